Source: an optimization exercise on an open RTL-to-GDS flow (aim: small area, a short achievable clock period and few clock cycles). Production flows keep margins and buffers that such runs may drop.
Where RTL was checked, it was by simulation tests only, not by an equivalence proof against the original.
The runs stand in the order in which they began. Some may have run side by side, so a run need not build on the results above it, and the first need not be the original design.
Not every run is shown, and edits may drop behaviour that the tests do not exercise.
For run 2, only the layout was checked, not whether the RTL still works.
Power is estimated from default activity; no workload was simulated.

**flow/config.mk**
```make
export PLATFORM = sky130hd
export DESIGN_NAME = CHIP
export DESIGN_NICKNAME = CHIP
export VERILOG_FILES = /design/flow/design.v
export SDC_FILE = /design/flow/constraint.sdc
export NUM_CORES = 8
export LEC_CHECK = 0
export CAP_MARGIN = 20
export CORE_MARGIN = 2
export CORE_UTILIZATION = 40
export SETUP_SLACK_MARGIN = 0.5
export SLEW_MARGIN = 20
```
**flow/constraint.sdc**
```tcl
create_clock -name core_clock -period 11.0 [get_ports {i_clk}]
set_input_delay 2.2000 -clock core_clock [delete_from_list [all_inputs] [get_ports {i_clk}]]
set_output_delay 2.2000 -clock core_clock [all_outputs]
set_load 0.01 [all_outputs]
```
**flow/design.v**
```verilog
module CHIP #(                                                                                  
    parameter BIT_W = 32                                                                        
)(                                                                                              
        input               i_clk,                                                              
        input               i_rst_n,                                                            
        input  [BIT_W-1:0]  i_IMEM_data,                                                        
        output [BIT_W-1:0]  o_IMEM_addr,                                                        
        output              o_IMEM_cen,   
        input               i_DMEM_stall,    
        input  [BIT_W-1:0]  i_DMEM_rdata,                                                       
        output              o_DMEM_cen,   
        output              o_DMEM_wen,    
        output [BIT_W-1:0]  o_DMEM_addr,                                                        
        output [BIT_W-1:0]  o_DMEM_wdata                                                        
);                                                                                              
        parameter       OP_AUIPC = 7'b0010111;
        parameter       OP_JAL   = 7'b1101111;
        parameter       OP_JALR  = 7'b1100111;
        parameter       R_type   = 7'b0110011;
        parameter       add      = 5'b00000;
        parameter       sub      = 5'b10000;
        parameter       mul      = 5'b01000;
        parameter       anD      = 5'b00111;
        parameter       xoR      = 5'b00100;
        parameter       I_type   = 7'b0010011;
        parameter       addi     = 3'b000;
        parameter       slli     = 3'b001;
        parameter       slti     = 3'b010;
        parameter       srai     = 3'b101;
        parameter       OP_ECALL = 7'b1110011;
        parameter       OP_LW    = 7'b0000011;  
        parameter       OP_SW    = 7'b0100011;  
        parameter       SB_type  = 7'b1100011;  
        parameter       beq      = 3'b000;
        parameter       bne      = 3'b001;
        parameter       blt      = 3'b100;
        parameter       bge      = 3'b101;
        parameter       Single   = 1'b0;
        parameter       Multi    = 1'b1;
        reg   [  BIT_W-1:0] PC, next_PC;
        wire                mem_cen, mem_wen;   
        wire                reg_wen;
        wire                mem_wait;
        reg                 br_taken;
        wire  [  BIT_W-1:0] Read_data1, Read_data2;  
        reg   [  BIT_W-1:0] Write_data;  
        wire  [        4:0] Read_register1, Read_register2, Write_register;  
        wire  [        6:0] op;
        reg   [  BIT_W-1:0] ALU_result;
        reg   [  BIT_W-1:0] ImmGen;
        wire  [        4:0] ALU_Control;
        reg                 state,state_nxt;
        wire  [        1:0] mode;
        wire  [2*BIT_W-1:0] out;
        wire                ready;
        wire                valid; 
        assign o_IMEM_addr = PC;
        assign Read_register1= i_IMEM_data[19:15];
        assign Read_register2 = i_IMEM_data[24:20];
        assign Write_register  = i_IMEM_data[11:7];
        assign op = i_IMEM_data[6:0];
        assign mem_cen = (op == OP_LW) | (op == OP_SW);
        assign mem_wait = mem_cen & i_DMEM_stall;
        assign reg_wen = !((op == SB_type) | (op == OP_SW) | (op == OP_ECALL)) && (state_nxt != Multi) && !mem_wait;
        assign o_IMEM_cen = 1'b1;
        assign ALU_Control = {i_IMEM_data[30], i_IMEM_data[25], i_IMEM_data[14:12]};
        assign mode = 2'b0;
        assign valid = ((state == Single) && (state_nxt == Multi))? 1'b1 : 1'b0;
        assign mem_wen = (op == OP_SW);
        assign o_DMEM_wen = mem_wen;
        assign o_DMEM_addr = ALU_result;
        assign o_DMEM_wdata = Read_data2;
        assign o_DMEM_cen = mem_cen;
    Reg_file reg0(               
        .i_clk  (i_clk),             
        .i_rst_n(i_rst_n),         
        .wen    (reg_wen),          
        .rs1    (Read_register1),                
        .rs2    (Read_register2),                
        .rd     (Write_register),                 
        .wdata  (Write_data),             
        .rdata1 (Read_data1),           
        .rdata2 (Read_data2)
    );
    MULDIV_unit hw2(
        .i_clk  (i_clk),
        .i_rst_n(i_rst_n),
        .i_valid(valid),
        .o_done (ready),
        .i_inst (mode),
        .i_A    (Read_data1),
        .i_B    (Read_data2),
        .o_data (out)
    );
    always @(*) begin
        if ((state_nxt == Multi) || mem_wait) next_PC = PC;
        else begin
            case (op)
            SB_type: next_PC = br_taken? (PC + (ImmGen << 1)) : (PC + 4);
            OP_ECALL: next_PC = PC;
            OP_JAL : next_PC = ALU_result;
            OP_JALR: next_PC = ALU_result;
            default: next_PC = PC + 4;
            endcase 
        end      
    end
    always @(*) begin
        case (op)
            OP_JAL:     Write_data = PC + 4;
            OP_JALR:    Write_data = PC + 4;
            OP_LW:      Write_data = i_DMEM_rdata;
            default:    Write_data = ALU_result;
        endcase
    end
    always @(*) begin
        case (op)
            SB_type :   ImmGen = {{21{i_IMEM_data[31]}}, i_IMEM_data[7], i_IMEM_data[30:25], i_IMEM_data[11:8]};
            OP_AUIPC:   ImmGen = {i_IMEM_data[31:12], 12'b0};
            OP_JAL:     ImmGen = {{12{i_IMEM_data[31]}}, i_IMEM_data[19:12], i_IMEM_data[20], i_IMEM_data[30:21], 1'b0};
            OP_SW:      ImmGen=  {{21{i_IMEM_data[31]}}, i_IMEM_data[30:25], i_IMEM_data[11:7]};
            R_type:  ImmGen = 32'b0;
            I_type:  begin
                case (ALU_Control[2:0])
                    slli:    ImmGen = {27'b0, i_IMEM_data[24:20]};
                    srai:    ImmGen = {27'b0, i_IMEM_data[24:20]};
                    default: ImmGen = {{21{i_IMEM_data[31]}}, i_IMEM_data[30:20]};
                endcase
            end
            default: ImmGen = {{21{i_IMEM_data[31]}}, i_IMEM_data[30:20]};
        endcase 
    end
    always @(*) begin
        case (op)
            SB_type:    ALU_result = Read_data1 - Read_data2;
            OP_AUIPC:   ALU_result = PC + ImmGen;
            OP_JAL:     ALU_result = PC + ImmGen;
            R_type: begin
                case (ALU_Control)
                    add:     ALU_result = Read_data1 + Read_data2;
                    sub:     ALU_result = Read_data1 - Read_data2;
                    anD:     ALU_result = Read_data1 & Read_data2;
                    xoR:     ALU_result = Read_data1 ^ Read_data2;
                    mul:     ALU_result = out[31:0];
                    default: ALU_result = 32'b0;
                endcase
            end
            I_type:  begin
                case (ALU_Control[2:0])
                    addi:    ALU_result = Read_data1 + ImmGen;
                    slli:    ALU_result = Read_data1 << ImmGen;
                    slti:    ALU_result = {31'b0, ($signed(Read_data1) < $signed(ImmGen))};
                    srai:    ALU_result = $signed(Read_data1) >>> ImmGen[4:0];
                    default: ALU_result = 32'b0;
                endcase
            end
            default: ALU_result = Read_data1 + ImmGen;
        endcase
    end
    always @(*) begin
        case (ALU_Control[2:0])
            beq:     br_taken = (Read_data1 == Read_data2);
            bne:     br_taken = (Read_data1 != Read_data2);
            blt:     br_taken = ($signed(Read_data1) <  $signed(Read_data2));
            bge:     br_taken = ($signed(Read_data1) >= $signed(Read_data2));
            default: br_taken = 1'b0;
        endcase
    end
    always @(*) begin
        case (state)
            Single:  state_nxt = ((op == R_type) && (ALU_Control == mul))? Multi : Single;
            Multi:   state_nxt = ready? Single : Multi;
            default: state_nxt = Single;
        endcase
    end
    always @(posedge i_clk or negedge i_rst_n) begin
        if (!i_rst_n) begin
            PC <= 32'h00010000;  
            state <= Single;
        end
        else begin
            PC <= next_PC;
            state <= state_nxt;
        end
    end
endmodule
module Reg_file(i_clk, i_rst_n, wen, rs1, rs2, rd, wdata, rdata1, rdata2);
    parameter BITS = 32;
    parameter word_depth = 32;
    parameter addr_width = 5;  
    input i_clk, i_rst_n, wen;  
    input [BITS-1:0] wdata;
    input [addr_width-1:0] rs1, rs2, rd;
    output [BITS-1:0] rdata1, rdata2;
    reg [BITS-1:0] mem [0:word_depth-1];
    reg [BITS-1:0] mem_nxt [0:word_depth-1];
    integer i;
    assign rdata1 = mem[rs1];
    assign rdata2 = mem[rs2];
    always @(*) begin
        for (i=0; i<word_depth; i=i+1)
            mem_nxt[i] = (wen && (rd == i)) ? wdata : mem[i];
    end
    always @(posedge i_clk or negedge i_rst_n) begin
        if (!i_rst_n) begin
            mem[0] <= 0;
            for (i=1; i<word_depth; i=i+1) begin
                case(i)
                    32'd2: mem[i] <= 32'hbffffff0;
                    32'd3: mem[i] <= 32'h10008000;
                    default: mem[i] <= 32'h0;
                endcase
            end
        end
        else begin
            mem[0] <= 0;
            for (i=1; i<word_depth; i=i+1)
                mem[i] <= mem_nxt[i];
        end       
    end
endmodule
module MULDIV_unit(i_clk, i_rst_n, i_valid, i_A, i_B, i_inst, o_data, o_done);
    parameter DATA_W = 32;
    input                       i_clk;
    input                       i_rst_n;
    input                       i_valid;
    input [DATA_W - 1 : 0]      i_A;
    input [DATA_W - 1 : 0]      i_B;
    input [         1 : 0]      i_inst;
    output [2*DATA_W - 1 : 0]   o_data;
    output                      o_done;
    parameter S_IDLE = 2'd0;
    parameter S_MUL  = 2'd1;
    parameter S_OUT  = 2'd2;
    reg        [            3 : 0]       state, next_state;
    reg        [            4 : 0]       count, next_count;
    reg        [ 2*DATA_W - 1 : 0]       shift;
    reg        [ 2*DATA_W - 1 : 0]       next_shift;
    reg        [      DATA_W  : 0]       output_data;
    reg        [   DATA_W - 1 : 0]       input_data;
    reg        [   DATA_W - 1 : 0]       next_input_data;
    reg                                  o_valid;
    assign o_data = shift;
    assign o_done = o_valid;
    always @(*) begin
        case(state)
            S_IDLE  : begin
                if (i_valid && i_inst==2'b0) begin
                    next_state <= S_MUL;
                end
                else begin
                    next_state <= S_IDLE;
                end
            end
            S_MUL   : begin
                if (count==31) begin
                    next_state <= S_OUT;
                end
                else begin
                    next_state <= S_MUL;
                end
            end
            S_OUT   : begin
                next_state <= S_IDLE;                  
            end
            default : next_state <= 0;
        endcase
    end
    always @(*) begin
        if(state==S_MUL && count<31) begin
            next_count = count + 1;
        end
        else begin
            next_count = 0;
        end
    end
    always @(*) begin
        case(state)
            S_IDLE   : begin
                output_data = 0;
            end           
            S_MUL   : begin
                if (shift[0] == 1) begin
                    output_data = i_B + shift[63:32];
                end 
                else begin
                    output_data = shift[63:32];
                end
            end
            S_OUT   : begin
                    output_data = 0;                 
            end
            default : output_data = 0;
        endcase
    end
    always @(*) begin
        if(state==S_OUT) o_valid = 1;
        else o_valid = 0;
    end
    always @(*) begin
        if (!i_valid) begin
            next_input_data = 0;
        end
        else begin
            next_input_data = i_B;
        end
    end
    always @(*) begin
        case(state)
            S_IDLE   : begin
                if (!i_valid) begin
                    next_shift[31:0] = 0;
                    next_shift[63:32] = 32'b0;
                end
                else begin
                    next_shift[31:0] = i_A;
                    next_shift[63:32] = 32'b0;
                end
            end
            S_MUL   : begin
                next_shift = {output_data, shift[31:1]};
            end
            S_OUT   : begin
                next_shift = shift;                 
            end
            default : next_shift = shift;
        endcase
    end
    always @(posedge i_clk or negedge i_rst_n) begin
        if (!i_rst_n) begin
            state <= S_IDLE;
            shift <= 0;
            count <= 0;
            input_data <= 0;
        end
        else begin
            state <= next_state;
            count <= next_count;
            shift <= next_shift;
            input_data <= next_input_data;
        end
    end
endmodule
```
**flow/run.sh**
```bash
#!/bin/bash
# synth_recipe.tcl (not shown) runs the flow's synth.tcl, then flattens the netlist and writes it again
# the make line also repeats each setting of config.mk as NAME=value (left out here)
make -C /OpenROAD-flow-scripts/flow DESIGN_CONFIG=/design/flow/config.mk WORK_HOME=/design/flow/orfs CLKGATE_MAP_FILE= SYNTH_SCRIPT=/design/flow/synth_recipe.tcl finish
```
==> impl_metrics.json, run 1 <==
{
  "cpPeakStageDelay_ns": 0.52,
  "cts.sinks": 1096,
  "cp-start-kind": "input port",
  "antenna_found_initial": 52,
  "cp.required_ns": 8.80,
  "dp_hpwl_mm": 380,
  "drive_gt1_share_pct": 23.2,
  "dr.pass1.iters": 12,
  "synth_ff_type": "dfrtp_1",
  "grt_pass1_vias": 81100,
  "hold_buffers": 0,
  "power.switching_w": 0.00887,
  "ys_top_cells_by_count": "dfrtp_1, nand2_1, o21ai_0, clkbuf_1, nor2_1",
  "min_period_ns": 10.70,
  "syn_to_final_growth_pct": 26.5,
  "worstMarginPinSlew_ns": 1.33,
  "post-route-cell-area_sq_mm": 0.0927,
  "cp_slowest_cell": "a2111o_1",
  "wire_per_inst_microns": 43.4,
  "path_delay_family": "buffers and inverters",
  "syn_avg_cell_area_sq_um": 8.56,
  "vias": 86600,
  "drc": 0,
  "use_met3_pct": 22.9,
  "cts-root-buf": "clkbuf_16",
  "initial_core_util_pct": 40.2,
  "whs_path_depth": 1,
  "cp-end-kind": "output pin",
  "place_area_sq_mm": 0.0863,
  "drt-vias-per-instance": 7.23,
  "grt_pass1_wl_mm": 695,
  "hold_violations": 0,
  "totalPowerFinal_w": 0.0196,
  "clk_latency_ns": 0.84,
  "clock.fmax_mhz": 93.4,
  "ir_drop_v": 0.000159,
  "ant_nets": 0,
  "status": "no timing/DRC/antenna violations",
  "overflow": 0,
  "die_x_microns": 432,
  "yosysSeqAreaShare_pct": 37.5,
  "synth_seq_cells": 1096,
  "synth.most_common_cell": "dfrtp_1",
  "clock_skew_ns": 0.0815,
  "fin_nets": 9728,
  "worst-path-buf-inv": 10,
  "post-place-ws_ns": -0.544,
  "die_area_sq_mm": 0.187,
  "cts_buffers": 134,
  "synth_area_leaders": "dfrtp_1, o21ai_0, a22oi_1",
  "met2_usage_pct": 75.5,
  "worst-r2r-cell-count": 22,
  "fin_util_pct": 50.8,
  "synth_edf_count": 0,
  "setup-violations-final": 0,
  "finalMaxSlewViolations": 0,
  "grt_use_met1_pct": 61.7,
  "grt_max_degree": 171,
  "synth_top_area_share_pct": 36.4,
  "critPathKind": "in2out",
  "yosys_warnings": 5,
  "wl_mm": 519,
  "power_frac_comb_pct": 44.2,
  "cp_max_fo": 14,
  "setup-tns-final_ns": 0,
  "grt_use_total_pct": 54.1,
  "leakage_nw": 42.3,
  "fin_crit_sh_pct": 97.3,
  "layout_setup_ws_ns": 0.299,
  "cts_tree": "yes",
  "port_buffers": 164,
  "nFillCells": 17200,
  "rows": 157,
  "core_sq_mm": 0.182,
  "cpMostUsedCell": "buf_4",
  "htree_levels": 4,
  "chipHeight_microns": 432,
  "clock_path_buffers": 3,
  "gp_congestion": 1.15,
  "rsz0062_at_grt": "yes",
  "syn_inst": 8566,
  "pwr-share-seq_pct": 31.7,
  "hold_path.class": "reg2reg",
  "async_reset_ff_share_pct": 100,
  "yosysUniqueCellTypes": 118,
  "grt-busiest-layer": "met2",
  "max_slew_margin_pct": 10.8,
  "p_sw_share_pct": 45.1,
  "p_int_w": 0.0108,
  "synth_area_sq_mm": 0.0733,
  "power_density_mw_per_mm2": 212,
  "ios": 166,
  "syn_nets": 8862,
  "clkTransAtPathRegs_ns": 0.06,
  "maxCapViolCount": 0,
  "path_depth": 25,
  "dr.first_iter.drc_count": 15600,
  "arrival_ns": 8.50,
  "synth_area_leader_cell": "dfrtp_1",
  "clockPowerShare_pct": 24.1
}
final cells by class:
type                            count  area (sq um)  area share [%]
Inverter                          183           687           0.741
Clock buffer                      190          3800            4.09
Tap cell                         2385          2980            3.22
Antenna cell                       43           108           0.116
Timing Repair Buffer             1461         12900            13.9
Sequential cell                  1096         27500            29.6
Multi-Input combinational cell   6556         44000            47.4
Clock inverter                     56           837           0.903
worst reg2reg max path, delay by kind of cell (launching register included):
kind / cells / cell delay, ns
adders and majority gates: 1 / 0.28
AOI/OAI and AO/OA: 5 / 1.15
buffers and inverters: 5 / 1.08
DFF: 1 / 0.52
and+or+nand+nor: 11 / 3.82
stage by stage:
step           cells  hold slack, ns
3_5_place_dp   11600           0.475
3_3_place_gp   11600           0.467
6_report       12000           0.482
4_1_cts        11900           0.483
5_1_grt        11900           0.507
2_1_floorplan   8566           0.447
layer usage:
layer	routed length, microns	part of all wire (%)
met1	178000	34
met2	206000	40
met3	70900	14
met4	63300	12
met5	336	0.065
power by group through the flow:
stage,clock (W),sequential [W],combinational [W]
3_3_place_gp,0,0.00614,0.00792
5_1_grt,0.00491,0.00619,0.00892
4_1_cts,0.00473,0.00607,0.00814
2_1_floorplan,0,0.00550,0.00388
6_report,0.00474,0.00622,0.00868
3_5_place_dp,0,0.00613,0.00801
worst paths after layout:
| kind | start | to | slack [ns] |
|---|---|---|---|
| setup / recovery | i_IMEM_data[18] | o_DMEM_addr[29] | 0.30 |
| hold / removal | hw2.count[0] | hw2.count[0] | 0.48 |
| setup reg to reg | reg0.mem[25][18] | reg0.mem[6][24] | 3.91 |
| hold reg to reg | hw2.count[0] | hw2.count[0] | 0.48 |
| max in group asynchronous | i_rst_n | reg0.mem[20][6] | 7.26 |
| min in group asynchronous | i_rst_n | PC[26] | 1.36 |
placed cells by master (no fill, tap or decap), types with 106 or more instances in the layout:
cell | Yosys | layout
clkdlybuf4s50_1 | 0 | 135
a221oi_1 | 143 | 133
and3_1 | 471 | 470
a21oi_1 | 391 | 376
inv_1 | 180 | 178
buf_4 | 8 | 1159
ha_1 | 223 | 219
a22oi_1 | 500 | 491
xnor2_1 | 111 | 106
mux2_2 | 259 | 259
clkbuf_16 | 0 | 136
nor2_1 | 504 | 435
nand2_1 | 999 | 964
nand3_1 | 252 | 248
o21ai_0 | 796 | 791
dfrtp_1 | 1066 | 1064
buf_12 | 0 | 113
nand4_1 | 120 | 120
nor3_1 | 164 | 156
repair_timing:
item / 4_1_cts / 5_1_grt
resized for setup: 137 / 159
gates cloned: 2 / 0
endpoints found under the setup margin: 30 / 30
pin swaps: 42 / 59
setup buffers: 30 / 32
flip-flops by register name (all words and copies together), names as in the netlist:
register   flops
PC            32
hw2.count      5
hw2.shift     64
hw2.state      2
reg0.mem     992
state          1
cell families after synthesis:
logic type	share of synthesized area, %
compound gates	26.9
mux	5.05
other cells	0.00512
simple gates	19.6
flops	37.5
xor+xnor	1.90
buf+inv	5.04
fa+ha+maj	3.97
Testbench counts, summed over its fixed seeds: cycles 95,004.
==> run 2: changes to the inputs <==
==> flow/design.v (replaced) <==
module CHIP #(
    parameter BIT_W = 32
)(
    input               i_clk,
    input               i_rst_n,
    input  [BIT_W-1:0]  i_IMEM_data,
    output [BIT_W-1:0]  o_IMEM_addr,
    output              o_IMEM_cen,
    input               i_DMEM_stall,
    input  [BIT_W-1:0]  i_DMEM_rdata,
    output              o_DMEM_cen,
    output              o_DMEM_wen,
    output [BIT_W-1:0]  o_DMEM_addr,
    output [BIT_W-1:0]  o_DMEM_wdata
);
    localparam [6:0] OP_R     = 7'b0110011;
    localparam [6:0] OP_I     = 7'b0010011;
    localparam [6:0] OP_AUIPC = 7'b0010111;
    localparam [6:0] OP_JAL   = 7'b1101111;
    localparam [6:0] OP_JALR  = 7'b1100111;
    localparam [6:0] OP_LW    = 7'b0000011;
    localparam [6:0] OP_SW    = 7'b0100011;
    localparam [6:0] OP_BR    = 7'b1100011;
    localparam [6:0] OP_ECALL = 7'b1110011;
    localparam [31:0] PC_RESET = 32'h00010000;
    localparam [31:0] SP_RESET = 32'hbffffff0;
    localparam [31:0] GP_RESET = 32'h10008000;
    reg  [31:0] pc_f;
    reg  [31:0] ir;
    reg  [31:0] pc_d;
    reg         v_d;
    reg         v_e;
    reg  [31:0] x_e, y_e, b_e, t_e;
    reg  [4:0]  rd_e;
    reg         e_wr;        
    reg         e_ld, e_st, e_mul, e_br, e_jalr;
    reg         e_sub;
    reg  [2:0]  e_sel;       
    reg  [2:0]  e_f3;        
    reg         p_cen, p_wen, p_ld;
    reg  [31:0] p_addr, p_wdata;
    reg  [4:0]  p_rd;
    reg         w_v, w_wen, w_ld;
    reg  [31:0] w_addr, w_wdata;
    reg  [4:0]  w_rd;
    reg         r_v;
    reg  [4:0]  r_rd;
    reg  [31:0] r_data;
    reg         m_busy, m_done;
    reg  [4:0]  m_rd;
    reg  [31:0] m_a, m_b, m_acc;
    reg  [31:0] rf [1:31];
    reg  [31:1] rf_v;
    wire [6:0] op_d  = ir[6:0];
    wire [4:0] rd_d  = ir[11:7];
    wire [4:0] rs1_d = ir[19:15];
    wire [4:0] rs2_d = ir[24:20];
    wire [2:0] f3_d  = ir[14:12];
    wire d_r     = (op_d == OP_R);
    wire d_i     = (op_d == OP_I);
    wire d_auipc = (op_d == OP_AUIPC);
    wire d_jal   = (op_d == OP_JAL);
    wire d_jalr  = (op_d == OP_JALR);
    wire d_ld    = (op_d == OP_LW);
    wire d_st    = (op_d == OP_SW);
    wire d_br    = (op_d == OP_BR);
    wire d_ecall = (op_d == OP_ECALL);
    wire d_mul   = d_r & ir[25];
    wire d_use1  = d_r | d_i | d_jalr | d_ld | d_st | d_br;
    wire d_use2  = d_r | d_st | d_br;
    wire d_wrany = (d_r | d_i | d_auipc | d_jal | d_jalr | d_ld) & (rd_d != 5'd0);
    wire [31:0] imm_i = {{20{ir[31]}}, ir[31:20]};
    wire [31:0] imm_s = {{20{ir[31]}}, ir[31:25], ir[11:7]};
    wire [31:0] imm_u = {ir[31:12], 12'b0};
    wire [31:0] imm_b = {{19{ir[31]}}, ir[31], ir[7], ir[30:25], ir[11:8], 1'b0};
    wire [31:0] imm_j = {{11{ir[31]}}, ir[31], ir[19:12], ir[20], ir[30:21], 1'b0};
    function [31:0] rf_init;
        input [4:0] r;
        begin
            case (r)
                5'd2:    rf_init = SP_RESET;
                5'd3:    rf_init = GP_RESET;
                default: rf_init = 32'd0;
            endcase
        end
    endfunction
    wire [31:0] rf_rd1 = (rs1_d == 5'd0) ? 32'd0 : (rf_v[rs1_d] ? rf[rs1_d] : rf_init(rs1_d));
    wire [31:0] rf_rd2 = (rs2_d == 5'd0) ? 32'd0 : (rf_v[rs2_d] ? rf[rs2_d] : rf_init(rs2_d));
    wire [31:0] ex_res;
    wire        ex_wr_now;           
    wire [31:0] rs1_val = (ex_wr_now && rd_e == rs1_d) ? ex_res : rf_rd1;
    wire [31:0] rs2_val = (ex_wr_now && rd_e == rs2_d) ? ex_res : rf_rd2;
    wire pe_e = v_e & (e_ld | e_mul) & (rd_e != 5'd0);
    wire pe_p = p_cen & p_ld;
    wire pe_w = w_v & w_ld;
    wire pe_m = m_busy | m_done;
    function busy_reg;
        input [4:0] r;
        begin
            busy_reg = (r != 5'd0) &&
                       ((pe_e && rd_e == r) || (pe_p && p_rd == r) || (pe_w && w_rd == r) ||
                        (r_v && r_rd == r) || (pe_m && m_rd == r));
        end
    endfunction
    wire hazard_d = v_d & ((d_use1 & busy_reg(rs1_d)) | (d_use2 & busy_reg(rs2_d)) |
                           (d_wrany & busy_reg(rd_d)) | d_ecall);
    wire [31:0] y_in = e_sub ? ~y_e : y_e;
    wire [32:0] sum33 = {1'b0, x_e} + {1'b0, y_in} + {32'd0, e_sub};
    wire [31:0] sum = sum33[31:0];
    wire        lt = (x_e[31] ^ y_e[31]) ? x_e[31] : sum[31];
    wire        eq = (x_e == y_e);
    wire [31:0] shl = x_e << y_e[4:0];
    wire [31:0] sra = $signed(x_e) >>> y_e[4:0];
    reg  [31:0] res;
    always @(*) begin
        case (e_sel)
            3'd0:    res = sum;
            3'd1:    res = x_e & y_e;
            3'd2:    res = x_e ^ y_e;
            3'd3:    res = {31'd0, lt};
            3'd4:    res = shl;
            3'd5:    res = sra;
            default: res = b_e;             
        endcase
    end
    assign ex_res = res;
    reg taken;
    always @(*) begin
        case (e_f3)
            3'b000:  taken = eq;
            3'b001:  taken = ~eq;
            3'b100:  taken = lt;
            3'b101:  taken = ~lt;
            default: taken = 1'b0;
        endcase
    end
    wire wp_r = r_v;
    wire wp_m = m_done & ~r_v;
    wire port_taken = r_v | m_done;
    wire stall_e = v_e & (((e_ld | e_st) & w_v) |
                          (e_mul & (m_busy | m_done)) |
                          (e_wr & port_taken));
    wire go_e = v_e & ~stall_e;
    assign ex_wr_now = go_e & e_wr;
    wire redirect_e = go_e & ((e_br & taken) | e_jalr);
    wire [31:0] target_e = e_jalr ? {sum[31:1], 1'b0} : t_e;
    wire stall_d = stall_e | hazard_d;
    wire go_d = v_d & ~stall_d;
    wire redirect_d = go_d & d_jal;
    wire [31:0] target_d = pc_d + (d_jal ? imm_j : imm_b);
    always @(posedge i_clk or negedge i_rst_n) begin
        if (!i_rst_n) begin
            pc_f <= PC_RESET;
            v_d  <= 1'b0;
        end else begin
            if (redirect_e) begin
                pc_f <= target_e;
                v_d  <= 1'b0;
            end else if (!stall_d) begin
                pc_f <= redirect_d ? target_d : pc_f + 32'd4;
                v_d  <= ~redirect_d;
            end
        end
    end
    always @(posedge i_clk) begin
        if (!redirect_e && !stall_d) begin
            ir   <= i_IMEM_data;
            pc_d <= pc_f;
        end
    end
    assign o_IMEM_addr = pc_f;
    assign o_IMEM_cen  = 1'b1;
    always @(posedge i_clk or negedge i_rst_n) begin
        if (!i_rst_n) begin
            v_e <= 1'b0;
        end else begin
            if (redirect_e) v_e <= 1'b0;
            else if (!stall_e) v_e <= v_d & ~hazard_d;
        end
    end
    always @(posedge i_clk) begin
        if (!stall_e) begin
            x_e    <= d_auipc ? pc_d : rs1_val;
            y_e    <= d_auipc ? imm_u :
                      d_st    ? imm_s :
                      (d_r | d_br) ? rs2_val : imm_i;
            b_e    <= (d_jal | d_jalr) ? pc_f : rs2_val;    
            t_e    <= target_d;
            rd_e   <= rd_d;
            e_wr   <= ((d_r & ~d_mul) | d_i | d_auipc | d_jal | d_jalr) & (rd_d != 5'd0);
            e_ld   <= d_ld;
            e_st   <= d_st;
            e_mul  <= d_mul;
            e_br   <= d_br;
            e_jalr <= d_jalr;
            e_sub  <= (d_r & ir[30]) | d_br | (d_i & f3_d == 3'b010);
            e_f3   <= f3_d;
            if (d_jal | d_jalr)                  e_sel <= 3'd6;
            else if (d_r & f3_d == 3'b111)       e_sel <= 3'd1;
            else if (d_r & f3_d == 3'b100)       e_sel <= 3'd2;
            else if (d_i & f3_d == 3'b010)       e_sel <= 3'd3;
            else if (d_i & f3_d == 3'b001)       e_sel <= 3'd4;
            else if (d_i & f3_d == 3'b101)       e_sel <= 3'd5;
            else                                 e_sel <= 3'd0;
        end
    end
    wire        wb_en   = wp_r | wp_m | ex_wr_now;
    wire [4:0]  wb_rd   = wp_r ? r_rd : wp_m ? m_rd : rd_e;
    wire [31:0] wb_data = wp_r ? r_data : wp_m ? m_acc : ex_res;
    integer k;
    always @(posedge i_clk) begin
        for (k = 1; k < 32; k = k + 1)
            if (wb_en && wb_rd == k) rf[k] <= wb_data;
    end
    always @(posedge i_clk or negedge i_rst_n) begin
        if (!i_rst_n) rf_v <= 31'd0;
        else if (wb_en && wb_rd != 5'd0) rf_v[wb_rd] <= 1'b1;
    end
    wire enq = go_e & (e_ld | e_st);
    wire port_free = ~p_cen | ~i_DMEM_stall;      
    wire q_ld = e_ld & (rd_e != 5'd0);
    always @(posedge i_clk or negedge i_rst_n) begin
        if (!i_rst_n) begin
            p_cen <= 1'b0;
            w_v   <= 1'b0;
            r_v   <= 1'b0;
        end else begin
            r_v <= p_cen & ~i_DMEM_stall & p_ld;
            if (port_free) begin
                p_cen <= w_v | enq;
                w_v   <= 1'b0;
            end else if (enq) begin
                w_v   <= 1'b1;
            end
        end
    end
    always @(posedge i_clk) begin
        if (port_free) begin
            p_wen   <= w_v ? w_wen   : e_st;
            p_ld    <= w_v ? w_ld    : q_ld;
            p_addr  <= w_v ? w_addr  : sum;
            p_wdata <= w_v ? w_wdata : b_e;
            p_rd    <= w_v ? w_rd    : rd_e;
        end
        if (enq) begin
            w_wen   <= e_st;
            w_ld    <= q_ld;
            w_addr  <= sum;
            w_wdata <= b_e;
            w_rd    <= rd_e;
        end
        r_rd   <= p_rd;
        r_data <= i_DMEM_rdata;
    end
    assign o_DMEM_cen   = p_cen;
    assign o_DMEM_wen   = p_wen;
    assign o_DMEM_addr  = p_addr;
    assign o_DMEM_wdata = p_wdata;
    wire        m_start = go_e & e_mul;
    wire [31:0] m_pp0 = m_b[0] ? m_a : 32'd0;
    wire [31:0] m_pp1 = m_b[1] ? {m_a[30:0], 1'b0} : 32'd0;
    wire [31:0] m_nacc = m_acc + m_pp0 + m_pp1;
    wire [31:0] m_nb = {2'b00, m_b[31:2]};
    always @(posedge i_clk or negedge i_rst_n) begin
        if (!i_rst_n) begin
            m_busy <= 1'b0;
            m_done <= 1'b0;
        end else begin
            if (m_start) begin
                m_busy <= 1'b1;
            end else if (m_busy && m_nb == 32'd0) begin
                m_busy <= 1'b0;
                m_done <= 1'b1;
            end else if (wp_m) begin
                m_done <= 1'b0;
            end
        end
    end
    always @(posedge i_clk) begin
        if (m_start) begin
            m_a   <= x_e;
            m_b   <= y_e;
            m_acc <= 32'd0;
            m_rd  <= rd_e;
        end else if (m_busy) begin
            m_a   <= {m_a[29:0], 2'b00};
            m_b   <= m_nb;
            m_acc <= m_nacc;
        end
    end
endmodule
==> run 2 against run 1 <==
Effect of this change: cell count fell by 25%; clock skew up 0.023 ns; wire length down 27%; setup slack improved by 5.0 ns; via count fell by 22%; critical path depth down 12; largest cell class is now sequential cells; sequential cell count up 456; die area increased by 6.3%; first-iteration DRC count fell by 12%; clock-buffer cell count increased by 24; sequential power is 25% higher; highest routed layer unchanged; sequential share of layout area grew 21 points.
==> impl_metrics.json, run 2 <==
{
  "final_common_cell": "edfxtp_1",
  "drc": 0,
  "drive_gt1_share_pct": 13.8,
  "syn_avg_cell_area_sq_um": 12.6,
  "overflow": 0,
  "syn_nets": 6412,
  "cts_setup_buffers": 0,
  "cpMostUsedCell": "buf_4",
  "synth_area_leaders": "edfxtp_1, a221oi_1, a22o_1",
  "hold_violations": 0,
  "fin_util_pct": 46.2,
  "clock.fmax_mhz": 176,
  "hold_path.class": "reg2reg",
  "min_period_ns": 5.67,
  "synth_seq_cells": 1552,
  "cp-end-kind": "flip-flop",
  "top_register": "rf",
  "rsz0062_at_grt": "no",
  "worstMarginPinSlew_ns": 1.30,
  "grt_pass1_wl_mm": 512,
  "setup-violations-final": 0,
  "cp.required_ns": 11.77,
  "clkTransAtPathRegs_ns": 0.06,
  "cp-start-kind": "flip-flop",
  "cpPeakStageDelay_ns": 0.97,
  "die_x_microns": 445,
  "synth_top_area_share_pct": 54.4,
  "maxCapViolCount": 0,
  "grt_use_total_pct": 37.2,
  "most-common-layout-cells": "edfxtp_1, nand2_1, a221oi_1",
  "status": "no timing/DRC/antenna violations",
  "cp_max_fo": 63,
  "grt_max_degree": 82,
  "dr.pass1.iters": 11,
  "htree_levels": 4,
  "dr.first_iter.drc_count": 13800,
  "synth_area_leader_cell": "edfxtp_1",
  "cp_slowest_cell": "nand4b_1",
  "gp_congestion": 1.09,
  "power_density_mw_per_mm2": 190,
  "yosysUniqueCellTypes": 95,
  "ir_drop_v": 0.000196,
  "max_slew_margin_pct": 13.2,
  "leakage_nw": 30.9,
  "yosys_warnings": 34,
  "ios": 166,
  "async_reset_ff_share_pct": 4.51,
  "chipHeight_microns": 445,
  "port_buffers": 164,
  "synth_area_sq_mm": 0.0780,
  "critPathKind": "reg2reg",
  "fin_nets": 6542,
  "syn_inst": 6168,
  "synth_edf_count": 1413,
  "ys_top_cells_by_count": "edfxtp_1, nand2_1, a221oi_1, a22o_1, clkbuf_1",
  "rows": 162,
  "die_area_sq_mm": 0.198,
  "initial_core_util_pct": 40.1,
  "finalMaxSlewViolations": 0,
  "syn_to_final_growth_pct": 15.1,
  "cts-root-buf": "clkbuf_16",
  "yosysSeqAreaShare_pct": 58.4,
  "wl_mm": 381,
  "cts_tree": "yes",
  "crit_chain": "buf_4, xor2_1, ha_1, a21oi_1, o21ai_0, a22oi_1, a211oi_1, or4_4, a31o_1, a211oi_4, buf_4, nand4b_1, nand2_1",
  "hold_buffers": 0,
  "wire_per_inst_microns": 42.3,
  "antenna_found_initial": 36,
  "cts_buffers": 172,
  "drt-vias-per-instance": 7.47,
  "arrival_ns": 6.44,
  "largest_reg_flops": 992,
  "synth.most_common_cell": "edfxtp_1",
  "vias": 67300,
  "clock_skew_ns": 0.105,
  "clk_latency_ns": 0.90,
  "cts.sinks": 1552,
  "fin_crit_sh_pct": 51.6,
  "setup-tns-final_ns": 0,
  "clock_path_buffers": 3,
  "ant_nets": 0,
  "dp_hpwl_mm": 231,
  "grt_pass1_vias": 62400,
  "cts.repair.resized": 0,
  "core_sq_mm": 0.194,
  "synth_ff_type": "edfxtp_1"
}
run 2: changes by cell type in the layout (fill, tap and decap cells not counted), sizes merged, moves of 273 or more:
cell    change
nand2     -512
o21ai     -648
a22oi     -282
edfxtp   +1413
a22o      +273
and3      -435
dfrtp     -997
buf      -1060
run 2: path summary, 6_finish.rpt:
path,slack (ns),start,endpoint,cells past startpoint
setup / recovery,5.33,e_sub,v_e,13
max in group asynchronous,8.47,i_rst_n,w_v,2
hold / removal,0.48,rf_v[14],rf_v[14],1
hold reg to reg,0.48,rf_v[14],rf_v[14],1
setup reg to reg,5.33,e_sub,v_e,13
min in group asynchronous,1.20,i_rst_n,rf_v[3],1
run 2: routing by layer:
metal	track usage [%]	routed length (microns)
met1	43.9	125000
met2	52.5	156000
met3	17.6	62900
met4	27.7	36900
met5	0.659	322
run 2: kinds of logic after synthesis:
logic type,synth area share [%]
multiplexers,4.99
AND/OR/NAND/NOR,9.18
other,0.00481
AO/OA/AOI/OAI,19.5
buffers and inverters,2.63
adder cells (fa/ha/maj),3.16
flip-flops,58.4
XOR/XNOR,2.12
run 2: final cells by class:
type                            instances  area, sq um
Sequential cell                      1552        45600
Timing Repair Buffer                  409         3500
Clock buffer                          214         4630
Tap cell                             2542         3180
Antenna cell                           32         80.1
Clock inverter                        106         1100
Inverter                               77          294
Fill cell                           17200       105000
Multi-Input combinational cell       4086        31400
run 2: worst max-delay path: cells and delay by family (launching register included):
kind	cells	cell delay, ns
compound gates	6	1.74
flops	1	0.34
simple gates	3	1.75
fa+ha+maj	1	0.39
buf+inv	2	1.07
xor+xnor	1	0.14
run 2: power by group:
| group | switching, W | internal [W] |
|---|---|---|
| sequential | 0.000683 | 0.00708 |
| clock | 0.00258 | 0.00335 |
| combinational | 0.00214 | 0.00124 |
| total | 0.00541 | 0.0117 |
run 2: metrics by stage:
step                instances  power [W]  area [sq um]  worst slack [ns]  hold slack (ns)
floorplan                6168    0.00942         78000              4.34            0.424
global placement         8664     0.0110         83800              5.61            0.460
detailed placement       8664     0.0111         83800              5.56            0.470
CTS                      8984     0.0169         89500              5.54            0.483
global route             8988     0.0175         89700              5.17            0.512
finish                   9018     0.0171         89700              5.33            0.485
==> run 3: changes to the inputs <==
--- a/flow/design.v
+++ b/flow/design.v
@@ -31,5 +31,5 @@
     reg         v_d;
     reg         v_e;
-    reg  [31:0] x_e, y_e, b_e, t_e;
+    reg  [31:0] x_e, y_e, b_e;    
     reg  [4:0]  rd_e;
     reg         e_wr;        
@@ -41,10 +41,4 @@
     reg  [31:0] p_addr, p_wdata;
     reg  [4:0]  p_rd;
-    reg         w_v, w_wen, w_ld;
-    reg  [31:0] w_addr, w_wdata;
-    reg  [4:0]  w_rd;
-    reg         r_v;
-    reg  [4:0]  r_rd;
-    reg  [31:0] r_data;
     reg         m_busy, m_done;
     reg  [4:0]  m_rd;
@@ -93,5 +87,4 @@
     wire pe_e = v_e & (e_ld | e_mul) & (rd_e != 5'd0);
     wire pe_p = p_cen & p_ld;
-    wire pe_w = w_v & w_ld;
     wire pe_m = m_busy | m_done;
     function busy_reg;
@@ -99,6 +92,6 @@
         begin
             busy_reg = (r != 5'd0) &&
-                       ((pe_e && rd_e == r) || (pe_p && p_rd == r) || (pe_w && w_rd == r) ||
-                        (r_v && r_rd == r) || (pe_m && m_rd == r));
+                       ((pe_e && rd_e == r) || (pe_p && p_rd == r) ||
+                        (pe_m && m_rd == r));
         end
     endfunction
@@ -135,8 +128,9 @@
         endcase
     end
-    wire wp_r = r_v;
-    wire wp_m = m_done & ~r_v;
-    wire port_taken = r_v | m_done;
-    wire stall_e = v_e & (((e_ld | e_st) & w_v) |
+    wire ld_done = p_cen & p_ld & ~i_DMEM_stall;
+    wire wp_r = ld_done;
+    wire wp_m = m_done & ~ld_done;
+    wire port_taken = ld_done | m_done;
+    wire stall_e = v_e & (((e_ld | e_st) & p_cen & i_DMEM_stall) |
                           (e_mul & (m_busy | m_done)) |
                           (e_wr & port_taken));
@@ -144,9 +138,13 @@
     assign ex_wr_now = go_e & e_wr;
     wire redirect_e = go_e & ((e_br & taken) | e_jalr);
-    wire [31:0] target_e = e_jalr ? {sum[31:1], 1'b0} : t_e;
+    wire [31:0] target_e = e_jalr ? {sum[31:1], 1'b0} : b_e;
     wire stall_d = stall_e | hazard_d;
-    wire go_d = v_d & ~stall_d;
-    wire redirect_d = go_d & d_jal;
-    wire [31:0] target_d = pc_d + (d_jal ? imm_j : imm_b);
+    wire [31:0] link_d   = pc_d + 32'd4;
+    wire [31:0] target_b = pc_d + imm_b;      
+    wire [31:0] f_inst = i_IMEM_data;
+    wire        f_jal  = (f_inst[6:0] == OP_JAL);
+    wire [31:0] f_imm_j = {{11{f_inst[31]}}, f_inst[31], f_inst[19:12], f_inst[20], f_inst[30:21], 1'b0};
+    wire [31:0] target_j = pc_f + f_imm_j;
+    wire [31:0] pc_4 = pc_f + 32'd4;
     always @(posedge i_clk or negedge i_rst_n) begin
         if (!i_rst_n) begin
@@ -158,12 +156,12 @@
                 v_d  <= 1'b0;
             end else if (!stall_d) begin
-                pc_f <= redirect_d ? target_d : pc_f + 32'd4;
-                v_d  <= ~redirect_d;
+                pc_f <= f_jal ? target_j : pc_4;
+                v_d  <= 1'b1;
             end
         end
     end
     always @(posedge i_clk) begin
-        if (!redirect_e && !stall_d) begin
-            ir   <= i_IMEM_data;
+        if (!stall_d) begin
+            ir   <= f_inst;
             pc_d <= pc_f;
         end
@@ -185,6 +183,5 @@
                       d_st    ? imm_s :
                       (d_r | d_br) ? rs2_val : imm_i;
-            b_e    <= (d_jal | d_jalr) ? pc_f : rs2_val;    
-            t_e    <= target_d;
+            b_e    <= (d_jal | d_jalr) ? link_d : d_br ? target_b : rs2_val;
             rd_e   <= rd_d;
             e_wr   <= ((d_r & ~d_mul) | d_i | d_auipc | d_jal | d_jalr) & (rd_d != 5'd0);
@@ -206,6 +203,6 @@
     end
     wire        wb_en   = wp_r | wp_m | ex_wr_now;
-    wire [4:0]  wb_rd   = wp_r ? r_rd : wp_m ? m_rd : rd_e;
-    wire [31:0] wb_data = wp_r ? r_data : wp_m ? m_acc : ex_res;
+    wire [4:0]  wb_rd   = wp_r ? p_rd : wp_m ? m_rd : rd_e;
+    wire [31:0] wb_data = wp_r ? i_DMEM_rdata : wp_m ? m_acc : ex_res;
     integer k;
     always @(posedge i_clk) begin
@@ -223,33 +220,16 @@
         if (!i_rst_n) begin
             p_cen <= 1'b0;
-            w_v   <= 1'b0;
-            r_v   <= 1'b0;
-        end else begin
-            r_v <= p_cen & ~i_DMEM_stall & p_ld;
-            if (port_free) begin
-                p_cen <= w_v | enq;
-                w_v   <= 1'b0;
-            end else if (enq) begin
-                w_v   <= 1'b1;
-            end
+        end else begin
+            if (port_free) p_cen <= enq;
         end
     end
     always @(posedge i_clk) begin
         if (port_free) begin
-            p_wen   <= w_v ? w_wen   : e_st;
-            p_ld    <= w_v ? w_ld    : q_ld;
-            p_addr  <= w_v ? w_addr  : sum;
-            p_wdata <= w_v ? w_wdata : b_e;
-            p_rd    <= w_v ? w_rd    : rd_e;
-        end
-        if (enq) begin
-            w_wen   <= e_st;
-            w_ld    <= q_ld;
-            w_addr  <= sum;
-            w_wdata <= b_e;
-            w_rd    <= rd_e;
-        end
-        r_rd   <= p_rd;
-        r_data <= i_DMEM_rdata;
+            p_wen   <= e_st;
+            p_ld    <= q_ld;
+            p_addr  <= sum;
+            p_wdata <= b_e;
+            p_rd    <= rd_e;
+        end
     end
     assign o_DMEM_cen   = p_cen;
==> flow/flow/run.sh (new file) <==
#!/bin/bash
set -euo pipefail
MARGIN=$(cat "$(dirname "$0")/margin.txt")
bash standard.sh SETUP_SLACK_MARGIN="$MARGIN" finish > flow_make.log 2>&1
==> flow/flow/margin.txt (new file) <==
6.5
==> flow/standard.sh (new file) <==
#!/bin/bash
# synth_recipe.tcl (not shown) runs the flow's synth.tcl, then flattens the netlist and writes it again
# the make line also repeats each setting of config.mk as NAME=value (left out here)
make -C /OpenROAD-flow-scripts/flow DESIGN_CONFIG=/design/flow/config.mk WORK_HOME=/design/flow/orfs CLKGATE_MAP_FILE= SYNTH_SCRIPT=/design/flow/synth_recipe.tcl "${@:-finish}"
--- a/flow/config.mk
+++ b/flow/config.mk
@@ -6,4 +6,5 @@
 export NUM_CORES = 8
 export LEC_CHECK = 0
+export ABC_CLOCK_PERIOD_IN_PS = 3500
 export CAP_MARGIN = 20
 export CORE_MARGIN = 2
removed: flow/run.sh
==> run 3 against run 2 <==
Effect of this change: final area shrank 2.4%; critical endpoint is now x_e[28]; die area shrank 4.6%; wire length grew 0.73%.
==> impl_metrics.json, run 3 <==
{
  "post-route-cell-area_sq_mm": 0.0876,
  "place_area_sq_mm": 0.0804,
  "die_area_sq_mm": 0.189,
  "gp_congestion": 1.02,
  "met2_usage_pct": 54.9,
  "syn_avg_cell_area_sq_um": 12.0,
  "ios": 166,
  "wire_per_inst_microns": 42.4,
  "htree_levels": 4,
  "wl_mm": 384,
  "crit_chain": "buf_4, buf_8, nand2_1, nor2_4, buf_4, a221oi_1, nand4_1, nor3_1, o21bai_1, a21oi_1, nand3_1, o211ai_1",
  "rows": 158,
  "vias": 67100,
  "synth_top_area_share_pct": 52.9,
  "hold_violations": 0,
  "setup-violations-final": 0,
  "synth_area_leaders": "edfxtp_1, a221oi_1, a22o_1",
  "cts-root-buf": "clkbuf_16",
  "syn_inst": 6185,
  "initial_core_util_pct": 40.2,
  "cpMostUsedCell": "buf_4",
  "cp-end-kind": "flip-flop",
  "crit_path_start": "ir[19]",
  "hold_path.class": "reg2reg",
  "syn_nets": 6461,
  "use_met3_pct": 17.4,
  "min_period_ns": 4.64,
  "synth_edf_count": 1310,
  "drive_gt1_share_pct": 15.7,
  "clock_path_buffers": 3,
  "cp-start-kind": "flip-flop",
  "ir_drop_v": 0.000183,
  "dr.first_iter.drc_count": 13900,
  "cts_buffers": 153,
  "fin_nets": 6698,
  "cpPeakStageDelay_ns": 0.74,
  "rrSetupSlack_ns": 6.36,
  "core_sq_mm": 0.185,
  "critPathKind": "reg2reg",
  "fin_cells": 9062,
  "post-place-ws_ns": 4.29,
  "holdCritStartpoint": "rf_v[30]",
  "dp_cells": 8665,
  "cp_max_fo": 36,
  "final_common_cell": "edfxtp_1",
  "clk_latency_ns": 0.87,
  "worstMarginPinSlew_ns": 1.19,
  "hold_buffers": 0,
  "grt_use_total_pct": 38.9,
  "port_buffers": 164,
  "finalMaxSlewViolations": 0,
  "antenna_found_initial": 46,
  "leakage_nw": 30.7,
  "synth_ff_type": "edfxtp_1",
  "grt_max_degree": 78,
  "maxCapViolCount": 0,
  "grt_pass1_vias": 62300,
  "async_reset_ff_share_pct": 4.82,
  "top_register": "rf",
  "rsz0062_at_grt": "yes",
  "setup-tns-final_ns": 0,
  "max_slew_margin_pct": 20.0,
  "cts.sinks": 1410,
  "chipHeight_microns": 435,
  "die_x_microns": 435,
  "syn_to_final_growth_pct": 17.8,
  "drt-vias-per-instance": 7.40,
  "layout_setup_ws_ns": 6.36,
  "yosysUniqueCellTypes": 100,
  "clock.fmax_mhz": 215,
  "ys_top_cells_by_count": "edfxtp_1, nand2_1, nor2_1, a221oi_1, clkbuf_1",
  "arrival_ns": 5.30,
  "clock_skew_ns": 0.117,
  "fin_crit_sh_pct": 42.2,
  "synth_area_sq_mm": 0.0744,
  "grt_pass1_wl_mm": 513,
  "worst-path-buf-inv": 3,
  "path_delay_family": "buffers and inverters",
  "cp_slowest_cell": "buf_4",
  "drc": 0,
  "dr.pass1.iters": 11,
  "yosys_warnings": 34,
  "yosysSeqAreaShare_pct": 56.0,
  "r2r-start": "ir[19]",
  "totalPowerFinal_w": 0.0171,
  "largest_reg_flops": 992,
  "synth_area_leader_cell": "edfxtp_1",
  "status": "no timing/DRC/antenna violations",
  "synth_seq_cells": 1410,
  "most-common-layout-cells": "edfxtp_1, nand2_1, a221oi_1",
  "ant_nets": 0,
  "cp.required_ns": 11.65,
  "cts_tree": "yes",
  "grt-busiest-layer": "met2",
  "overflow": 0,
  "clkTransAtPathRegs_ns": 0.06,
  "power_density_mw_per_mm2": 196,
  "dp_hpwl_mm": 237,
  "grt_use_met1_pct": 45.0,
  "synth.most_common_cell": "edfxtp_1"
}
[run 3: through the flow]
stage                     utilization, %  hold WS (ns)
after floorplan                        -         0.427
after global placement              43.4         0.437
after detailed placement            43.4         0.468
after CTS                           46.8         0.479
after global routing                47.3         0.491
final                               47.3         0.484
[run 3: kinds of logic (layout without fill, tap and decap cells)]
kind of cell               count (synthesis)  after routing  share of synthesized area (%)
AOI/OAI and AO/OA                       2040           2047                           20.4
other                                      1             31                        0.00504
buffers and inverters                    505            864                           2.70
and+or+nand+nor                         1593           1594                           10.3
xor gates and xnor gates                 205            205                           2.42
DFF                                     1410           1410                           56.0
adders and majority gates                209            209                           3.86
muxes                                    222            222                           4.28
[run 3: where the power goes]
group          switching [W]  leakage (nW)  internal [W]
clock network        0.00240          2.51       0.00303
registers           0.000657          13.4       0.00653
logic                0.00285          14.8       0.00168
total                0.00591          30.7        0.0112
[run 3: final cells by class]
cell class / count / area, sq um
clock buffer: 177 / 3950
antenna: 30 / 75.1
clock inverter: 108 / 1270
inverter: 81 / 333
timing repair buffer: 496 / 4400
sequential: 1410 / 41700
multi-input combinational: 4278 / 32700
timing repair inverter: 2 / 10.0
tap: 2480 / 3100
fill: 16600 / 97500
[run 3: worst paths after layout]
check,endpoint,cells past startpoint
max,x_e[28],12
min,rf_v[30],1
max reg2reg,x_e[28],12
min reg2reg,rf_v[30],1
max in group asynchronous,pc_f[5],2
min in group asynchronous,p_cen,1
[run 3: what timing repair did]
item                                    4_1_cts  5_1_grt
endpoints found under the setup margin     2211     1307
pin swaps                                    32       33
cloned                                        6        4
setup buffers                                38       30
gates resized for setup                     132      108
[run 3: per-layer routing]
metal  wire length, microns  share of wire, %
met1                 126000                33
met4                  40400                11
met3                  60700                16
met2                 156000                41
met5                    810              0.21
Testbench counts for the RTL of run 3, summed over its fixed seeds: cycles 76,688.
==> run 4: changes to the inputs <==
--- a/flow/design.v
+++ b/flow/design.v
@@ -83,7 +83,7 @@
     wire [31:0] ex_res;
     wire        ex_wr_now;           
-    wire [31:0] rs1_val = (ex_wr_now && rd_e == rs1_d) ? ex_res : rf_rd1;
-    wire [31:0] rs2_val = (ex_wr_now && rd_e == rs2_d) ? ex_res : rf_rd2;
-    wire pe_e = v_e & (e_ld | e_mul) & (rd_e != 5'd0);
+    wire [31:0] rs1_val = rf_rd1;
+    wire [31:0] rs2_val = rf_rd2;
+    wire pe_e = v_e & (e_ld | e_mul | e_wr) & (rd_e != 5'd0);
     wire pe_p = p_cen & p_ld;
     wire pe_m = m_busy | m_done;
@@ -237,5 +237,5 @@
     assign o_DMEM_addr  = p_addr;
     assign o_DMEM_wdata = p_wdata;
-    wire        m_start = go_e & e_mul;
+    wire        m_start = v_e & e_mul & ~m_busy & ~m_done;    
     wire [31:0] m_pp0 = m_b[0] ? m_a : 32'd0;
     wire [31:0] m_pp1 = m_b[1] ? {m_a[30:0], 1'b0} : 32'd0;
@@ -258,12 +258,10 @@
     end
     always @(posedge i_clk) begin
+        m_a <= m_start ? x_e : {m_a[29:0], 2'b00};
+        m_b <= m_start ? y_e : m_nb;
         if (m_start) begin
-            m_a   <= x_e;
-            m_b   <= y_e;
             m_acc <= 32'd0;
             m_rd  <= rd_e;
         end else if (m_busy) begin
-            m_a   <= {m_a[29:0], 2'b00};
-            m_b   <= m_nb;
             m_acc <= m_nacc;
         end
==> flow/flow/margin.txt (replaced) <==
7.0
==> run 4 against run 3 <==
Effect of this change: the layout now fails its checks (max-capacitance violations, max-slew violations); clock-buffer cell count fell by 2; synthesized cell count decreased by 0.50%; critical path type unchanged; fmax rose by 9.2%; clock power grew 3%.
==> impl_metrics.json, run 4 <==
{
  "power_density_mw_per_mm2": 183,
  "syn_to_final_growth_pct": 24.0,
  "drive_gt1_share_pct": 20.9,
  "hold_path.class": "reg2reg",
  "cp_max_fo": 11,
  "synth_area_leader_cell": "edfxtp_1",
  "synth_edf_count": 1246,
  "synth.most_common_cell": "edfxtp_1",
  "grt_max_degree": 89,
  "synth_top_area_share_pct": 51.3,
  "most-common-layout-cells": "edfxtp_1, a22oi_1, nand2_1",
  "p_int_w": 0.0112,
  "cp-start-kind": "flip-flop",
  "rows": 156,
  "clock.fmax_mhz": 235,
  "ant_nets": 0,
  "dp_hpwl_mm": 221,
  "yosys_warnings": 34,
  "antenna_found_initial": 21,
  "largest_reg_flops": 992,
  "synth_area_leaders": "edfxtp_1, a22oi_1, ha_1",
  "finalMaxSlewViolations": 3,
  "synth_seq_cells": 1410,
  "drc": 0,
  "power.switching_w": 0.00530,
  "setup-tns-final_ns": 0,
  "htree_levels": 4,
  "fin_util_pct": 50.0,
  "clockPowerShare_pct": 33.9,
  "clock_path_buffers": 3,
  "ir_drop_v": 0.000133,
  "worst-r2r-cell-count": 16,
  "dr.first_iter.drc_count": 14400,
  "synth_area_sq_mm": 0.0730,
  "overflow": 0,
  "arrival_ns": 4.85,
  "rsz0062_at_grt": "yes",
  "min_period_ns": 4.25,
  "cts_buffers": 154,
  "grt_use_total_pct": 39.2,
  "dp_cells": 8445,
  "initial_core_util_pct": 40.3,
  "fin_crit_sh_pct": 38.6,
  "syn_avg_cell_area_sq_um": 11.9,
  "fin_cells": 9029,
  "whs_path_depth": 2,
  "fin_nets": 6782,
  "cts_tree": "yes",
  "die_area_sq_mm": 0.186,
  "pwr-share-seq_pct": 40.6,
  "dr.pass1.iters": 14,
  "top_register": "rf",
  "critPathKind": "reg2reg",
  "gp_congestion": 1.03,
  "wire_per_inst_microns": 42.5,
  "vias": 67200,
  "wl_mm": 384,
  "leakage_nw": 32.1,
  "synth_ff_type": "edfxtp_1",
  "syn_inst": 6154,
  "final_common_cell": "edfxtp_1",
  "yosysSeqAreaShare_pct": 56.2,
  "async_reset_ff_share_pct": 4.82,
  "cts.sinks": 1410,
  "grt_pass1_wl_mm": 503,
  "hold_buffers": 0,
  "port_buffers": 164,
  "p_sw_share_pct": 32.1,
  "clkTransAtPathRegs_ns": 0.07,
  "syn_nets": 6430,
  "cp.required_ns": 11.60,
  "grt_pass1_vias": 60800,
  "yosysUniqueCellTypes": 95,
  "chipHeight_microns": 431,
  "setup-violations-final": 0,
  "ys_top_cells_by_count": "edfxtp_1, a22oi_1, nor2_1, nand2_1, clkbuf_1",
  "clock_skew_ns": 0.0888,
  "cp-end-kind": "flip-flop",
  "core_sq_mm": 0.181,
  "hold_violations": 0,
  "clk_latency_ns": 0.87,
  "ios": 166,
  "die_x_microns": 431,
  "power_frac_comb_pct": 25.5,
  "drt-vias-per-instance": 7.45,
  "maxCapViolCount": 1,
  "nFillCells": 15600,
  "status": "failed layout checks",
  "worstMarginPinSlew_ns": 1.89,
  "max_slew_margin_pct": -25.9,
  "violations": "max-capacitance violations, max-slew violations",
  "cts-root-buf": "clkbuf_16"
}
## run 4: worst paths after layout
check                             start   endpoint  slack, ns
max in group asynchronous       i_rst_n    pc_f[4]       8.75
worst max register to register   x_e[2]  rf[7][18]       6.75
worst max-delay path             x_e[2]  rf[7][18]       6.75
worst min register to register  m_b[21]    m_b[19]       0.44
min in group asynchronous       i_rst_n     m_busy       1.24
worst min-delay path            m_b[21]    m_b[19]       0.44
## run 4: worst max-delay path: stages (launching register included)
cell,delay (ns)
edfxtp_1,0.95
ha_2,0.48
a211oi_4,0.29
o211ai_1,0.17
buf_4,0.17
a21o_1,0.19
o21ai_4,0.21
buf_6,0.13
nand2_4,0.05
xor2_4,0.19
a221oi_4,0.32
nor3_4,0.09
a21oi_4,0.18
buf_12,0.13
buf_12,0.14
a21oi_4,0.09
buf_12,0.22
## run 4: cell type report
cell class              instances  area, sq um  area share, %
flip-flops and latches       1410        41100           45.4
multi-input cells            4256        34100           37.6
repair buffers                611         6610           7.30
clock buffers                 175         3980           4.40
well taps                    2370         2970           3.28
clock inverters               111         1430           1.58
inverters                      73          303          0.335
diodes                         23         57.6         0.0636
## run 4: power groups by stage
| stage | registers, W | clock network, W | logic (W) |
|---|---|---|---|
| global placement | 0.00688 | 0 | 0.00287 |
| finish | 0.00670 | 0.00561 | 0.00421 |
| CTS | 0.00669 | 0.00559 | 0.00359 |
| floorplan | 0.00671 | 0 | 0.00164 |
| detailed placement | 0.00688 | 0 | 0.00291 |
| global route | 0.00670 | 0.00579 | 0.00431 |
## run 4: cells by family (layout without fill, tap and decap cells)
family	Yosys count	count (layout)	share of synthesized area, %
fa+ha+maj	209	209	3.93
buf+inv	517	970	2.78
flops	1410	1410	56.2
mux	188	188	4.05
xor+xnor	210	210	2.53
simple gates	1621	1628	10.8
other cells	1	24	0.00514
compound gates	1998	2020	19.7
## run 4: per-stage QoR
stage | hold slack (ns) | power [W] | instance area (sq um) | worst slack [ns]
4_1_cts | 0.445 | 0.0159 | 87800 | 6.73
6_report | 0.443 | 0.0165 | 90500 | 6.75
3_3_place_gp | 0.431 | 0.00976 | 78700 | 4.55
5_1_grt | 0.456 | 0.0168 | 90500 | 6.74
2_1_floorplan | 0.422 | 0.00834 | 73900 | 6.09
3_5_place_dp | 0.436 | 0.00979 | 78700 | 4.73
## run 4: layer usage
layer  up-vias  share of wire [%]  global-route usage, %  wire length [microns]
li1      25400                  -                      -                      -
met1     32500                 33                   46.5                 127000
met2      7174                 40                   54.8                 152000
met3      2116                 17                   19.0                  65600
met4        20                9.8                   28.6                  37800
met5         -               0.18                   1.01                    691
## run 4: timing repair
action | in CTS | in global routing
gates resized for setup | 522 | 281
gates cloned | 22 | 20
pin swaps | 91 | 111
setup buffers | 131 | 97
endpoints found under the setup margin | 2356 | 1964
Testbench counts for the RTL of run 4, summed over its fixed seeds: cycles 79,174.
==> run 5: changes to the inputs <==
--- a/flow/design.v
+++ b/flow/design.v
@@ -83,7 +83,7 @@
     wire [31:0] ex_res;
     wire        ex_wr_now;           
-    wire [31:0] rs1_val = rf_rd1;
-    wire [31:0] rs2_val = rf_rd2;
-    wire pe_e = v_e & (e_ld | e_mul | e_wr) & (rd_e != 5'd0);
+    wire [31:0] rs1_val = (ex_wr_now && rd_e == rs1_d) ? ex_res : rf_rd1;
+    wire [31:0] rs2_val = (ex_wr_now && rd_e == rs2_d) ? ex_res : rf_rd2;
+    wire pe_e = v_e & (e_ld | e_mul) & (rd_e != 5'd0);
     wire pe_p = p_cen & p_ld;
     wire pe_m = m_busy | m_done;
==> run 5 against run 4 <==
Effect of this change: the run now finishes clean; setup slack worse by 0.26 ns; clock skew is 0.0076 ns lower; sequential cell count did not move; critical endpoint is now rf_v[1]; largest cell class unchanged; highest routed layer unchanged.
==> impl_metrics.json, run 5 <==
{
  "ys_top_cells_by_count": "edfxtp_1, nand2_1, nor2_1, a22oi_1, clkbuf_1",
  "die_x_microns": 434,
  "cp.required_ns": 11.72,
  "worst-r2r-cell-count": 12,
  "whs_ns": 0.440,
  "cp-end-kind": "flip-flop",
  "synth_top_area_share_pct": 50.5,
  "gp_congestion": 1.02,
  "ir_drop_v": 0.000149,
  "synth_ff_type": "edfxtp_1",
  "yosysSeqAreaShare_pct": 55.4,
  "maxCapViolCount": 0,
  "hold_violations": 0,
  "syn_inst": 6200,
  "cts_tree": "yes",
  "rrSetupSlack_ns": 6.58,
  "whs_path_depth": 2,
  "drt-vias-per-instance": 7.51,
  "grt_use_total_pct": 40.2,
  "r2r-start": "ir[19]",
  "min_period_ns": 4.51,
  "cp_max_fo": 6,
  "synth_seq_cells": 1410,
  "core_sq_mm": 0.183,
  "grt_pass1_wl_mm": 523,
  "clkTransAtPathRegs_ns": 0.06,
  "fin_nets": 7063,
  "dp_hpwl_mm": 232,
  "cts-root-buf": "clkbuf_16",
  "drive_gt1_share_pct": 24.6,
  "status": "no timing/DRC/antenna violations",
  "hold_path.class": "reg2reg",
  "worst-path-buf-inv": 5,
  "power_density_mw_per_mm2": 177,
  "crit_path_start": "i_DMEM_stall",
  "cts_buffers": 149,
  "yosysUniqueCellTypes": 101,
  "setup-violations-final": 0,
  "fin_util_pct": 51.5,
  "fin_crit_sh_pct": 41.0,
  "arrival_ns": 5.23,
  "ios": 166,
  "wl_mm": 403,
  "cpMostUsedCell": "buf_4",
  "clk_latency_ns": 0.85,
  "cts.sinks": 1410,
  "crit_chain": "buf_8, nand3b_1, buf_12, buf_4, o21ai_4, inv_1, nor2_4, nand2_1, ha_4, or4_4, nor3_4, o21bai_4, buf_4, nor3_2, nand4_1, o21bai_1",
  "port_buffers": 164,
  "worstMarginPinSlew_ns": 1.29,
  "largest_reg_flops": 992,
  "die_area_sq_mm": 0.189,
  "initial_core_util_pct": 40.3,
  "drc": 0,
  "clock.fmax_mhz": 222,
  "cpPeakStageDelay_ns": 0.55,
  "async_reset_ff_share_pct": 4.82,
  "wire_per_inst_microns": 42.8,
  "nFillCells": 15800,
  "cp_slowest_cell": "or4_4",
  "vias": 70700,
  "antenna_found_initial": 25,
  "dr.first_iter.drc_count": 15700,
  "overflow": 0,
  "ant_nets": 0,
  "rr_endpoint": "x_e[17]",
  "synth_area_leader_cell": "edfxtp_1",
  "syn_to_final_growth_pct": 27.6,
  "most-common-layout-cells": "edfxtp_1, nand2_1, buf_4",
  "chipHeight_microns": 434,
  "grt_max_degree": 89,
  "synth.most_common_cell": "edfxtp_1",
  "critPathKind": "in2reg",
  "finalMaxSlewViolations": 0,
  "rows": 157,
  "dr.pass1.iters": 15,
  "yosys_warnings": 34,
  "top_register": "rf",
  "cp-start-kind": "input port",
  "hold_buffers": 0,
  "cp-endpoint": "rf_v[1]",
  "rsz0062_at_grt": "yes",
  "synth_edf_count": 1246,
  "leakage_nw": 33.5,
  "syn_avg_cell_area_sq_um": 11.9,
  "max_slew_margin_pct": 13.6,
  "synth_area_leaders": "edfxtp_1, a22oi_1, a221oi_1",
  "syn_nets": 6476,
  "clock_path_buffers": 3,
  "synth_area_sq_mm": 0.0740,
  "htree_levels": 4,
  "path_depth": 16,
  "clock_skew_ns": 0.0812,
  "grt_pass1_vias": 63000,
  "setup-tns-final_ns": 0,
  "final_common_cell": "edfxtp_1",
  "path_delay_family": "simple AND/OR/NAND/NOR gates"
}
## run 5: kinds of logic (layout without fill, tap and decap cells)
kind of cell | Yosys count | count (layout) | synth area share, %
compound gates | 2001 | 2032 | 20.1
xor+xnor | 215 | 215 | 2.56
fa+ha+maj | 209 | 209 | 3.88
buf+inv | 485 | 1158 | 2.64
flops | 1410 | 1410 | 55.4
mux | 258 | 258 | 4.86
other cells | 1 | 38 | 0.00507
simple gates | 1621 | 1625 | 10.5
## run 5: metrics by stage
step	instances	setup WS (ns)	power [W]	area, sq um
after floorplan	6200	5.80	0.00853	74500
after global placement	8644	4.34	0.0102	79800
after detailed placement	8645	4.14	0.0102	79900
after CTS	9182	6.54	0.0159	90100
after global routing	9386	6.41	0.0170	94400
final	9409	6.49	0.0168	94500
## run 5: power by group
part           leakage, nW  total (W)  switching [W]  internal, W
clock network         2.31    0.00507        0.00235      0.00272
logic                 17.8    0.00486        0.00292      0.00194
registers             13.3    0.00684       0.000425      0.00641
## run 5: repair_timing
item                                     CTS  global route
resized for setup                        662           527
cloned                                    48            37
endpoints found under the setup margin  2375          2121
pin swaps                                135           198
buffers inserted                         217           153
## run 5: how the worst min path moves through the flow
stage / from / end / slack, ns
global placement: m_b[21] / m_b[19] / 0.43
CTS: m_b[20] / m_b[18] / 0.45
finish: m_b[17] / m_b[15] / 0.44
floorplan: m_b[16] / m_b[14] / 0.42
global route: m_b[28] / m_b[26] / 0.46
detailed placement: m_b[18] / m_b[16] / 0.43
## run 5: worst min-delay path, cell delays in order (launching register included)
cell and delay, ns:
dfxtp_1 0.31, nand2_1 0.05, nand2_1 0.04
## run 5: metal layers
layer	up-vias	wire length, microns	global-route usage [%]
met5	-	973	2.99
met4	44	44000	32.2
met3	2514	68700	18.8
met2	7833	159000	56.0
met1	34100	130000	47.1
li1	26200	-	-
## run 5: layout make-up
| type | instances | area [sq um] | area share [%] |
|---|---|---|---|
| clock inverters | 90 | 838 | 0.887 |
| flip-flops and latches | 1410 | 41100 | 43.5 |
| well taps | 2464 | 3080 | 3.26 |
| multi-input cells | 4340 | 36000 | 38.1 |
| repair buffers | 816 | 9200 | 9.74 |
| diodes | 37 | 92.6 | 0.0980 |
| clock buffers | 182 | 3920 | 4.15 |
| repair inverters | 1 | 5.00 | 0.00530 |
| inverters | 69 | 272 | 0.287 |
Testbench counts for the RTL of run 5, summed over its fixed seeds: cycles 76,688.
==> run 6: changes to the inputs <==
--- a/flow/design.v
+++ b/flow/design.v
@@ -30,4 +30,5 @@
     reg  [31:0] pc_d;
     reg         v_d;
+    reg  [31:0] oh1_d, oh2_d;    
     reg         v_e;
     reg  [31:0] x_e, y_e, b_e;    
@@ -79,6 +80,17 @@
         end
     endfunction
-    wire [31:0] rf_rd1 = (rs1_d == 5'd0) ? 32'd0 : (rf_v[rs1_d] ? rf[rs1_d] : rf_init(rs1_d));
-    wire [31:0] rf_rd2 = (rs2_d == 5'd0) ? 32'd0 : (rf_v[rs2_d] ? rf[rs2_d] : rf_init(rs2_d));
+    function [31:0] rf_sel;
+        input [31:0] oh;
+        integer j;
+        begin
+            rf_sel = 32'd0;
+            for (j = 1; j < 32; j = j + 1)
+                rf_sel = rf_sel | ({32{oh[j]}} & rf[j]);
+        end
+    endfunction
+    wire        rf_v1  = |(oh1_d & {rf_v, 1'b1});
+    wire        rf_v2  = |(oh2_d & {rf_v, 1'b1});
+    wire [31:0] rf_rd1 = rf_v1 ? rf_sel(oh1_d) : ({32{oh1_d[2]}} & SP_RESET) | ({32{oh1_d[3]}} & GP_RESET);
+    wire [31:0] rf_rd2 = rf_v2 ? rf_sel(oh2_d) : ({32{oh2_d[2]}} & SP_RESET) | ({32{oh2_d[3]}} & GP_RESET);
     wire [31:0] ex_res;
     wire        ex_wr_now;           
@@ -163,6 +175,8 @@
     always @(posedge i_clk) begin
         if (!stall_d) begin
-            ir   <= f_inst;
-            pc_d <= pc_f;
+            ir    <= f_inst;
+            pc_d  <= pc_f;
+            oh1_d <= 32'd1 << f_inst[19:15];
+            oh2_d <= 32'd1 << f_inst[24:20];
         end
     end
==> flow/flow/run.sh (replaced) <==
#!/bin/bash
set -uo pipefail
HERE=$(dirname "$0")
MARGIN=$(cat "$HERE/margin.txt")
RPT=orfs/reports/sky130hd/CHIP/base/6_finish.rpt

violations() {
  # prints the number of max slew / max cap violations in the finish report
  awk '/report_check_types/ {on=1} on && /VIOLATED/ {n++} /max_slew_check_slack/ {on=0} END {print n+0}' "$RPT"
}

bash standard.sh SETUP_SLACK_MARGIN="$MARGIN" finish > flow_make.log 2>&1
rc=$?
if [[ $rc -ne 0 || ! -f "$RPT" || $(violations) -ne 0 ]]; then
  mv orfs orfs_first
  rm -f out/final.def
  bash standard.sh SETUP_SLACK_MARGIN="$MARGIN" SKIP_GATE_CLONING=1 finish > flow_make_2.log 2>&1
  rc=$?

fi
exit $rc
==> run 6 against run 5 <==
Effect of this change: cell count decreased by 1.5%; register-to-register slack gained 0.08 ns; power fell by 2.8%; wire length shrank 1.7%; critical path type is now reg2reg; fmax up 4.0%; sequential cell count rose by 64; clock-buffer cell count rose by 5; clock skew is 0.013 ns higher; synthesized cell count down 0.15%; sequential power increased by 2%; global-route usage decreased by 0.50 points; critical path depth up 2.
==> impl_metrics.json, run 6 <==
{
  "synth_seq_cells": 1474,
  "largest_reg_flops": 992,
  "drc": 0,
  "power.switching_w": 0.00511,
  "core_sq_mm": 0.186,
  "clockPowerShare_pct": 34.6,
  "clock_skew_ns": 0.0940,
  "gp_congestion": 1.04,
  "die_x_microns": 437,
  "maxCapViolCount": 0,
  "synth_area_leader_cell": "edfxtp_1",
  "top_register": "rf",
  "power_frac_comb_pct": 22.7,
  "totalPowerFinal_w": 0.0163,
  "fin_crit_sh_pct": 39.4,
  "synth_top_area_share_pct": 52.6,
  "final_common_cell": "edfxtp_1",
  "pwr-share-seq_pct": 42.7,
  "dr.first_iter.drc_count": 15400,
  "drt-met1-wl_mm": 129,
  "yosysSeqAreaShare_pct": 57.4,
  "met2WireLength_mm": 159,
  "met3_length_mm": 65.6,
  "rrSetupSlack_ns": 6.66,
  "finalMaxSlewViolations": 0,
  "clk_latency_ns": 0.87,
  "min_period_ns": 4.34,
  "fin_nets": 6893,
  "die_area_sq_mm": 0.191,
  "grt_use_total_pct": 39.7,
  "power_density_mw_per_mm2": 177,
  "cts-root-buf": "clkbuf_16",
  "ir_drop_v": 0.000148,
  "clock_path_buffers": 3,
  "rsz0062_at_grt": "yes",
  "setup-tns-final_ns": 0,
  "worstMarginPinSlew_ns": 1.30,
  "clkTransAtPathRegs_ns": 0.06,
  "antenna_found_initial": 34,
  "drt-vias-per-instance": 7.43,
  "p_sw_share_pct": 31.4,
  "dp_hpwl_mm": 234,
  "htree_levels": 4,
  "ys_top_cells_by_count": "edfxtp_1, nor2_1, nand2_1, a22oi_1, clkbuf_1",
  "cp-end-kind": "flip-flop",
  "synth_area_leaders": "edfxtp_1, a22oi_1, a221oi_1",
  "nFillCells": 16100,
  "dr.pass1.iters": 14,
  "syn_inst": 6191,
  "wl_mm": 396,
  "initial_core_util_pct": 40.3,
  "rows": 158,
  "status": "no timing/DRC/antenna violations",
  "ios": 166,
  "cts_buffers": 158,
  "port_buffers": 164,
  "setup-violations-final": 0,
  "max_slew_margin_pct": 12.9,
  "syn_nets": 6457,
  "cp_max_fo": 15,
  "yosysUniqueCellTypes": 90,
  "yosys_warnings": 2,
  "hold_violations": 0,
  "whs_ns": 0.435,
  "wire_per_inst_microns": 42.7,
  "critPathKind": "reg2reg",
  "arrival_ns": 5.06,
  "leakage_nw": 32.9,
  "chipHeight_microns": 437,
  "syn_to_final_growth_pct": 22.7,
  "cts_tree": "yes",
  "grt_max_degree": 83,
  "dr.max_layer_used": "met5",
  "grt_pass1_wl_mm": 525,
  "cts.sinks": 1474,
  "ant_nets": 0,
  "synth_ff_type": "edfxtp_1",
  "grt_pass1_vias": 63300,
  "overflow": 0,
  "hold_path.class": "reg2reg",
  "vias": 68900,
  "syn_avg_cell_area_sq_um": 12.1,
  "clock.fmax_mhz": 230,
  "cp.required_ns": 11.72,
  "async_reset_ff_share_pct": 4.61,
  "synth_area_sq_mm": 0.0748,
  "most-common-layout-cells": "edfxtp_1, nand2_1, nor2_1",
  "p_int_w": 0.0112,
  "cp-start-kind": "flip-flop",
  "drive_gt1_share_pct": 19.4,
  "synth.most_common_cell": "edfxtp_1",
  "synth_edf_count": 1310
}
-- run 6: cell count changes after synthesis, moves of 30 or more --
cell and delta:
edfxtp_1 +64, nand2_1 -54, buf_2 -36, o211ai_1 -30
a22oi_1 +56, clkbuf_1 +39, mux2i_1 -75, o21a_1 -31
a22o_1 +65, nand3_1 +42
-- run 6: stage by stage --
stage               setup WS, ns  instances  area, sq um  util, %
floorplan                   6.21       6191        75200        -
global placement            3.98       8680        80500     43.4
detailed placement          3.97       8680        80600     43.4
CTS                         6.77       9133        89800     48.4
global route                6.61       9244        91800     49.4
finish                      6.66       9268        91800     49.5
-- run 6: area by class of cell --
class                           instances  area (sq um)  share of cell area (%)
Antenna cell                           32          80.1                  0.0872
Clock inverter                        102          1290                    1.40
Multi-Input combinational cell       4251         32900                    35.8
Clock buffer                          187          4130                    4.49
Tap cell                             2480          3100                    3.38
Inverter                               71           300                   0.327
Timing Repair inverter                  1          16.3                  0.0177
Timing Repair Buffer                  670          7050                    7.68
Sequential cell                      1474         43000                    46.8
-- run 6: kinds of logic (layout without fill, tap and decap cells) --
family | count (synthesis) | count (layout) | share of synthesized area, %
compound gates | 2044 | 2058 | 20.1
xor+xnor | 211 | 211 | 2.47
fa+ha+maj | 199 | 199 | 3.67
buf+inv | 486 | 1031 | 2.48
flops | 1474 | 1474 | 57.4
mux | 172 | 172 | 3.55
other cells | 1 | 33 | 0.00501
simple gates | 1604 | 1610 | 10.3
-- run 6: final timing paths --
| kind | end | start | cells after the start |
|---|---|---|---|
| min | m_b[1] | m_b[3] | 2 |
| min in group asynchronous | pc_f[23] | i_rst_n | 1 |
| min reg2reg | m_b[1] | m_b[3] | 2 |
| max reg2reg | rf[6][23] | e_sub | 18 |
| max in group asynchronous | p_cen | i_rst_n | 2 |
| max | rf[6][23] | e_sub | 18 |
-- run 6: repair_timing --
action,CTS,global route
gates resized for setup,535,220
pin swaps,80,90
endpoints found under the hold margin,0,0
endpoints found under the setup margin,2390,1935
cloned,33,16
setup buffers,131,85
hold buffers,0,0
-- run 6: worst max-delay path: stages, from the launching register on --
cell	delay, ns
edfxtp_1	0.43
buf_12	0.20
buf_4	0.15
xor2_2	0.19
ha_4	0.25
and4_1	0.15
a211o_1	0.34
a211oi_4	0.41
nand4bb_1	0.19
buf_4	0.17
buf_4	0.14
a21oi_4	0.26
xnor2_4	0.21
a21oi_4	0.11
nor3_4	0.32
a21oi_2	0.09
o21ai_4	0.19
buf_12	0.15
bufbuf_16	0.28
-- run 6: layer usage --
metal	global-route usage, %	up-vias
li1	-	25900
met1	47.1	33200
met2	56.2	7326
met3	17.6	2348
met4	30.7	38
met5	0.832	-
-- run 6: power by group through the flow --
| stage | combinational, W | clock, W | sequential, W |
|---|---|---|---|
| floorplan | 0.00158 | 0 | 0.00691 |
| global placement | 0.00281 | 0 | 0.00711 |
| detailed placement | 0.00282 | 0 | 0.00711 |
| CTS | 0.00333 | 0.00561 | 0.00693 |
| global route | 0.00382 | 0.00583 | 0.00694 |
| finish | 0.00370 | 0.00564 | 0.00695 |
Testbench counts for the RTL of run 6, summed over its fixed seeds: cycles 76,688.
==> run 7: changes to the inputs <==
--- a/flow/design.v
+++ b/flow/design.v
@@ -95,7 +95,7 @@
     wire [31:0] ex_res;
     wire        ex_wr_now;           
-    wire [31:0] rs1_val = (ex_wr_now && rd_e == rs1_d) ? ex_res : rf_rd1;
-    wire [31:0] rs2_val = (ex_wr_now && rd_e == rs2_d) ? ex_res : rf_rd2;
-    wire pe_e = v_e & (e_ld | e_mul) & (rd_e != 5'd0);
+    wire [31:0] rs1_val = rf_rd1;
+    wire [31:0] rs2_val = rf_rd2;
+    wire pe_e = v_e & (e_ld | e_mul | e_wr) & (rd_e != 5'd0);
     wire pe_p = p_cen & p_ld;
     wire pe_m = m_busy | m_done;
==> run 7 against run 6 <==
Effect of this change: critical endpoint is now rf[21][28]; critical path type unchanged; die area down 1.1%; wire length is 3.6% lower; register-to-register slack improved by 0.05 ns; clock skew about the same; critical path depth unchanged.
==> impl_metrics.json, run 7 <==
{
  "clkTransAtPathRegs_ns": 0.06,
  "ir_drop_v": 0.000131,
  "syn_nets": 6384,
  "cp_max_fo": 8,
  "maxCapViolCount": 0,
  "setup-tns-final_ns": 0,
  "fin_util_pct": 49.6,
  "fin_nets": 6792,
  "ios": 166,
  "synth.most_common_cell": "edfxtp_1",
  "hold_path.class": "reg2reg",
  "synthSimpleGateAreaFrac_pct": 10.2,
  "drive_gt1_share_pct": 18.2,
  "post-route-cell-area_sq_mm": 0.0910,
  "synth_area_leaders": "edfxtp_1, a22oi_1, a221oi_1",
  "top_register": "rf",
  "synth_xor_area_share_pct": 2.41,
  "yosys_warnings": 2,
  "synth_top_area_share_pct": 53.2,
  "cp.required_ns": 11.66,
  "ant_nets": 0,
  "synth_area_sq_mm": 0.0740,
  "rows": 157,
  "cp-end-kind": "flip-flop",
  "ys_top_cells_by_count": "edfxtp_1, nor2_1, nand2_1, a22oi_1, clkbuf_1",
  "setup-violations-final": 0,
  "wire_per_inst_microns": 41.8,
  "worstMarginPinSlew_ns": 1.42,
  "status": "no timing/DRC/antenna violations",
  "synth_edf_count": 1310,
  "cts.sinks": 1474,
  "synth_fa_ha_area_share_pct": 3.71,
  "cts-root-buf": "clkbuf_16",
  "synth_area_leader_cell": "edfxtp_1",
  "die_x_microns": 434,
  "wl_mm": 382,
  "place_area_sq_mm": 0.0801,
  "synth_compound_area_share_pct": 19.5,
  "syn_avg_cell_area_sq_um": 12.1,
  "grt_pass1_wl_mm": 502,
  "cts_tree": "yes",
  "overflow": 0,
  "async_reset_ff_share_pct": 4.61,
  "gp_congestion": 1.05,
  "yosysUniqueCellTypes": 90,
  "drc": 0,
  "antenna_found_initial": 36,
  "cts_buffers": 154,
  "syn_to_final_growth_pct": 23.0,
  "synth_top_family_by_area": "compound AO/OA/AOI/OAI gates",
  "power_density_mw_per_mm2": 182,
  "clk_latency_ns": 0.86,
  "synth_ff_type": "edfxtp_1",
  "fin_cells": 9146,
  "vias": 67500,
  "grt_use_total_pct": 38.5,
  "initial_core_util_pct": 40.3,
  "port_buffers": 164,
  "dp_hpwl_mm": 226,
  "final_common_cell": "edfxtp_1",
  "critPathKind": "reg2reg",
  "fin_crit_sh_pct": 39.0,
  "chipHeight_microns": 434,
  "finalMaxSlewViolations": 0,
  "clock_skew_ns": 0.0942,
  "rsz0062_at_grt": "yes",
  "dp_cells": 8561,
  "synthMuxAreaShare_pct": 3.64,
  "drt-vias-per-instance": 7.38,
  "dr.first_iter.drc_count": 15000,
  "min_period_ns": 4.29,
  "syn_inst": 6118,
  "largest_reg_flops": 992,
  "yosysSeqAreaShare_pct": 58.1,
  "grt_max_degree": 75,
  "arrival_ns": 4.95,
  "synth_seq_cells": 1474,
  "cp-start-kind": "flip-flop",
  "clock.fmax_mhz": 233,
  "die_area_sq_mm": 0.188,
  "hold_buffers": 0,
  "htree_levels": 4,
  "leakage_nw": 32.3,
  "grt_pass1_vias": 62000,
  "clock_path_buffers": 3,
  "core_sq_mm": 0.183,
  "hold_violations": 0,
  "max_slew_margin_pct": 4.30,
  "most-common-layout-cells": "edfxtp_1, nand2_1, nor2_1",
  "dr.pass1.iters": 12
}
[run 7: kinds of logic after synthesis]
family,count (synthesis)
AO/OA/AOI/OAI,1964
AND/OR/NAND/NOR,1595
flip-flops,1474
buffers and inverters,479
XOR/XNOR,204
multiplexers,202
adder cells (fa/ha/maj),199
other,1
[run 7: metrics by stage]
| step | total power, W | hold slack, ns | setup slack [ns] |
|---|---|---|---|
| after floorplan | 0.00867 | 0.422 | 6.06 |
| after global placement | 0.0101 | 0.429 | 3.91 |
| after detailed placement | 0.0101 | 0.438 | 3.90 |
| after CTS | 0.0160 | 0.420 | 6.85 |
| after global routing | 0.0169 | 0.423 | 6.64 |
| final | 0.0166 | 0.409 | 6.71 |
[run 7: report_power, final]
part           total [W]  switching (W)  leakage (nW)  internal (W)
sequential       0.00701       0.000414          14.1       0.00659
combinational    0.00404        0.00244          15.6       0.00160
clock            0.00557        0.00240          2.57       0.00317
[run 7: worst paths after layout]
kind / from / to / slack [ns] / cells past startpoint
setup / recovery: e_sub / rf[21][28] / 6.71 / 18
hold / removal: m_b[23] / m_b[21] / 0.41 / 2
setup reg to reg: e_sub / rf[21][28] / 6.71 / 18
hold reg to reg: m_b[23] / m_b[21] / 0.41 / 2
max in group asynchronous: i_rst_n / pc_f[5] / 8.53 / 2
min in group asynchronous: i_rst_n / pc_f[21] / 1.19 / 1
[run 7: timing repair]
| action | in CTS | in global routing |
|---|---|---|
| setup buffers | 187 | 86 |
| cloned | 0 | 0 |
| pin swaps | 96 | 79 |
| gates resized for setup | 417 | 183 |
| setup endpoints to repair | 2337 | 1435 |
[run 7: worst max-delay path, stage by stage, from the launching register on]
cell and delay [ns]:
edfxtp_1 0.42, buf_12 0.17, buf_12 0.14, mux2_4 0.29
fa_2 0.41, a211oi_4 0.26, o21ai_2 0.11, and3_4 0.23
a21oi_4 0.24, buf_6 0.14, o21ai_4 0.06, a31o_4 0.24
nor4_4 0.32, a21oi_2 0.09, or3_4 0.42, a31oi_4 0.20
buf_6 0.13, buf_12 0.10, buf_16 0.16
[run 7: layout make-up]
class | count | area [sq um]
Antenna cell | 25 | 62.6
Clock buffer | 187 | 4070
Clock inverter | 100 | 1260
Fill cell | 16000 | 92500
Inverter | 74 | 302
Multi-Input combinational cell | 4165 | 31900
Sequential cell | 1474 | 43000
Tap cell | 2464 | 3080
Timing Repair Buffer | 657 | 7340
[run 7: per-layer routing]
layer	vias up	part of all wire (%)	track usage (%)
met3	2274	18	17.1
met2	7248	40	54.2
met1	32500	33	46.5
li1	25400	-	-
met5	-	0.18	0.859
met4	38	9.7	27.9
Testbench counts for the RTL of run 7, summed over its fixed seeds: cycles 79,174.
==> run 8: changes to the inputs <==
--- a/flow/design.v
+++ b/flow/design.v
@@ -95,7 +95,7 @@
     wire [31:0] ex_res;
     wire        ex_wr_now;           
-    wire [31:0] rs1_val = rf_rd1;
-    wire [31:0] rs2_val = rf_rd2;
-    wire pe_e = v_e & (e_ld | e_mul | e_wr) & (rd_e != 5'd0);
+    wire [31:0] rs1_val = (ex_wr_now && rd_e == rs1_d) ? ex_res : rf_rd1;
+    wire [31:0] rs2_val = (ex_wr_now && rd_e == rs2_d) ? ex_res : rf_rd2;
+    wire pe_e = v_e & (e_ld | e_mul) & (rd_e != 5'd0);
     wire pe_p = p_cen & p_ld;
     wire pe_m = m_busy | m_done;
@@ -152,5 +152,4 @@
     wire [31:0] target_e = e_jalr ? {sum[31:1], 1'b0} : b_e;
     wire stall_d = stall_e | hazard_d;
-    wire [31:0] link_d   = pc_d + 32'd4;
     wire [31:0] target_b = pc_d + imm_b;      
     wire [31:0] f_inst = i_IMEM_data;
@@ -193,9 +192,10 @@
     always @(posedge i_clk) begin
         if (!stall_e) begin
-            x_e    <= d_auipc ? pc_d : rs1_val;
-            y_e    <= d_auipc ? imm_u :
+            x_e    <= (d_auipc | d_jal) ? pc_d : rs1_val;
+            y_e    <= d_jal   ? 32'd4 :
+                      d_auipc ? imm_u :
                       d_st    ? imm_s :
                       (d_r | d_br) ? rs2_val : imm_i;
-            b_e    <= (d_jal | d_jalr) ? link_d : d_br ? target_b : rs2_val;
+            b_e    <= d_jalr ? pc_f : d_br ? target_b : rs2_val;
             rd_e   <= rd_d;
             e_wr   <= ((d_r & ~d_mul) | d_i | d_auipc | d_jal | d_jalr) & (rd_d != 5'd0);
@@ -207,5 +207,5 @@
             e_sub  <= (d_r & ir[30]) | d_br | (d_i & f3_d == 3'b010);
             e_f3   <= f3_d;
-            if (d_jal | d_jalr)                  e_sel <= 3'd6;
+            if (d_jalr)                          e_sel <= 3'd6;
             else if (d_r & f3_d == 3'b111)       e_sel <= 3'd1;
             else if (d_r & f3_d == 3'b100)       e_sel <= 3'd2;
==> flow/flow/margin.txt (replaced) <==
6.75
==> run 8 against run 7 <==
Effect of this change: register-to-register slack worse by 0.15 ns; synthesized cell count increased by 1.3%; critical path depth is 8 lower; cell count shrank 0.31%; core utilization is 1.8 points lower; wire length fell by 0.36%; sequential power barely moved; final area shrank 2.7%; setup slack got worse by 0.15 ns.
==> impl_metrics.json, run 8 <==
{
  "clock_path_buffers": 3,
  "clock.fmax_mhz": 225,
  "grt_use_total_pct": 38.5,
  "drt-vias-per-instance": 7.38,
  "dr.pass1.iters": 11,
  "critPathKind": "reg2reg",
  "layout_setup_ws_ns": 6.56,
  "ios": 166,
  "async_reset_ff_share_pct": 4.61,
  "grt_max_degree": 81,
  "synth_edf_count": 1310,
  "p_sw_share_pct": 30.9,
  "yosysUniqueCellTypes": 95,
  "drive_gt1_share_pct": 15.8,
  "hold_path.class": "reg2reg",
  "die_area_sq_mm": 0.190,
  "cts-root-buf": "clkbuf_16",
  "synth_seq_cells": 1474,
  "max_slew_margin_pct": 4.58,
  "clkTransAtPathRegs_ns": 0.06,
  "maxCapViolCount": 0,
  "synth_area_leader_cell": "edfxtp_1",
  "drc": 0,
  "hold_violations": 0,
  "ys_top_cells_by_count": "edfxtp_1, nor2_1, nand2_1, a22oi_1, clkbuf_1",
  "syn_to_final_growth_pct": 18.7,
  "vias": 67300,
  "worst-r2r-cell-count": 10,
  "totalPowerFinal_w": 0.0157,
  "cts_buffers": 157,
  "antenna_found_initial": 35,
  "fin_crit_sh_pct": 40.4,
  "gp_congestion": 1.04,
  "clock_skew_ns": 0.0659,
  "synth_area_sq_mm": 0.0746,
  "rsz0062_at_grt": "yes",
  "cts.sinks": 1474,
  "power_frac_comb_pct": 20.5,
  "worstHoldEndpoint": "m_a[3]",
  "die_x_microns": 436,
  "clockPowerShare_pct": 34.9,
  "cp-end-kind": "flip-flop",
  "wl_mm": 381,
  "overflow": 0,
  "yosysSeqAreaShare_pct": 57.6,
  "finalMaxSlewViolations": 0,
  "cp-start-kind": "flip-flop",
  "dp_hpwl_mm": 231,
  "r2r-start": "oh2_d[14]",
  "ir_drop_v": 0.000145,
  "post-place-ws_ns": 4.16,
  "setup-violations-final": 0,
  "ant_nets": 0,
  "syn_avg_cell_area_sq_um": 12.0,
  "grt_pass1_vias": 61500,
  "core_sq_mm": 0.185,
  "syn_inst": 6200,
  "chipHeight_microns": 436,
  "synth_area_leaders": "edfxtp_1, a22oi_1, a221oi_1",
  "cts_tree": "yes",
  "synth.most_common_cell": "edfxtp_1",
  "syn_nets": 6465,
  "power_density_mw_per_mm2": 177,
  "yosys_warnings": 2,
  "arrival_ns": 5.00,
  "leakage_nw": 31.3,
  "final_common_cell": "edfxtp_1",
  "rrSetupSlack_ns": 6.56,
  "setup-tns-final_ns": 0,
  "synth_ff_type": "edfxtp_1",
  "pwr-share-seq_pct": 44.6,
  "whs_path_depth": 2,
  "largest_reg_flops": 992,
  "clk_latency_ns": 0.84,
  "min_period_ns": 4.44,
  "rr_endpoint": "y_e[17]",
  "most-common-layout-cells": "edfxtp_1, nand2_1, nor2_1",
  "status": "no timing/DRC/antenna violations",
  "power.switching_w": 0.00484,
  "initial_core_util_pct": 40.3,
  "fin_nets": 6745,
  "dr.first_iter.drc_count": 14900,
  "cp.required_ns": 11.55,
  "rows": 158,
  "wire_per_inst_microns": 41.7,
  "grt_pass1_wl_mm": 509,
  "port_buffers": 164,
  "worstMarginPinSlew_ns": 1.42,
  "top_register": "rf",
  "holdCritStartpoint": "m_a[1]",
  "synth_top_area_share_pct": 52.8,
  "cp_max_fo": 33,
  "htree_levels": 4,
  "p_int_w": 0.0108
}
[run 8: changes by cell type after synthesis, sizes merged, moves of 14 or more]
cell    before  now
a21o        79  103
xor2       108   71
buf         66   84
a21oi      290  262
nor3        90  119
or4          7   24
o22ai       34   62
nand3      202  178
o21a        31   45
a22oi      384  361
a211oi      22   38
[run 8: cell type report]
| type | count | area [sq um] |
|---|---|---|
| well taps | 2480 | 3100 |
| clock buffers | 187 | 4140 |
| fillers | 16400 | 96700 |
| clock inverters | 101 | 1100 |
| diodes | 29 | 72.6 |
| repair inverters | 1 | 5.00 |
| repair buffers | 527 | 4970 |
| inverters | 85 | 343 |
| multi-input cells | 4234 | 31800 |
| flip-flops and latches | 1474 | 43000 |
[run 8: critical path, cell delays in order, from the launching register on]
cell	delay, ns
edfxtp_1	0.32
buf_4	0.50
buf_4	0.53
a22oi_1	0.21
nand4_1	0.14
nor3_2	0.07
buf_8	0.22
o41ai_2	1.22
nor2_1	0.08
a21o_1	0.30
a221o_1	0.37
[run 8: repair_timing]
item / in CTS / in global routing
gates cloned: 12 / 5
gates resized for setup: 230 / 171
endpoints found under the setup margin: 2331 / 1361
pin swaps: 41 / 60
hold buffers: 0 / 0
buffers inserted: 51 / 50
[run 8: metrics by stage]
step	instances	hold slack, ns	util (%)	area (sq um)
after global routing	9092	0.446	47.8	88500
after detailed placement	8680	0.438	43.4	80500
after CTS	9031	0.416	47.1	87200
after global placement	8677	0.432	43.4	80400
after floorplan	6200	0.422	-	75200
final	9118	0.423	47.8	88500
[run 8: how the worst max path moves through the flow]
stage / from / end / slack (ns) / depth (start not counted)
floorplan: i_DMEM_stall / rf_v[28] / 5.93 / 16
global placement: i_DMEM_stall / rf[10][24] / 4.17 / 10
detailed placement: i_DMEM_stall / rf[10][24] / 4.16 / 10
CTS: e_sub / rf[10][25] / 6.55 / 13
global route: e_sub / rf[26][20] / 6.56 / 18
finish: oh2_d[14] / y_e[17] / 6.56 / 10
[run 8: logic make-up after synthesis]
kind of cell	count (synthesis)	share of synthesized area [%]
AO/OA/AOI/OAI	2037	20.3
other	1	0.00503
buffers and inverters	505	2.62
flip-flops	1474	57.6
multiplexers	195	3.59
adder cells (fa/ha/maj)	199	3.68
XOR/XNOR	164	1.93
AND/OR/NAND/NOR	1625	10.3
[run 8: per-layer routing]
layer	track usage (%)	routed length [microns]	part of all wire (%)	vias up
met5	0.378	433	0.11	-
met4	29.0	38000	10	44
met3	17.9	62500	16	2114
met2	54.0	153000	40	6999
met1	45.8	126000	33	32600
li1	-	-	-	25600
[run 8: power groups by stage]
stage | clock network, W | registers (W) | logic [W]
after global routing | 0.00568 | 0.00697 | 0.00334
after detailed placement | 0 | 0.00707 | 0.00275
final | 0.00547 | 0.00698 | 0.00321
after global placement | 0 | 0.00708 | 0.00272
after CTS | 0.00546 | 0.00696 | 0.00292
after floorplan | 0 | 0.00683 | 0.00159
Testbench counts for the RTL of run 8, summed over its fixed seeds: cycles 76,688.
==> run 9: changes to the inputs <==
--- a/flow/design.v
+++ b/flow/design.v
@@ -37,5 +37,6 @@
     reg         e_ld, e_st, e_mul, e_br, e_jalr;
     reg         e_sub;
-    reg  [2:0]  e_sel;       
+    reg  [6:0]  e_sel;       
+    reg  [4:0]  e_sh;        
     reg  [2:0]  e_f3;        
     reg         p_cen, p_wen, p_ld;
@@ -115,18 +116,13 @@
     wire        lt = (x_e[31] ^ y_e[31]) ? x_e[31] : sum[31];
     wire        eq = (x_e == y_e);
-    wire [31:0] shl = x_e << y_e[4:0];
-    wire [31:0] sra = $signed(x_e) >>> y_e[4:0];
-    reg  [31:0] res;
-    always @(*) begin
-        case (e_sel)
-            3'd0:    res = sum;
-            3'd1:    res = x_e & y_e;
-            3'd2:    res = x_e ^ y_e;
-            3'd3:    res = {31'd0, lt};
-            3'd4:    res = shl;
-            3'd5:    res = sra;
-            default: res = b_e;             
-        endcase
-    end
+    wire [31:0] shl = x_e << e_sh;
+    wire [31:0] sra = $signed(x_e) >>> e_sh;
+    wire [31:0] res = ({32{e_sel[0]}} & sum) |
+                      ({32{e_sel[1]}} & (x_e & y_e)) |
+                      ({32{e_sel[2]}} & (x_e ^ y_e)) |
+                      ({32{e_sel[3]}} & {31'd0, lt}) |
+                      ({32{e_sel[4]}} & shl) |
+                      ({32{e_sel[5]}} & sra) |
+                      ({32{e_sel[6]}} & b_e);           
     assign ex_res = res;
     reg taken;
@@ -207,11 +203,12 @@
             e_sub  <= (d_r & ir[30]) | d_br | (d_i & f3_d == 3'b010);
             e_f3   <= f3_d;
-            if (d_jalr)                          e_sel <= 3'd6;
-            else if (d_r & f3_d == 3'b111)       e_sel <= 3'd1;
-            else if (d_r & f3_d == 3'b100)       e_sel <= 3'd2;
-            else if (d_i & f3_d == 3'b010)       e_sel <= 3'd3;
-            else if (d_i & f3_d == 3'b001)       e_sel <= 3'd4;
-            else if (d_i & f3_d == 3'b101)       e_sel <= 3'd5;
-            else                                 e_sel <= 3'd0;
+            e_sh   <= ir[24:20];
+            if (d_jalr)                          e_sel <= 7'b1000000;
+            else if (d_r & f3_d == 3'b111)       e_sel <= 7'b0000010;
+            else if (d_r & f3_d == 3'b100)       e_sel <= 7'b0000100;
+            else if (d_i & f3_d == 3'b010)       e_sel <= 7'b0001000;
+            else if (d_i & f3_d == 3'b001)       e_sel <= 7'b0010000;
+            else if (d_i & f3_d == 3'b101)       e_sel <= 7'b0100000;
+            else                                 e_sel <= 7'b0000001;
         end
     end
==> run 9 against run 8 <==
Effect of this change: still clean on timing, DRC and antenna; fmax increased by 3.8%; final area shrank 0.28%; hold slack better by 0.018 ns; non-clock buffer count shrank 40; clock-buffer cell count rose by 7; die area is 0.45% lower; register-to-register slack better by 0.16 ns; wire length fell by 0.37%; via count decreased by 2.6%; largest cell class unchanged; largest power group unchanged.
==> impl_metrics.json, run 9 <==
{
  "status": "no timing/DRC/antenna violations",
  "drive_gt1_share_pct": 16.0,
  "dr.max_layer_used": "met5",
  "dp_cells": 8498,
  "initial_core_util_pct": 40.2,
  "nFillCells": 16300,
  "fin_cells": 8901,
  "dr.first_iter.drc_count": 14400,
  "finalMaxSlewViolations": 0,
  "largest_reg_flops": 992,
  "rsz0062_at_grt": "yes",
  "most-common-layout-cells": "edfxtp_1, nand2_1, nor2_1",
  "clk_latency_ns": 0.85,
  "vias": 65600,
  "multi_input_area_sq_mm": 0.0312,
  "syn_inst": 6019,
  "power.switching_w": 0.00476,
  "synth_area_leaders": "edfxtp_1, a221oi_1, a22o_1",
  "hold_buffers": 0,
  "cts.sinks": 1483,
  "grt_use_total_pct": 38.5,
  "arrival_ns": 4.85,
  "wire_per_inst_microns": 42.6,
  "pwr-share-seq_pct": 44.6,
  "drc": 0,
  "fin_nets": 6536,
  "syn_nets": 6283,
  "min_period_ns": 4.28,
  "cp.required_ns": 11.57,
  "synth_seq_cells": 1483,
  "met2WireLength_mm": 155,
  "setup-violations-final": 0,
  "synth.most_common_cell": "edfxtp_1",
  "cts_tree": "yes",
  "cp-end-kind": "flip-flop",
  "ys_top_cells_by_count": "edfxtp_1, nand2_1, nor2_1, clkbuf_1, a221oi_1",
  "async_reset_ff_share_pct": 4.59,
  "p_int_w": 0.0109,
  "syn_to_final_growth_pct": 18.9,
  "power_density_mw_per_mm2": 177,
  "max_slew_margin_pct": 12.3,
  "cp-start-kind": "flip-flop",
  "antenna_found_initial": 22,
  "ios": 166,
  "yosys_warnings": 2,
  "overflow": 0,
  "yosysSeqAreaShare_pct": 58.2,
  "ant_nets": 0,
  "ir_drop_v": 0.000139,
  "yosysUniqueCellTypes": 101,
  "hold_violations": 0,
  "grt_pass1_vias": 60700,
  "clock_path_buffers": 3,
  "power_frac_comb_pct": 19.0,
  "worstMarginPinSlew_ns": 1.31,
  "leakage_nw": 30.8,
  "hold_path.class": "reg2reg",
  "dr.pass1.iters": 11,
  "final_common_cell": "edfxtp_1",
  "clock.fmax_mhz": 234,
  "port_buffers": 164,
  "p_sw_share_pct": 30.4,
  "drt-met1-wl_mm": 124,
  "grt_pass1_wl_mm": 506,
  "core_sq_mm": 0.185,
  "whs_ns": 0.441,
  "wl_mm": 379,
  "clkTransAtPathRegs_ns": 0.06,
  "die_x_microns": 435,
  "chipHeight_microns": 435,
  "fin_crit_sh_pct": 38.9,
  "drt-vias-per-instance": 7.37,
  "die_area_sq_mm": 0.189,
  "clockPowerShare_pct": 36.4,
  "synth_ff_type": "edfxtp_1",
  "synth_edf_count": 1319,
  "cts_buffers": 160,
  "gp_congestion": 0.999,
  "layout_setup_ws_ns": 6.72,
  "critPathKind": "reg2reg",
  "cts-root-buf": "clkbuf_16",
  "synth_area_sq_mm": 0.0742,
  "met3_length_mm": 60.3,
  "dp_hpwl_mm": 225,
  "syn_avg_cell_area_sq_um": 12.3,
  "cp_max_fo": 16,
  "regArea_sq_mm": 0.0433,
  "synth_area_leader_cell": "edfxtp_1",
  "clock_skew_ns": 0.0643,
  "htree_levels": 4,
  "grt_max_degree": 133,
  "top_register": "rf",
  "maxCapViolCount": 0,
  "setup-tns-final_ns": 0,
  "rows": 158,
  "synth_top_area_share_pct": 53.4,
  "post-place-ws_ns": 4.44
}
[run 9: cell count changes after synthesis, moves of 18 or more]
cell / before / now
a21o_1: 102 / 50
a221oi_1: 301 / 326
a22o_1: 289 / 310
a22oi_1: 361 / 323
a31oi_1: 38 / 20
buf_1: 62 / 44
mux2i_1: 122 / 102
mux4_2: 56 / 74
nand3_1: 178 / 153
nor2_1: 454 / 388
o21ai_1: 7 / 29
o21bai_1: 22 / 48
o22ai_1: 62 / 27
[run 9: per-stage QoR]
stage               power, W  area (sq um)  utilization [%]
floorplan            0.00827         74900                -
global placement     0.00960         79900             43.2
detailed placement   0.00961         80000             43.3
CTS                   0.0154         87300             47.2
global route          0.0159         88300             47.8
finish                0.0157         88300             47.8
[run 9: cell type report]
cell class / instances / area share, %
Clock inverter: 104 / 1.36
Clock buffer: 194 / 4.86
Timing Repair Buffer: 487 / 5.40
Multi-Input combinational cell: 4050 / 35.4
Inverter: 89 / 0.427
Tap cell: 2480 / 3.51
Sequential cell: 1483 / 49.0
Timing Repair inverter: 1 / 0.0128
Antenna cell: 13 / 0.0368
[run 9: critical path, stage by stage, from the launching register on]
cell,delay (ns)
edfxtp_1,0.83
ha_1,0.43
nor2b_1,0.19
o31ai_2,0.33
a21oi_1,0.15
a21oi_1,0.25
xnor2_2,0.21
a221o_1,0.65
mux2i_4,0.62
a21oi_4,0.12
buf_12,0.22
[run 9: power by group through the flow]
stage | clock network, W | logic [W] | registers, W
after detailed placement | 0 | 0.00256 | 0.00705
after floorplan | 0 | 0.00141 | 0.00686
after CTS | 0.00569 | 0.00271 | 0.00695
after global placement | 0 | 0.00255 | 0.00706
after global routing | 0.00591 | 0.00307 | 0.00696
final | 0.00570 | 0.00298 | 0.00698
[run 9: repair_timing]
action / in CTS / in global routing
endpoints found under the hold margin: 0 / 0
pin swaps: 47 / 58
gates resized for setup: 276 / 129
endpoints found under the setup margin: 2359 / 1641
buffers inserted: 52 / 23
gates cloned: 15 / 2
[run 9: cells by family (layout without fill, tap and decap cells)]
family                   count (synthesis)  in the layout  share of synthesized area (%)
multiplexers                           188            188                           3.81
AO/OA/AOI/OAI                         1960           1971                           19.8
XOR/XNOR                               175            175                           2.06
flip-flops                            1483           1483                           58.2
adder cells (fa/ha/maj)                197            197                           3.66
buffers and inverters                  499            875                           2.66
other                                    1             14                        0.00505
AND/OR/NAND/NOR                       1516           1518                           9.72
[run 9: per-layer routing]
layer | vias to the layer above | track usage, %
li1 | 24900 | -
met1 | 31800 | 44.8
met2 | 6701 | 55.1
met3 | 2146 | 16.9
met4 | 22 | 30.4
met5 | - | 0.252
[run 9: worst paths after layout]
kind	slack [ns]	cells past startpoint	to	start
min in group asynchronous	1.53	1	pc_f[24]	i_rst_n
max in group asynchronous	8.69	1	pc_f[9]	i_rst_n
worst min register to register	0.44	2	m_b[9]	m_b[11]
worst max register to register	6.72	10	rf[21][8]	x_e[2]
worst max-delay path	6.72	10	rf[21][8]	x_e[2]
worst min-delay path	0.44	2	m_b[9]	m_b[11]
Testbench counts for the RTL of run 9, summed over its fixed seeds: cycles 76,688.
==> run 10: changes to the inputs <==
--- a/flow/design.v
+++ b/flow/design.v
@@ -28,5 +28,5 @@
     reg  [31:0] pc_f;
     reg  [31:0] ir;
-    reg  [31:0] pc_d;
+    reg  [31:0] pcx_d;           
     reg         v_d;
     reg  [31:0] oh1_d, oh2_d;    
@@ -69,6 +69,4 @@
     wire [31:0] imm_s = {{20{ir[31]}}, ir[31:25], ir[11:7]};
     wire [31:0] imm_u = {ir[31:12], 12'b0};
-    wire [31:0] imm_b = {{19{ir[31]}}, ir[31], ir[7], ir[30:25], ir[11:8], 1'b0};
-    wire [31:0] imm_j = {{11{ir[31]}}, ir[31], ir[19:12], ir[20], ir[30:21], 1'b0};
     function [31:0] rf_init;
         input [4:0] r;
@@ -148,9 +146,11 @@
     wire [31:0] target_e = e_jalr ? {sum[31:1], 1'b0} : b_e;
     wire stall_d = stall_e | hazard_d;
-    wire [31:0] target_b = pc_d + imm_b;      
     wire [31:0] f_inst = i_IMEM_data;
     wire        f_jal  = (f_inst[6:0] == OP_JAL);
+    wire        f_br   = (f_inst[6:0] == OP_BR);
     wire [31:0] f_imm_j = {{11{f_inst[31]}}, f_inst[31], f_inst[19:12], f_inst[20], f_inst[30:21], 1'b0};
-    wire [31:0] target_j = pc_f + f_imm_j;
+    wire [31:0] f_imm_b = {{19{f_inst[31]}}, f_inst[31], f_inst[7], f_inst[30:25], f_inst[11:8], 1'b0};
+    wire [31:0] target_j = pc_f + f_imm_j;    
+    wire [31:0] target_b = pc_f + f_imm_b;    
     wire [31:0] pc_4 = pc_f + 32'd4;
     always @(posedge i_clk or negedge i_rst_n) begin
@@ -171,5 +171,5 @@
         if (!stall_d) begin
             ir    <= f_inst;
-            pc_d  <= pc_f;
+            pcx_d <= f_br ? target_b : f_jal ? pc_4 : pc_f;
             oh1_d <= 32'd1 << f_inst[19:15];
             oh2_d <= 32'd1 << f_inst[24:20];
@@ -188,10 +188,9 @@
     always @(posedge i_clk) begin
         if (!stall_e) begin
-            x_e    <= (d_auipc | d_jal) ? pc_d : rs1_val;
-            y_e    <= d_jal   ? 32'd4 :
-                      d_auipc ? imm_u :
+            x_e    <= d_auipc ? pcx_d : rs1_val;
+            y_e    <= d_auipc ? imm_u :
                       d_st    ? imm_s :
                       (d_r | d_br) ? rs2_val : imm_i;
-            b_e    <= d_jalr ? pc_f : d_br ? target_b : rs2_val;
+            b_e    <= d_jalr ? pc_f : (d_br | d_jal) ? pcx_d : rs2_val;
             rd_e   <= rd_d;
             e_wr   <= ((d_r & ~d_mul) | d_i | d_auipc | d_jal | d_jalr) & (rd_d != 5'd0);
@@ -204,5 +203,5 @@
             e_f3   <= f3_d;
             e_sh   <= ir[24:20];
-            if (d_jalr)                          e_sel <= 7'b1000000;
+            if (d_jalr | d_jal)                  e_sel <= 7'b1000000;
             else if (d_r & f3_d == 3'b111)       e_sel <= 7'b0000010;
             else if (d_r & f3_d == 3'b100)       e_sel <= 7'b0000100;
@@ -223,5 +222,7 @@
     always @(posedge i_clk or negedge i_rst_n) begin
         if (!i_rst_n) rf_v <= 31'd0;
-        else if (wb_en && wb_rd != 5'd0) rf_v[wb_rd] <= 1'b1;
+        else
+            for (k = 1; k < 32; k = k + 1)
+                if (wb_en && wb_rd == k) rf_v[k] <= 1'b1;
     end
     wire enq = go_e & (e_ld | e_st);
==> flow/flow/margin.txt (replaced) <==
7.0
==> run 10 against run 9 <==
Effect of this change: power rose by 5.5%; hold slack got worse by 0.027 ns; fmax fell by 3.2%; global-route usage rose by 1.1 points; synthesized cell count rose by 2.5%; critical path type unchanged; largest power group unchanged.
==> impl_metrics.json, run 10 <==
{
  "wire_per_inst_microns": 42.7,
  "largest_reg_flops": 992,
  "yosysSeqAreaShare_pct": 58.2,
  "clock_path_buffers": 3,
  "synth_seq_cells": 1483,
  "hold_path.class": "reg2reg",
  "synth_ff_type": "edfxtp_1",
  "chipHeight_microns": 435,
  "totalPowerFinal_w": 0.0165,
  "leakage_nw": 32.7,
  "grt_pass1_vias": 62700,
  "syn_inst": 6167,
  "fin_crit_sh_pct": 40.2,
  "grt_pass1_wl_mm": 521,
  "fin_nets": 6832,
  "synth_area_leaders": "edfxtp_1, a22oi_1, a221oi_1",
  "status": "no timing/DRC/antenna violations",
  "rsz0062_at_grt": "yes",
  "grt_max_degree": 84,
  "syn_to_final_growth_pct": 23.1,
  "power_density_mw_per_mm2": 181,
  "nFillCells": 16000,
  "worstMarginPinSlew_ns": 1.34,
  "gp_congestion": 1.04,
  "synth_area_sq_mm": 0.0743,
  "wl_mm": 394,
  "rows": 158,
  "top_register": "rf",
  "htree_levels": 4,
  "clockPowerShare_pct": 34.0,
  "fin_util_pct": 49.4,
  "drive_gt1_share_pct": 20.6,
  "drt-vias-per-instance": 7.43,
  "cts.sinks": 1483,
  "setup-tns-final_ns": 0,
  "power.switching_w": 0.00523,
  "p_sw_share_pct": 31.7,
  "post-place-ws_ns": 3.86,
  "synth.most_common_cell": "edfxtp_1",
  "finalMaxSlewViolations": 0,
  "final_common_cell": "edfxtp_1",
  "grt_use_total_pct": 39.6,
  "dp_hpwl_mm": 233,
  "holdCritStartpoint": "m_a[5]",
  "clock.fmax_mhz": 226,
  "synth_edf_count": 1319,
  "die_x_microns": 435,
  "synth_top_area_share_pct": 53.3,
  "synth_area_leader_cell": "edfxtp_1",
  "yosys_warnings": 2,
  "cts-root-buf": "clkbuf_16",
  "cts_tree": "yes",
  "crit_path_start": "e_sub",
  "clock_skew_ns": 0.0860,
  "met2_usage_pct": 55.2,
  "p_int_w": 0.0113,
  "clk_latency_ns": 0.85,
  "cp.required_ns": 11.47,
  "core_sq_mm": 0.185,
  "layout_setup_ws_ns": 6.58,
  "vias": 68500,
  "cp_max_fo": 31,
  "grt_use_met1_pct": 46.2,
  "max_slew_margin_pct": 10.6,
  "async_reset_ff_share_pct": 4.59,
  "ys_top_cells_by_count": "edfxtp_1, nand2_1, nor2_1, a22oi_1, clkbuf_1",
  "antenna_found_initial": 20,
  "overflow": 0,
  "die_area_sq_mm": 0.189,
  "ios": 166,
  "hold_violations": 0,
  "syn_nets": 6405,
  "dr.pass1.iters": 13,
  "use_met3_pct": 19.2,
  "whs_ns": 0.414,
  "ant_nets": 0,
  "pwr-share-seq_pct": 42.1,
  "clkTransAtPathRegs_ns": 0.07,
  "port_buffers": 164,
  "arrival_ns": 4.89,
  "cp-end-kind": "flip-flop",
  "ir_drop_v": 0.000177,
  "most-common-layout-cells": "edfxtp_1, nand2_1, nor2_1",
  "initial_core_util_pct": 40.2,
  "r2r-start": "e_sub",
  "drc": 0,
  "setup-violations-final": 0,
  "cp-start-kind": "flip-flop",
  "grt-busiest-layer": "met2",
  "power_frac_comb_pct": 23.9,
  "critPathKind": "reg2reg",
  "cts_buffers": 155,
  "dr.first_iter.drc_count": 15700,
  "min_period_ns": 4.42,
  "yosysUniqueCellTypes": 82,
  "syn_avg_cell_area_sq_um": 12.0,
  "maxCapViolCount": 0
}
## run 10: cell types whose count changed in the layout (fill, tap and decap cells not counted), moves of 31 or more
cell             delta
o21bai_1           -34
or2_2              +31
a221oi_1           -39
buf_12             +32
buf_4             +133
a22oi_1            +58
nor2_1             +45
ha_1               -50
clkdlybuf4s50_1    -59
xor2_1             +48
dlygate4sd2_1      +53
## run 10: power groups by stage
stage               clock network [W]  logic (W)  registers, W
finish                        0.00562    0.00394       0.00695
CTS                           0.00560    0.00342       0.00693
detailed placement                  0    0.00276       0.00715
global placement                    0    0.00274       0.00716
global route                  0.00583    0.00402       0.00693
floorplan                           0    0.00146       0.00691
## run 10: cell families after synthesis
group / count (synthesis) / synth area share [%]
compound gates: 1979 / 19.5
xor+xnor: 208 / 2.45
fa+ha+maj: 171 / 3.23
buf+inv: 502 / 2.57
flops: 1483 / 58.2
mux: 181 / 3.60
other cells: 1 / 0.00505
simple gates: 1642 / 10.4
## run 10: layer usage
layer  part of all wire, %  wire (microns)
met5                  0.12             457
met4                    10           40500
met1                    32          126000
met3                    17           68700
met2                    40          158000
## run 10: timing repair
item	4_1_cts	5_1_grt
gates resized for setup	567	289
setup buffers	153	85
pin swaps	132	127
setup endpoints to repair	2441	2016
gates cloned	31	20
hold buffers	0	0
## run 10: critical path, cell delays in order, from the launching register on
cell and delay (ns):
edfxtp_1 0.38, buf_6 0.16, buf_12 0.15, buf_4 0.14
xor2_2 0.16, inv_1 0.07, fa_2 0.38, xnor2_1 0.73
nand2_1 0.12, nand3_1 0.17, a31oi_1 0.11, inv_1 0.32
mux2i_1 0.22, a21oi_4 0.91
## run 10: area by class of cell
class	instances	area, sq um	share of cell area [%]
repair inverters	3	22.5	0.0246
clock buffers	199	4230	4.63
flip-flops and latches	1483	43300	47.4
inverters	62	236	0.259
well taps	2480	3100	3.39
repair buffers	685	6980	7.64
multi-input cells	4204	32400	35.4
diodes	18	45.0	0.0493
clock inverters	85	1130	1.24
## run 10: final timing paths
path / to / slack (ns) / cells after the start
worst max register to register: rf[12][2] / 6.58 / 13
max in group asynchronous: pc_f[6] / 8.43 / 2
worst min register to register: m_a[7] / 0.41 / 2
min in group asynchronous: pc_f[29] / 1.21 / 1
worst max-delay path: rf[12][2] / 6.58 / 13
worst min-delay path: m_a[7] / 0.41 / 2
## run 10: metrics by stage
step,instance area (sq um),cells
6_report,91400,9219
2_1_floorplan,74300,6167
4_1_cts,88900,9095
3_3_place_gp,79700,8627
3_5_place_dp,79800,8627
5_1_grt,91400,9202
Testbench counts for the RTL of run 10, summed over its fixed seeds: cycles 76,688.
==> run 11: changes to the inputs <==
==> flow/flow/margin.txt (replaced) <==
6.75
==> run 11 against run 10 <==
Effect of this change: critical path depth is 2 lower; clock-buffer cell count down 2; synthesized cell count unchanged; clock skew rose by 0.0019 ns; non-clock buffer count shrank 156; hold slack got worse by 0.0065 ns; fmax rose by 0.42%; highest routed layer unchanged; clock power fell by 2%; cell count down 1.9%; largest cell class unchanged; still clean on timing, DRC and antenna; register-to-register slack gained 0.02 ns; sequential power grew 2%; die area did not move.
==> impl_metrics.json, run 11 <==
{
  "status": "no timing/DRC/antenna violations",
  "crit_chain": "ha_1, and4_1, and3_1, nand2_1, nor2b_2, nor2_1, xnor2_2, a21o_1, mux2i_1, a21oi_2, buf_4",
  "clock_path_buffers": 3,
  "most-common-layout-cells": "edfxtp_1, nand2_1, nor2_1",
  "hold_violations": 0,
  "power_density_mw_per_mm2": 180,
  "antenna_found_initial": 19,
  "syn_nets": 6405,
  "ys_top_cells_by_count": "edfxtp_1, nand2_1, nor2_1, a22oi_1, clkbuf_1",
  "clkTransAtPathRegs_ns": 0.06,
  "vias": 66100,
  "cts.sinks": 1483,
  "dp_hpwl_mm": 233,
  "grt_pass1_wl_mm": 504,
  "clockPowerShare_pct": 34.9,
  "cp.required_ns": 11.63,
  "wire_per_inst_microns": 41.6,
  "cp_slowest_cell": "edfxtp_1",
  "yosys_warnings": 2,
  "leakage_nw": 31.2,
  "cpPeakStageDelay_ns": 0.72,
  "min_period_ns": 4.40,
  "chipHeight_microns": 435,
  "synth_area_sq_mm": 0.0743,
  "dr.first_iter.drc_count": 14500,
  "rows": 158,
  "cts_tree": "yes",
  "cp-start-kind": "flip-flop",
  "post-route-cell-area_sq_mm": 0.0880,
  "syn_avg_cell_area_sq_um": 12.0,
  "fin_crit_sh_pct": 40.0,
  "cp-end-kind": "flip-flop",
  "wl_mm": 376,
  "initial_core_util_pct": 40.2,
  "synth.most_common_cell": "edfxtp_1",
  "synth_ff_type": "edfxtp_1",
  "finalMaxSlewViolations": 0,
  "grt_use_total_pct": 38.1,
  "critPathKind": "reg2reg",
  "htree_levels": 4,
  "grt_max_degree": 78,
  "clk_latency_ns": 0.87,
  "cp_max_fo": 31,
  "final_common_cell": "edfxtp_1",
  "die_x_microns": 435,
  "cts_buffers": 158,
  "largest_reg_flops": 992,
  "syn_to_final_growth_pct": 18.6,
  "max_slew_margin_pct": 11.5,
  "top_register": "rf",
  "synth_edf_count": 1319,
  "setup-tns-final_ns": 0,
  "setup-violations-final": 0,
  "drt-vias-per-instance": 7.31,
  "synth_area_leaders": "edfxtp_1, a22oi_1, a221oi_1",
  "yosysUniqueCellTypes": 82,
  "gp_congestion": 1.01,
  "clock_skew_ns": 0.0879,
  "power.switching_w": 0.00495,
  "syn_inst": 6167,
  "ir_drop_v": 0.000147,
  "synth_seq_cells": 1483,
  "fin_nets": 6654,
  "dr.pass1.iters": 14,
  "arrival_ns": 5.03,
  "overflow": 0,
  "rsz0062_at_grt": "yes",
  "pwr-share-seq_pct": 44.7,
  "drive_gt1_share_pct": 16.0,
  "hold_buffers": 0,
  "async_reset_ff_share_pct": 4.59,
  "core_sq_mm": 0.185,
  "clock.fmax_mhz": 227,
  "synth_top_area_share_pct": 53.3,
  "ios": 166,
  "hold_path.class": "reg2reg",
  "power_frac_comb_pct": 20.4,
  "place_area_sq_mm": 0.0797,
  "maxCapViolCount": 0,
  "p_sw_share_pct": 31.3,
  "worstMarginPinSlew_ns": 1.32,
  "p_int_w": 0.0109,
  "die_area_sq_mm": 0.189,
  "cts-root-buf": "clkbuf_16",
  "drc": 0,
  "synth_area_leader_cell": "edfxtp_1",
  "grt_pass1_vias": 61100,
  "port_buffers": 164,
  "nFillCells": 16300,
  "ant_nets": 0,
  "yosysSeqAreaShare_pct": 58.2
}
[run 11: cell types whose count changed in the layout (fill, tap and decap cells not counted), moves of 15 or more]
cell / before / now
dlygate4sd2_1: 54 / 12
o21ai_1: 35 / 16
a21oi_4: 42 / 19
ha_4: 36 / 17
buf_4: 378 / 275
buf_12: 66 / 48
buf_6: 45 / 18
nand2_1: 445 / 461
ha_1: 86 / 101
o21ai_0: 199 / 234
clkdlybuf4s50_1: 90 / 137
[run 11: routing by layer]
| metal | vias to the layer above | wire [microns] | GRT usage, % |
|---|---|---|---|
| met5 | - | 148 | 0.151 |
| met4 | 22 | 34700 | 26.8 |
| met3 | 2065 | 58800 | 15.2 |
| met2 | 6792 | 156000 | 55.4 |
| met1 | 32000 | 126000 | 46.1 |
| li1 | 25200 | - | - |
[run 11: cell families after synthesis]
| kind of cell | Yosys count | share of synthesized area, % |
|---|---|---|
| compound gates | 1979 | 19.5 |
| xor+xnor | 208 | 2.45 |
| fa+ha+maj | 171 | 3.23 |
| buf+inv | 502 | 2.57 |
| flops | 1483 | 58.2 |
| mux | 181 | 3.60 |
| other cells | 1 | 0.00505 |
| simple gates | 1642 | 10.4 |
[run 11: repair_timing]
item,4_1_cts,5_1_grt
setup endpoints to repair,2448,1632
pin swaps,74,53
gates resized for setup,315,126
buffers inserted,81,43
[run 11: power by group through the flow]
stage | logic (W) | clock network (W) | registers, W
final | 0.00323 | 0.00552 | 0.00707
after global routing | 0.00335 | 0.00573 | 0.00705
after CTS | 0.00296 | 0.00551 | 0.00704
after detailed placement | 0.00269 | 0 | 0.00718
after global placement | 0.00267 | 0 | 0.00718
after floorplan | 0.00146 | 0 | 0.00691
[run 11: worst max-delay path: cells and delay by family (launching register included)]
family | cells | cell delay (ns)
compound gates | 2 | 0.64
xor+xnor | 1 | 0.58
fa+ha+maj | 1 | 0.62
buf+inv | 1 | 0.31
flops | 1 | 0.72
mux | 1 | 0.24
simple gates | 5 | 1.06
[run 11: path summary, 6_finish.rpt]
path                            cells after the start    start        end  slack [ns]
worst max-delay path                               11  x_e[13]  rf[5][19]        6.60
worst min-delay path                                2  m_b[14]    m_b[12]        0.41
worst max register to register                     11  x_e[13]  rf[5][19]        6.60
worst min register to register                      2  m_b[14]    m_b[12]        0.41
max in group asynchronous                           2  i_rst_n     m_busy        8.43
min in group asynchronous                           1  i_rst_n   pc_f[23]        1.21
[run 11: stage by stage]
step	hold WS (ns)	total power (W)	setup WS, ns	utilization, %	instances
floorplan	0.422	0.00836	4.73	-	6167
global placement	0.433	0.00986	3.26	43.1	8609
detailed placement	0.437	0.00986	3.20	43.1	8610
CTS	0.395	0.0155	6.58	47.1	8984
global route	0.424	0.0161	6.61	47.6	9029
finish	0.407	0.0158	6.60	47.6	9041
[run 11: cell type report]
class / count / area, sq um / area share [%]
multi-input cells: 4182 / 30700 / 34.9
well taps: 2480 / 3100 / 3.53
clock buffers: 197 / 4220 / 4.80
repair buffers: 529 / 5360 / 6.09
clock inverters: 96 / 1040 / 1.19
diodes: 12 / 30.0 / 0.0341
flip-flops and latches: 1483 / 43300 / 49.2
inverters: 62 / 236 / 0.269
==> run 12: changes to the inputs <==
--- a/flow/design.v
+++ b/flow/design.v
@@ -29,4 +29,5 @@
     reg  [31:0] ir;
     reg  [31:0] pcx_d;           
+    reg         pred_d;          
     reg         v_d;
     reg  [31:0] oh1_d, oh2_d;    
@@ -37,4 +38,5 @@
     reg         e_ld, e_st, e_mul, e_br, e_jalr;
     reg         e_sub;
+    reg         e_pred;
     reg  [6:0]  e_sel;       
     reg  [4:0]  e_sh;        
@@ -143,5 +145,5 @@
     wire go_e = v_e & ~stall_e;
     assign ex_wr_now = go_e & e_wr;
-    wire redirect_e = go_e & ((e_br & taken) | e_jalr);
+    wire redirect_e = go_e & ((e_br & (taken ^ e_pred)) | e_jalr);
     wire [31:0] target_e = e_jalr ? {sum[31:1], 1'b0} : b_e;
     wire stall_d = stall_e | hazard_d;
@@ -149,4 +151,5 @@
     wire        f_jal  = (f_inst[6:0] == OP_JAL);
     wire        f_br   = (f_inst[6:0] == OP_BR);
+    wire        f_pred = f_br & f_inst[31];             
     wire [31:0] f_imm_j = {{11{f_inst[31]}}, f_inst[31], f_inst[19:12], f_inst[20], f_inst[30:21], 1'b0};
     wire [31:0] f_imm_b = {{19{f_inst[31]}}, f_inst[31], f_inst[7], f_inst[30:25], f_inst[11:8], 1'b0};
@@ -163,5 +166,5 @@
                 v_d  <= 1'b0;
             end else if (!stall_d) begin
-                pc_f <= f_jal ? target_j : pc_4;
+                pc_f <= f_jal ? target_j : f_pred ? target_b : pc_4;
                 v_d  <= 1'b1;
             end
@@ -171,5 +174,6 @@
         if (!stall_d) begin
             ir    <= f_inst;
-            pcx_d <= f_br ? target_b : f_jal ? pc_4 : pc_f;
+            pcx_d <= (f_br & ~f_pred) ? target_b : (f_jal | f_pred) ? pc_4 : pc_f;
+            pred_d <= f_pred;
             oh1_d <= 32'd1 << f_inst[19:15];
             oh2_d <= 32'd1 << f_inst[24:20];
@@ -202,4 +206,5 @@
             e_sub  <= (d_r & ir[30]) | d_br | (d_i & f3_d == 3'b010);
             e_f3   <= f3_d;
+            e_pred <= pred_d;
             e_sh   <= ir[24:20];
             if (d_jalr | d_jal)                  e_sel <= 7'b1000000;
==> flow/flow/run.sh (replaced) <==
#!/bin/bash
set -uo pipefail
HERE=$(dirname "$0")
MARGIN=$(cat "$HERE/margin.txt")
RPT=orfs/reports/sky130hd/CHIP/base/6_finish.rpt

violations() {
  # the number of max slew / max cap violations in the finish report
  awk '/report_check_types/ {on=1} on && /VIOLATED/ {n++} /max_slew_check_slack/ {on=0} END {print n+0}' "$RPT"
}

bash standard.sh SETUP_SLACK_MARGIN="$MARGIN" SKIP_GATE_CLONING=1 finish > flow_make.log 2>&1
rc=$?
if [[ $rc -ne 0 || ! -f "$RPT" || $(violations) -ne 0 ]]; then
  mv orfs orfs_first
  rm -f out/final.def
  MARGIN2=$(awk -v m="$MARGIN" 'BEGIN {print m - 0.25}')
  bash standard.sh SETUP_SLACK_MARGIN="$MARGIN2" SKIP_GATE_CLONING=1 finish > flow_make_2.log 2>&1
  rc=$?
fi
exit $rc
==> run 12 against run 11 <==
Effect of this change: still clean; combinational power is 9.0% higher; core utilization is 0.13 points higher; clock skew is 0.0033 ns lower; clock power hardly changed; synthesized area is 0.62% higher; global-route usage is 0.92 points lower; setup slack better by 0.098 ns; non-clock buffer count is 9 lower; sequential power is 1% higher; register-to-register slack better by 0.098 ns; die area is 0.62% higher; first-iteration DRC count is 4.0% lower; critical path type unchanged; critical endpoint is now rf[2][27]; highest routed layer unchanged.
==> impl_metrics.json, run 12 <==
{
  "clk_latency_ns": 0.85,
  "initial_core_util_pct": 40.3,
  "antenna_found_initial": 15,
  "worstMarginPinSlew_ns": 1.42,
  "wl_mm": 368,
  "fin_cells": 8891,
  "clock_path_buffers": 3,
  "async_reset_ff_share_pct": 4.58,
  "cpMostUsedCell": "buf_4",
  "die_x_microns": 436,
  "most-common-layout-cells": "edfxtp_1, nor2_1, a22oi_1",
  "cp-start-kind": "flip-flop",
  "synth.most_common_cell": "edfxtp_1",
  "drt-vias-per-instance": 7.38,
  "arrival_ns": 4.85,
  "top_register": "rf",
  "fin_crit_sh_pct": 39.1,
  "hold_violations": 0,
  "cts_tree": "yes",
  "worst-r2r-cell-count": 12,
  "synth_seq_cells": 1485,
  "worst-path-buf-inv": 2,
  "overflow": 0,
  "chipHeight_microns": 436,
  "critPathKind": "reg2reg",
  "power_density_mw_per_mm2": 183,
  "maxCapViolCount": 0,
  "synth_area_sq_mm": 0.0747,
  "grt_max_degree": 81,
  "synth_area_leaders": "edfxtp_1, a22oi_1, a221oi_1",
  "yosysUniqueCellTypes": 107,
  "max_slew_margin_pct": 5.66,
  "largest_reg_flops": 992,
  "syn_to_final_growth_pct": 18.5,
  "multi_input_area_sq_mm": 0.0314,
  "yosys_warnings": 2,
  "synth_area_leader_cell": "edfxtp_1",
  "min_period_ns": 4.30,
  "cp_max_fo": 31,
  "gp_congestion": 1.00,
  "cp.required_ns": 11.54,
  "whs_path_depth": 1,
  "cp_slowest_cell": "edfxtp_1",
  "crit_chain": "ha_1, a21oi_1, o31ai_4, nand2b_1, nand3b_2, a31oi_4, buf_4, xor2_4, o2111ai_2, mux2i_2, a21oi_2, buf_4",
  "nFillCells": 16400,
  "fin_nets": 6500,
  "clock.fmax_mhz": 232,
  "clkTransAtPathRegs_ns": 0.07,
  "rows": 158,
  "syn_nets": 6262,
  "synth_top_area_share_pct": 53.1,
  "hold_buffers": 0,
  "htree_levels": 4,
  "rrSetupSlack_ns": 6.70,
  "setup-tns-final_ns": 0,
  "ys_top_cells_by_count": "edfxtp_1, nor2_1, a22oi_1, clkbuf_1, a221oi_1",
  "ios": 166,
  "drive_gt1_share_pct": 17.9,
  "cts_buffers": 158,
  "finalMaxSlewViolations": 0,
  "dr.pass1.iters": 14,
  "final_common_cell": "edfxtp_1",
  "setup-violations-final": 0,
  "dp_hpwl_mm": 220,
  "synth_edf_count": 1321,
  "wire_per_inst_microns": 41.3,
  "path_delay_family": "compound AO/OA/AOI/OAI gates",
  "syn_avg_cell_area_sq_um": 12.4,
  "yosysSeqAreaShare_pct": 57.9,
  "vias": 65600,
  "ant_nets": 0,
  "rsz0062_at_grt": "yes",
  "syn_inst": 6024,
  "holdCritStartpoint": "m_a[11]",
  "hold_path.class": "reg2reg",
  "dr.first_iter.drc_count": 13900,
  "die_area_sq_mm": 0.190,
  "cts-root-buf": "clkbuf_16",
  "leakage_nw": 31.1,
  "cts.sinks": 1485,
  "ir_drop_v": 0.000127,
  "cp-end-kind": "flip-flop",
  "r2r-start": "x_e[18]",
  "status": "no timing/DRC/antenna violations",
  "port_buffers": 164,
  "grt_pass1_wl_mm": 497,
  "grt_pass1_vias": 60800,
  "rr_endpoint": "rf[2][27]",
  "regArea_sq_mm": 0.0433,
  "cpPeakStageDelay_ns": 0.85,
  "drc": 0,
  "grt_use_total_pct": 37.2,
  "worstHoldEndpoint": "m_a[13]",
  "core_sq_mm": 0.185,
  "dp_cells": 8458,
  "clock_skew_ns": 0.0846,
  "synth_ff_type": "edfxtp_1"
}
==> run 12: logic make-up after synthesis <==
logic type | share of synthesized area, %
compound gates | 19.4
xor+xnor | 2.44
fa+ha+maj | 3.21
buf+inv | 2.77
flops | 57.9
mux | 5.11
other cells | 0.00502
simple gates | 9.11
==> run 12: layout make-up <==
cell class	count	share of cell area, %
diodes	17	0.0480
flip-flops and latches	1485	48.9
inverters	74	0.319
clock buffers	190	4.74
multi-input cells	4023	35.5
clock inverters	102	1.27
repair buffers	520	5.73
well taps	2480	3.50
==> run 12: worst max path at each step <==
stage / from / endpoint / cells past startpoint
after floorplan: i_DMEM_stall / rf[10][10] / 6
after global placement: i_DMEM_stall / pc_f[23] / 9
after detailed placement: i_DMEM_stall / pc_f[23] / 9
after CTS: e_sub / rf[26][15] / 12
after global routing: e_sub / rf[29][27] / 15
final: x_e[18] / rf[2][27] / 12
==> run 12: where the power goes <==
part | leakage (nW) | switching [W] | internal [W]
sequential | 14.3 | 0.000522 | 0.00663
clock | 2.59 | 0.00244 | 0.00309
combinational | 14.3 | 0.00218 | 0.00134
==> run 12: layer usage <==
metal	up-vias	GRT usage (%)	share of wire, %
met4	27	26.2	9.4
met2	6748	53.9	41
li1	24800	-	-
met3	2058	15.9	16
met1	32000	44.3	33
met5	-	0.806	0.19
==> run 12: metrics by stage <==
stage          cell area (sq um)  setup slack [ns]  hold slack (ns)  total power [W]  util, %
6_report                   88600              6.70            0.452           0.0162     47.8
5_1_grt                    88500              6.68            0.476           0.0165     47.7
4_1_cts                    87500              6.65            0.459           0.0159     47.2
3_5_place_dp               80300              4.21            0.462           0.0102     43.3
3_3_place_gp               80200              4.22            0.456           0.0102     43.3
2_1_floorplan              75400              6.50            0.400          0.00868        -
==> run 12: what timing repair did <==
item,in CTS,in global routing
setup endpoints to repair,2329,1381
hold endpoints to repair,0,0
buffers inserted,77,47
pin swaps,58,52
gates resized for setup,253,170
Testbench counts for the RTL of run 12, summed over its fixed seeds: cycles 76,381.
==> run 13: changes to the inputs <==
==> flow/flow/margin.txt (replaced) <==
6.5
==> run 13 against run 12 <==
Effect of this change: largest power group unchanged; synthesized cell count stayed put; hold slack better by 0.013 ns; die area stayed put; sequential share of layout area is 0.34 points higher; critical path depth is 1 lower; largest cell class unchanged; still clean.
==> impl_metrics.json, run 13 <==
{
  "worst-r2r-cell-count": 13,
  "gp_congestion": 1.01,
  "overflow": 0,
  "met2WireLength_mm": 152,
  "cp_max_fo": 33,
  "synth_area_leader_cell": "edfxtp_1",
  "synth_area_sq_mm": 0.0747,
  "drc": 0,
  "antenna_found_initial": 18,
  "synthMuxAreaShare_pct": 5.11,
  "ios": 166,
  "clock_path_buffers": 3,
  "dr.pass1.iters": 13,
  "dr.first_iter.drc_count": 13900,
  "most-common-layout-cells": "edfxtp_1, nor2_1, a22oi_1",
  "ant_nets": 0,
  "drt-met1-wl_mm": 121,
  "hold_path.class": "reg2reg",
  "wire_per_inst_microns": 41.4,
  "core_sq_mm": 0.185,
  "clkTransAtPathRegs_ns": 0.06,
  "synth.most_common_cell": "edfxtp_1",
  "rsz0062_at_grt": "yes",
  "holdCritStartpoint": "e_st",
  "min_period_ns": 4.59,
  "chipHeight_microns": 436,
  "worstMarginPinSlew_ns": 1.31,
  "hold_violations": 0,
  "synth_ff_type": "edfxtp_1",
  "cp.required_ns": 11.42,
  "yosysSeqAreaShare_pct": 57.9,
  "drive_gt1_share_pct": 16.0,
  "cpMostUsedCell": "nor2_4",
  "power.switching_w": 0.00506,
  "ir_drop_v": 0.000125,
  "syn_to_final_growth_pct": 17.6,
  "grt_max_degree": 79,
  "synth_top_area_share_pct": 53.1,
  "whs_path_depth": 0,
  "yosysUniqueCellTypes": 107,
  "finalMaxSlewViolations": 0,
  "path_delay_family": "buffers and inverters",
  "arrival_ns": 5.01,
  "grt_use_total_pct": 37.0,
  "clockPowerShare_pct": 35.3,
  "die_area_sq_mm": 0.190,
  "clock.fmax_mhz": 218,
  "wl_mm": 366,
  "rows": 158,
  "synth_xor_area_share_pct": 2.44,
  "cp_slowest_cell": "clkdlybuf4s50_1",
  "final_common_cell": "edfxtp_1",
  "largest_reg_flops": 992,
  "cp-start-kind": "input port",
  "dr.max_layer_used": "met5",
  "synth_compound_area_share_pct": 19.4,
  "p_sw_share_pct": 31.2,
  "p_int_w": 0.0112,
  "maxCapViolCount": 0,
  "setup-tns-final_ns": 0,
  "synthSimpleGateAreaFrac_pct": 9.11,
  "r2r-start": "oh2_d[28]",
  "syn_inst": 6024,
  "rr_endpoint": "b_e[31]",
  "clk_latency_ns": 0.84,
  "pwr-share-seq_pct": 43.9,
  "worstHoldEndpoint": "p_wen",
  "drt-vias-per-instance": 7.34,
  "cpPeakStageDelay_ns": 0.63,
  "setup-violations-final": 0,
  "async_reset_ff_share_pct": 4.58,
  "initial_core_util_pct": 40.3,
  "cts_buffers": 159,
  "cts_tree": "yes",
  "cts-root-buf": "clkbuf_16",
  "rrSetupSlack_ns": 6.46,
  "dp_hpwl_mm": 221,
  "synth_fa_ha_area_share_pct": 3.21,
  "cp-end-kind": "flip-flop",
  "synth_area_leaders": "edfxtp_1, a22oi_1, a221oi_1",
  "top_register": "rf",
  "dp_cells": 8466,
  "yosys_warnings": 2,
  "critPathKind": "in2reg",
  "fin_nets": 6465,
  "ys_top_cells_by_count": "edfxtp_1, nor2_1, a22oi_1, clkbuf_1, a221oi_1",
  "grt_pass1_vias": 60200,
  "synth_seq_cells": 1485,
  "port_buffers": 164,
  "power_density_mw_per_mm2": 185,
  "fin_crit_sh_pct": 41.7,
  "synth_edf_count": 1321,
  "grt_pass1_wl_mm": 493,
  "met3_length_mm": 57.0,
  "die_x_microns": 436,
  "leakage_nw": 31.0,
  "synth_top_family_by_area": "compound AO/OA/AOI/OAI gates",
  "cts.sinks": 1485,
  "htree_levels": 4,
  "power_frac_comb_pct": 20.8,
  "clock_skew_ns": 0.0840,
  "crit_chain": "clkdlybuf4s50_1, nor2_1, buf_4, nand2_1, o221ai_4, nor2_4, a32oi_1, o21ai_2, nand2_2, nor2_4, clkbuf_8",
  "max_slew_margin_pct": 12.2,
  "syn_nets": 6262,
  "vias": 65000,
  "syn_avg_cell_area_sq_um": 12.4,
  "fin_cells": 8850,
  "status": "no timing/DRC/antenna violations",
  "worst-path-buf-inv": 3
}
-- run 13: cell counts after synthesis --
No cell type changed its count.
-- run 13: power by group through the flow --
stage | registers [W] | clock network (W) | logic (W)
2_1_floorplan | 0.00695 | 0 | 0.00171
3_3_place_gp | 0.00723 | 0 | 0.00293
3_5_place_dp | 0.00722 | 0 | 0.00296
4_1_cts | 0.00710 | 0.00570 | 0.00310
5_1_grt | 0.00711 | 0.00595 | 0.00349
6_report | 0.00713 | 0.00573 | 0.00337
-- run 13: kinds of logic (layout without fill, tap and decap cells) --
logic type | count (synthesis) | in the layout
and+or+nand+nor | 1423 | 1423
adders and majority gates | 171 | 171
muxes | 289 | 289
AOI/OAI and AO/OA | 1932 | 1932
other | 1 | 14
DFF | 1485 | 1485
buffers and inverters | 516 | 849
xor gates and xnor gates | 207 | 207
-- run 13: cell type report --
cell class	instances	area (sq um)
Clock buffer	184	4110
Fill cell	16500	97600
Timing Repair Buffer	484	4800
Clock inverter	107	1370
Antenna cell	13	32.5
Tap cell	2480	3100
Inverter	74	282
Multi-Input combinational cell	4023	30900
Sequential cell	1485	43300
-- run 13: layer usage --
layer,vias to the layer above,track usage [%]
li1,24700,-
met1,31500,43.8
met2,6673,53.7
met3,1982,15.5
met4,26,26.9
met5,-,0.378
-- run 13: metrics by stage --
stage / hold WS, ns / setup slack [ns] / power [W] / utilization (%) / cell area, sq um
floorplan: 0.400 / 6.46 / 0.00866 / - / 75300
global placement: 0.443 / 4.45 / 0.0102 / 43.3 / 80200
CTS: 0.460 / 6.18 / 0.0159 / 46.8 / 86900
finish: 0.464 / 6.41 / 0.0162 / 47.4 / 87900
global route: 0.466 / 6.41 / 0.0166 / 47.4 / 87800
detailed placement: 0.454 / 4.39 / 0.0102 / 43.3 / 80200
-- run 13: repair_timing --
action,CTS,global route
pin swaps,36,27
hold buffers,0,0
gates resized for setup,158,126
buffers inserted,44,34
endpoints found under the setup margin,2121,1488
cloned,0,0
-- run 13: worst max-delay path by stage --
stage | from | endpoint | depth (start not counted)
2_1_floorplan | i_DMEM_stall | rf[21][0] | 7
6_report | i_DMEM_stall | rf[18][10] | 11
5_1_grt | i_DMEM_stall | rf[18][10] | 11
3_5_place_dp | i_DMEM_stall | pc_f[23] | 9
4_1_cts | e_sub | rf[30][22] | 15
3_3_place_gp | i_DMEM_stall | pc_f[23] | 9
==> run 14: changes to the inputs <==
==> flow/flow/margin.txt (replaced) <==
6.75
--- a/flow/config.mk
+++ b/flow/config.mk
@@ -10,4 +10,6 @@
 export CORE_MARGIN = 2
 export CORE_UTILIZATION = 40
+export CTS_CLUSTER_DIAMETER = 60
+export CTS_CLUSTER_SIZE = 40
 export SETUP_SLACK_MARGIN = 0.5
 export SLEW_MARGIN = 20
==> run 14 against run 13 <==
Effect of this change: synthesized area is the same; global-route usage shrank 0.15 points; first-iteration DRC count grew 1.3%; synthesized cell count is the same; via count shrank 0.26%; cell count shrank 0.66%; core utilization shrank 0.45 points; clock-buffer cell count shrank 73; die area is the same; largest power group unchanged.
==> impl_metrics.json, run 14 <==
{
  "port_buffers": 164,
  "use_met3_pct": 15.4,
  "maxCapViolCount": 0,
  "drc": 0,
  "wire_per_inst_microns": 41.5,
  "post-route-cell-area_sq_mm": 0.0870,
  "whs_path_depth": 0,
  "final_common_cell": "edfxtp_1",
  "dp_hpwl_mm": 220,
  "worstHoldEndpoint": "p_wen",
  "synth_top_area_share_pct": 53.1,
  "synth_area_leaders": "edfxtp_1, a22oi_1, a221oi_1",
  "setup-violations-final": 0,
  "syn_inst": 6024,
  "met2_usage_pct": 53.7,
  "cts.sinks": 1485,
  "grt_pass1_wl_mm": 491,
  "max_slew_margin_pct": 7.21,
  "clk_latency_ns": 0.84,
  "syn_to_final_growth_pct": 16.5,
  "core_sq_mm": 0.185,
  "leakage_nw": 30.4,
  "grt_pass1_vias": 60000,
  "syn_nets": 6262,
  "r2r-start": "e_sub",
  "ys_top_cells_by_count": "edfxtp_1, nor2_1, a22oi_1, clkbuf_1, a221oi_1",
  "crit_chain": "dlygate4sd2_1, ha_4, and2_4, and3_4, o2111a_1, a211o_1, a21oi_4, o21ai_4, a21oi_2, xor2_1, mux2_2, nand3_1, mux2_2",
  "cp-start-kind": "input port",
  "drt-vias-per-instance": 7.37,
  "grt_use_total_pct": 36.8,
  "synth.most_common_cell": "edfxtp_1",
  "clkTransAtPathRegs_ns": 0.09,
  "rows": 158,
  "hold_violations": 0,
  "whs_ns": 0.489,
  "worstMarginPinSlew_ns": 1.39,
  "rsz0062_at_grt": "yes",
  "dr.first_iter.drc_count": 14100,
  "grt-busiest-layer": "met2",
  "grt_use_met1_pct": 43.8,
  "synth_area_leader_cell": "edfxtp_1",
  "status": "no timing/DRC/antenna violations",
  "clock.fmax_mhz": 233,
  "critPathKind": "in2reg",
  "syn_avg_cell_area_sq_um": 12.4,
  "vias": 64800,
  "power_density_mw_per_mm2": 174,
  "hold_buffers": 0,
  "fin_cells": 8792,
  "fin_nets": 6433,
  "hold_path.class": "reg2reg",
  "clock_skew_ns": 0.105,
  "min_period_ns": 4.30,
  "overflow": 0,
  "drive_gt1_share_pct": 17.0,
  "ir_drop_v": 0.000133,
  "cp_max_fo": 7,
  "ios": 166,
  "grt_max_degree": 81,
  "largest_reg_flops": 992,
  "rr_endpoint": "rf[2][24]",
  "wl_mm": 365,
  "synth_ff_type": "edfxtp_1",
  "regArea_sq_mm": 0.0433,
  "cts_tree": "yes",
  "cp.required_ns": 11.74,
  "multi_input_area_sq_mm": 0.0313,
  "most-common-layout-cells": "edfxtp_1, nor2_1, a22oi_1",
  "ant_nets": 0,
  "antenna_found_initial": 22,
  "die_x_microns": 436,
  "chipHeight_microns": 436,
  "die_area_sq_mm": 0.190,
  "initial_core_util_pct": 40.3,
  "holdCritStartpoint": "e_st",
  "dr.pass1.iters": 12,
  "top_register": "rf",
  "clock_path_buffers": 3,
  "async_reset_ff_share_pct": 4.58,
  "fin_crit_sh_pct": 39.1,
  "dp_cells": 8458,
  "htree_levels": 3,
  "setup-tns-final_ns": 0,
  "finalMaxSlewViolations": 0,
  "yosys_warnings": 2,
  "synth_edf_count": 1321,
  "cpPeakStageDelay_ns": 0.37,
  "cp-end-kind": "flip-flop",
  "cts-root-buf": "clkbuf_16",
  "synth_seq_cells": 1485,
  "gp_congestion": 1.00,
  "worst-r2r-cell-count": 15,
  "yosysSeqAreaShare_pct": 57.9,
  "totalPowerFinal_w": 0.0152,
  "yosysUniqueCellTypes": 107,
  "cts_buffers": 108,
  "place_area_sq_mm": 0.0803,
  "rrSetupSlack_ns": 6.71,
  "cp_slowest_cell": "mux2_2",
  "nFillCells": 16600,
  "arrival_ns": 5.04,
  "cpMostUsedCell": "mux2_2",
  "synth_area_sq_mm": 0.0747
}
run 14: cell counts after synthesis:
Identical to the previous run, type by type.
run 14: area by class of cell:
| class | count | area share, % |
|---|---|---|
| Sequential cell | 1485 | 49.8 |
| Clock inverter | 94 | 1.51 |
| Timing Repair Buffer | 503 | 5.68 |
| Multi-Input combinational cell | 4023 | 35.9 |
| Clock buffer | 111 | 3.13 |
| Inverter | 74 | 0.328 |
| Tap cell | 2480 | 3.57 |
| Antenna cell | 22 | 0.0633 |
run 14: per-layer routing:
layer,routed length [microns],share of wire [%],vias up
met2,153000,42,6513
met1,120000,33,31700
met5,317,0.087,-
met3,57300,16,1895
li1,-,-,24600
met4,34300,9.4,23
run 14: worst max-delay path, delay by kind of cell:
family,cells,cell delay [ns]
fa+ha+maj,1,0.28
compound gates,5,1.04
simple gates,3,0.44
buf+inv,1,0.35
mux,2,0.51
xor+xnor,1,0.21
run 14: what timing repair did:
action | CTS | global route
setup endpoints to repair | 2330 | 1422
pin swaps | 47 | 49
gates resized for setup | 235 | 175
setup buffers | 71 | 36
run 14: cell families after synthesis:
family	share of synthesized area [%]
xor+xnor	2.44
compound gates	19.4
fa+ha+maj	3.21
flops	57.9
mux	5.11
buf+inv	2.77
simple gates	9.11
other cells	0.00502
run 14: worst max path at each step:
stage,from,endpoint,slack (ns),depth (start not counted)
after global routing,e_sub,rf[2][24],6.66,15
after detailed placement,i_DMEM_stall,pc_f[23],4.21,9
after global placement,i_DMEM_stall,pc_f[23],4.22,9
after CTS,e_sub,rf[16][30],6.65,14
final,i_IMEM_data[28],pc_f[31],6.70,13
after floorplan,i_DMEM_stall,rf[10][10],6.50,6
run 14: power by group:
| group | total (W) | switching, W | internal (W) |
|---|---|---|---|
| combinational | 0.00347 | 0.00216 | 0.00131 |
| clock | 0.00457 | 0.00243 | 0.00215 |
| sequential | 0.00713 | 0.000512 | 0.00662 |
| total | 0.0152 | 0.00510 | 0.0101 |
run 14: metrics by stage:
step                util (%)  setup WS, ns
floorplan                  -          6.50
global placement        43.3          4.22
detailed placement      43.3          4.21
CTS                     46.4          6.65
global route            46.9          6.66
finish                  46.9          6.70

## re-timing with driven ports
The flow's constraints put no driver on any port. The routed layouts listed below were extracted and timed again, unchanged, in two steps.
Step 1, drivers: a clkbuf_16 drives i_clk and a buf_2 each remaining input, both assumed.
Step 2 also shifts input and output timing later by t, the mid clock arrival at the registers, as if the neighbouring blocks saw the same clock.
Three values: ideal, step 1, step 2; two values: the first two.
| run | shift t [ns] | setup slack, ns | worst setup path at the end | slew at the worst register clock pin (ns) |
|---|---|---|---|---|
| run 1 | 0.888 | 0.299 / 0.223 / 0.223 | input to output | 0.07 / 0.07 |
| run 2 | 0.935 | 5.328 / 5.328 / 5.328 | register to register | 0.07 / 0.07 |
| run 3 | 0.905 | 6.358 / 6.358 / 5.521 | input to register | 0.07 / 0.07 |
| run 4 | 0.907 | 6.749 / 6.749 / 5.899 | input to register | 0.07 / 0.07 |
| run 5 | 0.904 | 6.487 / 6.422 / 5.518 | input to register | 0.07 / 0.07 |
| run 6 | 0.899 | 6.661 / 6.661 / 5.804 | input to register | 0.07 / 0.07 |
| run 7 | 0.894 | 6.709 / 6.709 / 5.913 | input to register | 0.07 / 0.07 |
| run 8 | 0.905 | 6.557 / 6.557 / 5.739 | input to register | 0.07 / 0.07 |
| run 9 | 0.913 | 6.720 / 6.651 / 5.861 | input to register | 0.08 / 0.08 |
| run 10 | 0.895 | 6.578 / 6.578 / 5.906 | input to register | 0.07 / 0.07 |
| run 11 | 0.910 | 6.597 / 6.597 / 5.914 | input to register | 0.07 / 0.07 |
| run 12 | 0.883 | 6.695 / 6.695 / 5.901 | input to register | 0.07 / 0.07 |
| run 13 | 0.885 | 6.410 / 6.400 / 5.514 | input to register | 0.08 / 0.08 |
| run 14 | 0.860 | 6.704 / 6.656 / 5.894 | input to register | 0.10 / 0.10 |
For run 5, which loses most, drivers alone change the setup slack by -0.065 ns; drivers and shift together by -0.969 ns.
